Source: an optimization exercise on an open RTL-to-GDS flow (aim: small area and a short achievable clock period). Production flows keep margins and buffers that such runs may drop.
Only simulation tests tie the RTL to the original design; equivalence was not proved.
Runs are listed by start time; runs that overlapped did not see each other's results, and the first one shown may already differ from the original design.
Not every run is shown, and edits may drop behaviour that the tests do not exercise.

### design/flow/run.sh
#!/bin/bash
# synth_recipe.tcl (not shown) runs the flow's synth.tcl, then flattens the netlist and writes it again
# the make line also repeats each setting of config.mk as NAME=value (left out here)
make -C /OpenROAD-flow-scripts/flow DESIGN_CONFIG=/design/flow/config.mk WORK_HOME=/design/flow/orfs CLKGATE_MAP_FILE= SYNTH_SCRIPT=/design/flow/synth_recipe.tcl finish
### design/flow/config.mk
export PLATFORM = sky130hd
export DESIGN_NAME = sequencer
export DESIGN_NICKNAME = sequencer
export VERILOG_FILES = /design/flow/design.v
export SDC_FILE = /design/flow/constraint.sdc
export NUM_CORES = 4
export LEC_CHECK = 0
export CAP_MARGIN = 20
export CORE_MARGIN = 2
export CORE_UTILIZATION = 40
export PLACE_DENSITY = 0.6
export SLEW_MARGIN = 20
### design/flow/constraint.sdc
create_clock -name core_clock -period 15.0 [get_ports {clk}]
set_input_delay 3.0000 -clock core_clock [delete_from_list [all_inputs] [get_ports {clk}]]
set_output_delay 3.0000 -clock core_clock [all_outputs]
set_load 0.01 [all_outputs]
### design/flow/design.v
module base_ram #(
  parameter int unsigned Words = 32
) (
  input  logic        clk,
  input  logic        nrst,
  input  logic        we,
  input  logic        re,
  input  logic[7:0]   raddr1,
  input  logic[7:0]   raddr2,
  input  logic[7:0]   waddr,
  input  logic[31:0]  wdata,
  output logic[31:0]  rdataA,
  output logic[31:0]  rdataB
);
  localparam int unsigned AW = $clog2(Words);
  logic[31:0] mem [Words-1:0];  
  always_ff @(posedge clk) begin
    if (nrst && we)
      mem[waddr[AW-1:0]] <= wdata;
  end
  always_ff @(posedge clk, negedge nrst) begin
    if(!nrst) begin
      rdataA <= 'hdead_dead;
      rdataB <= 'hdead_dead;
    end
    else if (re) begin
      rdataA	<= mem[raddr1[AW-1:0]];
      rdataB	<= mem[raddr2[AW-1:0]];
    end
    else begin
      rdataA	<= rdataA;
      rdataB	<= rdataB;
    end
  end
endmodule
module tc_sram #(
  parameter int unsigned NumWords		= 128, 			 
  parameter int unsigned NumBanks		= 4,				 
  parameter int unsigned WordsPerBank	= NumWords/NumBanks,
  parameter int unsigned DataWidth    	= 32,  				 
  parameter int unsigned AddrWidth 	= 8
) (
  input  logic	clk,      									 
  input  logic  nrst,     									 
  input  logic  [NumBanks-1:0]re,
  input  logic  [NumBanks-1:0]we,
  input  logic[NumBanks-1:0][AddrWidth-1:0]waddr,    		 
  input  logic[NumBanks-1:0][AddrWidth-1:0]raddr1,
  input  logic[NumBanks-1:0][AddrWidth-1:0]raddr2,
  input  logic[NumBanks-1:0][DataWidth-1:0]wdata,    		 
  output logic[NumBanks-1:0][DataWidth-1:0]rdataA,   		 
  output logic[NumBanks-1:0][DataWidth-1:0]rdataB
);
  genvar i;
    generate
      for (i = 0; i < 4; i = i + 1) begin : MEM_Banks
          base_ram #(.Words(WordsPerBank)) BSRAM
          	(
              .clk(clk),
              .nrst(nrst),
              .we (we[i]),
              .re(re[i]),
              .raddr1(raddr1[i]),
              .raddr2(raddr2[i]),
              .waddr(waddr[i]),
              .wdata (wdata[i]),
              .rdataA(rdataA[i]),
              .rdataB(rdataB[i])
            );
      end
    endgenerate
endmodule
module sc_sram (
  input logic clk,
  input logic nrst,
  input logic we,
  input logic[4:0] addr,
  input logic[31:0] wdata,
  output logic[31:0] rdata
);
  logic[31:0] mem [31:0];  
  always_ff @(posedge clk) begin
    if (nrst && we)
      mem[addr] <= wdata;
  end
  always_ff @(posedge clk, negedge nrst) begin
    if(!nrst) begin
      rdata <= 32'd0;
    end
    else if (we == 1'b1) begin
      rdata	 <= rdata;
    end
    else begin
      rdata	<= mem[addr];
    end
  end
endmodule
module fifo_queue #(
  parameter int unsigned Depth = 16
) (
  input logic clk,
  input logic nrst,
  input logic write,
  input logic read,
  input logic[31:0] wdata,
  output logic[31:0] rdata,
  output logic full,
  output logic empty
 );
  localparam int unsigned PW = $clog2(Depth);
  logic[PW-1:0] fifo_cnt;
  logic[31:0] fifo_mem [Depth-1:0] ;  
  logic [PW-1:0] rd_ptr;
  logic [PW-1:0] wr_ptr;
  always_comb begin
    full = (fifo_cnt == Depth);
    empty = (fifo_cnt == 'd0);
  end
  always_ff @(posedge clk, negedge nrst) begin
    if(!nrst)
      fifo_cnt <= 'd0;
    else if(!full && write && !read)
      fifo_cnt <= fifo_cnt + 1'b1;
    else if(!empty && read && !write)
      fifo_cnt <= fifo_cnt - 1'b1;
    else
      fifo_cnt <= fifo_cnt;
  end
  always_ff @(posedge clk, negedge nrst) begin
    if(!nrst) begin
      for (int k = 0; k < Depth; k++)
        fifo_mem[k] <= '0;
    end
    else if (write)
      fifo_mem[wr_ptr] <= wdata;
  end
  always_ff @(posedge clk, negedge nrst) begin
    if(!nrst) begin
      rd_ptr <= 'd0;
      wr_ptr <= 'd0;
      rdata <= 'hdead;
    end
    else if(!read && write) begin
      wr_ptr <= wr_ptr + 1'b1;
    end
    else if(!write && read) begin
      rdata <= fifo_mem[rd_ptr];
      rd_ptr <= rd_ptr + 1'b1;
    end
    else if (read && write) begin
      rdata <= fifo_mem[rd_ptr];
      rd_ptr	<= rd_ptr + 1;
      wr_ptr	<= wr_ptr + 1;
    end
    else begin
      rd_ptr <= rd_ptr;
      wr_ptr <= wr_ptr;
      rdata <= 'hdead;
    end
  end
endmodule
module valu (
  input logic nrst,
  input logic valu_en,
  input logic[31:0] inA,
  input logic[31:0] inB,
  input logic[7:0] vrfb_addr,  
  input logic[8:0] op,
  output logic[31:0] out_res,
  output logic valid_out,
  output logic[7:0] vrfo_addr
  );
  always_comb begin
    if(!nrst)
      out_res = '0;
    else if(valu_en == 1'b1 && inA != 'hdead_dead && inB != 'hdead_dead) begin
      if( op == 9'h000 || op == 9'h004)
        out_res = inA + inB;
      else if(op == 9'h0B8 || op == 9'h0BC)
        out_res = inA * inB;
      else
        out_res = 'hdead_dead;
    end
    else
      out_res = 'hdead_dead;
  end
  assign vrfo_addr = vrfb_addr;
  assign valid_out = (!nrst || out_res == 'hdead_dead || valu_en == 1'b0) ? 1'b0 : 1'b1;
endmodule
  module arbiter (
  input logic clk,
  input logic nrst,
  input logic ld_req,
  input logic valu_req,
  output logic ld_gnt,
  output logic valu_gnt
);
  always_ff @(posedge clk, negedge nrst) begin
    if(!nrst) begin
      ld_gnt 	<= 'd0;
      valu_gnt	<= 'd0;
    end
    else begin
      if(ld_req == 1) begin
        valu_gnt	<= 'b0;
        ld_gnt		<= 'b1;
      end
      else if (valu_req == 1 && ld_req == 0) begin
        ld_gnt 		<= 'b0;
        valu_gnt	<= 'b1;
      end
      else begin
        valu_gnt	<= 'b0;
        ld_gnt		<= 'b0;
      end
    end
  end
endmodule
module sequencer (
  input logic clk,
  input logic nrst,
  output logic vseq_busy,  
  input logic[4:0] vs1,
  input logic[4:0] vs2,
  input logic[4:0] vd,
  input logic[2:0] lmul,
  input logic[2:0] vsew,
  input logic[31:0] vl,  
  input logic[15:0] var_dec_bits,  
  input logic[127:0] ld_data,  
  output logic[127:0] st_data,  
  input logic rw_done,  
  input logic w_done,  
  input logic s_done,  
  output logic[2:0] vid,
  input logic[4:0] s_addr,  
  input logic[31:0] s_inData,
  output logic[31:0] s_outData,
  input logic se  
);
  logic ldg;
  logic oqg;  
  assign vseq_busy = 1'b0;
  logic[3:0][7:0] vrf_addr1;  
  logic[3:0][7:0] vrf_addr2;
  logic[3:0][7:0] vrfd_addr;
  logic [3:0][31:0] inData;
  logic [3:0][31:0] outDataA;
  logic [3:0][31:0] outDataB;
  logic[3:0]vre;
  logic[3:0]vwe;
  logic lreq;
  logic oq_req;
  logic[31:0] srcA_ele;  
  logic[31:0] srcB_ele;
  logic[2:0]  vfu_id;
  logic[8:0]  valu_op;
  logic valu_start;  
  logic alu_dvalid;  
  logic[31:0] Vin_A;
  logic[31:0] Vin_B;
  logic[31:0] result;  
  logic oq_full;
  logic oq_empty;  
  logic[31:0] rq_out;  
  logic valid_out;  
  logic[31:0] valid_data;  
  logic [7:0] base_addr;
  logic [7:0] rbase_addr1;
  logic [7:0] rbase_addr2;
  logic [2:0] cnt;
  logic [2:0] w_cnt;  
  logic wb_rdy;
  logic wb_valid; 
  logic[7:0] wb_addr;
  logic[2:0] oq_cnt;
  localparam	IS0 = 4'd0,
  				IS1	= 4'd1,
  				IS2 = 4'd2,
  				IS3 = 4'd3,
  				IS4	= 4'd4;
  logic[3:0] INS;
  localparam	oq_IS0 = 4'd0,
  				oq_IS1 = 4'd1,
  				oq_IS2 = 4'd2,
  				oq_IS3 = 4'd3,
  				oq_IS4 = 4'd4;
  logic[3:0] oq_INS;
  assign valu_op = !nrst ? 9'd0 : var_dec_bits[15:7];  
  assign vid = !nrst ? 'd0 : vfu_id; 
  always_comb begin
    if(!nrst) begin
      base_addr = '0;
    end
    else begin
      case(vd) 
        5'd0 : begin
          base_addr = 7'd0;
        end
        5'd1 : begin
          base_addr = 7'd8;
        end
        5'd2 : begin
          base_addr = 7'd16;
        end
        5'd3 : begin
          base_addr = 7'd24;
        end
        default : begin
          base_addr = 7'd0;
        end
      endcase
    end
  end
  always_comb begin
    if(!nrst) begin
      rbase_addr1 = '0;
    end
    else begin
      case(vs1) 
        5'd0 : begin
          rbase_addr1 = 7'd0;
        end
        5'd1 : begin
          rbase_addr1 = 7'd8;
        end
        5'd2 : begin
          rbase_addr1 = 7'd16;
        end
        5'd3 : begin
          rbase_addr1 = 7'd24;
        end
        default : begin
          rbase_addr1 = '0;
        end
      endcase
    end
  end
  always_comb begin
    if(!nrst) begin
      rbase_addr2 = '0;
    end
    else begin
      case(vs2) 
        5'd0 : begin
          rbase_addr2 = 7'd0;
        end
        5'd1 : begin
          rbase_addr2 = 7'd8;
        end
        5'd2 : begin
          rbase_addr2 = 7'd16;
        end
        5'd3 : begin
          rbase_addr2 = 7'd24;
        end
        default : begin
          rbase_addr2 = '0;
        end
      endcase
    end
  end
  always_ff @(posedge clk, negedge nrst) begin
    if(!nrst)
      cnt <= 'd0;
    else if ((vfu_id[2] == 1) && INS == IS3) begin
      cnt <= cnt + 1;
    end
    else
      cnt <= cnt;
  end
  always_ff @(posedge clk, negedge nrst) begin
    if(!nrst)
      w_cnt <= 'd0;
    else if (vfu_id[0] == 1 && rw_done == 0 && ldg == 1)  
      w_cnt <= w_cnt + 1;
    else
      w_cnt <= 'd0;
  end
  always_ff @(posedge clk, negedge nrst) begin
    if(!nrst) begin
      vfu_id <= 3'b000;
      lreq <= 1'b0;
    end
    else if(var_dec_bits[6:0] == 7'b0000111) begin  
      vfu_id <= 3'b001; 
      lreq <= 1'b1;
    end
    else if (var_dec_bits[6:0] == 7'b0100111) begin
      vfu_id <= 3'b010;  
      lreq	 <= 1'b0;
    end
    else if (var_dec_bits[6:0] == 7'b1010111 && var_dec_bits[9:7] != 3'b111) begin
      vfu_id <= 3'b100;  
      lreq	 <= 1'b0;	
    end
    else begin
      vfu_id <= 3'b000;
      lreq <= 1'b0;
    end
  end
  assign valu_start = (vfu_id[2] == 1 && oq_full != 1);  
  always_ff @(posedge clk, negedge nrst) begin
    if(!nrst)
      wb_rdy <= 'b0;
    else if (oq_empty == 0)
      wb_rdy <= 'b1;
    else 
      wb_rdy <= 'b0;
  end
  always_ff @(posedge clk, negedge nrst) begin
    if(!nrst) begin
      wb_valid	<= 'b0;
      valid_data <= '0;
    end
    else if(oqg == 1 && wb_rdy == 1) begin
      wb_valid 	<= 'b1;
      valid_data <= rq_out;
    end
    else begin
      wb_valid	<= 'b0;
      valid_data <= '0;
    end
  end
  always_ff @(posedge clk, negedge nrst) begin
    if(!nrst)
      oq_req	<= 1'b0;
    else if(oq_empty != 1) 
      oq_req  <= 1'b1;
    else
      oq_req  <= 1'b0;
  end
    always_ff @(posedge clk, negedge nrst) begin
      if(!nrst) begin
        vwe			<= 'd0;
        vrfd_addr	<= 'd0;
        INS			<= IS0;
        oq_INS		<= oq_IS0;
        vre			<= 'd0;
        vrf_addr1	<= 'd0;
        vrf_addr2	<= 'd0;
        inData		<= '0;
        st_data		<= {4{32'hDEAD_DEAD}};
        Vin_A		<= 'hdead_dead;
        Vin_B		<= 'hdead_dead;
      end
      else if(vfu_id[0] == 1'b1 && ldg == 1) begin
        if(rw_done == 1) begin
          vwe 			<= 4'd0;
          vrfd_addr[0]	<= vrfd_addr[0];
          vrfd_addr[1]	<= vrfd_addr[1];
          vrfd_addr[2]	<= vrfd_addr[2];
          vrfd_addr[3]	<= vrfd_addr[3];
          inData[0]		<= 32'hDEAD_DEAD;
          inData[1]		<= 32'hDEAD_DEAD;
          inData[2]		<= 32'hDEAD_DEAD;
          inData[3]		<= 32'hDEAD_DEAD;
        end
        else begin
          vwe 			<= 4'hf;
          vrfd_addr[0]	<= base_addr + w_cnt;
          vrfd_addr[1]	<= base_addr + w_cnt;
          vrfd_addr[2]	<= base_addr + w_cnt;
          vrfd_addr[3]	<= base_addr + w_cnt;
          inData[0]		<= ld_data[31:0];
          inData[1]		<= ld_data[63:32];
          inData[2]		<= ld_data[95:64];
          inData[3]		<= ld_data[127:96];
        end
      end
      else if (vfu_id[1] == 1'b1) begin
        if(s_done == 1) begin
          vre 			<= 4'd0;
          vrf_addr1[0]	<= vrf_addr1[0];
          vrf_addr1[1]	<= vrf_addr1[1];
          vrf_addr1[2]	<= vrf_addr1[2];
          vrf_addr1[3]	<= vrf_addr1[3];
          st_data[31:0]		<= 32'hDEAD_DEAD;
          st_data[63:32]	<= 32'hDEAD_DEAD;
          st_data[95:64]	<= 32'hDEAD_DEAD;
          st_data[127:96]	<= 32'hDEAD_DEAD;
        end
        else begin
          vre 			<= 4'hf;
          vrf_addr1[0]	<= base_addr + w_cnt;
          vrf_addr1[1]	<= base_addr + w_cnt;
          vrf_addr1[2]	<= base_addr + w_cnt;
          vrf_addr1[3]	<= base_addr + w_cnt;
          st_data[31:0]		<= outDataA[0];
          st_data[63:32]	<= outDataA[1];
          st_data[95:64]	<= outDataA[2];
          st_data[127:96]	<= outDataA[3];
        end
      end
      else begin
        if(wb_valid == 1) begin
          case(oq_INS)
            oq_IS0	: begin
              vwe				<= 4'd1;
              vrfd_addr[0] 		<= wb_addr + oq_cnt;
              inData[0]	 		<= valid_data;
              oq_INS			<= oq_IS1;
            end
            oq_IS1	: begin
              vwe 				<= 4'd2;
              vrfd_addr[1]		<= wb_addr + oq_cnt;
              inData[1]			<= valid_data;
              oq_INS			<= oq_IS2;
            end
            oq_IS2	: begin
              vwe				<= 4'd4;
              vrfd_addr[2]		<= wb_addr + oq_cnt;
              inData[2]			<= valid_data;
              oq_INS			<= oq_IS3;
            end
            oq_IS3 	: begin
              vwe				<= 4'd8;
              vrfd_addr[3]		<= wb_addr + oq_cnt;
              inData[3]			<= valid_data;
              oq_INS			<= oq_IS0;
            end
          endcase
        end
        if(vfu_id[2] == 1'b1) begin
          case(INS)
            IS0	: begin
              vre				<= 4'd1;
              vrf_addr1[0] 	<= rbase_addr1 + cnt;
              Vin_A			<= outDataA[0];
              if(var_dec_bits[9] != 1) begin
                vrf_addr2[0] 	<= rbase_addr2 + cnt;
                Vin_B			<= outDataB[0];
              end
              else begin
                vrf_addr2[0]	<= '0;
                Vin_B			<= s_outData;
              end
              if(w_done == 0)
                INS				<= IS1;
              else begin
                INS			<= INS;
                vre			<= 'd0;
                vrf_addr1	<= '0;
                Vin_A		<= 'hdead_dead;
                Vin_B		<= 'hdead_dead;
              end
            end
            IS1	: begin
              vre				<= 4'd2;
              vrf_addr1[1] 	<= rbase_addr1 + cnt;
              Vin_A			<= outDataA[1];
              if(var_dec_bits[9] != 1) begin
                vrf_addr2[1] 	<= rbase_addr2 + cnt;
                Vin_B			<= outDataB[1];
              end
              else begin
                vrf_addr2[1]	<= '0;
                Vin_B			<= s_outData;
              end
              INS				<= IS2;
            end
            IS2	: begin
              vre				<= 4'd4;
              vrf_addr1[2] 	<= rbase_addr1 + cnt;
              Vin_A			<= outDataA[2];
              if(var_dec_bits[9] != 1) begin
                vrf_addr2[2] 	<= rbase_addr2 + cnt;
                Vin_B			<= outDataB[2];
              end
              else begin
                vrf_addr2[2]	<= '0;
                Vin_B			<= s_outData;
              end
              INS				<= IS3;
            end
            IS3 	: begin
              vre				<= 4'd8;
              vrf_addr1[3] 	<= rbase_addr1 + cnt;
              Vin_A			<= outDataA[3];
              if(var_dec_bits[9] != 1) begin
                vrf_addr2[3] 	<= rbase_addr2 + cnt;
                Vin_B			<= outDataB[3];
              end
              else begin
                vrf_addr2[3]	<= '0;
                Vin_B			<= s_outData;
              end
              INS				<= IS0;
           end
          endcase
        end
      end
    end
  always_ff @(posedge clk, negedge nrst) begin
    if(!nrst)
      oq_cnt <= 'd0;
    else if (wb_valid == 1 && oq_INS == oq_IS3) begin
      oq_cnt <= oq_cnt + 1;
    end
    else
      oq_cnt <= oq_cnt;
  end
    tc_sram #(
    .NumWords('d128),  
    .NumBanks('d4),	    
    .WordsPerBank('d32),  
    .DataWidth('d32),   
    .AddrWidth('d8)  
  )
  sram_dut0(
    .clk(clk),       
    .nrst(nrst),      
    .re(vre),
    .we(vwe),
    .waddr(vrfd_addr),     
    .raddr1(vrf_addr1),
    .raddr2(vrf_addr2),
    .wdata(inData),     
    .rdataA(outDataA),
    .rdataB(outDataB)
  );
  sc_sram scalar_RF(
    .clk(clk),
    .nrst(nrst),
    .we(se),
    .addr(s_addr),
    .wdata(s_inData),
    .rdata(s_outData)
  );
  valu v_alu(
    .nrst(nrst),
    .valu_en(valu_start),
    .inA(Vin_A),
    .inB(Vin_B),
    .vrfb_addr(base_addr),
    .op(valu_op),
    .out_res(result),
    .valid_out(alu_dvalid),
    .vrfo_addr(wb_addr)
  );
  fifo_queue #(.Depth(16)) fq_out (
    .clk(clk),
    .nrst(nrst),
    .write(alu_dvalid),  
    .read(wb_rdy),    
    .rdata(rq_out),
    .wdata(result),
    .full(oq_full),
    .empty(oq_empty)
  );
  arbiter arb_dut(
    .clk(clk),
    .nrst(nrst),
    .ld_req(lreq),
    .valu_req(oq_req),
    .ld_gnt(ldg),
    .valu_gnt(oqg)
  );
endmodule  
==> results of run 1 <==
## area by class of cell
type | instances | share of cell area [%]
Antenna cell | 102 | 0.0758
Clock buffer | 948 | 5.66
Clock inverter | 324 | 1.07
Inverter | 386 | 0.432
Multi-Input combinational cell | 8016 | 31.5
Sequential cell | 6404 | 55.4
Tap cell | 9858 | 3.66
Timing Repair Buffer | 835 | 2.20
## Yosys cell counts (all sizes together) (12+ instances only)
| cell type | instances | area share (%) |
|---|---|---|
| dfrtp | 965 | 8.1 |
| a222oi | 24 | 0.081 |
| o21a | 13 | 0.033 |
| nand3 | 61 | 0.10 |
| nand4 | 55 | 0.12 |
| dfstp | 319 | 2.8 |
| inv | 385 | 0.49 |
| ha | 175 | 0.74 |
| fa | 410 | 2.8 |
| nor2 | 638 | 0.81 |
| mux4 | 2820 | 21 |
| nor3b | 18 | 0.045 |
| nand2b | 21 | 0.044 |
| a21oi | 579 | 0.98 |
| xnor2 | 85 | 0.25 |
| clkbuf | 845 | 1.1 |
| a22o | 81 | 0.24 |
| o22a | 102 | 0.30 |
| mux2i | 304 | 1.0 |
| and2 | 228 | 0.48 |
| nand3b | 12 | 0.030 |
| nand4b | 19 | 0.096 |
| o22ai | 127 | 0.27 |
| o21ai | 299 | 0.50 |
| or3 | 13 | 0.027 |
| nand2 | 699 | 0.89 |
| nor2b | 19 | 0.040 |
| buf | 381 | 0.60 |
| a21o | 27 | 0.068 |
| a22oi | 246 | 0.62 |
| nor3 | 37 | 0.064 |
| o221ai | 44 | 0.13 |
| and3 | 46 | 0.097 |
| a31oi | 53 | 0.11 |
| a221oi | 43 | 0.14 |
| mux2 | 539 | 2.2 |
| edfxtp | 5120 | 52 |
| xor2 | 41 | 0.12 |
## sequential cells by signal, indices dropped and copies added, names as in the netlist, 4 cells and up
register,count
sram_dut0.MEM_Banks.BSRAM.raddr1,20
sram_dut0.MEM_Banks.BSRAM.rdataA,128
st_data,128
fq_out.rdata,32
fq_out.rd_ptr,4
sram_dut0.MEM_Banks.BSRAM.waddr,20
Vin_A,32
fq_out.fifo_mem,512
sram_dut0.MEM_Banks.BSRAM.rdataB,128
fq_out.fifo_cnt,4
vre,4
valid_data,32
Vin_B,32
fq_out.wr_ptr,4
scalar_RF.rdata,32
sram_dut0.MEM_Banks.BSRAM.mem,4096
vwe,4
inData,128
scalar_RF.mem,1024
sram_dut0.MEM_Banks.BSRAM.raddr2,20
## metal layers
layer / global-route usage [%] / share of wire [%] / up-vias
li1: - / - / 66100
met1: 35.1 / 38 / 93200
met2: 39.4 / 45 / 9868
met3: 7.76 / 11 / 1830
met4: 13.5 / 6.0 / 14
met5: 0.102 / 0.014 / -
## metrics by stage
stage | hold WS (ps) | utilization [%] | setup slack, ps | instances
floorplan | 411 | - | 5960 | 16000
global placement | 457 | 42.4 | 4190 | 25500
detailed placement | 457 | 42.4 | 4220 | 25500
CTS | 458 | 45.4 | 4160 | 26800
global route | 487 | 45.5 | 3650 | 26800
finish | 445 | 45.5 | 4010 | 26900
## how the worst min path moves through the flow
stage,slack (ps),end,depth (start not counted),start
floorplan,410,arb_dut.ld_gnt$_DFF_PN0_,0,vfu_id[0]$_DFF_PN0_
detailed placement,460,fq_out.fifo_cnt[3]$_DFFE_PN0P_,1,fq_out.fifo_cnt[3]$_DFFE_PN0P_
finish,450,valid_data[8]$_DFF_PN0_,1,fq_out.rdata[8]$_DFFE_PN0N_
CTS,460,valid_data[8]$_DFF_PN0_,1,fq_out.rdata[8]$_DFFE_PN0N_
global placement,460,w_cnt[0]$_DFF_PN0_,1,w_cnt[0]$_DFF_PN0_
global route,490,fq_out.fifo_cnt[3]$_DFFE_PN0P_,1,fq_out.fifo_cnt[3]$_DFFE_PN0P_
## logic make-up (layout without fill, tap and decap cells)
kind of cell	count (synthesis)	count (layout)	share of synthesized area, %
AO/OA/AOI/OAI	1727	1727	3.75
XOR/XNOR	126	126	0.371
adder cells (fa/ha/maj)	585	585	3.50
buffers and inverters	1612	2493	2.15
flip-flops	6404	6404	62.6
multiplexers	3663	3663	24.6
other	1	103	0.00126
AND/OR/NAND/NOR	1914	1914	2.98
## critical path: stages, from the launching register on
cell and delay [ps]:
sky130_fd_sc_hd__dfstp_2 1090, sky130_fd_sc_hd__ha_1 420, sky130_fd_sc_hd__inv_1 150, sky130_fd_sc_hd__fa_1 500
sky130_fd_sc_hd__fa_1 450, sky130_fd_sc_hd__fa_1 530, sky130_fd_sc_hd__fa_1 440, sky130_fd_sc_hd__fa_1 490
sky130_fd_sc_hd__fa_1 560, sky130_fd_sc_hd__fa_1 430, sky130_fd_sc_hd__fa_1 510, sky130_fd_sc_hd__inv_1 40
sky130_fd_sc_hd__ha_1 390, sky130_fd_sc_hd__nand3_1 200, sky130_fd_sc_hd__or4_1 530, sky130_fd_sc_hd__o21ai_1 360
sky130_fd_sc_hd__o21ai_0 190, sky130_fd_sc_hd__xor2_1 470, sky130_fd_sc_hd__a221oi_1 180, sky130_fd_sc_hd__and4b_1 300
sky130_fd_sc_hd__a41oi_4 260, sky130_fd_sc_hd__buf_4 500, sky130_fd_sc_hd__and4bb_2 710, sky130_fd_sc_hd__buf_4 650
sky130_fd_sc_hd__mux2_2 400
==> notes.md, run 1 <==
- For the worst setup path, the data required time is 16020 ps.
- Area of the die: 751000 sq um
* Num ports: about 400
- Post-route setup TNS: 0 ps
* Final ANT Viol Nets: 0
- The via count of the first global-routing pass came to 169000.
- After filler insertion, the fill cell instance count of the layout stands at ~63000.
- CTS saw 6404 sinks.
* DR vias/cell: approximately 6.4
* Post-detail-place hpwl: 611 mm
* Die Y-Extent: 866 um
- Clock edge transition at the registers on the reported setup and hold paths: 60 ps
- The most critical setup path has its endpoint at fq_out.fifo_mem[3][0]$_DFFE_PN0P_.
- In the routed design, unresolved DRC markers number 0.
- The worst setup path is launched from a register.
- The routed design could run at a clock period as short as ~11000 ps.
* Routed wire length per instance: 37.5 um
- Entering global routing, the biggest net connects around 180 pins.
- Buffers added to address setup during post-CTS repair amount to 0.
- The worst register-to-register path begins at Vin_B[10]$_DFFE_PN1P_.
- The clock reaches the later pin of the worst-skew pair after 1190 ps.
* Most frequent cells in the layout: sky130_fd_sc_hd__edfxtp_1 (5120), sky130_fd_sc_hd__mux4_2 (2820), sky130_fd_sc_hd__dfrtp_1 (897), sky130_fd_sc_hd__nand2_1 (689), sky130_fd_sc_hd__clkbuf_16 (689)
- In this run the worst setup path begins at Vin_B[10]$_DFFE_PN1P_.
* Type of destination of the critical path: register
- Mean instance size in the synthesized netlist: 18.6 sq um
* Maximum Capacitance Violations: 0
* FF-to-FF End: fq_out.fifo_mem[3][0]$_DFFE_PN0P_
- First-iteration detailed-routing DRC count: ~23000
- Slack of the worst reg-to-reg path: roughly 4000 ps
- TritonCTS built the clock tree.
* Cell Area, Synth: 297000 sq um
* Inserted Clock Buffers: roughly 680
- Main flop type after synthesis: sky130_fd_sc_hd__edfxtp_1
* Antenna violations before repair: 97
- Final worst-path cycle share: 73.2%
* Proportion of layout cells with a drive suffix above 1: 31.6%
- The final number of hold-violating endpoints came to 0.
* Slew Limit Fails: 0
- Class of the most critical hold timing path: reg -> reg
- From synthesis to final layout, the design area changed by 13.2%.
- Master cell of the clock root buffer: sky130_fd_sc_hd__clkbuf_16
* Status: complete, no violations
* Post-synth EDFFs: 5120
* Total grt overflow: 0
* First-pass GRT wire length: 1380 mm
- Unrepaired setup endpoints after global routing: no
- Total core area: 741000 sq um
- Measured against its own limit, the worst slew margin works out to 10.9%.
- Commonest non-fill, non-tap cell in the layout: sky130_fd_sc_hd__edfxtp_1
- The number of nets in the synthesized netlist is 16900.
- CP max FO: 32
- In the synthesized netlist the async set-or-reset flop fraction comes to 20.0%.
- Final WL: 1010 mm
* Post-route standard cell area excluding fillers: 337000 sq um
* Worst Setup Path Type: reg -> reg
* Depth of the CTS H-tree: 6
* Largest clock skew in the final design: 101 ps
- STA puts the critical path data arrival time at approximately 12000 ps.
* Sequential cell area: ~190000 sq um
- Yosys printed 7 warnings.
- Resized Gates After CTS: 0
- Synthesis instantiated roughly 100 different standard cells from the library.
- The floorplan has around 320 rows.
- The multi-input combinational cells in the finished layout cover a total of 106000 sq um.
* Initial Utilization: 40.2%
- Setup violations remaining at the end of the flow were counted as 0.
- Once placement finished, the instance area stood at 314000 sq um.
- Bufs on Longest Clock Path: 4
* Count of state elements after synthesis: 6404
- Via count: 171000
- Max Fclk: 0.0910 GHz
- In this run the horizontal extent of the chip is 866 um.
- After synthesis, flip-flops and latches occupy 62.6% of the total area.
* Number of cell instances on the worst register-to-register path: 24
* Port Buf Inserts: approximately 360
- Across every metal layer, demand over resource in global routing totals around a quarter.
- Number of instances in the synthesized netlist: 16000
- The congestion estimate from routability-driven global placement came to 0.954.
- For this design, the CTS-stage hold fixing added 0 buffers.
- Before antenna repair, the detailed router went through 10 iterations.
- After the last flow step, the layout net total stands at 17100.
- For the pin with the worst max-slew slack, the measured transition is 1340 ps.
Power of run 1 is not shown: the default activity estimate is doubtful for this run.
==> run 2: changes to the inputs <==
==> design/flow/design.v (replaced) <==
module mul_tree (
  input  logic [31:0] a,
  input  logic [31:0] b,
  output logic [4-1:0][31:0] rows
);
  wire t1 = (a[0] & b[28]) ^ (a[1] & b[27]);
  wire t2 = (a[0] & b[28]) & (a[1] & b[27]);
  wire t3 = (a[0] & b[29]) ^ (a[1] & b[28]) ^ (a[2] & b[27]);
  wire t4 = ((a[0] & b[29]) & (a[1] & b[28])) | ((a[0] & b[29]) & (a[2] & b[27])) | ((a[1] & b[28]) & (a[2] & b[27]));
  wire t5 = (a[3] & b[26]) ^ (a[4] & b[25]);
  wire t6 = (a[3] & b[26]) & (a[4] & b[25]);
  wire t7 = (a[0] & b[30]) ^ (a[1] & b[29]) ^ (a[2] & b[28]);
  wire t8 = ((a[0] & b[30]) & (a[1] & b[29])) | ((a[0] & b[30]) & (a[2] & b[28])) | ((a[1] & b[29]) & (a[2] & b[28]));
  wire t9 = (a[3] & b[27]) ^ (a[4] & b[26]) ^ (a[5] & b[25]);
  wire t10 = ((a[3] & b[27]) & (a[4] & b[26])) | ((a[3] & b[27]) & (a[5] & b[25])) | ((a[4] & b[26]) & (a[5] & b[25]));
  wire t11 = (a[6] & b[24]) ^ (a[7] & b[23]);
  wire t12 = (a[6] & b[24]) & (a[7] & b[23]);
  wire t13 = (a[0] & b[31]) ^ (a[1] & b[30]) ^ (a[2] & b[29]);
  wire t14 = ((a[0] & b[31]) & (a[1] & b[30])) | ((a[0] & b[31]) & (a[2] & b[29])) | ((a[1] & b[30]) & (a[2] & b[29]));
  wire t15 = (a[3] & b[28]) ^ (a[4] & b[27]) ^ (a[5] & b[26]);
  wire t16 = ((a[3] & b[28]) & (a[4] & b[27])) | ((a[3] & b[28]) & (a[5] & b[26])) | ((a[4] & b[27]) & (a[5] & b[26]));
  wire t17 = (a[6] & b[25]) ^ (a[7] & b[24]) ^ (a[8] & b[23]);
  wire t18 = ((a[6] & b[25]) & (a[7] & b[24])) | ((a[6] & b[25]) & (a[8] & b[23])) | ((a[7] & b[24]) & (a[8] & b[23]));
  wire t19 = (a[9] & b[22]) ^ (a[10] & b[21]);
  wire t20 = (a[9] & b[22]) & (a[10] & b[21]);
  wire t21 = (a[0] & b[19]) ^ (a[1] & b[18]);
  wire t22 = (a[0] & b[19]) & (a[1] & b[18]);
  wire t23 = (a[0] & b[20]) ^ (a[1] & b[19]) ^ (a[2] & b[18]);
  wire t24 = ((a[0] & b[20]) & (a[1] & b[19])) | ((a[0] & b[20]) & (a[2] & b[18])) | ((a[1] & b[19]) & (a[2] & b[18]));
  wire t25 = (a[3] & b[17]) ^ (a[4] & b[16]);
  wire t26 = (a[3] & b[17]) & (a[4] & b[16]);
  wire t27 = (a[0] & b[21]) ^ (a[1] & b[20]) ^ (a[2] & b[19]);
  wire t28 = ((a[0] & b[21]) & (a[1] & b[20])) | ((a[0] & b[21]) & (a[2] & b[19])) | ((a[1] & b[20]) & (a[2] & b[19]));
  wire t29 = (a[3] & b[18]) ^ (a[4] & b[17]) ^ (a[5] & b[16]);
  wire t30 = ((a[3] & b[18]) & (a[4] & b[17])) | ((a[3] & b[18]) & (a[5] & b[16])) | ((a[4] & b[17]) & (a[5] & b[16]));
  wire t31 = (a[6] & b[15]) ^ (a[7] & b[14]);
  wire t32 = (a[6] & b[15]) & (a[7] & b[14]);
  wire t33 = (a[0] & b[22]) ^ (a[1] & b[21]) ^ (a[2] & b[20]);
  wire t34 = ((a[0] & b[22]) & (a[1] & b[21])) | ((a[0] & b[22]) & (a[2] & b[20])) | ((a[1] & b[21]) & (a[2] & b[20]));
  wire t35 = (a[3] & b[19]) ^ (a[4] & b[18]) ^ (a[5] & b[17]);
  wire t36 = ((a[3] & b[19]) & (a[4] & b[18])) | ((a[3] & b[19]) & (a[5] & b[17])) | ((a[4] & b[18]) & (a[5] & b[17]));
  wire t37 = (a[6] & b[16]) ^ (a[7] & b[15]) ^ (a[8] & b[14]);
  wire t38 = ((a[6] & b[16]) & (a[7] & b[15])) | ((a[6] & b[16]) & (a[8] & b[14])) | ((a[7] & b[15]) & (a[8] & b[14]));
  wire t39 = (a[9] & b[13]) ^ (a[10] & b[12]);
  wire t40 = (a[9] & b[13]) & (a[10] & b[12]);
  wire t41 = (a[0] & b[23]) ^ (a[1] & b[22]) ^ (a[2] & b[21]);
  wire t42 = ((a[0] & b[23]) & (a[1] & b[22])) | ((a[0] & b[23]) & (a[2] & b[21])) | ((a[1] & b[22]) & (a[2] & b[21]));
  wire t43 = (a[3] & b[20]) ^ (a[4] & b[19]) ^ (a[5] & b[18]);
  wire t44 = ((a[3] & b[20]) & (a[4] & b[19])) | ((a[3] & b[20]) & (a[5] & b[18])) | ((a[4] & b[19]) & (a[5] & b[18]));
  wire t45 = (a[6] & b[17]) ^ (a[7] & b[16]) ^ (a[8] & b[15]);
  wire t46 = ((a[6] & b[17]) & (a[7] & b[16])) | ((a[6] & b[17]) & (a[8] & b[15])) | ((a[7] & b[16]) & (a[8] & b[15]));
  wire t47 = (a[9] & b[14]) ^ (a[10] & b[13]) ^ (a[11] & b[12]);
  wire t48 = ((a[9] & b[14]) & (a[10] & b[13])) | ((a[9] & b[14]) & (a[11] & b[12])) | ((a[10] & b[13]) & (a[11] & b[12]));
  wire t49 = (a[12] & b[11]) ^ (a[13] & b[10]);
  wire t50 = (a[12] & b[11]) & (a[13] & b[10]);
  wire t51 = (a[0] & b[24]) ^ (a[1] & b[23]) ^ (a[2] & b[22]);
  wire t52 = ((a[0] & b[24]) & (a[1] & b[23])) | ((a[0] & b[24]) & (a[2] & b[22])) | ((a[1] & b[23]) & (a[2] & b[22]));
  wire t53 = (a[3] & b[21]) ^ (a[4] & b[20]) ^ (a[5] & b[19]);
  wire t54 = ((a[3] & b[21]) & (a[4] & b[20])) | ((a[3] & b[21]) & (a[5] & b[19])) | ((a[4] & b[20]) & (a[5] & b[19]));
  wire t55 = (a[6] & b[18]) ^ (a[7] & b[17]) ^ (a[8] & b[16]);
  wire t56 = ((a[6] & b[18]) & (a[7] & b[17])) | ((a[6] & b[18]) & (a[8] & b[16])) | ((a[7] & b[17]) & (a[8] & b[16]));
  wire t57 = (a[9] & b[15]) ^ (a[10] & b[14]) ^ (a[11] & b[13]);
  wire t58 = ((a[9] & b[15]) & (a[10] & b[14])) | ((a[9] & b[15]) & (a[11] & b[13])) | ((a[10] & b[14]) & (a[11] & b[13]));
  wire t59 = (a[12] & b[12]) ^ (a[13] & b[11]) ^ (a[14] & b[10]);
  wire t60 = ((a[12] & b[12]) & (a[13] & b[11])) | ((a[12] & b[12]) & (a[14] & b[10])) | ((a[13] & b[11]) & (a[14] & b[10]));
  wire t61 = (a[15] & b[9]) ^ (a[16] & b[8]);
  wire t62 = (a[15] & b[9]) & (a[16] & b[8]);
  wire t63 = (a[0] & b[25]) ^ (a[1] & b[24]) ^ (a[2] & b[23]);
  wire t64 = ((a[0] & b[25]) & (a[1] & b[24])) | ((a[0] & b[25]) & (a[2] & b[23])) | ((a[1] & b[24]) & (a[2] & b[23]));
  wire t65 = (a[3] & b[22]) ^ (a[4] & b[21]) ^ (a[5] & b[20]);
  wire t66 = ((a[3] & b[22]) & (a[4] & b[21])) | ((a[3] & b[22]) & (a[5] & b[20])) | ((a[4] & b[21]) & (a[5] & b[20]));
  wire t67 = (a[6] & b[19]) ^ (a[7] & b[18]) ^ (a[8] & b[17]);
  wire t68 = ((a[6] & b[19]) & (a[7] & b[18])) | ((a[6] & b[19]) & (a[8] & b[17])) | ((a[7] & b[18]) & (a[8] & b[17]));
  wire t69 = (a[9] & b[16]) ^ (a[10] & b[15]) ^ (a[11] & b[14]);
  wire t70 = ((a[9] & b[16]) & (a[10] & b[15])) | ((a[9] & b[16]) & (a[11] & b[14])) | ((a[10] & b[15]) & (a[11] & b[14]));
  wire t71 = (a[12] & b[13]) ^ (a[13] & b[12]) ^ (a[14] & b[11]);
  wire t72 = ((a[12] & b[13]) & (a[13] & b[12])) | ((a[12] & b[13]) & (a[14] & b[11])) | ((a[13] & b[12]) & (a[14] & b[11]));
  wire t73 = (a[15] & b[10]) ^ (a[16] & b[9]) ^ (a[17] & b[8]);
  wire t74 = ((a[15] & b[10]) & (a[16] & b[9])) | ((a[15] & b[10]) & (a[17] & b[8])) | ((a[16] & b[9]) & (a[17] & b[8]));
  wire t75 = (a[18] & b[7]) ^ (a[19] & b[6]);
  wire t76 = (a[18] & b[7]) & (a[19] & b[6]);
  wire t77 = (a[0] & b[26]) ^ (a[1] & b[25]) ^ (a[2] & b[24]);
  wire t78 = ((a[0] & b[26]) & (a[1] & b[25])) | ((a[0] & b[26]) & (a[2] & b[24])) | ((a[1] & b[25]) & (a[2] & b[24]));
  wire t79 = (a[3] & b[23]) ^ (a[4] & b[22]) ^ (a[5] & b[21]);
  wire t80 = ((a[3] & b[23]) & (a[4] & b[22])) | ((a[3] & b[23]) & (a[5] & b[21])) | ((a[4] & b[22]) & (a[5] & b[21]));
  wire t81 = (a[6] & b[20]) ^ (a[7] & b[19]) ^ (a[8] & b[18]);
  wire t82 = ((a[6] & b[20]) & (a[7] & b[19])) | ((a[6] & b[20]) & (a[8] & b[18])) | ((a[7] & b[19]) & (a[8] & b[18]));
  wire t83 = (a[9] & b[17]) ^ (a[10] & b[16]) ^ (a[11] & b[15]);
  wire t84 = ((a[9] & b[17]) & (a[10] & b[16])) | ((a[9] & b[17]) & (a[11] & b[15])) | ((a[10] & b[16]) & (a[11] & b[15]));
  wire t85 = (a[12] & b[14]) ^ (a[13] & b[13]) ^ (a[14] & b[12]);
  wire t86 = ((a[12] & b[14]) & (a[13] & b[13])) | ((a[12] & b[14]) & (a[14] & b[12])) | ((a[13] & b[13]) & (a[14] & b[12]));
  wire t87 = (a[15] & b[11]) ^ (a[16] & b[10]) ^ (a[17] & b[9]);
  wire t88 = ((a[15] & b[11]) & (a[16] & b[10])) | ((a[15] & b[11]) & (a[17] & b[9])) | ((a[16] & b[10]) & (a[17] & b[9]));
  wire t89 = (a[18] & b[8]) ^ (a[19] & b[7]) ^ (a[20] & b[6]);
  wire t90 = ((a[18] & b[8]) & (a[19] & b[7])) | ((a[18] & b[8]) & (a[20] & b[6])) | ((a[19] & b[7]) & (a[20] & b[6]));
  wire t91 = (a[21] & b[5]) ^ (a[22] & b[4]);
  wire t92 = (a[21] & b[5]) & (a[22] & b[4]);
  wire t93 = (a[0] & b[27]) ^ (a[1] & b[26]) ^ (a[2] & b[25]);
  wire t94 = ((a[0] & b[27]) & (a[1] & b[26])) | ((a[0] & b[27]) & (a[2] & b[25])) | ((a[1] & b[26]) & (a[2] & b[25]));
  wire t95 = (a[3] & b[24]) ^ (a[4] & b[23]) ^ (a[5] & b[22]);
  wire t96 = ((a[3] & b[24]) & (a[4] & b[23])) | ((a[3] & b[24]) & (a[5] & b[22])) | ((a[4] & b[23]) & (a[5] & b[22]));
  wire t97 = (a[6] & b[21]) ^ (a[7] & b[20]) ^ (a[8] & b[19]);
  wire t98 = ((a[6] & b[21]) & (a[7] & b[20])) | ((a[6] & b[21]) & (a[8] & b[19])) | ((a[7] & b[20]) & (a[8] & b[19]));
  wire t99 = (a[9] & b[18]) ^ (a[10] & b[17]) ^ (a[11] & b[16]);
  wire t100 = ((a[9] & b[18]) & (a[10] & b[17])) | ((a[9] & b[18]) & (a[11] & b[16])) | ((a[10] & b[17]) & (a[11] & b[16]));
  wire t101 = (a[12] & b[15]) ^ (a[13] & b[14]) ^ (a[14] & b[13]);
  wire t102 = ((a[12] & b[15]) & (a[13] & b[14])) | ((a[12] & b[15]) & (a[14] & b[13])) | ((a[13] & b[14]) & (a[14] & b[13]));
  wire t103 = (a[15] & b[12]) ^ (a[16] & b[11]) ^ (a[17] & b[10]);
  wire t104 = ((a[15] & b[12]) & (a[16] & b[11])) | ((a[15] & b[12]) & (a[17] & b[10])) | ((a[16] & b[11]) & (a[17] & b[10]));
  wire t105 = (a[18] & b[9]) ^ (a[19] & b[8]) ^ (a[20] & b[7]);
  wire t106 = ((a[18] & b[9]) & (a[19] & b[8])) | ((a[18] & b[9]) & (a[20] & b[7])) | ((a[19] & b[8]) & (a[20] & b[7]));
  wire t107 = (a[21] & b[6]) ^ (a[22] & b[5]) ^ (a[23] & b[4]);
  wire t108 = ((a[21] & b[6]) & (a[22] & b[5])) | ((a[21] & b[6]) & (a[23] & b[4])) | ((a[22] & b[5]) & (a[23] & b[4]));
  wire t109 = (a[24] & b[3]) ^ (a[25] & b[2]);
  wire t110 = (a[24] & b[3]) & (a[25] & b[2]);
  wire t111 = t1 ^ (a[2] & b[26]) ^ (a[3] & b[25]);
  wire t112 = (t1 & (a[2] & b[26])) | (t1 & (a[3] & b[25])) | ((a[2] & b[26]) & (a[3] & b[25]));
  wire t113 = (a[4] & b[24]) ^ (a[5] & b[23]) ^ (a[6] & b[22]);
  wire t114 = ((a[4] & b[24]) & (a[5] & b[23])) | ((a[4] & b[24]) & (a[6] & b[22])) | ((a[5] & b[23]) & (a[6] & b[22]));
  wire t115 = (a[7] & b[21]) ^ (a[8] & b[20]) ^ (a[9] & b[19]);
  wire t116 = ((a[7] & b[21]) & (a[8] & b[20])) | ((a[7] & b[21]) & (a[9] & b[19])) | ((a[8] & b[20]) & (a[9] & b[19]));
  wire t117 = (a[10] & b[18]) ^ (a[11] & b[17]) ^ (a[12] & b[16]);
  wire t118 = ((a[10] & b[18]) & (a[11] & b[17])) | ((a[10] & b[18]) & (a[12] & b[16])) | ((a[11] & b[17]) & (a[12] & b[16]));
  wire t119 = (a[13] & b[15]) ^ (a[14] & b[14]) ^ (a[15] & b[13]);
  wire t120 = ((a[13] & b[15]) & (a[14] & b[14])) | ((a[13] & b[15]) & (a[15] & b[13])) | ((a[14] & b[14]) & (a[15] & b[13]));
  wire t121 = (a[16] & b[12]) ^ (a[17] & b[11]) ^ (a[18] & b[10]);
  wire t122 = ((a[16] & b[12]) & (a[17] & b[11])) | ((a[16] & b[12]) & (a[18] & b[10])) | ((a[17] & b[11]) & (a[18] & b[10]));
  wire t123 = (a[19] & b[9]) ^ (a[20] & b[8]) ^ (a[21] & b[7]);
  wire t124 = ((a[19] & b[9]) & (a[20] & b[8])) | ((a[19] & b[9]) & (a[21] & b[7])) | ((a[20] & b[8]) & (a[21] & b[7]));
  wire t125 = (a[22] & b[6]) ^ (a[23] & b[5]) ^ (a[24] & b[4]);
  wire t126 = ((a[22] & b[6]) & (a[23] & b[5])) | ((a[22] & b[6]) & (a[24] & b[4])) | ((a[23] & b[5]) & (a[24] & b[4]));
  wire t127 = (a[25] & b[3]) ^ (a[26] & b[2]) ^ (a[27] & b[1]);
  wire t128 = ((a[25] & b[3]) & (a[26] & b[2])) | ((a[25] & b[3]) & (a[27] & b[1])) | ((a[26] & b[2]) & (a[27] & b[1]));
  wire t129 = t3 ^ t5 ^ (a[5] & b[24]);
  wire t130 = (t3 & t5) | (t3 & (a[5] & b[24])) | (t5 & (a[5] & b[24]));
  wire t131 = (a[6] & b[23]) ^ (a[7] & b[22]) ^ (a[8] & b[21]);
  wire t132 = ((a[6] & b[23]) & (a[7] & b[22])) | ((a[6] & b[23]) & (a[8] & b[21])) | ((a[7] & b[22]) & (a[8] & b[21]));
  wire t133 = (a[9] & b[20]) ^ (a[10] & b[19]) ^ (a[11] & b[18]);
  wire t134 = ((a[9] & b[20]) & (a[10] & b[19])) | ((a[9] & b[20]) & (a[11] & b[18])) | ((a[10] & b[19]) & (a[11] & b[18]));
  wire t135 = (a[12] & b[17]) ^ (a[13] & b[16]) ^ (a[14] & b[15]);
  wire t136 = ((a[12] & b[17]) & (a[13] & b[16])) | ((a[12] & b[17]) & (a[14] & b[15])) | ((a[13] & b[16]) & (a[14] & b[15]));
  wire t137 = (a[15] & b[14]) ^ (a[16] & b[13]) ^ (a[17] & b[12]);
  wire t138 = ((a[15] & b[14]) & (a[16] & b[13])) | ((a[15] & b[14]) & (a[17] & b[12])) | ((a[16] & b[13]) & (a[17] & b[12]));
  wire t139 = (a[18] & b[11]) ^ (a[19] & b[10]) ^ (a[20] & b[9]);
  wire t140 = ((a[18] & b[11]) & (a[19] & b[10])) | ((a[18] & b[11]) & (a[20] & b[9])) | ((a[19] & b[10]) & (a[20] & b[9]));
  wire t141 = (a[21] & b[8]) ^ (a[22] & b[7]) ^ (a[23] & b[6]);
  wire t142 = ((a[21] & b[8]) & (a[22] & b[7])) | ((a[21] & b[8]) & (a[23] & b[6])) | ((a[22] & b[7]) & (a[23] & b[6]));
  wire t143 = (a[24] & b[5]) ^ (a[25] & b[4]) ^ (a[26] & b[3]);
  wire t144 = ((a[24] & b[5]) & (a[25] & b[4])) | ((a[24] & b[5]) & (a[26] & b[3])) | ((a[25] & b[4]) & (a[26] & b[3]));
  wire t145 = (a[27] & b[2]) ^ (a[28] & b[1]) ^ (a[29] & b[0]);
  wire t146 = ((a[27] & b[2]) & (a[28] & b[1])) | ((a[27] & b[2]) & (a[29] & b[0])) | ((a[28] & b[1]) & (a[29] & b[0]));
  wire t147 = t7 ^ t9 ^ t11;
  wire t148 = (t7 & t9) | (t7 & t11) | (t9 & t11);
  wire t149 = (a[8] & b[22]) ^ (a[9] & b[21]) ^ (a[10] & b[20]);
  wire t150 = ((a[8] & b[22]) & (a[9] & b[21])) | ((a[8] & b[22]) & (a[10] & b[20])) | ((a[9] & b[21]) & (a[10] & b[20]));
  wire t151 = (a[11] & b[19]) ^ (a[12] & b[18]) ^ (a[13] & b[17]);
  wire t152 = ((a[11] & b[19]) & (a[12] & b[18])) | ((a[11] & b[19]) & (a[13] & b[17])) | ((a[12] & b[18]) & (a[13] & b[17]));
  wire t153 = (a[14] & b[16]) ^ (a[15] & b[15]) ^ (a[16] & b[14]);
  wire t154 = ((a[14] & b[16]) & (a[15] & b[15])) | ((a[14] & b[16]) & (a[16] & b[14])) | ((a[15] & b[15]) & (a[16] & b[14]));
  wire t155 = (a[17] & b[13]) ^ (a[18] & b[12]) ^ (a[19] & b[11]);
  wire t156 = ((a[17] & b[13]) & (a[18] & b[12])) | ((a[17] & b[13]) & (a[19] & b[11])) | ((a[18] & b[12]) & (a[19] & b[11]));
  wire t157 = (a[20] & b[10]) ^ (a[21] & b[9]) ^ (a[22] & b[8]);
  wire t158 = ((a[20] & b[10]) & (a[21] & b[9])) | ((a[20] & b[10]) & (a[22] & b[8])) | ((a[21] & b[9]) & (a[22] & b[8]));
  wire t159 = (a[23] & b[7]) ^ (a[24] & b[6]) ^ (a[25] & b[5]);
  wire t160 = ((a[23] & b[7]) & (a[24] & b[6])) | ((a[23] & b[7]) & (a[25] & b[5])) | ((a[24] & b[6]) & (a[25] & b[5]));
  wire t161 = (a[26] & b[4]) ^ (a[27] & b[3]) ^ (a[28] & b[2]);
  wire t162 = ((a[26] & b[4]) & (a[27] & b[3])) | ((a[26] & b[4]) & (a[28] & b[2])) | ((a[27] & b[3]) & (a[28] & b[2]));
  wire t163 = (a[29] & b[1]) ^ (a[30] & b[0]) ^ t4;
  wire t164 = ((a[29] & b[1]) & (a[30] & b[0])) | ((a[29] & b[1]) & t4) | ((a[30] & b[0]) & t4);
  wire t165 = t13 ^ t15 ^ t17;
  wire t166 = (t13 & t15) | (t13 & t17) | (t15 & t17);
  wire t167 = t19 ^ (a[11] & b[20]) ^ (a[12] & b[19]);
  wire t168 = (t19 & (a[11] & b[20])) | (t19 & (a[12] & b[19])) | ((a[11] & b[20]) & (a[12] & b[19]));
  wire t169 = (a[13] & b[18]) ^ (a[14] & b[17]) ^ (a[15] & b[16]);
  wire t170 = ((a[13] & b[18]) & (a[14] & b[17])) | ((a[13] & b[18]) & (a[15] & b[16])) | ((a[14] & b[17]) & (a[15] & b[16]));
  wire t171 = (a[16] & b[15]) ^ (a[17] & b[14]) ^ (a[18] & b[13]);
  wire t172 = ((a[16] & b[15]) & (a[17] & b[14])) | ((a[16] & b[15]) & (a[18] & b[13])) | ((a[17] & b[14]) & (a[18] & b[13]));
  wire t173 = (a[19] & b[12]) ^ (a[20] & b[11]) ^ (a[21] & b[10]);
  wire t174 = ((a[19] & b[12]) & (a[20] & b[11])) | ((a[19] & b[12]) & (a[21] & b[10])) | ((a[20] & b[11]) & (a[21] & b[10]));
  wire t175 = (a[22] & b[9]) ^ (a[23] & b[8]) ^ (a[24] & b[7]);
  wire t176 = ((a[22] & b[9]) & (a[23] & b[8])) | ((a[22] & b[9]) & (a[24] & b[7])) | ((a[23] & b[8]) & (a[24] & b[7]));
  wire t177 = (a[25] & b[6]) ^ (a[26] & b[5]) ^ (a[27] & b[4]);
  wire t178 = ((a[25] & b[6]) & (a[26] & b[5])) | ((a[25] & b[6]) & (a[27] & b[4])) | ((a[26] & b[5]) & (a[27] & b[4]));
  wire t179 = (a[28] & b[3]) ^ (a[29] & b[2]) ^ (a[30] & b[1]);
  wire t180 = ((a[28] & b[3]) & (a[29] & b[2])) | ((a[28] & b[3]) & (a[30] & b[1])) | ((a[29] & b[2]) & (a[30] & b[1]));
  wire t181 = (a[31] & b[0]) ^ t8 ^ t10;
  wire t182 = ((a[31] & b[0]) & t8) | ((a[31] & b[0]) & t10) | (t8 & t10);
  wire t183 = (a[0] & b[13]) ^ (a[1] & b[12]);
  wire t184 = (a[0] & b[13]) & (a[1] & b[12]);
  wire t185 = (a[0] & b[14]) ^ (a[1] & b[13]) ^ (a[2] & b[12]);
  wire t186 = ((a[0] & b[14]) & (a[1] & b[13])) | ((a[0] & b[14]) & (a[2] & b[12])) | ((a[1] & b[13]) & (a[2] & b[12]));
  wire t187 = (a[3] & b[11]) ^ (a[4] & b[10]);
  wire t188 = (a[3] & b[11]) & (a[4] & b[10]);
  wire t189 = (a[0] & b[15]) ^ (a[1] & b[14]) ^ (a[2] & b[13]);
  wire t190 = ((a[0] & b[15]) & (a[1] & b[14])) | ((a[0] & b[15]) & (a[2] & b[13])) | ((a[1] & b[14]) & (a[2] & b[13]));
  wire t191 = (a[3] & b[12]) ^ (a[4] & b[11]) ^ (a[5] & b[10]);
  wire t192 = ((a[3] & b[12]) & (a[4] & b[11])) | ((a[3] & b[12]) & (a[5] & b[10])) | ((a[4] & b[11]) & (a[5] & b[10]));
  wire t193 = (a[6] & b[9]) ^ (a[7] & b[8]);
  wire t194 = (a[6] & b[9]) & (a[7] & b[8]);
  wire t195 = (a[0] & b[16]) ^ (a[1] & b[15]) ^ (a[2] & b[14]);
  wire t196 = ((a[0] & b[16]) & (a[1] & b[15])) | ((a[0] & b[16]) & (a[2] & b[14])) | ((a[1] & b[15]) & (a[2] & b[14]));
  wire t197 = (a[3] & b[13]) ^ (a[4] & b[12]) ^ (a[5] & b[11]);
  wire t198 = ((a[3] & b[13]) & (a[4] & b[12])) | ((a[3] & b[13]) & (a[5] & b[11])) | ((a[4] & b[12]) & (a[5] & b[11]));
  wire t199 = (a[6] & b[10]) ^ (a[7] & b[9]) ^ (a[8] & b[8]);
  wire t200 = ((a[6] & b[10]) & (a[7] & b[9])) | ((a[6] & b[10]) & (a[8] & b[8])) | ((a[7] & b[9]) & (a[8] & b[8]));
  wire t201 = (a[9] & b[7]) ^ (a[10] & b[6]);
  wire t202 = (a[9] & b[7]) & (a[10] & b[6]);
  wire t203 = (a[0] & b[17]) ^ (a[1] & b[16]) ^ (a[2] & b[15]);
  wire t204 = ((a[0] & b[17]) & (a[1] & b[16])) | ((a[0] & b[17]) & (a[2] & b[15])) | ((a[1] & b[16]) & (a[2] & b[15]));
  wire t205 = (a[3] & b[14]) ^ (a[4] & b[13]) ^ (a[5] & b[12]);
  wire t206 = ((a[3] & b[14]) & (a[4] & b[13])) | ((a[3] & b[14]) & (a[5] & b[12])) | ((a[4] & b[13]) & (a[5] & b[12]));
  wire t207 = (a[6] & b[11]) ^ (a[7] & b[10]) ^ (a[8] & b[9]);
  wire t208 = ((a[6] & b[11]) & (a[7] & b[10])) | ((a[6] & b[11]) & (a[8] & b[9])) | ((a[7] & b[10]) & (a[8] & b[9]));
  wire t209 = (a[9] & b[8]) ^ (a[10] & b[7]) ^ (a[11] & b[6]);
  wire t210 = ((a[9] & b[8]) & (a[10] & b[7])) | ((a[9] & b[8]) & (a[11] & b[6])) | ((a[10] & b[7]) & (a[11] & b[6]));
  wire t211 = (a[12] & b[5]) ^ (a[13] & b[4]);
  wire t212 = (a[12] & b[5]) & (a[13] & b[4]);
  wire t213 = (a[0] & b[18]) ^ (a[1] & b[17]) ^ (a[2] & b[16]);
  wire t214 = ((a[0] & b[18]) & (a[1] & b[17])) | ((a[0] & b[18]) & (a[2] & b[16])) | ((a[1] & b[17]) & (a[2] & b[16]));
  wire t215 = (a[3] & b[15]) ^ (a[4] & b[14]) ^ (a[5] & b[13]);
  wire t216 = ((a[3] & b[15]) & (a[4] & b[14])) | ((a[3] & b[15]) & (a[5] & b[13])) | ((a[4] & b[14]) & (a[5] & b[13]));
  wire t217 = (a[6] & b[12]) ^ (a[7] & b[11]) ^ (a[8] & b[10]);
  wire t218 = ((a[6] & b[12]) & (a[7] & b[11])) | ((a[6] & b[12]) & (a[8] & b[10])) | ((a[7] & b[11]) & (a[8] & b[10]));
  wire t219 = (a[9] & b[9]) ^ (a[10] & b[8]) ^ (a[11] & b[7]);
  wire t220 = ((a[9] & b[9]) & (a[10] & b[8])) | ((a[9] & b[9]) & (a[11] & b[7])) | ((a[10] & b[8]) & (a[11] & b[7]));
  wire t221 = (a[12] & b[6]) ^ (a[13] & b[5]) ^ (a[14] & b[4]);
  wire t222 = ((a[12] & b[6]) & (a[13] & b[5])) | ((a[12] & b[6]) & (a[14] & b[4])) | ((a[13] & b[5]) & (a[14] & b[4]));
  wire t223 = (a[15] & b[3]) ^ (a[16] & b[2]);
  wire t224 = (a[15] & b[3]) & (a[16] & b[2]);
  wire t225 = t21 ^ (a[2] & b[17]) ^ (a[3] & b[16]);
  wire t226 = (t21 & (a[2] & b[17])) | (t21 & (a[3] & b[16])) | ((a[2] & b[17]) & (a[3] & b[16]));
  wire t227 = (a[4] & b[15]) ^ (a[5] & b[14]) ^ (a[6] & b[13]);
  wire t228 = ((a[4] & b[15]) & (a[5] & b[14])) | ((a[4] & b[15]) & (a[6] & b[13])) | ((a[5] & b[14]) & (a[6] & b[13]));
  wire t229 = (a[7] & b[12]) ^ (a[8] & b[11]) ^ (a[9] & b[10]);
  wire t230 = ((a[7] & b[12]) & (a[8] & b[11])) | ((a[7] & b[12]) & (a[9] & b[10])) | ((a[8] & b[11]) & (a[9] & b[10]));
  wire t231 = (a[10] & b[9]) ^ (a[11] & b[8]) ^ (a[12] & b[7]);
  wire t232 = ((a[10] & b[9]) & (a[11] & b[8])) | ((a[10] & b[9]) & (a[12] & b[7])) | ((a[11] & b[8]) & (a[12] & b[7]));
  wire t233 = (a[13] & b[6]) ^ (a[14] & b[5]) ^ (a[15] & b[4]);
  wire t234 = ((a[13] & b[6]) & (a[14] & b[5])) | ((a[13] & b[6]) & (a[15] & b[4])) | ((a[14] & b[5]) & (a[15] & b[4]));
  wire t235 = (a[16] & b[3]) ^ (a[17] & b[2]) ^ (a[18] & b[1]);
  wire t236 = ((a[16] & b[3]) & (a[17] & b[2])) | ((a[16] & b[3]) & (a[18] & b[1])) | ((a[17] & b[2]) & (a[18] & b[1]));
  wire t237 = t23 ^ t25 ^ (a[5] & b[15]);
  wire t238 = (t23 & t25) | (t23 & (a[5] & b[15])) | (t25 & (a[5] & b[15]));
  wire t239 = (a[6] & b[14]) ^ (a[7] & b[13]) ^ (a[8] & b[12]);
  wire t240 = ((a[6] & b[14]) & (a[7] & b[13])) | ((a[6] & b[14]) & (a[8] & b[12])) | ((a[7] & b[13]) & (a[8] & b[12]));
  wire t241 = (a[9] & b[11]) ^ (a[10] & b[10]) ^ (a[11] & b[9]);
  wire t242 = ((a[9] & b[11]) & (a[10] & b[10])) | ((a[9] & b[11]) & (a[11] & b[9])) | ((a[10] & b[10]) & (a[11] & b[9]));
  wire t243 = (a[12] & b[8]) ^ (a[13] & b[7]) ^ (a[14] & b[6]);
  wire t244 = ((a[12] & b[8]) & (a[13] & b[7])) | ((a[12] & b[8]) & (a[14] & b[6])) | ((a[13] & b[7]) & (a[14] & b[6]));
  wire t245 = (a[15] & b[5]) ^ (a[16] & b[4]) ^ (a[17] & b[3]);
  wire t246 = ((a[15] & b[5]) & (a[16] & b[4])) | ((a[15] & b[5]) & (a[17] & b[3])) | ((a[16] & b[4]) & (a[17] & b[3]));
  wire t247 = (a[18] & b[2]) ^ (a[19] & b[1]) ^ (a[20] & b[0]);
  wire t248 = ((a[18] & b[2]) & (a[19] & b[1])) | ((a[18] & b[2]) & (a[20] & b[0])) | ((a[19] & b[1]) & (a[20] & b[0]));
  wire t249 = t27 ^ t29 ^ t31;
  wire t250 = (t27 & t29) | (t27 & t31) | (t29 & t31);
  wire t251 = (a[8] & b[13]) ^ (a[9] & b[12]) ^ (a[10] & b[11]);
  wire t252 = ((a[8] & b[13]) & (a[9] & b[12])) | ((a[8] & b[13]) & (a[10] & b[11])) | ((a[9] & b[12]) & (a[10] & b[11]));
  wire t253 = (a[11] & b[10]) ^ (a[12] & b[9]) ^ (a[13] & b[8]);
  wire t254 = ((a[11] & b[10]) & (a[12] & b[9])) | ((a[11] & b[10]) & (a[13] & b[8])) | ((a[12] & b[9]) & (a[13] & b[8]));
  wire t255 = (a[14] & b[7]) ^ (a[15] & b[6]) ^ (a[16] & b[5]);
  wire t256 = ((a[14] & b[7]) & (a[15] & b[6])) | ((a[14] & b[7]) & (a[16] & b[5])) | ((a[15] & b[6]) & (a[16] & b[5]));
  wire t257 = (a[17] & b[4]) ^ (a[18] & b[3]) ^ (a[19] & b[2]);
  wire t258 = ((a[17] & b[4]) & (a[18] & b[3])) | ((a[17] & b[4]) & (a[19] & b[2])) | ((a[18] & b[3]) & (a[19] & b[2]));
  wire t259 = (a[20] & b[1]) ^ (a[21] & b[0]) ^ t24;
  wire t260 = ((a[20] & b[1]) & (a[21] & b[0])) | ((a[20] & b[1]) & t24) | ((a[21] & b[0]) & t24);
  wire t261 = t33 ^ t35 ^ t37;
  wire t262 = (t33 & t35) | (t33 & t37) | (t35 & t37);
  wire t263 = t39 ^ (a[11] & b[11]) ^ (a[12] & b[10]);
  wire t264 = (t39 & (a[11] & b[11])) | (t39 & (a[12] & b[10])) | ((a[11] & b[11]) & (a[12] & b[10]));
  wire t265 = (a[13] & b[9]) ^ (a[14] & b[8]) ^ (a[15] & b[7]);
  wire t266 = ((a[13] & b[9]) & (a[14] & b[8])) | ((a[13] & b[9]) & (a[15] & b[7])) | ((a[14] & b[8]) & (a[15] & b[7]));
  wire t267 = (a[16] & b[6]) ^ (a[17] & b[5]) ^ (a[18] & b[4]);
  wire t268 = ((a[16] & b[6]) & (a[17] & b[5])) | ((a[16] & b[6]) & (a[18] & b[4])) | ((a[17] & b[5]) & (a[18] & b[4]));
  wire t269 = (a[19] & b[3]) ^ (a[20] & b[2]) ^ (a[21] & b[1]);
  wire t270 = ((a[19] & b[3]) & (a[20] & b[2])) | ((a[19] & b[3]) & (a[21] & b[1])) | ((a[20] & b[2]) & (a[21] & b[1]));
  wire t271 = (a[22] & b[0]) ^ t28 ^ t30;
  wire t272 = ((a[22] & b[0]) & t28) | ((a[22] & b[0]) & t30) | (t28 & t30);
  wire t273 = t41 ^ t43 ^ t45;
  wire t274 = (t41 & t43) | (t41 & t45) | (t43 & t45);
  wire t275 = t47 ^ t49 ^ (a[14] & b[9]);
  wire t276 = (t47 & t49) | (t47 & (a[14] & b[9])) | (t49 & (a[14] & b[9]));
  wire t277 = (a[15] & b[8]) ^ (a[16] & b[7]) ^ (a[17] & b[6]);
  wire t278 = ((a[15] & b[8]) & (a[16] & b[7])) | ((a[15] & b[8]) & (a[17] & b[6])) | ((a[16] & b[7]) & (a[17] & b[6]));
  wire t279 = (a[18] & b[5]) ^ (a[19] & b[4]) ^ (a[20] & b[3]);
  wire t280 = ((a[18] & b[5]) & (a[19] & b[4])) | ((a[18] & b[5]) & (a[20] & b[3])) | ((a[19] & b[4]) & (a[20] & b[3]));
  wire t281 = (a[21] & b[2]) ^ (a[22] & b[1]) ^ (a[23] & b[0]);
  wire t282 = ((a[21] & b[2]) & (a[22] & b[1])) | ((a[21] & b[2]) & (a[23] & b[0])) | ((a[22] & b[1]) & (a[23] & b[0]));
  wire t283 = t34 ^ t36 ^ t38;
  wire t284 = (t34 & t36) | (t34 & t38) | (t36 & t38);
  wire t285 = t51 ^ t53 ^ t55;
  wire t286 = (t51 & t53) | (t51 & t55) | (t53 & t55);
  wire t287 = t57 ^ t59 ^ t61;
  wire t288 = (t57 & t59) | (t57 & t61) | (t59 & t61);
  wire t289 = (a[17] & b[7]) ^ (a[18] & b[6]) ^ (a[19] & b[5]);
  wire t290 = ((a[17] & b[7]) & (a[18] & b[6])) | ((a[17] & b[7]) & (a[19] & b[5])) | ((a[18] & b[6]) & (a[19] & b[5]));
  wire t291 = (a[20] & b[4]) ^ (a[21] & b[3]) ^ (a[22] & b[2]);
  wire t292 = ((a[20] & b[4]) & (a[21] & b[3])) | ((a[20] & b[4]) & (a[22] & b[2])) | ((a[21] & b[3]) & (a[22] & b[2]));
  wire t293 = (a[23] & b[1]) ^ (a[24] & b[0]) ^ t42;
  wire t294 = ((a[23] & b[1]) & (a[24] & b[0])) | ((a[23] & b[1]) & t42) | ((a[24] & b[0]) & t42);
  wire t295 = t44 ^ t46 ^ t48;
  wire t296 = (t44 & t46) | (t44 & t48) | (t46 & t48);
  wire t297 = t63 ^ t65 ^ t67;
  wire t298 = (t63 & t65) | (t63 & t67) | (t65 & t67);
  wire t299 = t69 ^ t71 ^ t73;
  wire t300 = (t69 & t71) | (t69 & t73) | (t71 & t73);
  wire t301 = t75 ^ (a[20] & b[5]) ^ (a[21] & b[4]);
  wire t302 = (t75 & (a[20] & b[5])) | (t75 & (a[21] & b[4])) | ((a[20] & b[5]) & (a[21] & b[4]));
  wire t303 = (a[22] & b[3]) ^ (a[23] & b[2]) ^ (a[24] & b[1]);
  wire t304 = ((a[22] & b[3]) & (a[23] & b[2])) | ((a[22] & b[3]) & (a[24] & b[1])) | ((a[23] & b[2]) & (a[24] & b[1]));
  wire t305 = (a[25] & b[0]) ^ t52 ^ t54;
  wire t306 = ((a[25] & b[0]) & t52) | ((a[25] & b[0]) & t54) | (t52 & t54);
  wire t307 = t56 ^ t58 ^ t60;
  wire t308 = (t56 & t58) | (t56 & t60) | (t58 & t60);
  wire t309 = t77 ^ t79 ^ t81;
  wire t310 = (t77 & t79) | (t77 & t81) | (t79 & t81);
  wire t311 = t83 ^ t85 ^ t87;
  wire t312 = (t83 & t85) | (t83 & t87) | (t85 & t87);
  wire t313 = t89 ^ t91 ^ (a[23] & b[3]);
  wire t314 = (t89 & t91) | (t89 & (a[23] & b[3])) | (t91 & (a[23] & b[3]));
  wire t315 = (a[24] & b[2]) ^ (a[25] & b[1]) ^ (a[26] & b[0]);
  wire t316 = ((a[24] & b[2]) & (a[25] & b[1])) | ((a[24] & b[2]) & (a[26] & b[0])) | ((a[25] & b[1]) & (a[26] & b[0]));
  wire t317 = t64 ^ t66 ^ t68;
  wire t318 = (t64 & t66) | (t64 & t68) | (t66 & t68);
  wire t319 = t70 ^ t72 ^ t74;
  wire t320 = (t70 & t72) | (t70 & t74) | (t72 & t74);
  wire t321 = t93 ^ t95 ^ t97;
  wire t322 = (t93 & t95) | (t93 & t97) | (t95 & t97);
  wire t323 = t99 ^ t101 ^ t103;
  wire t324 = (t99 & t101) | (t99 & t103) | (t101 & t103);
  wire t325 = t105 ^ t107 ^ t109;
  wire t326 = (t105 & t107) | (t105 & t109) | (t107 & t109);
  wire t327 = (a[26] & b[1]) ^ (a[27] & b[0]) ^ t78;
  wire t328 = ((a[26] & b[1]) & (a[27] & b[0])) | ((a[26] & b[1]) & t78) | ((a[27] & b[0]) & t78);
  wire t329 = t80 ^ t82 ^ t84;
  wire t330 = (t80 & t82) | (t80 & t84) | (t82 & t84);
  wire t331 = t86 ^ t88 ^ t90;
  wire t332 = (t86 & t88) | (t86 & t90) | (t88 & t90);
  wire t333 = t111 ^ t113 ^ t115;
  wire t334 = (t111 & t113) | (t111 & t115) | (t113 & t115);
  wire t335 = t117 ^ t119 ^ t121;
  wire t336 = (t117 & t119) | (t117 & t121) | (t119 & t121);
  wire t337 = t123 ^ t125 ^ t127;
  wire t338 = (t123 & t125) | (t123 & t127) | (t125 & t127);
  wire t339 = (a[28] & b[0]) ^ t94 ^ t96;
  wire t340 = ((a[28] & b[0]) & t94) | ((a[28] & b[0]) & t96) | (t94 & t96);
  wire t341 = t98 ^ t100 ^ t102;
  wire t342 = (t98 & t100) | (t98 & t102) | (t100 & t102);
  wire t343 = t104 ^ t106 ^ t108;
  wire t344 = (t104 & t106) | (t104 & t108) | (t106 & t108);
  wire t345 = t129 ^ t131 ^ t133;
  wire t346 = (t129 & t131) | (t129 & t133) | (t131 & t133);
  wire t347 = t135 ^ t137 ^ t139;
  wire t348 = (t135 & t137) | (t135 & t139) | (t137 & t139);
  wire t349 = t141 ^ t143 ^ t145;
  wire t350 = (t141 & t143) | (t141 & t145) | (t143 & t145);
  wire t351 = t2 ^ t112 ^ t114;
  wire t352 = (t2 & t112) | (t2 & t114) | (t112 & t114);
  wire t353 = t116 ^ t118 ^ t120;
  wire t354 = (t116 & t118) | (t116 & t120) | (t118 & t120);
  wire t355 = t122 ^ t124 ^ t126;
  wire t356 = (t122 & t124) | (t122 & t126) | (t124 & t126);
  wire t357 = t147 ^ t149 ^ t151;
  wire t358 = (t147 & t149) | (t147 & t151) | (t149 & t151);
  wire t359 = t153 ^ t155 ^ t157;
  wire t360 = (t153 & t155) | (t153 & t157) | (t155 & t157);
  wire t361 = t159 ^ t161 ^ t163;
  wire t362 = (t159 & t161) | (t159 & t163) | (t161 & t163);
  wire t363 = t6 ^ t130 ^ t132;
  wire t364 = (t6 & t130) | (t6 & t132) | (t130 & t132);
  wire t365 = t134 ^ t136 ^ t138;
  wire t366 = (t134 & t136) | (t134 & t138) | (t136 & t138);
  wire t367 = t140 ^ t142 ^ t144;
  wire t368 = (t140 & t142) | (t140 & t144) | (t142 & t144);
  wire t369 = t165 ^ t167 ^ t169;
  wire t370 = (t165 & t167) | (t165 & t169) | (t167 & t169);
  wire t371 = t171 ^ t173 ^ t175;
  wire t372 = (t171 & t173) | (t171 & t175) | (t173 & t175);
  wire t373 = t177 ^ t179 ^ t181;
  wire t374 = (t177 & t179) | (t177 & t181) | (t179 & t181);
  wire t375 = t12 ^ t148 ^ t150;
  wire t376 = (t12 & t148) | (t12 & t150) | (t148 & t150);
  wire t377 = t152 ^ t154 ^ t156;
  wire t378 = (t152 & t154) | (t152 & t156) | (t154 & t156);
  wire t379 = t158 ^ t160 ^ t162;
  wire t380 = (t158 & t160) | (t158 & t162) | (t160 & t162);
  wire t381 = (a[0] & b[9]) ^ (a[1] & b[8]);
  wire t382 = (a[0] & b[9]) & (a[1] & b[8]);
  wire t383 = (a[0] & b[10]) ^ (a[1] & b[9]) ^ (a[2] & b[8]);
  wire t384 = ((a[0] & b[10]) & (a[1] & b[9])) | ((a[0] & b[10]) & (a[2] & b[8])) | ((a[1] & b[9]) & (a[2] & b[8]));
  wire t385 = (a[3] & b[7]) ^ (a[4] & b[6]);
  wire t386 = (a[3] & b[7]) & (a[4] & b[6]);
  wire t387 = (a[0] & b[11]) ^ (a[1] & b[10]) ^ (a[2] & b[9]);
  wire t388 = ((a[0] & b[11]) & (a[1] & b[10])) | ((a[0] & b[11]) & (a[2] & b[9])) | ((a[1] & b[10]) & (a[2] & b[9]));
  wire t389 = (a[3] & b[8]) ^ (a[4] & b[7]) ^ (a[5] & b[6]);
  wire t390 = ((a[3] & b[8]) & (a[4] & b[7])) | ((a[3] & b[8]) & (a[5] & b[6])) | ((a[4] & b[7]) & (a[5] & b[6]));
  wire t391 = (a[6] & b[5]) ^ (a[7] & b[4]);
  wire t392 = (a[6] & b[5]) & (a[7] & b[4]);
  wire t393 = (a[0] & b[12]) ^ (a[1] & b[11]) ^ (a[2] & b[10]);
  wire t394 = ((a[0] & b[12]) & (a[1] & b[11])) | ((a[0] & b[12]) & (a[2] & b[10])) | ((a[1] & b[11]) & (a[2] & b[10]));
  wire t395 = (a[3] & b[9]) ^ (a[4] & b[8]) ^ (a[5] & b[7]);
  wire t396 = ((a[3] & b[9]) & (a[4] & b[8])) | ((a[3] & b[9]) & (a[5] & b[7])) | ((a[4] & b[8]) & (a[5] & b[7]));
  wire t397 = (a[6] & b[6]) ^ (a[7] & b[5]) ^ (a[8] & b[4]);
  wire t398 = ((a[6] & b[6]) & (a[7] & b[5])) | ((a[6] & b[6]) & (a[8] & b[4])) | ((a[7] & b[5]) & (a[8] & b[4]));
  wire t399 = (a[9] & b[3]) ^ (a[10] & b[2]);
  wire t400 = (a[9] & b[3]) & (a[10] & b[2]);
  wire t401 = t183 ^ (a[2] & b[11]) ^ (a[3] & b[10]);
  wire t402 = (t183 & (a[2] & b[11])) | (t183 & (a[3] & b[10])) | ((a[2] & b[11]) & (a[3] & b[10]));
  wire t403 = (a[4] & b[9]) ^ (a[5] & b[8]) ^ (a[6] & b[7]);
  wire t404 = ((a[4] & b[9]) & (a[5] & b[8])) | ((a[4] & b[9]) & (a[6] & b[7])) | ((a[5] & b[8]) & (a[6] & b[7]));
  wire t405 = (a[7] & b[6]) ^ (a[8] & b[5]) ^ (a[9] & b[4]);
  wire t406 = ((a[7] & b[6]) & (a[8] & b[5])) | ((a[7] & b[6]) & (a[9] & b[4])) | ((a[8] & b[5]) & (a[9] & b[4]));
  wire t407 = (a[10] & b[3]) ^ (a[11] & b[2]) ^ (a[12] & b[1]);
  wire t408 = ((a[10] & b[3]) & (a[11] & b[2])) | ((a[10] & b[3]) & (a[12] & b[1])) | ((a[11] & b[2]) & (a[12] & b[1]));
  wire t409 = t185 ^ t187 ^ (a[5] & b[9]);
  wire t410 = (t185 & t187) | (t185 & (a[5] & b[9])) | (t187 & (a[5] & b[9]));
  wire t411 = (a[6] & b[8]) ^ (a[7] & b[7]) ^ (a[8] & b[6]);
  wire t412 = ((a[6] & b[8]) & (a[7] & b[7])) | ((a[6] & b[8]) & (a[8] & b[6])) | ((a[7] & b[7]) & (a[8] & b[6]));
  wire t413 = (a[9] & b[5]) ^ (a[10] & b[4]) ^ (a[11] & b[3]);
  wire t414 = ((a[9] & b[5]) & (a[10] & b[4])) | ((a[9] & b[5]) & (a[11] & b[3])) | ((a[10] & b[4]) & (a[11] & b[3]));
  wire t415 = (a[12] & b[2]) ^ (a[13] & b[1]) ^ (a[14] & b[0]);
  wire t416 = ((a[12] & b[2]) & (a[13] & b[1])) | ((a[12] & b[2]) & (a[14] & b[0])) | ((a[13] & b[1]) & (a[14] & b[0]));
  wire t417 = t189 ^ t191 ^ t193;
  wire t418 = (t189 & t191) | (t189 & t193) | (t191 & t193);
  wire t419 = (a[8] & b[7]) ^ (a[9] & b[6]) ^ (a[10] & b[5]);
  wire t420 = ((a[8] & b[7]) & (a[9] & b[6])) | ((a[8] & b[7]) & (a[10] & b[5])) | ((a[9] & b[6]) & (a[10] & b[5]));
  wire t421 = (a[11] & b[4]) ^ (a[12] & b[3]) ^ (a[13] & b[2]);
  wire t422 = ((a[11] & b[4]) & (a[12] & b[3])) | ((a[11] & b[4]) & (a[13] & b[2])) | ((a[12] & b[3]) & (a[13] & b[2]));
  wire t423 = (a[14] & b[1]) ^ (a[15] & b[0]) ^ t186;
  wire t424 = ((a[14] & b[1]) & (a[15] & b[0])) | ((a[14] & b[1]) & t186) | ((a[15] & b[0]) & t186);
  wire t425 = t195 ^ t197 ^ t199;
  wire t426 = (t195 & t197) | (t195 & t199) | (t197 & t199);
  wire t427 = t201 ^ (a[11] & b[5]) ^ (a[12] & b[4]);
  wire t428 = (t201 & (a[11] & b[5])) | (t201 & (a[12] & b[4])) | ((a[11] & b[5]) & (a[12] & b[4]));
  wire t429 = (a[13] & b[3]) ^ (a[14] & b[2]) ^ (a[15] & b[1]);
  wire t430 = ((a[13] & b[3]) & (a[14] & b[2])) | ((a[13] & b[3]) & (a[15] & b[1])) | ((a[14] & b[2]) & (a[15] & b[1]));
  wire t431 = (a[16] & b[0]) ^ t190 ^ t192;
  wire t432 = ((a[16] & b[0]) & t190) | ((a[16] & b[0]) & t192) | (t190 & t192);
  wire t433 = t203 ^ t205 ^ t207;
  wire t434 = (t203 & t205) | (t203 & t207) | (t205 & t207);
  wire t435 = t209 ^ t211 ^ (a[14] & b[3]);
  wire t436 = (t209 & t211) | (t209 & (a[14] & b[3])) | (t211 & (a[14] & b[3]));
  wire t437 = (a[15] & b[2]) ^ (a[16] & b[1]) ^ (a[17] & b[0]);
  wire t438 = ((a[15] & b[2]) & (a[16] & b[1])) | ((a[15] & b[2]) & (a[17] & b[0])) | ((a[16] & b[1]) & (a[17] & b[0]));
  wire t439 = t196 ^ t198 ^ t200;
  wire t440 = (t196 & t198) | (t196 & t200) | (t198 & t200);
  wire t441 = t213 ^ t215 ^ t217;
  wire t442 = (t213 & t215) | (t213 & t217) | (t215 & t217);
  wire t443 = t219 ^ t221 ^ t223;
  wire t444 = (t219 & t221) | (t219 & t223) | (t221 & t223);
  wire t445 = (a[17] & b[1]) ^ (a[18] & b[0]) ^ t204;
  wire t446 = ((a[17] & b[1]) & (a[18] & b[0])) | ((a[17] & b[1]) & t204) | ((a[18] & b[0]) & t204);
  wire t447 = t206 ^ t208 ^ t210;
  wire t448 = (t206 & t208) | (t206 & t210) | (t208 & t210);
  wire t449 = t225 ^ t227 ^ t229;
  wire t450 = (t225 & t227) | (t225 & t229) | (t227 & t229);
  wire t451 = t231 ^ t233 ^ t235;
  wire t452 = (t231 & t233) | (t231 & t235) | (t233 & t235);
  wire t453 = (a[19] & b[0]) ^ t214 ^ t216;
  wire t454 = ((a[19] & b[0]) & t214) | ((a[19] & b[0]) & t216) | (t214 & t216);
  wire t455 = t218 ^ t220 ^ t222;
  wire t456 = (t218 & t220) | (t218 & t222) | (t220 & t222);
  wire t457 = t237 ^ t239 ^ t241;
  wire t458 = (t237 & t239) | (t237 & t241) | (t239 & t241);
  wire t459 = t243 ^ t245 ^ t247;
  wire t460 = (t243 & t245) | (t243 & t247) | (t245 & t247);
  wire t461 = t22 ^ t226 ^ t228;
  wire t462 = (t22 & t226) | (t22 & t228) | (t226 & t228);
  wire t463 = t230 ^ t232 ^ t234;
  wire t464 = (t230 & t232) | (t230 & t234) | (t232 & t234);
  wire t465 = t249 ^ t251 ^ t253;
  wire t466 = (t249 & t251) | (t249 & t253) | (t251 & t253);
  wire t467 = t255 ^ t257 ^ t259;
  wire t468 = (t255 & t257) | (t255 & t259) | (t257 & t259);
  wire t469 = t26 ^ t238 ^ t240;
  wire t470 = (t26 & t238) | (t26 & t240) | (t238 & t240);
  wire t471 = t242 ^ t244 ^ t246;
  wire t472 = (t242 & t244) | (t242 & t246) | (t244 & t246);
  wire t473 = t261 ^ t263 ^ t265;
  wire t474 = (t261 & t263) | (t261 & t265) | (t263 & t265);
  wire t475 = t267 ^ t269 ^ t271;
  wire t476 = (t267 & t269) | (t267 & t271) | (t269 & t271);
  wire t477 = t32 ^ t250 ^ t252;
  wire t478 = (t32 & t250) | (t32 & t252) | (t250 & t252);
  wire t479 = t254 ^ t256 ^ t258;
  wire t480 = (t254 & t256) | (t254 & t258) | (t256 & t258);
  wire t481 = t273 ^ t275 ^ t277;
  wire t482 = (t273 & t275) | (t273 & t277) | (t275 & t277);
  wire t483 = t279 ^ t281 ^ t283;
  wire t484 = (t279 & t281) | (t279 & t283) | (t281 & t283);
  wire t485 = t40 ^ t262 ^ t264;
  wire t486 = (t40 & t262) | (t40 & t264) | (t262 & t264);
  wire t487 = t266 ^ t268 ^ t270;
  wire t488 = (t266 & t268) | (t266 & t270) | (t268 & t270);
  wire t489 = t285 ^ t287 ^ t289;
  wire t490 = (t285 & t287) | (t285 & t289) | (t287 & t289);
  wire t491 = t291 ^ t293 ^ t295;
  wire t492 = (t291 & t293) | (t291 & t295) | (t293 & t295);
  wire t493 = t50 ^ t274 ^ t276;
  wire t494 = (t50 & t274) | (t50 & t276) | (t274 & t276);
  wire t495 = t278 ^ t280 ^ t282;
  wire t496 = (t278 & t280) | (t278 & t282) | (t280 & t282);
  wire t497 = t297 ^ t299 ^ t301;
  wire t498 = (t297 & t299) | (t297 & t301) | (t299 & t301);
  wire t499 = t303 ^ t305 ^ t307;
  wire t500 = (t303 & t305) | (t303 & t307) | (t305 & t307);
  wire t501 = t62 ^ t286 ^ t288;
  wire t502 = (t62 & t286) | (t62 & t288) | (t286 & t288);
  wire t503 = t290 ^ t292 ^ t294;
  wire t504 = (t290 & t292) | (t290 & t294) | (t292 & t294);
  wire t505 = t309 ^ t311 ^ t313;
  wire t506 = (t309 & t311) | (t309 & t313) | (t311 & t313);
  wire t507 = t315 ^ t317 ^ t319;
  wire t508 = (t315 & t317) | (t315 & t319) | (t317 & t319);
  wire t509 = t76 ^ t298 ^ t300;
  wire t510 = (t76 & t298) | (t76 & t300) | (t298 & t300);
  wire t511 = t302 ^ t304 ^ t306;
  wire t512 = (t302 & t304) | (t302 & t306) | (t304 & t306);
  wire t513 = t321 ^ t323 ^ t325;
  wire t514 = (t321 & t323) | (t321 & t325) | (t323 & t325);
  wire t515 = t327 ^ t329 ^ t331;
  wire t516 = (t327 & t329) | (t327 & t331) | (t329 & t331);
  wire t517 = t92 ^ t310 ^ t312;
  wire t518 = (t92 & t310) | (t92 & t312) | (t310 & t312);
  wire t519 = t314 ^ t316 ^ t318;
  wire t520 = (t314 & t316) | (t314 & t318) | (t316 & t318);
  wire t521 = t333 ^ t335 ^ t337;
  wire t522 = (t333 & t335) | (t333 & t337) | (t335 & t337);
  wire t523 = t339 ^ t341 ^ t343;
  wire t524 = (t339 & t341) | (t339 & t343) | (t341 & t343);
  wire t525 = t110 ^ t322 ^ t324;
  wire t526 = (t110 & t322) | (t110 & t324) | (t322 & t324);
  wire t527 = t326 ^ t328 ^ t330;
  wire t528 = (t326 & t328) | (t326 & t330) | (t328 & t330);
  wire t529 = t345 ^ t347 ^ t349;
  wire t530 = (t345 & t347) | (t345 & t349) | (t347 & t349);
  wire t531 = t351 ^ t353 ^ t355;
  wire t532 = (t351 & t353) | (t351 & t355) | (t353 & t355);
  wire t533 = t128 ^ t334 ^ t336;
  wire t534 = (t128 & t334) | (t128 & t336) | (t334 & t336);
  wire t535 = t338 ^ t340 ^ t342;
  wire t536 = (t338 & t340) | (t338 & t342) | (t340 & t342);
  wire t537 = t357 ^ t359 ^ t361;
  wire t538 = (t357 & t359) | (t357 & t361) | (t359 & t361);
  wire t539 = t363 ^ t365 ^ t367;
  wire t540 = (t363 & t365) | (t363 & t367) | (t365 & t367);
  wire t541 = t146 ^ t346 ^ t348;
  wire t542 = (t146 & t346) | (t146 & t348) | (t346 & t348);
  wire t543 = t350 ^ t352 ^ t354;
  wire t544 = (t350 & t352) | (t350 & t354) | (t352 & t354);
  wire t545 = t369 ^ t371 ^ t373;
  wire t546 = (t369 & t371) | (t369 & t373) | (t371 & t373);
  wire t547 = t375 ^ t377 ^ t379;
  wire t548 = (t375 & t377) | (t375 & t379) | (t377 & t379);
  wire t549 = t164 ^ t358 ^ t360;
  wire t550 = (t164 & t358) | (t164 & t360) | (t358 & t360);
  wire t551 = t362 ^ t364 ^ t366;
  wire t552 = (t362 & t364) | (t362 & t366) | (t364 & t366);
  wire t553 = (a[0] & b[6]) ^ (a[1] & b[5]);
  wire t554 = (a[0] & b[6]) & (a[1] & b[5]);
  wire t555 = (a[0] & b[7]) ^ (a[1] & b[6]) ^ (a[2] & b[5]);
  wire t556 = ((a[0] & b[7]) & (a[1] & b[6])) | ((a[0] & b[7]) & (a[2] & b[5])) | ((a[1] & b[6]) & (a[2] & b[5]));
  wire t557 = (a[3] & b[4]) ^ (a[4] & b[3]);
  wire t558 = (a[3] & b[4]) & (a[4] & b[3]);
  wire t559 = (a[0] & b[8]) ^ (a[1] & b[7]) ^ (a[2] & b[6]);
  wire t560 = ((a[0] & b[8]) & (a[1] & b[7])) | ((a[0] & b[8]) & (a[2] & b[6])) | ((a[1] & b[7]) & (a[2] & b[6]));
  wire t561 = (a[3] & b[5]) ^ (a[4] & b[4]) ^ (a[5] & b[3]);
  wire t562 = ((a[3] & b[5]) & (a[4] & b[4])) | ((a[3] & b[5]) & (a[5] & b[3])) | ((a[4] & b[4]) & (a[5] & b[3]));
  wire t563 = (a[6] & b[2]) ^ (a[7] & b[1]);
  wire t564 = (a[6] & b[2]) & (a[7] & b[1]);
  wire t565 = t381 ^ (a[2] & b[7]) ^ (a[3] & b[6]);
  wire t566 = (t381 & (a[2] & b[7])) | (t381 & (a[3] & b[6])) | ((a[2] & b[7]) & (a[3] & b[6]));
  wire t567 = (a[4] & b[5]) ^ (a[5] & b[4]) ^ (a[6] & b[3]);
  wire t568 = ((a[4] & b[5]) & (a[5] & b[4])) | ((a[4] & b[5]) & (a[6] & b[3])) | ((a[5] & b[4]) & (a[6] & b[3]));
  wire t569 = (a[7] & b[2]) ^ (a[8] & b[1]) ^ (a[9] & b[0]);
  wire t570 = ((a[7] & b[2]) & (a[8] & b[1])) | ((a[7] & b[2]) & (a[9] & b[0])) | ((a[8] & b[1]) & (a[9] & b[0]));
  wire t571 = t383 ^ t385 ^ (a[5] & b[5]);
  wire t572 = (t383 & t385) | (t383 & (a[5] & b[5])) | (t385 & (a[5] & b[5]));
  wire t573 = (a[6] & b[4]) ^ (a[7] & b[3]) ^ (a[8] & b[2]);
  wire t574 = ((a[6] & b[4]) & (a[7] & b[3])) | ((a[6] & b[4]) & (a[8] & b[2])) | ((a[7] & b[3]) & (a[8] & b[2]));
  wire t575 = (a[9] & b[1]) ^ (a[10] & b[0]) ^ t382;
  wire t576 = ((a[9] & b[1]) & (a[10] & b[0])) | ((a[9] & b[1]) & t382) | ((a[10] & b[0]) & t382);
  wire t577 = t387 ^ t389 ^ t391;
  wire t578 = (t387 & t389) | (t387 & t391) | (t389 & t391);
  wire t579 = (a[8] & b[3]) ^ (a[9] & b[2]) ^ (a[10] & b[1]);
  wire t580 = ((a[8] & b[3]) & (a[9] & b[2])) | ((a[8] & b[3]) & (a[10] & b[1])) | ((a[9] & b[2]) & (a[10] & b[1]));
  wire t581 = (a[11] & b[0]) ^ t384 ^ t386;
  wire t582 = ((a[11] & b[0]) & t384) | ((a[11] & b[0]) & t386) | (t384 & t386);
  wire t583 = t393 ^ t395 ^ t397;
  wire t584 = (t393 & t395) | (t393 & t397) | (t395 & t397);
  wire t585 = t399 ^ (a[11] & b[1]) ^ (a[12] & b[0]);
  wire t586 = (t399 & (a[11] & b[1])) | (t399 & (a[12] & b[0])) | ((a[11] & b[1]) & (a[12] & b[0]));
  wire t587 = t388 ^ t390 ^ t392;
  wire t588 = (t388 & t390) | (t388 & t392) | (t390 & t392);
  wire t589 = t401 ^ t403 ^ t405;
  wire t590 = (t401 & t403) | (t401 & t405) | (t403 & t405);
  wire t591 = t407 ^ (a[13] & b[0]) ^ t394;
  wire t592 = (t407 & (a[13] & b[0])) | (t407 & t394) | ((a[13] & b[0]) & t394);
  wire t593 = t396 ^ t398 ^ t400;
  wire t594 = (t396 & t398) | (t396 & t400) | (t398 & t400);
  wire t595 = t409 ^ t411 ^ t413;
  wire t596 = (t409 & t411) | (t409 & t413) | (t411 & t413);
  wire t597 = t415 ^ t184 ^ t402;
  wire t598 = (t415 & t184) | (t415 & t402) | (t184 & t402);
  wire t599 = t404 ^ t406 ^ t408;
  wire t600 = (t404 & t406) | (t404 & t408) | (t406 & t408);
  wire t601 = t417 ^ t419 ^ t421;
  wire t602 = (t417 & t419) | (t417 & t421) | (t419 & t421);
  wire t603 = t423 ^ t188 ^ t410;
  wire t604 = (t423 & t188) | (t423 & t410) | (t188 & t410);
  wire t605 = t412 ^ t414 ^ t416;
  wire t606 = (t412 & t414) | (t412 & t416) | (t414 & t416);
  wire t607 = t425 ^ t427 ^ t429;
  wire t608 = (t425 & t427) | (t425 & t429) | (t427 & t429);
  wire t609 = t431 ^ t194 ^ t418;
  wire t610 = (t431 & t194) | (t431 & t418) | (t194 & t418);
  wire t611 = t420 ^ t422 ^ t424;
  wire t612 = (t420 & t422) | (t420 & t424) | (t422 & t424);
  wire t613 = t433 ^ t435 ^ t437;
  wire t614 = (t433 & t435) | (t433 & t437) | (t435 & t437);
  wire t615 = t439 ^ t202 ^ t426;
  wire t616 = (t439 & t202) | (t439 & t426) | (t202 & t426);
  wire t617 = t428 ^ t430 ^ t432;
  wire t618 = (t428 & t430) | (t428 & t432) | (t430 & t432);
  wire t619 = t441 ^ t443 ^ t445;
  wire t620 = (t441 & t443) | (t441 & t445) | (t443 & t445);
  wire t621 = t447 ^ t212 ^ t434;
  wire t622 = (t447 & t212) | (t447 & t434) | (t212 & t434);
  wire t623 = t436 ^ t438 ^ t440;
  wire t624 = (t436 & t438) | (t436 & t440) | (t438 & t440);
  wire t625 = t449 ^ t451 ^ t453;
  wire t626 = (t449 & t451) | (t449 & t453) | (t451 & t453);
  wire t627 = t455 ^ t224 ^ t442;
  wire t628 = (t455 & t224) | (t455 & t442) | (t224 & t442);
  wire t629 = t444 ^ t446 ^ t448;
  wire t630 = (t444 & t446) | (t444 & t448) | (t446 & t448);
  wire t631 = t457 ^ t459 ^ t461;
  wire t632 = (t457 & t459) | (t457 & t461) | (t459 & t461);
  wire t633 = t463 ^ t236 ^ t450;
  wire t634 = (t463 & t236) | (t463 & t450) | (t236 & t450);
  wire t635 = t452 ^ t454 ^ t456;
  wire t636 = (t452 & t454) | (t452 & t456) | (t454 & t456);
  wire t637 = t465 ^ t467 ^ t469;
  wire t638 = (t465 & t467) | (t465 & t469) | (t467 & t469);
  wire t639 = t471 ^ t248 ^ t458;
  wire t640 = (t471 & t248) | (t471 & t458) | (t248 & t458);
  wire t641 = t460 ^ t462 ^ t464;
  wire t642 = (t460 & t462) | (t460 & t464) | (t462 & t464);
  wire t643 = t473 ^ t475 ^ t477;
  wire t644 = (t473 & t475) | (t473 & t477) | (t475 & t477);
  wire t645 = t479 ^ t260 ^ t466;
  wire t646 = (t479 & t260) | (t479 & t466) | (t260 & t466);
  wire t647 = t468 ^ t470 ^ t472;
  wire t648 = (t468 & t470) | (t468 & t472) | (t470 & t472);
  wire t649 = t481 ^ t483 ^ t485;
  wire t650 = (t481 & t483) | (t481 & t485) | (t483 & t485);
  wire t651 = t487 ^ t272 ^ t474;
  wire t652 = (t487 & t272) | (t487 & t474) | (t272 & t474);
  wire t653 = t476 ^ t478 ^ t480;
  wire t654 = (t476 & t478) | (t476 & t480) | (t478 & t480);
  wire t655 = t489 ^ t491 ^ t493;
  wire t656 = (t489 & t491) | (t489 & t493) | (t491 & t493);
  wire t657 = t495 ^ t284 ^ t482;
  wire t658 = (t495 & t284) | (t495 & t482) | (t284 & t482);
  wire t659 = t484 ^ t486 ^ t488;
  wire t660 = (t484 & t486) | (t484 & t488) | (t486 & t488);
  wire t661 = t497 ^ t499 ^ t501;
  wire t662 = (t497 & t499) | (t497 & t501) | (t499 & t501);
  wire t663 = t503 ^ t296 ^ t490;
  wire t664 = (t503 & t296) | (t503 & t490) | (t296 & t490);
  wire t665 = t492 ^ t494 ^ t496;
  wire t666 = (t492 & t494) | (t492 & t496) | (t494 & t496);
  wire t667 = t505 ^ t507 ^ t509;
  wire t668 = (t505 & t507) | (t505 & t509) | (t507 & t509);
  wire t669 = t511 ^ t308 ^ t498;
  wire t670 = (t511 & t308) | (t511 & t498) | (t308 & t498);
  wire t671 = t500 ^ t502 ^ t504;
  wire t672 = (t500 & t502) | (t500 & t504) | (t502 & t504);
  wire t673 = t513 ^ t515 ^ t517;
  wire t674 = (t513 & t515) | (t513 & t517) | (t515 & t517);
  wire t675 = t519 ^ t320 ^ t506;
  wire t676 = (t519 & t320) | (t519 & t506) | (t320 & t506);
  wire t677 = t508 ^ t510 ^ t512;
  wire t678 = (t508 & t510) | (t508 & t512) | (t510 & t512);
  wire t679 = t521 ^ t523 ^ t525;
  wire t680 = (t521 & t523) | (t521 & t525) | (t523 & t525);
  wire t681 = t527 ^ t332 ^ t514;
  wire t682 = (t527 & t332) | (t527 & t514) | (t332 & t514);
  wire t683 = t516 ^ t518 ^ t520;
  wire t684 = (t516 & t518) | (t516 & t520) | (t518 & t520);
  wire t685 = t529 ^ t531 ^ t533;
  wire t686 = (t529 & t531) | (t529 & t533) | (t531 & t533);
  wire t687 = t535 ^ t344 ^ t522;
  wire t688 = (t535 & t344) | (t535 & t522) | (t344 & t522);
  wire t689 = t524 ^ t526 ^ t528;
  wire t690 = (t524 & t526) | (t524 & t528) | (t526 & t528);
  wire t691 = t537 ^ t539 ^ t541;
  wire t692 = (t537 & t539) | (t537 & t541) | (t539 & t541);
  wire t693 = t543 ^ t356 ^ t530;
  wire t694 = (t543 & t356) | (t543 & t530) | (t356 & t530);
  wire t695 = t532 ^ t534 ^ t536;
  wire t696 = (t532 & t534) | (t532 & t536) | (t534 & t536);
  wire t697 = t545 ^ t547 ^ t549;
  wire t698 = (t545 & t547) | (t545 & t549) | (t547 & t549);
  wire t699 = t551 ^ t368 ^ t538;
  wire t700 = (t551 & t368) | (t551 & t538) | (t368 & t538);
  wire t701 = t540 ^ t542 ^ t544;
  wire t702 = (t540 & t542) | (t540 & t544) | (t542 & t544);
  wire t703 = (a[0] & b[4]) ^ (a[1] & b[3]);
  wire t704 = (a[0] & b[4]) & (a[1] & b[3]);
  wire t705 = (a[0] & b[5]) ^ (a[1] & b[4]) ^ (a[2] & b[3]);
  wire t706 = ((a[0] & b[5]) & (a[1] & b[4])) | ((a[0] & b[5]) & (a[2] & b[3])) | ((a[1] & b[4]) & (a[2] & b[3]));
  wire t707 = (a[3] & b[2]) ^ (a[4] & b[1]);
  wire t708 = (a[3] & b[2]) & (a[4] & b[1]);
  wire t709 = t553 ^ (a[2] & b[4]) ^ (a[3] & b[3]);
  wire t710 = (t553 & (a[2] & b[4])) | (t553 & (a[3] & b[3])) | ((a[2] & b[4]) & (a[3] & b[3]));
  wire t711 = (a[4] & b[2]) ^ (a[5] & b[1]) ^ (a[6] & b[0]);
  wire t712 = ((a[4] & b[2]) & (a[5] & b[1])) | ((a[4] & b[2]) & (a[6] & b[0])) | ((a[5] & b[1]) & (a[6] & b[0]));
  wire t713 = t555 ^ t557 ^ (a[5] & b[2]);
  wire t714 = (t555 & t557) | (t555 & (a[5] & b[2])) | (t557 & (a[5] & b[2]));
  wire t715 = (a[6] & b[1]) ^ (a[7] & b[0]) ^ t554;
  wire t716 = ((a[6] & b[1]) & (a[7] & b[0])) | ((a[6] & b[1]) & t554) | ((a[7] & b[0]) & t554);
  wire t717 = t559 ^ t561 ^ t563;
  wire t718 = (t559 & t561) | (t559 & t563) | (t561 & t563);
  wire t719 = (a[8] & b[0]) ^ t556 ^ t558;
  wire t720 = ((a[8] & b[0]) & t556) | ((a[8] & b[0]) & t558) | (t556 & t558);
  wire t721 = t565 ^ t567 ^ t569;
  wire t722 = (t565 & t567) | (t565 & t569) | (t567 & t569);
  wire t723 = t560 ^ t562 ^ t564;
  wire t724 = (t560 & t562) | (t560 & t564) | (t562 & t564);
  wire t725 = t571 ^ t573 ^ t575;
  wire t726 = (t571 & t573) | (t571 & t575) | (t573 & t575);
  wire t727 = t566 ^ t568 ^ t570;
  wire t728 = (t566 & t568) | (t566 & t570) | (t568 & t570);
  wire t729 = t577 ^ t579 ^ t581;
  wire t730 = (t577 & t579) | (t577 & t581) | (t579 & t581);
  wire t731 = t572 ^ t574 ^ t576;
  wire t732 = (t572 & t574) | (t572 & t576) | (t574 & t576);
  wire t733 = t583 ^ t585 ^ t587;
  wire t734 = (t583 & t585) | (t583 & t587) | (t585 & t587);
  wire t735 = t578 ^ t580 ^ t582;
  wire t736 = (t578 & t580) | (t578 & t582) | (t580 & t582);
  wire t737 = t589 ^ t591 ^ t593;
  wire t738 = (t589 & t591) | (t589 & t593) | (t591 & t593);
  wire t739 = t584 ^ t586 ^ t588;
  wire t740 = (t584 & t586) | (t584 & t588) | (t586 & t588);
  wire t741 = t595 ^ t597 ^ t599;
  wire t742 = (t595 & t597) | (t595 & t599) | (t597 & t599);
  wire t743 = t590 ^ t592 ^ t594;
  wire t744 = (t590 & t592) | (t590 & t594) | (t592 & t594);
  wire t745 = t601 ^ t603 ^ t605;
  wire t746 = (t601 & t603) | (t601 & t605) | (t603 & t605);
  wire t747 = t596 ^ t598 ^ t600;
  wire t748 = (t596 & t598) | (t596 & t600) | (t598 & t600);
  wire t749 = t607 ^ t609 ^ t611;
  wire t750 = (t607 & t609) | (t607 & t611) | (t609 & t611);
  wire t751 = t602 ^ t604 ^ t606;
  wire t752 = (t602 & t604) | (t602 & t606) | (t604 & t606);
  wire t753 = t613 ^ t615 ^ t617;
  wire t754 = (t613 & t615) | (t613 & t617) | (t615 & t617);
  wire t755 = t608 ^ t610 ^ t612;
  wire t756 = (t608 & t610) | (t608 & t612) | (t610 & t612);
  wire t757 = t619 ^ t621 ^ t623;
  wire t758 = (t619 & t621) | (t619 & t623) | (t621 & t623);
  wire t759 = t614 ^ t616 ^ t618;
  wire t760 = (t614 & t616) | (t614 & t618) | (t616 & t618);
  wire t761 = t625 ^ t627 ^ t629;
  wire t762 = (t625 & t627) | (t625 & t629) | (t627 & t629);
  wire t763 = t620 ^ t622 ^ t624;
  wire t764 = (t620 & t622) | (t620 & t624) | (t622 & t624);
  wire t765 = t631 ^ t633 ^ t635;
  wire t766 = (t631 & t633) | (t631 & t635) | (t633 & t635);
  wire t767 = t626 ^ t628 ^ t630;
  wire t768 = (t626 & t628) | (t626 & t630) | (t628 & t630);
  wire t769 = t637 ^ t639 ^ t641;
  wire t770 = (t637 & t639) | (t637 & t641) | (t639 & t641);
  wire t771 = t632 ^ t634 ^ t636;
  wire t772 = (t632 & t634) | (t632 & t636) | (t634 & t636);
  wire t773 = t643 ^ t645 ^ t647;
  wire t774 = (t643 & t645) | (t643 & t647) | (t645 & t647);
  wire t775 = t638 ^ t640 ^ t642;
  wire t776 = (t638 & t640) | (t638 & t642) | (t640 & t642);
  wire t777 = t649 ^ t651 ^ t653;
  wire t778 = (t649 & t651) | (t649 & t653) | (t651 & t653);
  wire t779 = t644 ^ t646 ^ t648;
  wire t780 = (t644 & t646) | (t644 & t648) | (t646 & t648);
  wire t781 = t655 ^ t657 ^ t659;
  wire t782 = (t655 & t657) | (t655 & t659) | (t657 & t659);
  wire t783 = t650 ^ t652 ^ t654;
  wire t784 = (t650 & t652) | (t650 & t654) | (t652 & t654);
  wire t785 = t661 ^ t663 ^ t665;
  wire t786 = (t661 & t663) | (t661 & t665) | (t663 & t665);
  wire t787 = t656 ^ t658 ^ t660;
  wire t788 = (t656 & t658) | (t656 & t660) | (t658 & t660);
  wire t789 = t667 ^ t669 ^ t671;
  wire t790 = (t667 & t669) | (t667 & t671) | (t669 & t671);
  wire t791 = t662 ^ t664 ^ t666;
  wire t792 = (t662 & t664) | (t662 & t666) | (t664 & t666);
  wire t793 = t673 ^ t675 ^ t677;
  wire t794 = (t673 & t675) | (t673 & t677) | (t675 & t677);
  wire t795 = t668 ^ t670 ^ t672;
  wire t796 = (t668 & t670) | (t668 & t672) | (t670 & t672);
  wire t797 = t679 ^ t681 ^ t683;
  wire t798 = (t679 & t681) | (t679 & t683) | (t681 & t683);
  wire t799 = t674 ^ t676 ^ t678;
  wire t800 = (t674 & t676) | (t674 & t678) | (t676 & t678);
  wire t801 = t685 ^ t687 ^ t689;
  wire t802 = (t685 & t687) | (t685 & t689) | (t687 & t689);
  wire t803 = t680 ^ t682 ^ t684;
  wire t804 = (t680 & t682) | (t680 & t684) | (t682 & t684);
  wire t805 = t691 ^ t693 ^ t695;
  wire t806 = (t691 & t693) | (t691 & t695) | (t693 & t695);
  wire t807 = t686 ^ t688 ^ t690;
  wire t808 = (t686 & t688) | (t686 & t690) | (t688 & t690);
  wire t809 = t697 ^ t699 ^ t701;
  wire t810 = (t697 & t699) | (t697 & t701) | (t699 & t701);
  wire t811 = t692 ^ t694 ^ t696;
  wire t812 = (t692 & t694) | (t692 & t696) | (t694 & t696);
  assign rows[0][0] = (a[0] & b[0]);
  assign rows[0][1] = (a[0] & b[1]);
  assign rows[0][2] = (a[0] & b[2]);
  assign rows[0][3] = (a[0] & b[3]);
  assign rows[0][4] = t703;
  assign rows[0][5] = t705;
  assign rows[0][6] = t709;
  assign rows[0][7] = t713;
  assign rows[0][8] = t717;
  assign rows[0][9] = t721;
  assign rows[0][10] = t725;
  assign rows[0][11] = t729;
  assign rows[0][12] = t733;
  assign rows[0][13] = t737;
  assign rows[0][14] = t741;
  assign rows[0][15] = t745;
  assign rows[0][16] = t749;
  assign rows[0][17] = t753;
  assign rows[0][18] = t757;
  assign rows[0][19] = t761;
  assign rows[0][20] = t765;
  assign rows[0][21] = t769;
  assign rows[0][22] = t773;
  assign rows[0][23] = t777;
  assign rows[0][24] = t781;
  assign rows[0][25] = t785;
  assign rows[0][26] = t789;
  assign rows[0][27] = t793;
  assign rows[0][28] = t797;
  assign rows[0][29] = t801;
  assign rows[0][30] = t805;
  assign rows[0][31] = t809;
  assign rows[1][0] = 1'b0;
  assign rows[1][1] = (a[1] & b[0]);
  assign rows[1][2] = (a[1] & b[1]);
  assign rows[1][3] = (a[1] & b[2]);
  assign rows[1][4] = (a[2] & b[2]);
  assign rows[1][5] = t707;
  assign rows[1][6] = t711;
  assign rows[1][7] = t715;
  assign rows[1][8] = t719;
  assign rows[1][9] = t723;
  assign rows[1][10] = t727;
  assign rows[1][11] = t731;
  assign rows[1][12] = t735;
  assign rows[1][13] = t739;
  assign rows[1][14] = t743;
  assign rows[1][15] = t747;
  assign rows[1][16] = t751;
  assign rows[1][17] = t755;
  assign rows[1][18] = t759;
  assign rows[1][19] = t763;
  assign rows[1][20] = t767;
  assign rows[1][21] = t771;
  assign rows[1][22] = t775;
  assign rows[1][23] = t779;
  assign rows[1][24] = t783;
  assign rows[1][25] = t787;
  assign rows[1][26] = t791;
  assign rows[1][27] = t795;
  assign rows[1][28] = t799;
  assign rows[1][29] = t803;
  assign rows[1][30] = t807;
  assign rows[1][31] = t811;
  assign rows[2][0] = 1'b0;
  assign rows[2][1] = 1'b0;
  assign rows[2][2] = (a[2] & b[0]);
  assign rows[2][3] = (a[2] & b[1]);
  assign rows[2][4] = (a[3] & b[1]);
  assign rows[2][5] = (a[5] & b[0]);
  assign rows[2][6] = t706;
  assign rows[2][7] = t710;
  assign rows[2][8] = t714;
  assign rows[2][9] = t718;
  assign rows[2][10] = t722;
  assign rows[2][11] = t726;
  assign rows[2][12] = t730;
  assign rows[2][13] = t734;
  assign rows[2][14] = t738;
  assign rows[2][15] = t742;
  assign rows[2][16] = t746;
  assign rows[2][17] = t750;
  assign rows[2][18] = t754;
  assign rows[2][19] = t758;
  assign rows[2][20] = t762;
  assign rows[2][21] = t766;
  assign rows[2][22] = t770;
  assign rows[2][23] = t774;
  assign rows[2][24] = t778;
  assign rows[2][25] = t782;
  assign rows[2][26] = t786;
  assign rows[2][27] = t790;
  assign rows[2][28] = t794;
  assign rows[2][29] = t798;
  assign rows[2][30] = t802;
  assign rows[2][31] = t806;
  assign rows[3][0] = 1'b0;
  assign rows[3][1] = 1'b0;
  assign rows[3][2] = 1'b0;
  assign rows[3][3] = (a[3] & b[0]);
  assign rows[3][4] = (a[4] & b[0]);
  assign rows[3][5] = t704;
  assign rows[3][6] = t708;
  assign rows[3][7] = t712;
  assign rows[3][8] = t716;
  assign rows[3][9] = t720;
  assign rows[3][10] = t724;
  assign rows[3][11] = t728;
  assign rows[3][12] = t732;
  assign rows[3][13] = t736;
  assign rows[3][14] = t740;
  assign rows[3][15] = t744;
  assign rows[3][16] = t748;
  assign rows[3][17] = t752;
  assign rows[3][18] = t756;
  assign rows[3][19] = t760;
  assign rows[3][20] = t764;
  assign rows[3][21] = t768;
  assign rows[3][22] = t772;
  assign rows[3][23] = t776;
  assign rows[3][24] = t780;
  assign rows[3][25] = t784;
  assign rows[3][26] = t788;
  assign rows[3][27] = t792;
  assign rows[3][28] = t796;
  assign rows[3][29] = t800;
  assign rows[3][30] = t804;
  assign rows[3][31] = t808;
endmodule
module sequencer (
  input  logic         clk,
  input  logic         nrst,
  output logic         vseq_busy,
  input  logic [4:0]   vs1,
  input  logic [4:0]   vs2,
  input  logic [4:0]   vd,
  input  logic [2:0]   lmul,
  input  logic [2:0]   vsew,
  input  logic [31:0]  vl,
  input  logic [15:0]  var_dec_bits,
  input  logic [127:0] ld_data,
  output logic [127:0] st_data,
  input  logic         rw_done,
  input  logic         w_done,
  input  logic         s_done,
  output logic [2:0]   vid,
  input  logic [4:0]   s_addr,
  input  logic [31:0]  s_inData,
  output logic [31:0]  s_outData,
  input  logic         se
);
  localparam logic [31:0] DD   = 32'hDEAD_DEAD;
  localparam logic [31:0] QDEF = 32'h0000_DEAD;
  assign vseq_busy = 1'b0;
  logic [1:0] vd_i, vs1_i, vs2_i;
  assign vd_i  = (vd[4:2]  == 3'd0) ? vd[1:0]  : 2'd0;
  assign vs1_i = (vs1[4:2] == 3'd0) ? vs1[1:0] : 2'd0;
  assign vs2_i = (vs2[4:2] == 3'd0) ? vs2[1:0] : 2'd0;
  logic [2:0] vfu_id;
  logic       ldg, oqg;
  logic [2:0] cnt, w_cnt, oq_cnt;
  logic [1:0] INS, oq_INS;
  logic       wb_rdy, wb_valid;
  logic [31:0] valid_data;
  logic       q_empty;           
  logic [31:0] rq_out;           
  always_ff @(posedge clk, negedge nrst) begin
    if (!nrst) begin
      vfu_id <= 3'b000;
    end else if (var_dec_bits[6:0] == 7'b0000111) begin
      vfu_id <= 3'b001;
    end else if (var_dec_bits[6:0] == 7'b0100111) begin
      vfu_id <= 3'b010;
    end else if (var_dec_bits[6:0] == 7'b1010111 && var_dec_bits[9:7] != 3'b111) begin
      vfu_id <= 3'b100;
    end else begin
      vfu_id <= 3'b000;
    end
  end
  assign vid = vfu_id;
  always_ff @(posedge clk, negedge nrst) begin
    if (!nrst) begin
      ldg <= 1'b0;
      oqg <= 1'b0;
    end else begin
      ldg <= vfu_id[0];
      oqg <= !vfu_id[0] && wb_rdy;
    end
  end
  always_ff @(posedge clk, negedge nrst) begin
    if (!nrst) begin
      cnt        <= 3'd0;
      w_cnt      <= 3'd0;
      oq_cnt     <= 3'd0;
      wb_rdy     <= 1'b0;
      wb_valid   <= 1'b0;
      valid_data <= 32'd0;
    end else begin
      if (vfu_id[2] && INS == 2'd3)
        cnt <= cnt + 3'd1;
      w_cnt <= (vfu_id[0] && !rw_done && ldg) ? w_cnt + 3'd1 : 3'd0;
      if (wb_valid && oq_INS == 2'd3)
        oq_cnt <= oq_cnt + 3'd1;
      wb_rdy     <= !q_empty;
      wb_valid   <= oqg && wb_rdy;
      valid_data <= (oqg && wb_rdy) ? rq_out : 32'd0;
    end
  end
  logic [3:0]       vwe, vre;
  logic [3:0][4:0]  vrfd_addr, vrf_addr1, vrf_addr2;
  logic [3:0][31:0] inData, outDataA, outDataB;
  logic [31:0]      Vin_A, Vin_B;
  always_ff @(posedge clk, negedge nrst) begin
    if (!nrst) begin
      vwe       <= 4'd0;
      vrfd_addr <= '0;
      INS       <= 2'd0;
      oq_INS    <= 2'd0;
      vre       <= 4'd0;
      vrf_addr1 <= '0;
      vrf_addr2 <= '0;
      inData    <= '0;
      st_data   <= {4{DD}};
      Vin_A     <= DD;
      Vin_B     <= DD;
    end else if (vfu_id[0] && ldg) begin
      if (rw_done) begin
        vwe    <= 4'd0;
        inData <= {4{DD}};
      end else begin
        vwe <= 4'hf;
        for (int b = 0; b < 4; b++) begin
          vrfd_addr[b] <= {vd_i, w_cnt};
          inData[b]    <= ld_data[32*b +: 32];
        end
      end
    end else if (vfu_id[1]) begin
      if (s_done) begin
        vre     <= 4'd0;
        st_data <= {4{DD}};
      end else begin
        vre <= 4'hf;
        for (int b = 0; b < 4; b++)
          vrf_addr1[b] <= {vd_i, w_cnt};
        st_data <= outDataA;
      end
    end else begin
      if (wb_valid) begin
        vwe               <= 4'd1 << oq_INS;
        vrfd_addr[oq_INS] <= {vd_i, oq_cnt};
        inData[oq_INS]    <= valid_data;
        oq_INS            <= oq_INS + 2'd1;
      end
      if (vfu_id[2]) begin
        vre            <= 4'd1 << INS;
        vrf_addr1[INS] <= {vs1_i, cnt};
        Vin_A          <= outDataA[INS];
        if (!var_dec_bits[9]) begin
          vrf_addr2[INS] <= {vs2_i, cnt};
          Vin_B          <= outDataB[INS];
        end else begin
          vrf_addr2[INS] <= 5'd0;
          Vin_B          <= s_outData;
        end
        if (INS == 2'd0 && w_done) begin
          vre       <= 4'd0;
          vrf_addr1 <= '0;
          Vin_A     <= DD;
          Vin_B     <= DD;
        end else begin
          INS <= INS + 2'd1;
        end
      end
    end
  end
  logic [31:0] vmem [4][32];
  always_ff @(posedge clk) begin
    for (int b = 0; b < 4; b++)
      if (vwe[b])
        vmem[b][vrfd_addr[b]] <= inData[b];
  end
  always_ff @(posedge clk, negedge nrst) begin
    if (!nrst) begin
      outDataA <= {4{DD}};
      outDataB <= {4{DD}};
    end else begin
      for (int b = 0; b < 4; b++)
        if (vre[b]) begin
          outDataA[b] <= vmem[b][vrf_addr1[b]];
          outDataB[b] <= vmem[b][vrf_addr2[b]];
        end
    end
  end
  logic [31:0] smem [32];
  always_ff @(posedge clk) begin
    if (nrst && se)
      smem[s_addr] <= s_inData;
  end
  always_ff @(posedge clk, negedge nrst) begin
    if (!nrst)
      s_outData <= 32'd0;
    else if (!se)
      s_outData <= smem[s_addr];
  end
  logic [3:0][31:0] mrows;
  mul_tree u_mul (.a(Vin_A), .b(Vin_B), .rows(mrows));
  logic [8:0] op;
  logic       op_add, op_mul, pv_d;
  assign op     = var_dec_bits[15:7];
  assign op_add = (op == 9'h000) || (op == 9'h004);
  assign op_mul = (op == 9'h0B8) || (op == 9'h0BC);
  assign pv_d   = vfu_id[2] && (Vin_A != DD) && (Vin_B != DD) && (op_add || op_mul);
  logic             pv;    
  logic [3:0][31:0] pr;    
  always_ff @(posedge clk, negedge nrst) begin
    if (!nrst)
      pv <= 1'b0;
    else
      pv <= pv_d;
  end
  always_ff @(posedge clk) begin
    pr[0] <= op[3] ? mrows[0] : Vin_A;
    pr[1] <= op[3] ? mrows[1] : Vin_B;
    pr[2] <= op[3] ? mrows[2] : 32'd0;
    pr[3] <= op[3] ? mrows[3] : 32'd0;
  end
  logic [31:0] s1, c1, s2, c2, res;
  logic        res_dd, qw;
  assign s1 = pr[0] ^ pr[1] ^ pr[2];
  assign c1 = {((pr[0] & pr[1]) | (pr[0] & pr[2]) | (pr[1] & pr[2])), 1'b0};
  assign s2 = s1 ^ pr[3] ^ c1;
  assign c2 = {((s1 & pr[3]) | (s1 & c1) | (pr[3] & c1)), 1'b0};
  assign res = s2 + c2;
  assign res_dd = ((s2 ^ c2 ^ DD) == {((s2 & c2) | ((s2 | c2) & ~DD)), 1'b0});
  assign qw = pv && !res_dd;
  logic [3:0]  q_cnt;       
  logic [3:0]  q_wp;        
  logic [3:0]  q_rp;        
  logic        q_rd;        
  logic [31:0] q_rdata;     
  logic [31:0] qmem [16];
  logic [15:0] qv;          
  logic [3:0]  q_cnt_a;
  logic [31:0] q_rdval;
  always_comb begin
    if (qw && !q_rd)
      q_cnt_a = q_cnt + 4'd1;
    else if (q_rd && !qw && q_cnt != 4'd0)
      q_cnt_a = q_cnt - 4'd1;
    else
      q_cnt_a = q_cnt;
  end
  assign q_empty = (q_cnt_a == 4'd0);
  assign rq_out  = (!q_rd && !qw) ? QDEF : q_rdata;
  assign q_rdval = (qw && q_wp == q_rp) ? res : (qv[q_rp] ? qmem[q_rp] : 32'd0);
  always_ff @(posedge clk, negedge nrst) begin
    if (!nrst) begin
      q_cnt   <= 4'd0;
      q_wp    <= 4'd0;
      q_rp    <= 4'd0;
      q_rd    <= 1'b0;
      q_rdata <= QDEF;
      qv      <= 16'd0;
    end else begin
      q_cnt   <= q_cnt_a;
      q_wp    <= q_wp + {3'd0, qw};
      q_rp    <= q_rp + {3'd0, wb_rdy};
      q_rd    <= wb_rdy;
      q_rdata <= wb_rdy ? q_rdval : rq_out;
      if (qw)
        qv[q_wp] <= 1'b1;
    end
  end
  always_ff @(posedge clk) begin
    if (qw)
      qmem[q_wp] <= res;
  end
endmodule
==> run 2 against run 1 <==
Against the previous run: routed wire length down 0.29%; final cell count shrank 1.7%; sequential share of layout area is 1.4 points higher; synthesized cell count is 3.9% lower; utilization about the same; clock skew up 9.4 ps; global-route usage hardly changed; design area grew 0.44%; hold slack better by 10 ps; die area increased by 0.26%; critical path depth shrank 14; synthesized area is 0.27% higher; critical path type is now in -> reg; highest routed layer unchanged.
==> notes.md, run 2 <==
* CP max FO: 45
* Detailed-routing wirelength on met1: 378 mm
- Of all flip-flops after synthesis, the portion carrying an async set or reset was about an eighth.
* Final WL: ~1000 mm
- Depth of the CTS H-tree: 6
* Worst Tran Pin Value: around 1300 ps
* Commonest non-fill, non-tap cell in the layout: sky130_fd_sc_hd__edfxtp_1
- Static timing analysis puts the maximum clock frequency at 0.157 GHz.
- First-pass GRT wire length: around 1400 mm
* Element type at the critical path start: input pin
- Worst hold stages: 1
- Slew Limit Fails: 0
* Cell Area, Synth: 298000 sq um
* Most frequent cells in the layout: sky130_fd_sc_hd__edfxtp_1 (5632), sky130_fd_sc_hd__mux4_2 (3053), sky130_fd_sc_hd__clkbuf_16 (698), sky130_fd_sc_hd__nor2_1 (585), sky130_fd_sc_hd__inv_1 (511)
- The register with the most flip-flops in the layout has between 4000 and 5000 of them.
- Die Y-Extent: ~870 um
* Highest layer used for signal routing: met5
- The synthesized design spends more area on one cell type than any other, namely sky130_fd_sc_hd__edfxtp_1.
- # clock sinks: approximately 6500
- The run finished with no timing, DRC or antenna violations.
- Main flop type after synthesis: sky130_fd_sc_hd__edfxtp_1
- Final hold vios: 0
- Detailed placement ended at an HPWL of a little over 600 mm.
- Main area contributors after synthesis: sky130_fd_sc_hd__edfxtp_1 (57%), sky130_fd_sc_hd__mux4_2 (23%), sky130_fd_sc_hd__dfrtp_1 (4.0%), sky130_fd_sc_hd__fa_1 (2.9%), sky130_fd_sc_hd__dfstp_2 (2.8%)
- STA classifies the critical path endpoint as a register.
- Timing analysis after detailed placement gives a worst setup slack of 7380 ps.
* Number of warnings issued by yosys: 1
- In the final layout, the share of cells above drive strength 1 is 32.5%.
- Port Buf Inserts: approximately 360
- Detailed routing inserted a total of approximately 170k vias.
* Post-layout min period: 6370 ps
- Area of the die: ~750000 sq um
- After clock tree synthesis, the clock-pin slew on the worst setup and hold paths is 60 ps.
* Total iterations of the first detailed-routing run: 8
- After detailed routing, the average wire length per cell comes to 38.0 um.
* Ranking of synthesized cells by instance count: sky130_fd_sc_hd__edfxtp_1 (5632), sky130_fd_sc_hd__mux4_2 (3053), sky130_fd_sc_hd__nor2_1 (761)
- Setup Buffers After CTS: 0
- The worst setup path is of the in -> reg kind.
- Crit path setup slack, layout: 8630 ps
- Width of the die: ~870 um
* Master cell of the clock root buffer: sky130_fd_sc_hd__clkbuf_16
* CTS tree: yes
* First-iteration detailed-routing DRC count: approximately 23000
* Post-route setup TNS: 0 ps
- Compared with the post-synthesis result, the final layout area differs by 13.5%.
* Number of cell instances on the worst register-to-register path: 11
- The startpoint identified for the worst register-to-register timing path is pr[3]$_DFF_P_.
- Number of standard-cell rows in the floorplan: 317
* Global-route total usage across every layer: between 20% and 30%
- Vias in the first global route: 165000
- The endpoint identified for the worst register-to-register timing path is qmem[2][17]$_DFFE_PP_.
- The clock passes through at most 4 buffers.
* Mean instance size in the synthesized netlist: around 19 sq um
- Post-CTS Hold Buffers: 0
- Endpoints failing setup: 0
- Synthesis inferred around 6500 register bits.
* Inserted Clock Buffers: 692
* Largest clock skew in the final design: 110 ps
- Across all register-to-register paths, the minimum setup slack is 9310 ps.
* Initial Utilization: 40.1%
- Num ports: 404
* Most frequent cell after synthesis: sky130_fd_sc_hd__edfxtp_1
* Final ANT Viol Nets: 0
- In this run the most critical hold path is launched from qv[15]$_DFFE_PN0P_.
- The congestion estimate from routability-driven global placement came to 0.890.
- Post-synth EDFFs: 5632
- Synth Net Count: 16200
- The tool flagged a number of max-cap violations equal to 0.
* Number of instances in the synthesized netlist: approximately 15000
- The worst hold path belongs to the class reg -> reg.
- Summed over all nets, wire length on met2 after detailed routing comes to 454 mm.
* Total grt overflow: 0
- Setup repair after global routing left no endpoint under its margin.
* Yosys top cell area share: 56.7%
- Worst path required time: 16020 ps
- Number of cells after detailed placement: around 25000
- Endpoint of the worst hold path: qv[15]$_DFFE_PN0P_
- After detailed routing, the met3 layer carries 112 mm of wire.
- Number of distinct library cell variants in the gate-level netlist after synthesis: 79
* DR vias/cell: 6.32
- After detailed routing, the number of remaining DRC violations is 0.
* Worst skew pair latency: around 1200 ps
- The count of cells in the finished layout, fillers not included, comes to 26400.
* Final worst-path cycle share: 42.5%
- Data on the critical path arrives at its endpoint at around 7400 ps.
- Final net count: 16600
- After synthesis, flip-flops and latches occupy 64.3% of the total area.
* Total core area: 744000 sq um
- Entering global routing, the biggest net connects 149 pins.
* Antenna violations before repair: 147
- Tightest slew margin relative to the limit: 14.2%
* Resized Gates After CTS: 0
run 2: how the worst max path moves through the flow:
stage / slack, ps / startpoint / to / depth (start not counted)
3_5_place_dp: 7380 / s_addr[0] / s_outData[25]$_DFFE_PN0N_ / 10
4_1_cts: 8640 / s_addr[0] / s_outData[25]$_DFFE_PN0N_ / 10
3_3_place_gp: 7340 / s_addr[0] / s_outData[25]$_DFFE_PN0N_ / 10
5_1_grt: 8280 / s_addr[0] / s_outData[25]$_DFFE_PN0N_ / 10
6_report: 8630 / s_addr[0] / s_outData[25]$_DFFE_PN0N_ / 10
2_1_floorplan: 7920 / s_addr[1] / smem[11][0]$_DFFE_PP_ / 6
run 2: cells by family after synthesis:
| logic type | share of synthesized area (%) |
|---|---|
| xor+xnor | 0.332 |
| buf+inv | 2.16 |
| compound gates | 2.28 |
| simple gates | 3.22 |
| flops | 64.3 |
| other cells | 0.00126 |
| mux | 24.5 |
| fa+ha+maj | 3.26 |
run 2: metrics by stage:
stage | util (%) | cell area, sq um | hold WS (ps)
floorplan | - | 298000 | 378
global route | 45.4 | 338000 | 473
finish | 45.5 | 338000 | 455
detailed placement | 42.4 | 315000 | 442
CTS | 45.4 | 338000 | 456
global placement | 42.4 | 315000 | 436
run 2: final cells by class:
| class | count | area, sq um |
|---|---|---|
| Sequential cell | 6545 | 192000 |
| Clock buffer | 942 | 19000 |
| Timing Repair Buffer | 833 | 7370 |
| Antenna cell | 112 | 280 |
| Fill cell | 62900 | 406000 |
| Clock inverter | 349 | 3720 |
| Tap cell | 9889 | 12400 |
| Inverter | 516 | 1960 |
| Multi-Input combinational cell | 7243 | 102000 |
run 2: routing by layer:
metal | up-vias | track usage [%]
met5 | - | 0
met4 | 52 | 14.2
met3 | 1954 | 7.08
met2 | 10100 | 39.3
met1 | 91000 | 35.4
li1 | 63900 | -
run 2: critical path, stage by stage:
cell and delay (ps):
sky130_fd_sc_hd__buf_8 380, sky130_fd_sc_hd__buf_4 690, sky130_fd_sc_hd__buf_4 670, sky130_fd_sc_hd__buf_4 770
sky130_fd_sc_hd__mux4_2 610, sky130_fd_sc_hd__a22o_1 280, sky130_fd_sc_hd__a221oi_1 220, sky130_fd_sc_hd__o21ai_0 130
sky130_fd_sc_hd__a211oi_1 290, sky130_fd_sc_hd__a21oi_1 60
Power of run 2 is not shown: the default activity estimate is doubtful for this run.
==> run 3: changes to the inputs <==
==> design/flow/design.v (replaced) <==
module mul_tree (
  input  logic [31:0] a,
  input  logic [31:0] b,
  output logic [4-1:0][31:0] rows
);
  wire t1 = a[0] & b[0];
  wire t2 = a[0] & b[1];
  wire t3 = a[1] & b[0];
  wire t4 = a[0] & b[2];
  wire t5 = a[1] & b[1];
  wire t6 = a[2] & b[0];
  wire t7 = a[0] & b[3];
  wire t8 = a[1] & b[2];
  wire t9 = a[2] & b[1];
  wire t10 = a[3] & b[0];
  wire t11 = a[0] & b[4];
  wire t12 = a[1] & b[3];
  wire t13 = a[2] & b[2];
  wire t14 = a[3] & b[1];
  wire t15 = a[4] & b[0];
  wire t16 = a[0] & b[5];
  wire t17 = a[1] & b[4];
  wire t18 = a[2] & b[3];
  wire t19 = a[3] & b[2];
  wire t20 = a[4] & b[1];
  wire t21 = a[5] & b[0];
  wire t22 = a[0] & b[6];
  wire t23 = a[1] & b[5];
  wire t24 = a[2] & b[4];
  wire t25 = a[3] & b[3];
  wire t26 = a[4] & b[2];
  wire t27 = a[5] & b[1];
  wire t28 = a[6] & b[0];
  wire t29 = a[0] & b[7];
  wire t30 = a[1] & b[6];
  wire t31 = a[2] & b[5];
  wire t32 = a[3] & b[4];
  wire t33 = a[4] & b[3];
  wire t34 = a[5] & b[2];
  wire t35 = a[6] & b[1];
  wire t36 = a[7] & b[0];
  wire t37 = a[0] & b[8];
  wire t38 = a[1] & b[7];
  wire t39 = a[2] & b[6];
  wire t40 = a[3] & b[5];
  wire t41 = a[4] & b[4];
  wire t42 = a[5] & b[3];
  wire t43 = a[6] & b[2];
  wire t44 = a[7] & b[1];
  wire t45 = a[8] & b[0];
  wire t46 = a[0] & b[9];
  wire t47 = a[1] & b[8];
  wire t48 = a[2] & b[7];
  wire t49 = a[3] & b[6];
  wire t50 = a[4] & b[5];
  wire t51 = a[5] & b[4];
  wire t52 = a[6] & b[3];
  wire t53 = a[7] & b[2];
  wire t54 = a[8] & b[1];
  wire t55 = a[9] & b[0];
  wire t56 = a[0] & b[10];
  wire t57 = a[1] & b[9];
  wire t58 = a[2] & b[8];
  wire t59 = a[3] & b[7];
  wire t60 = a[4] & b[6];
  wire t61 = a[5] & b[5];
  wire t62 = a[6] & b[4];
  wire t63 = a[7] & b[3];
  wire t64 = a[8] & b[2];
  wire t65 = a[9] & b[1];
  wire t66 = a[10] & b[0];
  wire t67 = a[0] & b[11];
  wire t68 = a[1] & b[10];
  wire t69 = a[2] & b[9];
  wire t70 = a[3] & b[8];
  wire t71 = a[4] & b[7];
  wire t72 = a[5] & b[6];
  wire t73 = a[6] & b[5];
  wire t74 = a[7] & b[4];
  wire t75 = a[8] & b[3];
  wire t76 = a[9] & b[2];
  wire t77 = a[10] & b[1];
  wire t78 = a[11] & b[0];
  wire t79 = a[0] & b[12];
  wire t80 = a[1] & b[11];
  wire t81 = a[2] & b[10];
  wire t82 = a[3] & b[9];
  wire t83 = a[4] & b[8];
  wire t84 = a[5] & b[7];
  wire t85 = a[6] & b[6];
  wire t86 = a[7] & b[5];
  wire t87 = a[8] & b[4];
  wire t88 = a[9] & b[3];
  wire t89 = a[10] & b[2];
  wire t90 = a[11] & b[1];
  wire t91 = a[12] & b[0];
  wire t92 = a[0] & b[13];
  wire t93 = a[1] & b[12];
  wire t94 = a[2] & b[11];
  wire t95 = a[3] & b[10];
  wire t96 = a[4] & b[9];
  wire t97 = a[5] & b[8];
  wire t98 = a[6] & b[7];
  wire t99 = a[7] & b[6];
  wire t100 = a[8] & b[5];
  wire t101 = a[9] & b[4];
  wire t102 = a[10] & b[3];
  wire t103 = a[11] & b[2];
  wire t104 = a[12] & b[1];
  wire t105 = a[13] & b[0];
  wire t106 = a[0] & b[14];
  wire t107 = a[1] & b[13];
  wire t108 = a[2] & b[12];
  wire t109 = a[3] & b[11];
  wire t110 = a[4] & b[10];
  wire t111 = a[5] & b[9];
  wire t112 = a[6] & b[8];
  wire t113 = a[7] & b[7];
  wire t114 = a[8] & b[6];
  wire t115 = a[9] & b[5];
  wire t116 = a[10] & b[4];
  wire t117 = a[11] & b[3];
  wire t118 = a[12] & b[2];
  wire t119 = a[13] & b[1];
  wire t120 = a[14] & b[0];
  wire t121 = a[0] & b[15];
  wire t122 = a[1] & b[14];
  wire t123 = a[2] & b[13];
  wire t124 = a[3] & b[12];
  wire t125 = a[4] & b[11];
  wire t126 = a[5] & b[10];
  wire t127 = a[6] & b[9];
  wire t128 = a[7] & b[8];
  wire t129 = a[8] & b[7];
  wire t130 = a[9] & b[6];
  wire t131 = a[10] & b[5];
  wire t132 = a[11] & b[4];
  wire t133 = a[12] & b[3];
  wire t134 = a[13] & b[2];
  wire t135 = a[14] & b[1];
  wire t136 = a[15] & b[0];
  wire t137 = a[0] & b[16];
  wire t138 = a[1] & b[15];
  wire t139 = a[2] & b[14];
  wire t140 = a[3] & b[13];
  wire t141 = a[4] & b[12];
  wire t142 = a[5] & b[11];
  wire t143 = a[6] & b[10];
  wire t144 = a[7] & b[9];
  wire t145 = a[8] & b[8];
  wire t146 = a[9] & b[7];
  wire t147 = a[10] & b[6];
  wire t148 = a[11] & b[5];
  wire t149 = a[12] & b[4];
  wire t150 = a[13] & b[3];
  wire t151 = a[14] & b[2];
  wire t152 = a[15] & b[1];
  wire t153 = a[16] & b[0];
  wire t154 = a[0] & b[17];
  wire t155 = a[1] & b[16];
  wire t156 = a[2] & b[15];
  wire t157 = a[3] & b[14];
  wire t158 = a[4] & b[13];
  wire t159 = a[5] & b[12];
  wire t160 = a[6] & b[11];
  wire t161 = a[7] & b[10];
  wire t162 = a[8] & b[9];
  wire t163 = a[9] & b[8];
  wire t164 = a[10] & b[7];
  wire t165 = a[11] & b[6];
  wire t166 = a[12] & b[5];
  wire t167 = a[13] & b[4];
  wire t168 = a[14] & b[3];
  wire t169 = a[15] & b[2];
  wire t170 = a[16] & b[1];
  wire t171 = a[17] & b[0];
  wire t172 = a[0] & b[18];
  wire t173 = a[1] & b[17];
  wire t174 = a[2] & b[16];
  wire t175 = a[3] & b[15];
  wire t176 = a[4] & b[14];
  wire t177 = a[5] & b[13];
  wire t178 = a[6] & b[12];
  wire t179 = a[7] & b[11];
  wire t180 = a[8] & b[10];
  wire t181 = a[9] & b[9];
  wire t182 = a[10] & b[8];
  wire t183 = a[11] & b[7];
  wire t184 = a[12] & b[6];
  wire t185 = a[13] & b[5];
  wire t186 = a[14] & b[4];
  wire t187 = a[15] & b[3];
  wire t188 = a[16] & b[2];
  wire t189 = a[17] & b[1];
  wire t190 = a[18] & b[0];
  wire t191 = a[0] & b[19];
  wire t192 = a[1] & b[18];
  wire t193 = a[2] & b[17];
  wire t194 = a[3] & b[16];
  wire t195 = a[4] & b[15];
  wire t196 = a[5] & b[14];
  wire t197 = a[6] & b[13];
  wire t198 = a[7] & b[12];
  wire t199 = a[8] & b[11];
  wire t200 = a[9] & b[10];
  wire t201 = a[10] & b[9];
  wire t202 = a[11] & b[8];
  wire t203 = a[12] & b[7];
  wire t204 = a[13] & b[6];
  wire t205 = a[14] & b[5];
  wire t206 = a[15] & b[4];
  wire t207 = a[16] & b[3];
  wire t208 = a[17] & b[2];
  wire t209 = a[18] & b[1];
  wire t210 = a[19] & b[0];
  wire t211 = a[0] & b[20];
  wire t212 = a[1] & b[19];
  wire t213 = a[2] & b[18];
  wire t214 = a[3] & b[17];
  wire t215 = a[4] & b[16];
  wire t216 = a[5] & b[15];
  wire t217 = a[6] & b[14];
  wire t218 = a[7] & b[13];
  wire t219 = a[8] & b[12];
  wire t220 = a[9] & b[11];
  wire t221 = a[10] & b[10];
  wire t222 = a[11] & b[9];
  wire t223 = a[12] & b[8];
  wire t224 = a[13] & b[7];
  wire t225 = a[14] & b[6];
  wire t226 = a[15] & b[5];
  wire t227 = a[16] & b[4];
  wire t228 = a[17] & b[3];
  wire t229 = a[18] & b[2];
  wire t230 = a[19] & b[1];
  wire t231 = a[20] & b[0];
  wire t232 = a[0] & b[21];
  wire t233 = a[1] & b[20];
  wire t234 = a[2] & b[19];
  wire t235 = a[3] & b[18];
  wire t236 = a[4] & b[17];
  wire t237 = a[5] & b[16];
  wire t238 = a[6] & b[15];
  wire t239 = a[7] & b[14];
  wire t240 = a[8] & b[13];
  wire t241 = a[9] & b[12];
  wire t242 = a[10] & b[11];
  wire t243 = a[11] & b[10];
  wire t244 = a[12] & b[9];
  wire t245 = a[13] & b[8];
  wire t246 = a[14] & b[7];
  wire t247 = a[15] & b[6];
  wire t248 = a[16] & b[5];
  wire t249 = a[17] & b[4];
  wire t250 = a[18] & b[3];
  wire t251 = a[19] & b[2];
  wire t252 = a[20] & b[1];
  wire t253 = a[21] & b[0];
  wire t254 = a[0] & b[22];
  wire t255 = a[1] & b[21];
  wire t256 = a[2] & b[20];
  wire t257 = a[3] & b[19];
  wire t258 = a[4] & b[18];
  wire t259 = a[5] & b[17];
  wire t260 = a[6] & b[16];
  wire t261 = a[7] & b[15];
  wire t262 = a[8] & b[14];
  wire t263 = a[9] & b[13];
  wire t264 = a[10] & b[12];
  wire t265 = a[11] & b[11];
  wire t266 = a[12] & b[10];
  wire t267 = a[13] & b[9];
  wire t268 = a[14] & b[8];
  wire t269 = a[15] & b[7];
  wire t270 = a[16] & b[6];
  wire t271 = a[17] & b[5];
  wire t272 = a[18] & b[4];
  wire t273 = a[19] & b[3];
  wire t274 = a[20] & b[2];
  wire t275 = a[21] & b[1];
  wire t276 = a[22] & b[0];
  wire t277 = a[0] & b[23];
  wire t278 = a[1] & b[22];
  wire t279 = a[2] & b[21];
  wire t280 = a[3] & b[20];
  wire t281 = a[4] & b[19];
  wire t282 = a[5] & b[18];
  wire t283 = a[6] & b[17];
  wire t284 = a[7] & b[16];
  wire t285 = a[8] & b[15];
  wire t286 = a[9] & b[14];
  wire t287 = a[10] & b[13];
  wire t288 = a[11] & b[12];
  wire t289 = a[12] & b[11];
  wire t290 = a[13] & b[10];
  wire t291 = a[14] & b[9];
  wire t292 = a[15] & b[8];
  wire t293 = a[16] & b[7];
  wire t294 = a[17] & b[6];
  wire t295 = a[18] & b[5];
  wire t296 = a[19] & b[4];
  wire t297 = a[20] & b[3];
  wire t298 = a[21] & b[2];
  wire t299 = a[22] & b[1];
  wire t300 = a[23] & b[0];
  wire t301 = a[0] & b[24];
  wire t302 = a[1] & b[23];
  wire t303 = a[2] & b[22];
  wire t304 = a[3] & b[21];
  wire t305 = a[4] & b[20];
  wire t306 = a[5] & b[19];
  wire t307 = a[6] & b[18];
  wire t308 = a[7] & b[17];
  wire t309 = a[8] & b[16];
  wire t310 = a[9] & b[15];
  wire t311 = a[10] & b[14];
  wire t312 = a[11] & b[13];
  wire t313 = a[12] & b[12];
  wire t314 = a[13] & b[11];
  wire t315 = a[14] & b[10];
  wire t316 = a[15] & b[9];
  wire t317 = a[16] & b[8];
  wire t318 = a[17] & b[7];
  wire t319 = a[18] & b[6];
  wire t320 = a[19] & b[5];
  wire t321 = a[20] & b[4];
  wire t322 = a[21] & b[3];
  wire t323 = a[22] & b[2];
  wire t324 = a[23] & b[1];
  wire t325 = a[24] & b[0];
  wire t326 = a[0] & b[25];
  wire t327 = a[1] & b[24];
  wire t328 = a[2] & b[23];
  wire t329 = a[3] & b[22];
  wire t330 = a[4] & b[21];
  wire t331 = a[5] & b[20];
  wire t332 = a[6] & b[19];
  wire t333 = a[7] & b[18];
  wire t334 = a[8] & b[17];
  wire t335 = a[9] & b[16];
  wire t336 = a[10] & b[15];
  wire t337 = a[11] & b[14];
  wire t338 = a[12] & b[13];
  wire t339 = a[13] & b[12];
  wire t340 = a[14] & b[11];
  wire t341 = a[15] & b[10];
  wire t342 = a[16] & b[9];
  wire t343 = a[17] & b[8];
  wire t344 = a[18] & b[7];
  wire t345 = a[19] & b[6];
  wire t346 = a[20] & b[5];
  wire t347 = a[21] & b[4];
  wire t348 = a[22] & b[3];
  wire t349 = a[23] & b[2];
  wire t350 = a[24] & b[1];
  wire t351 = a[25] & b[0];
  wire t352 = a[0] & b[26];
  wire t353 = a[1] & b[25];
  wire t354 = a[2] & b[24];
  wire t355 = a[3] & b[23];
  wire t356 = a[4] & b[22];
  wire t357 = a[5] & b[21];
  wire t358 = a[6] & b[20];
  wire t359 = a[7] & b[19];
  wire t360 = a[8] & b[18];
  wire t361 = a[9] & b[17];
  wire t362 = a[10] & b[16];
  wire t363 = a[11] & b[15];
  wire t364 = a[12] & b[14];
  wire t365 = a[13] & b[13];
  wire t366 = a[14] & b[12];
  wire t367 = a[15] & b[11];
  wire t368 = a[16] & b[10];
  wire t369 = a[17] & b[9];
  wire t370 = a[18] & b[8];
  wire t371 = a[19] & b[7];
  wire t372 = a[20] & b[6];
  wire t373 = a[21] & b[5];
  wire t374 = a[22] & b[4];
  wire t375 = a[23] & b[3];
  wire t376 = a[24] & b[2];
  wire t377 = a[25] & b[1];
  wire t378 = a[26] & b[0];
  wire t379 = a[0] & b[27];
  wire t380 = a[1] & b[26];
  wire t381 = a[2] & b[25];
  wire t382 = a[3] & b[24];
  wire t383 = a[4] & b[23];
  wire t384 = a[5] & b[22];
  wire t385 = a[6] & b[21];
  wire t386 = a[7] & b[20];
  wire t387 = a[8] & b[19];
  wire t388 = a[9] & b[18];
  wire t389 = a[10] & b[17];
  wire t390 = a[11] & b[16];
  wire t391 = a[12] & b[15];
  wire t392 = a[13] & b[14];
  wire t393 = a[14] & b[13];
  wire t394 = a[15] & b[12];
  wire t395 = a[16] & b[11];
  wire t396 = a[17] & b[10];
  wire t397 = a[18] & b[9];
  wire t398 = a[19] & b[8];
  wire t399 = a[20] & b[7];
  wire t400 = a[21] & b[6];
  wire t401 = a[22] & b[5];
  wire t402 = a[23] & b[4];
  wire t403 = a[24] & b[3];
  wire t404 = a[25] & b[2];
  wire t405 = a[26] & b[1];
  wire t406 = a[27] & b[0];
  wire t407 = a[0] & b[28];
  wire t408 = a[1] & b[27];
  wire t409 = a[2] & b[26];
  wire t410 = a[3] & b[25];
  wire t411 = a[4] & b[24];
  wire t412 = a[5] & b[23];
  wire t413 = a[6] & b[22];
  wire t414 = a[7] & b[21];
  wire t415 = a[8] & b[20];
  wire t416 = a[9] & b[19];
  wire t417 = a[10] & b[18];
  wire t418 = a[11] & b[17];
  wire t419 = a[12] & b[16];
  wire t420 = a[13] & b[15];
  wire t421 = a[14] & b[14];
  wire t422 = a[15] & b[13];
  wire t423 = a[16] & b[12];
  wire t424 = a[17] & b[11];
  wire t425 = a[18] & b[10];
  wire t426 = a[19] & b[9];
  wire t427 = a[20] & b[8];
  wire t428 = a[21] & b[7];
  wire t429 = a[22] & b[6];
  wire t430 = a[23] & b[5];
  wire t431 = a[24] & b[4];
  wire t432 = a[25] & b[3];
  wire t433 = a[26] & b[2];
  wire t434 = a[27] & b[1];
  wire t435 = a[28] & b[0];
  wire t436 = a[0] & b[29];
  wire t437 = a[1] & b[28];
  wire t438 = a[2] & b[27];
  wire t439 = a[3] & b[26];
  wire t440 = a[4] & b[25];
  wire t441 = a[5] & b[24];
  wire t442 = a[6] & b[23];
  wire t443 = a[7] & b[22];
  wire t444 = a[8] & b[21];
  wire t445 = a[9] & b[20];
  wire t446 = a[10] & b[19];
  wire t447 = a[11] & b[18];
  wire t448 = a[12] & b[17];
  wire t449 = a[13] & b[16];
  wire t450 = a[14] & b[15];
  wire t451 = a[15] & b[14];
  wire t452 = a[16] & b[13];
  wire t453 = a[17] & b[12];
  wire t454 = a[18] & b[11];
  wire t455 = a[19] & b[10];
  wire t456 = a[20] & b[9];
  wire t457 = a[21] & b[8];
  wire t458 = a[22] & b[7];
  wire t459 = a[23] & b[6];
  wire t460 = a[24] & b[5];
  wire t461 = a[25] & b[4];
  wire t462 = a[26] & b[3];
  wire t463 = a[27] & b[2];
  wire t464 = a[28] & b[1];
  wire t465 = a[29] & b[0];
  wire t466 = a[0] & b[30];
  wire t467 = a[1] & b[29];
  wire t468 = a[2] & b[28];
  wire t469 = a[3] & b[27];
  wire t470 = a[4] & b[26];
  wire t471 = a[5] & b[25];
  wire t472 = a[6] & b[24];
  wire t473 = a[7] & b[23];
  wire t474 = a[8] & b[22];
  wire t475 = a[9] & b[21];
  wire t476 = a[10] & b[20];
  wire t477 = a[11] & b[19];
  wire t478 = a[12] & b[18];
  wire t479 = a[13] & b[17];
  wire t480 = a[14] & b[16];
  wire t481 = a[15] & b[15];
  wire t482 = a[16] & b[14];
  wire t483 = a[17] & b[13];
  wire t484 = a[18] & b[12];
  wire t485 = a[19] & b[11];
  wire t486 = a[20] & b[10];
  wire t487 = a[21] & b[9];
  wire t488 = a[22] & b[8];
  wire t489 = a[23] & b[7];
  wire t490 = a[24] & b[6];
  wire t491 = a[25] & b[5];
  wire t492 = a[26] & b[4];
  wire t493 = a[27] & b[3];
  wire t494 = a[28] & b[2];
  wire t495 = a[29] & b[1];
  wire t496 = a[30] & b[0];
  wire t497 = a[0] & b[31];
  wire t498 = a[1] & b[30];
  wire t499 = a[2] & b[29];
  wire t500 = a[3] & b[28];
  wire t501 = a[4] & b[27];
  wire t502 = a[5] & b[26];
  wire t503 = a[6] & b[25];
  wire t504 = a[7] & b[24];
  wire t505 = a[8] & b[23];
  wire t506 = a[9] & b[22];
  wire t507 = a[10] & b[21];
  wire t508 = a[11] & b[20];
  wire t509 = a[12] & b[19];
  wire t510 = a[13] & b[18];
  wire t511 = a[14] & b[17];
  wire t512 = a[15] & b[16];
  wire t513 = a[16] & b[15];
  wire t514 = a[17] & b[14];
  wire t515 = a[18] & b[13];
  wire t516 = a[19] & b[12];
  wire t517 = a[20] & b[11];
  wire t518 = a[21] & b[10];
  wire t519 = a[22] & b[9];
  wire t520 = a[23] & b[8];
  wire t521 = a[24] & b[7];
  wire t522 = a[25] & b[6];
  wire t523 = a[26] & b[5];
  wire t524 = a[27] & b[4];
  wire t525 = a[28] & b[3];
  wire t526 = a[29] & b[2];
  wire t527 = a[30] & b[1];
  wire t528 = a[31] & b[0];
  wire t529 = t407 ^ t408;
  wire t530 = t407 & t408;
  wire t531 = t436 ^ t437 ^ t438;
  wire t532 = (t436 & t437) | (t436 & t438) | (t437 & t438);
  wire t533 = t439 ^ t440;
  wire t534 = t439 & t440;
  wire t535 = t466 ^ t467 ^ t468;
  wire t536 = (t466 & t467) | (t466 & t468) | (t467 & t468);
  wire t537 = t469 ^ t470 ^ t471;
  wire t538 = (t469 & t470) | (t469 & t471) | (t470 & t471);
  wire t539 = t472 ^ t473;
  wire t540 = t472 & t473;
  wire t541 = t497 ^ t498 ^ t499;
  wire t542 = (t497 & t498) | (t497 & t499) | (t498 & t499);
  wire t543 = t500 ^ t501 ^ t502;
  wire t544 = (t500 & t501) | (t500 & t502) | (t501 & t502);
  wire t545 = t503 ^ t504 ^ t505;
  wire t546 = (t503 & t504) | (t503 & t505) | (t504 & t505);
  wire t547 = t506 ^ t507;
  wire t548 = t506 & t507;
  wire t549 = t191 ^ t192;
  wire t550 = t191 & t192;
  wire t551 = t211 ^ t212 ^ t213;
  wire t552 = (t211 & t212) | (t211 & t213) | (t212 & t213);
  wire t553 = t214 ^ t215;
  wire t554 = t214 & t215;
  wire t555 = t232 ^ t233 ^ t234;
  wire t556 = (t232 & t233) | (t232 & t234) | (t233 & t234);
  wire t557 = t235 ^ t236 ^ t237;
  wire t558 = (t235 & t236) | (t235 & t237) | (t236 & t237);
  wire t559 = t238 ^ t239;
  wire t560 = t238 & t239;
  wire t561 = t254 ^ t255 ^ t256;
  wire t562 = (t254 & t255) | (t254 & t256) | (t255 & t256);
  wire t563 = t257 ^ t258 ^ t259;
  wire t564 = (t257 & t258) | (t257 & t259) | (t258 & t259);
  wire t565 = t260 ^ t261 ^ t262;
  wire t566 = (t260 & t261) | (t260 & t262) | (t261 & t262);
  wire t567 = t263 ^ t264;
  wire t568 = t263 & t264;
  wire t569 = t277 ^ t278 ^ t279;
  wire t570 = (t277 & t278) | (t277 & t279) | (t278 & t279);
  wire t571 = t280 ^ t281 ^ t282;
  wire t572 = (t280 & t281) | (t280 & t282) | (t281 & t282);
  wire t573 = t283 ^ t284 ^ t285;
  wire t574 = (t283 & t284) | (t283 & t285) | (t284 & t285);
  wire t575 = t286 ^ t287 ^ t288;
  wire t576 = (t286 & t287) | (t286 & t288) | (t287 & t288);
  wire t577 = t289 ^ t290;
  wire t578 = t289 & t290;
  wire t579 = t301 ^ t302 ^ t303;
  wire t580 = (t301 & t302) | (t301 & t303) | (t302 & t303);
  wire t581 = t304 ^ t305 ^ t306;
  wire t582 = (t304 & t305) | (t304 & t306) | (t305 & t306);
  wire t583 = t307 ^ t308 ^ t309;
  wire t584 = (t307 & t308) | (t307 & t309) | (t308 & t309);
  wire t585 = t310 ^ t311 ^ t312;
  wire t586 = (t310 & t311) | (t310 & t312) | (t311 & t312);
  wire t587 = t313 ^ t314 ^ t315;
  wire t588 = (t313 & t314) | (t313 & t315) | (t314 & t315);
  wire t589 = t316 ^ t317;
  wire t590 = t316 & t317;
  wire t591 = t326 ^ t327 ^ t328;
  wire t592 = (t326 & t327) | (t326 & t328) | (t327 & t328);
  wire t593 = t329 ^ t330 ^ t331;
  wire t594 = (t329 & t330) | (t329 & t331) | (t330 & t331);
  wire t595 = t332 ^ t333 ^ t334;
  wire t596 = (t332 & t333) | (t332 & t334) | (t333 & t334);
  wire t597 = t335 ^ t336 ^ t337;
  wire t598 = (t335 & t336) | (t335 & t337) | (t336 & t337);
  wire t599 = t338 ^ t339 ^ t340;
  wire t600 = (t338 & t339) | (t338 & t340) | (t339 & t340);
  wire t601 = t341 ^ t342 ^ t343;
  wire t602 = (t341 & t342) | (t341 & t343) | (t342 & t343);
  wire t603 = t344 ^ t345;
  wire t604 = t344 & t345;
  wire t605 = t352 ^ t353 ^ t354;
  wire t606 = (t352 & t353) | (t352 & t354) | (t353 & t354);
  wire t607 = t355 ^ t356 ^ t357;
  wire t608 = (t355 & t356) | (t355 & t357) | (t356 & t357);
  wire t609 = t358 ^ t359 ^ t360;
  wire t610 = (t358 & t359) | (t358 & t360) | (t359 & t360);
  wire t611 = t361 ^ t362 ^ t363;
  wire t612 = (t361 & t362) | (t361 & t363) | (t362 & t363);
  wire t613 = t364 ^ t365 ^ t366;
  wire t614 = (t364 & t365) | (t364 & t366) | (t365 & t366);
  wire t615 = t367 ^ t368 ^ t369;
  wire t616 = (t367 & t368) | (t367 & t369) | (t368 & t369);
  wire t617 = t370 ^ t371 ^ t372;
  wire t618 = (t370 & t371) | (t370 & t372) | (t371 & t372);
  wire t619 = t373 ^ t374;
  wire t620 = t373 & t374;
  wire t621 = t379 ^ t380 ^ t381;
  wire t622 = (t379 & t380) | (t379 & t381) | (t380 & t381);
  wire t623 = t382 ^ t383 ^ t384;
  wire t624 = (t382 & t383) | (t382 & t384) | (t383 & t384);
  wire t625 = t385 ^ t386 ^ t387;
  wire t626 = (t385 & t386) | (t385 & t387) | (t386 & t387);
  wire t627 = t388 ^ t389 ^ t390;
  wire t628 = (t388 & t389) | (t388 & t390) | (t389 & t390);
  wire t629 = t391 ^ t392 ^ t393;
  wire t630 = (t391 & t392) | (t391 & t393) | (t392 & t393);
  wire t631 = t394 ^ t395 ^ t396;
  wire t632 = (t394 & t395) | (t394 & t396) | (t395 & t396);
  wire t633 = t397 ^ t398 ^ t399;
  wire t634 = (t397 & t398) | (t397 & t399) | (t398 & t399);
  wire t635 = t400 ^ t401 ^ t402;
  wire t636 = (t400 & t401) | (t400 & t402) | (t401 & t402);
  wire t637 = t403 ^ t404;
  wire t638 = t403 & t404;
  wire t639 = t529 ^ t409 ^ t410;
  wire t640 = (t529 & t409) | (t529 & t410) | (t409 & t410);
  wire t641 = t411 ^ t412 ^ t413;
  wire t642 = (t411 & t412) | (t411 & t413) | (t412 & t413);
  wire t643 = t414 ^ t415 ^ t416;
  wire t644 = (t414 & t415) | (t414 & t416) | (t415 & t416);
  wire t645 = t417 ^ t418 ^ t419;
  wire t646 = (t417 & t418) | (t417 & t419) | (t418 & t419);
  wire t647 = t420 ^ t421 ^ t422;
  wire t648 = (t420 & t421) | (t420 & t422) | (t421 & t422);
  wire t649 = t423 ^ t424 ^ t425;
  wire t650 = (t423 & t424) | (t423 & t425) | (t424 & t425);
  wire t651 = t426 ^ t427 ^ t428;
  wire t652 = (t426 & t427) | (t426 & t428) | (t427 & t428);
  wire t653 = t429 ^ t430 ^ t431;
  wire t654 = (t429 & t430) | (t429 & t431) | (t430 & t431);
  wire t655 = t432 ^ t433 ^ t434;
  wire t656 = (t432 & t433) | (t432 & t434) | (t433 & t434);
  wire t657 = t531 ^ t533 ^ t441;
  wire t658 = (t531 & t533) | (t531 & t441) | (t533 & t441);
  wire t659 = t442 ^ t443 ^ t444;
  wire t660 = (t442 & t443) | (t442 & t444) | (t443 & t444);
  wire t661 = t445 ^ t446 ^ t447;
  wire t662 = (t445 & t446) | (t445 & t447) | (t446 & t447);
  wire t663 = t448 ^ t449 ^ t450;
  wire t664 = (t448 & t449) | (t448 & t450) | (t449 & t450);
  wire t665 = t451 ^ t452 ^ t453;
  wire t666 = (t451 & t452) | (t451 & t453) | (t452 & t453);
  wire t667 = t454 ^ t455 ^ t456;
  wire t668 = (t454 & t455) | (t454 & t456) | (t455 & t456);
  wire t669 = t457 ^ t458 ^ t459;
  wire t670 = (t457 & t458) | (t457 & t459) | (t458 & t459);
  wire t671 = t460 ^ t461 ^ t462;
  wire t672 = (t460 & t461) | (t460 & t462) | (t461 & t462);
  wire t673 = t463 ^ t464 ^ t465;
  wire t674 = (t463 & t464) | (t463 & t465) | (t464 & t465);
  wire t675 = t535 ^ t537 ^ t539;
  wire t676 = (t535 & t537) | (t535 & t539) | (t537 & t539);
  wire t677 = t474 ^ t475 ^ t476;
  wire t678 = (t474 & t475) | (t474 & t476) | (t475 & t476);
  wire t679 = t477 ^ t478 ^ t479;
  wire t680 = (t477 & t478) | (t477 & t479) | (t478 & t479);
  wire t681 = t480 ^ t481 ^ t482;
  wire t682 = (t480 & t481) | (t480 & t482) | (t481 & t482);
  wire t683 = t483 ^ t484 ^ t485;
  wire t684 = (t483 & t484) | (t483 & t485) | (t484 & t485);
  wire t685 = t486 ^ t487 ^ t488;
  wire t686 = (t486 & t487) | (t486 & t488) | (t487 & t488);
  wire t687 = t489 ^ t490 ^ t491;
  wire t688 = (t489 & t490) | (t489 & t491) | (t490 & t491);
  wire t689 = t492 ^ t493 ^ t494;
  wire t690 = (t492 & t493) | (t492 & t494) | (t493 & t494);
  wire t691 = t495 ^ t496 ^ t532;
  wire t692 = (t495 & t496) | (t495 & t532) | (t496 & t532);
  wire t693 = t541 ^ t543 ^ t545;
  wire t694 = (t541 & t543) | (t541 & t545) | (t543 & t545);
  wire t695 = t547 ^ t508 ^ t509;
  wire t696 = (t547 & t508) | (t547 & t509) | (t508 & t509);
  wire t697 = t510 ^ t511 ^ t512;
  wire t698 = (t510 & t511) | (t510 & t512) | (t511 & t512);
  wire t699 = t513 ^ t514 ^ t515;
  wire t700 = (t513 & t514) | (t513 & t515) | (t514 & t515);
  wire t701 = t516 ^ t517 ^ t518;
  wire t702 = (t516 & t517) | (t516 & t518) | (t517 & t518);
  wire t703 = t519 ^ t520 ^ t521;
  wire t704 = (t519 & t520) | (t519 & t521) | (t520 & t521);
  wire t705 = t522 ^ t523 ^ t524;
  wire t706 = (t522 & t523) | (t522 & t524) | (t523 & t524);
  wire t707 = t525 ^ t526 ^ t527;
  wire t708 = (t525 & t526) | (t525 & t527) | (t526 & t527);
  wire t709 = t528 ^ t536 ^ t538;
  wire t710 = (t528 & t536) | (t528 & t538) | (t536 & t538);
  wire t711 = t92 ^ t93;
  wire t712 = t92 & t93;
  wire t713 = t106 ^ t107 ^ t108;
  wire t714 = (t106 & t107) | (t106 & t108) | (t107 & t108);
  wire t715 = t109 ^ t110;
  wire t716 = t109 & t110;
  wire t717 = t121 ^ t122 ^ t123;
  wire t718 = (t121 & t122) | (t121 & t123) | (t122 & t123);
  wire t719 = t124 ^ t125 ^ t126;
  wire t720 = (t124 & t125) | (t124 & t126) | (t125 & t126);
  wire t721 = t127 ^ t128;
  wire t722 = t127 & t128;
  wire t723 = t137 ^ t138 ^ t139;
  wire t724 = (t137 & t138) | (t137 & t139) | (t138 & t139);
  wire t725 = t140 ^ t141 ^ t142;
  wire t726 = (t140 & t141) | (t140 & t142) | (t141 & t142);
  wire t727 = t143 ^ t144 ^ t145;
  wire t728 = (t143 & t144) | (t143 & t145) | (t144 & t145);
  wire t729 = t146 ^ t147;
  wire t730 = t146 & t147;
  wire t731 = t154 ^ t155 ^ t156;
  wire t732 = (t154 & t155) | (t154 & t156) | (t155 & t156);
  wire t733 = t157 ^ t158 ^ t159;
  wire t734 = (t157 & t158) | (t157 & t159) | (t158 & t159);
  wire t735 = t160 ^ t161 ^ t162;
  wire t736 = (t160 & t161) | (t160 & t162) | (t161 & t162);
  wire t737 = t163 ^ t164 ^ t165;
  wire t738 = (t163 & t164) | (t163 & t165) | (t164 & t165);
  wire t739 = t166 ^ t167;
  wire t740 = t166 & t167;
  wire t741 = t172 ^ t173 ^ t174;
  wire t742 = (t172 & t173) | (t172 & t174) | (t173 & t174);
  wire t743 = t175 ^ t176 ^ t177;
  wire t744 = (t175 & t176) | (t175 & t177) | (t176 & t177);
  wire t745 = t178 ^ t179 ^ t180;
  wire t746 = (t178 & t179) | (t178 & t180) | (t179 & t180);
  wire t747 = t181 ^ t182 ^ t183;
  wire t748 = (t181 & t182) | (t181 & t183) | (t182 & t183);
  wire t749 = t184 ^ t185 ^ t186;
  wire t750 = (t184 & t185) | (t184 & t186) | (t185 & t186);
  wire t751 = t187 ^ t188;
  wire t752 = t187 & t188;
  wire t753 = t549 ^ t193 ^ t194;
  wire t754 = (t549 & t193) | (t549 & t194) | (t193 & t194);
  wire t755 = t195 ^ t196 ^ t197;
  wire t756 = (t195 & t196) | (t195 & t197) | (t196 & t197);
  wire t757 = t198 ^ t199 ^ t200;
  wire t758 = (t198 & t199) | (t198 & t200) | (t199 & t200);
  wire t759 = t201 ^ t202 ^ t203;
  wire t760 = (t201 & t202) | (t201 & t203) | (t202 & t203);
  wire t761 = t204 ^ t205 ^ t206;
  wire t762 = (t204 & t205) | (t204 & t206) | (t205 & t206);
  wire t763 = t207 ^ t208 ^ t209;
  wire t764 = (t207 & t208) | (t207 & t209) | (t208 & t209);
  wire t765 = t551 ^ t553 ^ t216;
  wire t766 = (t551 & t553) | (t551 & t216) | (t553 & t216);
  wire t767 = t217 ^ t218 ^ t219;
  wire t768 = (t217 & t218) | (t217 & t219) | (t218 & t219);
  wire t769 = t220 ^ t221 ^ t222;
  wire t770 = (t220 & t221) | (t220 & t222) | (t221 & t222);
  wire t771 = t223 ^ t224 ^ t225;
  wire t772 = (t223 & t224) | (t223 & t225) | (t224 & t225);
  wire t773 = t226 ^ t227 ^ t228;
  wire t774 = (t226 & t227) | (t226 & t228) | (t227 & t228);
  wire t775 = t229 ^ t230 ^ t231;
  wire t776 = (t229 & t230) | (t229 & t231) | (t230 & t231);
  wire t777 = t555 ^ t557 ^ t559;
  wire t778 = (t555 & t557) | (t555 & t559) | (t557 & t559);
  wire t779 = t240 ^ t241 ^ t242;
  wire t780 = (t240 & t241) | (t240 & t242) | (t241 & t242);
  wire t781 = t243 ^ t244 ^ t245;
  wire t782 = (t243 & t244) | (t243 & t245) | (t244 & t245);
  wire t783 = t246 ^ t247 ^ t248;
  wire t784 = (t246 & t247) | (t246 & t248) | (t247 & t248);
  wire t785 = t249 ^ t250 ^ t251;
  wire t786 = (t249 & t250) | (t249 & t251) | (t250 & t251);
  wire t787 = t252 ^ t253 ^ t552;
  wire t788 = (t252 & t253) | (t252 & t552) | (t253 & t552);
  wire t789 = t561 ^ t563 ^ t565;
  wire t790 = (t561 & t563) | (t561 & t565) | (t563 & t565);
  wire t791 = t567 ^ t265 ^ t266;
  wire t792 = (t567 & t265) | (t567 & t266) | (t265 & t266);
  wire t793 = t267 ^ t268 ^ t269;
  wire t794 = (t267 & t268) | (t267 & t269) | (t268 & t269);
  wire t795 = t270 ^ t271 ^ t272;
  wire t796 = (t270 & t271) | (t270 & t272) | (t271 & t272);
  wire t797 = t273 ^ t274 ^ t275;
  wire t798 = (t273 & t274) | (t273 & t275) | (t274 & t275);
  wire t799 = t276 ^ t556 ^ t558;
  wire t800 = (t276 & t556) | (t276 & t558) | (t556 & t558);
  wire t801 = t569 ^ t571 ^ t573;
  wire t802 = (t569 & t571) | (t569 & t573) | (t571 & t573);
  wire t803 = t575 ^ t577 ^ t291;
  wire t804 = (t575 & t577) | (t575 & t291) | (t577 & t291);
  wire t805 = t292 ^ t293 ^ t294;
  wire t806 = (t292 & t293) | (t292 & t294) | (t293 & t294);
  wire t807 = t295 ^ t296 ^ t297;
  wire t808 = (t295 & t296) | (t295 & t297) | (t296 & t297);
  wire t809 = t298 ^ t299 ^ t300;
  wire t810 = (t298 & t299) | (t298 & t300) | (t299 & t300);
  wire t811 = t562 ^ t564 ^ t566;
  wire t812 = (t562 & t564) | (t562 & t566) | (t564 & t566);
  wire t813 = t579 ^ t581 ^ t583;
  wire t814 = (t579 & t581) | (t579 & t583) | (t581 & t583);
  wire t815 = t585 ^ t587 ^ t589;
  wire t816 = (t585 & t587) | (t585 & t589) | (t587 & t589);
  wire t817 = t318 ^ t319 ^ t320;
  wire t818 = (t318 & t319) | (t318 & t320) | (t319 & t320);
  wire t819 = t321 ^ t322 ^ t323;
  wire t820 = (t321 & t322) | (t321 & t323) | (t322 & t323);
  wire t821 = t324 ^ t325 ^ t570;
  wire t822 = (t324 & t325) | (t324 & t570) | (t325 & t570);
  wire t823 = t572 ^ t574 ^ t576;
  wire t824 = (t572 & t574) | (t572 & t576) | (t574 & t576);
  wire t825 = t591 ^ t593 ^ t595;
  wire t826 = (t591 & t593) | (t591 & t595) | (t593 & t595);
  wire t827 = t597 ^ t599 ^ t601;
  wire t828 = (t597 & t599) | (t597 & t601) | (t599 & t601);
  wire t829 = t603 ^ t346 ^ t347;
  wire t830 = (t603 & t346) | (t603 & t347) | (t346 & t347);
  wire t831 = t348 ^ t349 ^ t350;
  wire t832 = (t348 & t349) | (t348 & t350) | (t349 & t350);
  wire t833 = t351 ^ t580 ^ t582;
  wire t834 = (t351 & t580) | (t351 & t582) | (t580 & t582);
  wire t835 = t584 ^ t586 ^ t588;
  wire t836 = (t584 & t586) | (t584 & t588) | (t586 & t588);
  wire t837 = t605 ^ t607 ^ t609;
  wire t838 = (t605 & t607) | (t605 & t609) | (t607 & t609);
  wire t839 = t611 ^ t613 ^ t615;
  wire t840 = (t611 & t613) | (t611 & t615) | (t613 & t615);
  wire t841 = t617 ^ t619 ^ t375;
  wire t842 = (t617 & t619) | (t617 & t375) | (t619 & t375);
  wire t843 = t376 ^ t377 ^ t378;
  wire t844 = (t376 & t377) | (t376 & t378) | (t377 & t378);
  wire t845 = t592 ^ t594 ^ t596;
  wire t846 = (t592 & t594) | (t592 & t596) | (t594 & t596);
  wire t847 = t598 ^ t600 ^ t602;
  wire t848 = (t598 & t600) | (t598 & t602) | (t600 & t602);
  wire t849 = t621 ^ t623 ^ t625;
  wire t850 = (t621 & t623) | (t621 & t625) | (t623 & t625);
  wire t851 = t627 ^ t629 ^ t631;
  wire t852 = (t627 & t629) | (t627 & t631) | (t629 & t631);
  wire t853 = t633 ^ t635 ^ t637;
  wire t854 = (t633 & t635) | (t633 & t637) | (t635 & t637);
  wire t855 = t405 ^ t406 ^ t606;
  wire t856 = (t405 & t406) | (t405 & t606) | (t406 & t606);
  wire t857 = t608 ^ t610 ^ t612;
  wire t858 = (t608 & t610) | (t608 & t612) | (t610 & t612);
  wire t859 = t614 ^ t616 ^ t618;
  wire t860 = (t614 & t616) | (t614 & t618) | (t616 & t618);
  wire t861 = t639 ^ t641 ^ t643;
  wire t862 = (t639 & t641) | (t639 & t643) | (t641 & t643);
  wire t863 = t645 ^ t647 ^ t649;
  wire t864 = (t645 & t647) | (t645 & t649) | (t647 & t649);
  wire t865 = t651 ^ t653 ^ t655;
  wire t866 = (t651 & t653) | (t651 & t655) | (t653 & t655);
  wire t867 = t435 ^ t622 ^ t624;
  wire t868 = (t435 & t622) | (t435 & t624) | (t622 & t624);
  wire t869 = t626 ^ t628 ^ t630;
  wire t870 = (t626 & t628) | (t626 & t630) | (t628 & t630);
  wire t871 = t632 ^ t634 ^ t636;
  wire t872 = (t632 & t634) | (t632 & t636) | (t634 & t636);
  wire t873 = t657 ^ t659 ^ t661;
  wire t874 = (t657 & t659) | (t657 & t661) | (t659 & t661);
  wire t875 = t663 ^ t665 ^ t667;
  wire t876 = (t663 & t665) | (t663 & t667) | (t665 & t667);
  wire t877 = t669 ^ t671 ^ t673;
  wire t878 = (t669 & t671) | (t669 & t673) | (t671 & t673);
  wire t879 = t530 ^ t640 ^ t642;
  wire t880 = (t530 & t640) | (t530 & t642) | (t640 & t642);
  wire t881 = t644 ^ t646 ^ t648;
  wire t882 = (t644 & t646) | (t644 & t648) | (t646 & t648);
  wire t883 = t650 ^ t652 ^ t654;
  wire t884 = (t650 & t652) | (t650 & t654) | (t652 & t654);
  wire t885 = t675 ^ t677 ^ t679;
  wire t886 = (t675 & t677) | (t675 & t679) | (t677 & t679);
  wire t887 = t681 ^ t683 ^ t685;
  wire t888 = (t681 & t683) | (t681 & t685) | (t683 & t685);
  wire t889 = t687 ^ t689 ^ t691;
  wire t890 = (t687 & t689) | (t687 & t691) | (t689 & t691);
  wire t891 = t534 ^ t658 ^ t660;
  wire t892 = (t534 & t658) | (t534 & t660) | (t658 & t660);
  wire t893 = t662 ^ t664 ^ t666;
  wire t894 = (t662 & t664) | (t662 & t666) | (t664 & t666);
  wire t895 = t668 ^ t670 ^ t672;
  wire t896 = (t668 & t670) | (t668 & t672) | (t670 & t672);
  wire t897 = t693 ^ t695 ^ t697;
  wire t898 = (t693 & t695) | (t693 & t697) | (t695 & t697);
  wire t899 = t699 ^ t701 ^ t703;
  wire t900 = (t699 & t701) | (t699 & t703) | (t701 & t703);
  wire t901 = t705 ^ t707 ^ t709;
  wire t902 = (t705 & t707) | (t705 & t709) | (t707 & t709);
  wire t903 = t540 ^ t676 ^ t678;
  wire t904 = (t540 & t676) | (t540 & t678) | (t676 & t678);
  wire t905 = t680 ^ t682 ^ t684;
  wire t906 = (t680 & t682) | (t680 & t684) | (t682 & t684);
  wire t907 = t686 ^ t688 ^ t690;
  wire t908 = (t686 & t688) | (t686 & t690) | (t688 & t690);
  wire t909 = t46 ^ t47;
  wire t910 = t46 & t47;
  wire t911 = t56 ^ t57 ^ t58;
  wire t912 = (t56 & t57) | (t56 & t58) | (t57 & t58);
  wire t913 = t59 ^ t60;
  wire t914 = t59 & t60;
  wire t915 = t67 ^ t68 ^ t69;
  wire t916 = (t67 & t68) | (t67 & t69) | (t68 & t69);
  wire t917 = t70 ^ t71 ^ t72;
  wire t918 = (t70 & t71) | (t70 & t72) | (t71 & t72);
  wire t919 = t73 ^ t74;
  wire t920 = t73 & t74;
  wire t921 = t79 ^ t80 ^ t81;
  wire t922 = (t79 & t80) | (t79 & t81) | (t80 & t81);
  wire t923 = t82 ^ t83 ^ t84;
  wire t924 = (t82 & t83) | (t82 & t84) | (t83 & t84);
  wire t925 = t85 ^ t86 ^ t87;
  wire t926 = (t85 & t86) | (t85 & t87) | (t86 & t87);
  wire t927 = t88 ^ t89;
  wire t928 = t88 & t89;
  wire t929 = t711 ^ t94 ^ t95;
  wire t930 = (t711 & t94) | (t711 & t95) | (t94 & t95);
  wire t931 = t96 ^ t97 ^ t98;
  wire t932 = (t96 & t97) | (t96 & t98) | (t97 & t98);
  wire t933 = t99 ^ t100 ^ t101;
  wire t934 = (t99 & t100) | (t99 & t101) | (t100 & t101);
  wire t935 = t102 ^ t103 ^ t104;
  wire t936 = (t102 & t103) | (t102 & t104) | (t103 & t104);
  wire t937 = t713 ^ t715 ^ t111;
  wire t938 = (t713 & t715) | (t713 & t111) | (t715 & t111);
  wire t939 = t112 ^ t113 ^ t114;
  wire t940 = (t112 & t113) | (t112 & t114) | (t113 & t114);
  wire t941 = t115 ^ t116 ^ t117;
  wire t942 = (t115 & t116) | (t115 & t117) | (t116 & t117);
  wire t943 = t118 ^ t119 ^ t120;
  wire t944 = (t118 & t119) | (t118 & t120) | (t119 & t120);
  wire t945 = t717 ^ t719 ^ t721;
  wire t946 = (t717 & t719) | (t717 & t721) | (t719 & t721);
  wire t947 = t129 ^ t130 ^ t131;
  wire t948 = (t129 & t130) | (t129 & t131) | (t130 & t131);
  wire t949 = t132 ^ t133 ^ t134;
  wire t950 = (t132 & t133) | (t132 & t134) | (t133 & t134);
  wire t951 = t135 ^ t136 ^ t714;
  wire t952 = (t135 & t136) | (t135 & t714) | (t136 & t714);
  wire t953 = t723 ^ t725 ^ t727;
  wire t954 = (t723 & t725) | (t723 & t727) | (t725 & t727);
  wire t955 = t729 ^ t148 ^ t149;
  wire t956 = (t729 & t148) | (t729 & t149) | (t148 & t149);
  wire t957 = t150 ^ t151 ^ t152;
  wire t958 = (t150 & t151) | (t150 & t152) | (t151 & t152);
  wire t959 = t153 ^ t718 ^ t720;
  wire t960 = (t153 & t718) | (t153 & t720) | (t718 & t720);
  wire t961 = t731 ^ t733 ^ t735;
  wire t962 = (t731 & t733) | (t731 & t735) | (t733 & t735);
  wire t963 = t737 ^ t739 ^ t168;
  wire t964 = (t737 & t739) | (t737 & t168) | (t739 & t168);
  wire t965 = t169 ^ t170 ^ t171;
  wire t966 = (t169 & t170) | (t169 & t171) | (t170 & t171);
  wire t967 = t724 ^ t726 ^ t728;
  wire t968 = (t724 & t726) | (t724 & t728) | (t726 & t728);
  wire t969 = t741 ^ t743 ^ t745;
  wire t970 = (t741 & t743) | (t741 & t745) | (t743 & t745);
  wire t971 = t747 ^ t749 ^ t751;
  wire t972 = (t747 & t749) | (t747 & t751) | (t749 & t751);
  wire t973 = t189 ^ t190 ^ t732;
  wire t974 = (t189 & t190) | (t189 & t732) | (t190 & t732);
  wire t975 = t734 ^ t736 ^ t738;
  wire t976 = (t734 & t736) | (t734 & t738) | (t736 & t738);
  wire t977 = t753 ^ t755 ^ t757;
  wire t978 = (t753 & t755) | (t753 & t757) | (t755 & t757);
  wire t979 = t759 ^ t761 ^ t763;
  wire t980 = (t759 & t761) | (t759 & t763) | (t761 & t763);
  wire t981 = t210 ^ t742 ^ t744;
  wire t982 = (t210 & t742) | (t210 & t744) | (t742 & t744);
  wire t983 = t746 ^ t748 ^ t750;
  wire t984 = (t746 & t748) | (t746 & t750) | (t748 & t750);
  wire t985 = t765 ^ t767 ^ t769;
  wire t986 = (t765 & t767) | (t765 & t769) | (t767 & t769);
  wire t987 = t771 ^ t773 ^ t775;
  wire t988 = (t771 & t773) | (t771 & t775) | (t773 & t775);
  wire t989 = t550 ^ t754 ^ t756;
  wire t990 = (t550 & t754) | (t550 & t756) | (t754 & t756);
  wire t991 = t758 ^ t760 ^ t762;
  wire t992 = (t758 & t760) | (t758 & t762) | (t760 & t762);
  wire t993 = t777 ^ t779 ^ t781;
  wire t994 = (t777 & t779) | (t777 & t781) | (t779 & t781);
  wire t995 = t783 ^ t785 ^ t787;
  wire t996 = (t783 & t785) | (t783 & t787) | (t785 & t787);
  wire t997 = t554 ^ t766 ^ t768;
  wire t998 = (t554 & t766) | (t554 & t768) | (t766 & t768);
  wire t999 = t770 ^ t772 ^ t774;
  wire t1000 = (t770 & t772) | (t770 & t774) | (t772 & t774);
  wire t1001 = t789 ^ t791 ^ t793;
  wire t1002 = (t789 & t791) | (t789 & t793) | (t791 & t793);
  wire t1003 = t795 ^ t797 ^ t799;
  wire t1004 = (t795 & t797) | (t795 & t799) | (t797 & t799);
  wire t1005 = t560 ^ t778 ^ t780;
  wire t1006 = (t560 & t778) | (t560 & t780) | (t778 & t780);
  wire t1007 = t782 ^ t784 ^ t786;
  wire t1008 = (t782 & t784) | (t782 & t786) | (t784 & t786);
  wire t1009 = t801 ^ t803 ^ t805;
  wire t1010 = (t801 & t803) | (t801 & t805) | (t803 & t805);
  wire t1011 = t807 ^ t809 ^ t811;
  wire t1012 = (t807 & t809) | (t807 & t811) | (t809 & t811);
  wire t1013 = t568 ^ t790 ^ t792;
  wire t1014 = (t568 & t790) | (t568 & t792) | (t790 & t792);
  wire t1015 = t794 ^ t796 ^ t798;
  wire t1016 = (t794 & t796) | (t794 & t798) | (t796 & t798);
  wire t1017 = t813 ^ t815 ^ t817;
  wire t1018 = (t813 & t815) | (t813 & t817) | (t815 & t817);
  wire t1019 = t819 ^ t821 ^ t823;
  wire t1020 = (t819 & t821) | (t819 & t823) | (t821 & t823);
  wire t1021 = t578 ^ t802 ^ t804;
  wire t1022 = (t578 & t802) | (t578 & t804) | (t802 & t804);
  wire t1023 = t806 ^ t808 ^ t810;
  wire t1024 = (t806 & t808) | (t806 & t810) | (t808 & t810);
  wire t1025 = t825 ^ t827 ^ t829;
  wire t1026 = (t825 & t827) | (t825 & t829) | (t827 & t829);
  wire t1027 = t831 ^ t833 ^ t835;
  wire t1028 = (t831 & t833) | (t831 & t835) | (t833 & t835);
  wire t1029 = t590 ^ t814 ^ t816;
  wire t1030 = (t590 & t814) | (t590 & t816) | (t814 & t816);
  wire t1031 = t818 ^ t820 ^ t822;
  wire t1032 = (t818 & t820) | (t818 & t822) | (t820 & t822);
  wire t1033 = t837 ^ t839 ^ t841;
  wire t1034 = (t837 & t839) | (t837 & t841) | (t839 & t841);
  wire t1035 = t843 ^ t845 ^ t847;
  wire t1036 = (t843 & t845) | (t843 & t847) | (t845 & t847);
  wire t1037 = t604 ^ t826 ^ t828;
  wire t1038 = (t604 & t826) | (t604 & t828) | (t826 & t828);
  wire t1039 = t830 ^ t832 ^ t834;
  wire t1040 = (t830 & t832) | (t830 & t834) | (t832 & t834);
  wire t1041 = t849 ^ t851 ^ t853;
  wire t1042 = (t849 & t851) | (t849 & t853) | (t851 & t853);
  wire t1043 = t855 ^ t857 ^ t859;
  wire t1044 = (t855 & t857) | (t855 & t859) | (t857 & t859);
  wire t1045 = t620 ^ t838 ^ t840;
  wire t1046 = (t620 & t838) | (t620 & t840) | (t838 & t840);
  wire t1047 = t842 ^ t844 ^ t846;
  wire t1048 = (t842 & t844) | (t842 & t846) | (t844 & t846);
  wire t1049 = t861 ^ t863 ^ t865;
  wire t1050 = (t861 & t863) | (t861 & t865) | (t863 & t865);
  wire t1051 = t867 ^ t869 ^ t871;
  wire t1052 = (t867 & t869) | (t867 & t871) | (t869 & t871);
  wire t1053 = t638 ^ t850 ^ t852;
  wire t1054 = (t638 & t850) | (t638 & t852) | (t850 & t852);
  wire t1055 = t854 ^ t856 ^ t858;
  wire t1056 = (t854 & t856) | (t854 & t858) | (t856 & t858);
  wire t1057 = t873 ^ t875 ^ t877;
  wire t1058 = (t873 & t875) | (t873 & t877) | (t875 & t877);
  wire t1059 = t879 ^ t881 ^ t883;
  wire t1060 = (t879 & t881) | (t879 & t883) | (t881 & t883);
  wire t1061 = t656 ^ t862 ^ t864;
  wire t1062 = (t656 & t862) | (t656 & t864) | (t862 & t864);
  wire t1063 = t866 ^ t868 ^ t870;
  wire t1064 = (t866 & t868) | (t866 & t870) | (t868 & t870);
  wire t1065 = t885 ^ t887 ^ t889;
  wire t1066 = (t885 & t887) | (t885 & t889) | (t887 & t889);
  wire t1067 = t891 ^ t893 ^ t895;
  wire t1068 = (t891 & t893) | (t891 & t895) | (t893 & t895);
  wire t1069 = t674 ^ t874 ^ t876;
  wire t1070 = (t674 & t874) | (t674 & t876) | (t874 & t876);
  wire t1071 = t878 ^ t880 ^ t882;
  wire t1072 = (t878 & t880) | (t878 & t882) | (t880 & t882);
  wire t1073 = t897 ^ t899 ^ t901;
  wire t1074 = (t897 & t899) | (t897 & t901) | (t899 & t901);
  wire t1075 = t903 ^ t905 ^ t907;
  wire t1076 = (t903 & t905) | (t903 & t907) | (t905 & t907);
  wire t1077 = t692 ^ t886 ^ t888;
  wire t1078 = (t692 & t886) | (t692 & t888) | (t886 & t888);
  wire t1079 = t890 ^ t892 ^ t894;
  wire t1080 = (t890 & t892) | (t890 & t894) | (t892 & t894);
  wire t1081 = t22 ^ t23;
  wire t1082 = t22 & t23;
  wire t1083 = t29 ^ t30 ^ t31;
  wire t1084 = (t29 & t30) | (t29 & t31) | (t30 & t31);
  wire t1085 = t32 ^ t33;
  wire t1086 = t32 & t33;
  wire t1087 = t37 ^ t38 ^ t39;
  wire t1088 = (t37 & t38) | (t37 & t39) | (t38 & t39);
  wire t1089 = t40 ^ t41 ^ t42;
  wire t1090 = (t40 & t41) | (t40 & t42) | (t41 & t42);
  wire t1091 = t43 ^ t44;
  wire t1092 = t43 & t44;
  wire t1093 = t909 ^ t48 ^ t49;
  wire t1094 = (t909 & t48) | (t909 & t49) | (t48 & t49);
  wire t1095 = t50 ^ t51 ^ t52;
  wire t1096 = (t50 & t51) | (t50 & t52) | (t51 & t52);
  wire t1097 = t53 ^ t54 ^ t55;
  wire t1098 = (t53 & t54) | (t53 & t55) | (t54 & t55);
  wire t1099 = t911 ^ t913 ^ t61;
  wire t1100 = (t911 & t913) | (t911 & t61) | (t913 & t61);
  wire t1101 = t62 ^ t63 ^ t64;
  wire t1102 = (t62 & t63) | (t62 & t64) | (t63 & t64);
  wire t1103 = t65 ^ t66 ^ t910;
  wire t1104 = (t65 & t66) | (t65 & t910) | (t66 & t910);
  wire t1105 = t915 ^ t917 ^ t919;
  wire t1106 = (t915 & t917) | (t915 & t919) | (t917 & t919);
  wire t1107 = t75 ^ t76 ^ t77;
  wire t1108 = (t75 & t76) | (t75 & t77) | (t76 & t77);
  wire t1109 = t78 ^ t912 ^ t914;
  wire t1110 = (t78 & t912) | (t78 & t914) | (t912 & t914);
  wire t1111 = t921 ^ t923 ^ t925;
  wire t1112 = (t921 & t923) | (t921 & t925) | (t923 & t925);
  wire t1113 = t927 ^ t90 ^ t91;
  wire t1114 = (t927 & t90) | (t927 & t91) | (t90 & t91);
  wire t1115 = t916 ^ t918 ^ t920;
  wire t1116 = (t916 & t918) | (t916 & t920) | (t918 & t920);
  wire t1117 = t929 ^ t931 ^ t933;
  wire t1118 = (t929 & t931) | (t929 & t933) | (t931 & t933);
  wire t1119 = t935 ^ t105 ^ t922;
  wire t1120 = (t935 & t105) | (t935 & t922) | (t105 & t922);
  wire t1121 = t924 ^ t926 ^ t928;
  wire t1122 = (t924 & t926) | (t924 & t928) | (t926 & t928);
  wire t1123 = t937 ^ t939 ^ t941;
  wire t1124 = (t937 & t939) | (t937 & t941) | (t939 & t941);
  wire t1125 = t943 ^ t712 ^ t930;
  wire t1126 = (t943 & t712) | (t943 & t930) | (t712 & t930);
  wire t1127 = t932 ^ t934 ^ t936;
  wire t1128 = (t932 & t934) | (t932 & t936) | (t934 & t936);
  wire t1129 = t945 ^ t947 ^ t949;
  wire t1130 = (t945 & t947) | (t945 & t949) | (t947 & t949);
  wire t1131 = t951 ^ t716 ^ t938;
  wire t1132 = (t951 & t716) | (t951 & t938) | (t716 & t938);
  wire t1133 = t940 ^ t942 ^ t944;
  wire t1134 = (t940 & t942) | (t940 & t944) | (t942 & t944);
  wire t1135 = t953 ^ t955 ^ t957;
  wire t1136 = (t953 & t955) | (t953 & t957) | (t955 & t957);
  wire t1137 = t959 ^ t722 ^ t946;
  wire t1138 = (t959 & t722) | (t959 & t946) | (t722 & t946);
  wire t1139 = t948 ^ t950 ^ t952;
  wire t1140 = (t948 & t950) | (t948 & t952) | (t950 & t952);
  wire t1141 = t961 ^ t963 ^ t965;
  wire t1142 = (t961 & t963) | (t961 & t965) | (t963 & t965);
  wire t1143 = t967 ^ t730 ^ t954;
  wire t1144 = (t967 & t730) | (t967 & t954) | (t730 & t954);
  wire t1145 = t956 ^ t958 ^ t960;
  wire t1146 = (t956 & t958) | (t956 & t960) | (t958 & t960);
  wire t1147 = t969 ^ t971 ^ t973;
  wire t1148 = (t969 & t971) | (t969 & t973) | (t971 & t973);
  wire t1149 = t975 ^ t740 ^ t962;
  wire t1150 = (t975 & t740) | (t975 & t962) | (t740 & t962);
  wire t1151 = t964 ^ t966 ^ t968;
  wire t1152 = (t964 & t966) | (t964 & t968) | (t966 & t968);
  wire t1153 = t977 ^ t979 ^ t981;
  wire t1154 = (t977 & t979) | (t977 & t981) | (t979 & t981);
  wire t1155 = t983 ^ t752 ^ t970;
  wire t1156 = (t983 & t752) | (t983 & t970) | (t752 & t970);
  wire t1157 = t972 ^ t974 ^ t976;
  wire t1158 = (t972 & t974) | (t972 & t976) | (t974 & t976);
  wire t1159 = t985 ^ t987 ^ t989;
  wire t1160 = (t985 & t987) | (t985 & t989) | (t987 & t989);
  wire t1161 = t991 ^ t764 ^ t978;
  wire t1162 = (t991 & t764) | (t991 & t978) | (t764 & t978);
  wire t1163 = t980 ^ t982 ^ t984;
  wire t1164 = (t980 & t982) | (t980 & t984) | (t982 & t984);
  wire t1165 = t993 ^ t995 ^ t997;
  wire t1166 = (t993 & t995) | (t993 & t997) | (t995 & t997);
  wire t1167 = t999 ^ t776 ^ t986;
  wire t1168 = (t999 & t776) | (t999 & t986) | (t776 & t986);
  wire t1169 = t988 ^ t990 ^ t992;
  wire t1170 = (t988 & t990) | (t988 & t992) | (t990 & t992);
  wire t1171 = t1001 ^ t1003 ^ t1005;
  wire t1172 = (t1001 & t1003) | (t1001 & t1005) | (t1003 & t1005);
  wire t1173 = t1007 ^ t788 ^ t994;
  wire t1174 = (t1007 & t788) | (t1007 & t994) | (t788 & t994);
  wire t1175 = t996 ^ t998 ^ t1000;
  wire t1176 = (t996 & t998) | (t996 & t1000) | (t998 & t1000);
  wire t1177 = t1009 ^ t1011 ^ t1013;
  wire t1178 = (t1009 & t1011) | (t1009 & t1013) | (t1011 & t1013);
  wire t1179 = t1015 ^ t800 ^ t1002;
  wire t1180 = (t1015 & t800) | (t1015 & t1002) | (t800 & t1002);
  wire t1181 = t1004 ^ t1006 ^ t1008;
  wire t1182 = (t1004 & t1006) | (t1004 & t1008) | (t1006 & t1008);
  wire t1183 = t1017 ^ t1019 ^ t1021;
  wire t1184 = (t1017 & t1019) | (t1017 & t1021) | (t1019 & t1021);
  wire t1185 = t1023 ^ t812 ^ t1010;
  wire t1186 = (t1023 & t812) | (t1023 & t1010) | (t812 & t1010);
  wire t1187 = t1012 ^ t1014 ^ t1016;
  wire t1188 = (t1012 & t1014) | (t1012 & t1016) | (t1014 & t1016);
  wire t1189 = t1025 ^ t1027 ^ t1029;
  wire t1190 = (t1025 & t1027) | (t1025 & t1029) | (t1027 & t1029);
  wire t1191 = t1031 ^ t824 ^ t1018;
  wire t1192 = (t1031 & t824) | (t1031 & t1018) | (t824 & t1018);
  wire t1193 = t1020 ^ t1022 ^ t1024;
  wire t1194 = (t1020 & t1022) | (t1020 & t1024) | (t1022 & t1024);
  wire t1195 = t1033 ^ t1035 ^ t1037;
  wire t1196 = (t1033 & t1035) | (t1033 & t1037) | (t1035 & t1037);
  wire t1197 = t1039 ^ t836 ^ t1026;
  wire t1198 = (t1039 & t836) | (t1039 & t1026) | (t836 & t1026);
  wire t1199 = t1028 ^ t1030 ^ t1032;
  wire t1200 = (t1028 & t1030) | (t1028 & t1032) | (t1030 & t1032);
  wire t1201 = t1041 ^ t1043 ^ t1045;
  wire t1202 = (t1041 & t1043) | (t1041 & t1045) | (t1043 & t1045);
  wire t1203 = t1047 ^ t848 ^ t1034;
  wire t1204 = (t1047 & t848) | (t1047 & t1034) | (t848 & t1034);
  wire t1205 = t1036 ^ t1038 ^ t1040;
  wire t1206 = (t1036 & t1038) | (t1036 & t1040) | (t1038 & t1040);
  wire t1207 = t1049 ^ t1051 ^ t1053;
  wire t1208 = (t1049 & t1051) | (t1049 & t1053) | (t1051 & t1053);
  wire t1209 = t1055 ^ t860 ^ t1042;
  wire t1210 = (t1055 & t860) | (t1055 & t1042) | (t860 & t1042);
  wire t1211 = t1044 ^ t1046 ^ t1048;
  wire t1212 = (t1044 & t1046) | (t1044 & t1048) | (t1046 & t1048);
  wire t1213 = t1057 ^ t1059 ^ t1061;
  wire t1214 = (t1057 & t1059) | (t1057 & t1061) | (t1059 & t1061);
  wire t1215 = t1063 ^ t872 ^ t1050;
  wire t1216 = (t1063 & t872) | (t1063 & t1050) | (t872 & t1050);
  wire t1217 = t1052 ^ t1054 ^ t1056;
  wire t1218 = (t1052 & t1054) | (t1052 & t1056) | (t1054 & t1056);
  wire t1219 = t1065 ^ t1067 ^ t1069;
  wire t1220 = (t1065 & t1067) | (t1065 & t1069) | (t1067 & t1069);
  wire t1221 = t1071 ^ t884 ^ t1058;
  wire t1222 = (t1071 & t884) | (t1071 & t1058) | (t884 & t1058);
  wire t1223 = t1060 ^ t1062 ^ t1064;
  wire t1224 = (t1060 & t1062) | (t1060 & t1064) | (t1062 & t1064);
  wire t1225 = t1073 ^ t1075 ^ t1077;
  wire t1226 = (t1073 & t1075) | (t1073 & t1077) | (t1075 & t1077);
  wire t1227 = t1079 ^ t896 ^ t1066;
  wire t1228 = (t1079 & t896) | (t1079 & t1066) | (t896 & t1066);
  wire t1229 = t1068 ^ t1070 ^ t1072;
  wire t1230 = (t1068 & t1070) | (t1068 & t1072) | (t1070 & t1072);
  wire t1231 = t11 ^ t12;
  wire t1232 = t11 & t12;
  wire t1233 = t16 ^ t17 ^ t18;
  wire t1234 = (t16 & t17) | (t16 & t18) | (t17 & t18);
  wire t1235 = t19 ^ t20;
  wire t1236 = t19 & t20;
  wire t1237 = t1081 ^ t24 ^ t25;
  wire t1238 = (t1081 & t24) | (t1081 & t25) | (t24 & t25);
  wire t1239 = t26 ^ t27 ^ t28;
  wire t1240 = (t26 & t27) | (t26 & t28) | (t27 & t28);
  wire t1241 = t1083 ^ t1085 ^ t34;
  wire t1242 = (t1083 & t1085) | (t1083 & t34) | (t1085 & t34);
  wire t1243 = t35 ^ t36 ^ t1082;
  wire t1244 = (t35 & t36) | (t35 & t1082) | (t36 & t1082);
  wire t1245 = t1087 ^ t1089 ^ t1091;
  wire t1246 = (t1087 & t1089) | (t1087 & t1091) | (t1089 & t1091);
  wire t1247 = t45 ^ t1084 ^ t1086;
  wire t1248 = (t45 & t1084) | (t45 & t1086) | (t1084 & t1086);
  wire t1249 = t1093 ^ t1095 ^ t1097;
  wire t1250 = (t1093 & t1095) | (t1093 & t1097) | (t1095 & t1097);
  wire t1251 = t1088 ^ t1090 ^ t1092;
  wire t1252 = (t1088 & t1090) | (t1088 & t1092) | (t1090 & t1092);
  wire t1253 = t1099 ^ t1101 ^ t1103;
  wire t1254 = (t1099 & t1101) | (t1099 & t1103) | (t1101 & t1103);
  wire t1255 = t1094 ^ t1096 ^ t1098;
  wire t1256 = (t1094 & t1096) | (t1094 & t1098) | (t1096 & t1098);
  wire t1257 = t1105 ^ t1107 ^ t1109;
  wire t1258 = (t1105 & t1107) | (t1105 & t1109) | (t1107 & t1109);
  wire t1259 = t1100 ^ t1102 ^ t1104;
  wire t1260 = (t1100 & t1102) | (t1100 & t1104) | (t1102 & t1104);
  wire t1261 = t1111 ^ t1113 ^ t1115;
  wire t1262 = (t1111 & t1113) | (t1111 & t1115) | (t1113 & t1115);
  wire t1263 = t1106 ^ t1108 ^ t1110;
  wire t1264 = (t1106 & t1108) | (t1106 & t1110) | (t1108 & t1110);
  wire t1265 = t1117 ^ t1119 ^ t1121;
  wire t1266 = (t1117 & t1119) | (t1117 & t1121) | (t1119 & t1121);
  wire t1267 = t1112 ^ t1114 ^ t1116;
  wire t1268 = (t1112 & t1114) | (t1112 & t1116) | (t1114 & t1116);
  wire t1269 = t1123 ^ t1125 ^ t1127;
  wire t1270 = (t1123 & t1125) | (t1123 & t1127) | (t1125 & t1127);
  wire t1271 = t1118 ^ t1120 ^ t1122;
  wire t1272 = (t1118 & t1120) | (t1118 & t1122) | (t1120 & t1122);
  wire t1273 = t1129 ^ t1131 ^ t1133;
  wire t1274 = (t1129 & t1131) | (t1129 & t1133) | (t1131 & t1133);
  wire t1275 = t1124 ^ t1126 ^ t1128;
  wire t1276 = (t1124 & t1126) | (t1124 & t1128) | (t1126 & t1128);
  wire t1277 = t1135 ^ t1137 ^ t1139;
  wire t1278 = (t1135 & t1137) | (t1135 & t1139) | (t1137 & t1139);
  wire t1279 = t1130 ^ t1132 ^ t1134;
  wire t1280 = (t1130 & t1132) | (t1130 & t1134) | (t1132 & t1134);
  wire t1281 = t1141 ^ t1143 ^ t1145;
  wire t1282 = (t1141 & t1143) | (t1141 & t1145) | (t1143 & t1145);
  wire t1283 = t1136 ^ t1138 ^ t1140;
  wire t1284 = (t1136 & t1138) | (t1136 & t1140) | (t1138 & t1140);
  wire t1285 = t1147 ^ t1149 ^ t1151;
  wire t1286 = (t1147 & t1149) | (t1147 & t1151) | (t1149 & t1151);
  wire t1287 = t1142 ^ t1144 ^ t1146;
  wire t1288 = (t1142 & t1144) | (t1142 & t1146) | (t1144 & t1146);
  wire t1289 = t1153 ^ t1155 ^ t1157;
  wire t1290 = (t1153 & t1155) | (t1153 & t1157) | (t1155 & t1157);
  wire t1291 = t1148 ^ t1150 ^ t1152;
  wire t1292 = (t1148 & t1150) | (t1148 & t1152) | (t1150 & t1152);
  wire t1293 = t1159 ^ t1161 ^ t1163;
  wire t1294 = (t1159 & t1161) | (t1159 & t1163) | (t1161 & t1163);
  wire t1295 = t1154 ^ t1156 ^ t1158;
  wire t1296 = (t1154 & t1156) | (t1154 & t1158) | (t1156 & t1158);
  wire t1297 = t1165 ^ t1167 ^ t1169;
  wire t1298 = (t1165 & t1167) | (t1165 & t1169) | (t1167 & t1169);
  wire t1299 = t1160 ^ t1162 ^ t1164;
  wire t1300 = (t1160 & t1162) | (t1160 & t1164) | (t1162 & t1164);
  wire t1301 = t1171 ^ t1173 ^ t1175;
  wire t1302 = (t1171 & t1173) | (t1171 & t1175) | (t1173 & t1175);
  wire t1303 = t1166 ^ t1168 ^ t1170;
  wire t1304 = (t1166 & t1168) | (t1166 & t1170) | (t1168 & t1170);
  wire t1305 = t1177 ^ t1179 ^ t1181;
  wire t1306 = (t1177 & t1179) | (t1177 & t1181) | (t1179 & t1181);
  wire t1307 = t1172 ^ t1174 ^ t1176;
  wire t1308 = (t1172 & t1174) | (t1172 & t1176) | (t1174 & t1176);
  wire t1309 = t1183 ^ t1185 ^ t1187;
  wire t1310 = (t1183 & t1185) | (t1183 & t1187) | (t1185 & t1187);
  wire t1311 = t1178 ^ t1180 ^ t1182;
  wire t1312 = (t1178 & t1180) | (t1178 & t1182) | (t1180 & t1182);
  wire t1313 = t1189 ^ t1191 ^ t1193;
  wire t1314 = (t1189 & t1191) | (t1189 & t1193) | (t1191 & t1193);
  wire t1315 = t1184 ^ t1186 ^ t1188;
  wire t1316 = (t1184 & t1186) | (t1184 & t1188) | (t1186 & t1188);
  wire t1317 = t1195 ^ t1197 ^ t1199;
  wire t1318 = (t1195 & t1197) | (t1195 & t1199) | (t1197 & t1199);
  wire t1319 = t1190 ^ t1192 ^ t1194;
  wire t1320 = (t1190 & t1192) | (t1190 & t1194) | (t1192 & t1194);
  wire t1321 = t1201 ^ t1203 ^ t1205;
  wire t1322 = (t1201 & t1203) | (t1201 & t1205) | (t1203 & t1205);
  wire t1323 = t1196 ^ t1198 ^ t1200;
  wire t1324 = (t1196 & t1198) | (t1196 & t1200) | (t1198 & t1200);
  wire t1325 = t1207 ^ t1209 ^ t1211;
  wire t1326 = (t1207 & t1209) | (t1207 & t1211) | (t1209 & t1211);
  wire t1327 = t1202 ^ t1204 ^ t1206;
  wire t1328 = (t1202 & t1204) | (t1202 & t1206) | (t1204 & t1206);
  wire t1329 = t1213 ^ t1215 ^ t1217;
  wire t1330 = (t1213 & t1215) | (t1213 & t1217) | (t1215 & t1217);
  wire t1331 = t1208 ^ t1210 ^ t1212;
  wire t1332 = (t1208 & t1210) | (t1208 & t1212) | (t1210 & t1212);
  wire t1333 = t1219 ^ t1221 ^ t1223;
  wire t1334 = (t1219 & t1221) | (t1219 & t1223) | (t1221 & t1223);
  wire t1335 = t1214 ^ t1216 ^ t1218;
  wire t1336 = (t1214 & t1216) | (t1214 & t1218) | (t1216 & t1218);
  wire t1337 = t1225 ^ t1227 ^ t1229;
  wire t1338 = (t1225 & t1227) | (t1225 & t1229) | (t1227 & t1229);
  wire t1339 = t1220 ^ t1222 ^ t1224;
  wire t1340 = (t1220 & t1222) | (t1220 & t1224) | (t1222 & t1224);
  assign rows[0][0] = t1;
  assign rows[0][1] = t2;
  assign rows[0][2] = t4;
  assign rows[0][3] = t7;
  assign rows[0][4] = t1231;
  assign rows[0][5] = t1233;
  assign rows[0][6] = t1237;
  assign rows[0][7] = t1241;
  assign rows[0][8] = t1245;
  assign rows[0][9] = t1249;
  assign rows[0][10] = t1253;
  assign rows[0][11] = t1257;
  assign rows[0][12] = t1261;
  assign rows[0][13] = t1265;
  assign rows[0][14] = t1269;
  assign rows[0][15] = t1273;
  assign rows[0][16] = t1277;
  assign rows[0][17] = t1281;
  assign rows[0][18] = t1285;
  assign rows[0][19] = t1289;
  assign rows[0][20] = t1293;
  assign rows[0][21] = t1297;
  assign rows[0][22] = t1301;
  assign rows[0][23] = t1305;
  assign rows[0][24] = t1309;
  assign rows[0][25] = t1313;
  assign rows[0][26] = t1317;
  assign rows[0][27] = t1321;
  assign rows[0][28] = t1325;
  assign rows[0][29] = t1329;
  assign rows[0][30] = t1333;
  assign rows[0][31] = t1337;
  assign rows[1][0] = 1'b0;
  assign rows[1][1] = t3;
  assign rows[1][2] = t5;
  assign rows[1][3] = t8;
  assign rows[1][4] = t13;
  assign rows[1][5] = t1235;
  assign rows[1][6] = t1239;
  assign rows[1][7] = t1243;
  assign rows[1][8] = t1247;
  assign rows[1][9] = t1251;
  assign rows[1][10] = t1255;
  assign rows[1][11] = t1259;
  assign rows[1][12] = t1263;
  assign rows[1][13] = t1267;
  assign rows[1][14] = t1271;
  assign rows[1][15] = t1275;
  assign rows[1][16] = t1279;
  assign rows[1][17] = t1283;
  assign rows[1][18] = t1287;
  assign rows[1][19] = t1291;
  assign rows[1][20] = t1295;
  assign rows[1][21] = t1299;
  assign rows[1][22] = t1303;
  assign rows[1][23] = t1307;
  assign rows[1][24] = t1311;
  assign rows[1][25] = t1315;
  assign rows[1][26] = t1319;
  assign rows[1][27] = t1323;
  assign rows[1][28] = t1327;
  assign rows[1][29] = t1331;
  assign rows[1][30] = t1335;
  assign rows[1][31] = t1339;
  assign rows[2][0] = 1'b0;
  assign rows[2][1] = 1'b0;
  assign rows[2][2] = t6;
  assign rows[2][3] = t9;
  assign rows[2][4] = t14;
  assign rows[2][5] = t21;
  assign rows[2][6] = t1234;
  assign rows[2][7] = t1238;
  assign rows[2][8] = t1242;
  assign rows[2][9] = t1246;
  assign rows[2][10] = t1250;
  assign rows[2][11] = t1254;
  assign rows[2][12] = t1258;
  assign rows[2][13] = t1262;
  assign rows[2][14] = t1266;
  assign rows[2][15] = t1270;
  assign rows[2][16] = t1274;
  assign rows[2][17] = t1278;
  assign rows[2][18] = t1282;
  assign rows[2][19] = t1286;
  assign rows[2][20] = t1290;
  assign rows[2][21] = t1294;
  assign rows[2][22] = t1298;
  assign rows[2][23] = t1302;
  assign rows[2][24] = t1306;
  assign rows[2][25] = t1310;
  assign rows[2][26] = t1314;
  assign rows[2][27] = t1318;
  assign rows[2][28] = t1322;
  assign rows[2][29] = t1326;
  assign rows[2][30] = t1330;
  assign rows[2][31] = t1334;
  assign rows[3][0] = 1'b0;
  assign rows[3][1] = 1'b0;
  assign rows[3][2] = 1'b0;
  assign rows[3][3] = t10;
  assign rows[3][4] = t15;
  assign rows[3][5] = t1232;
  assign rows[3][6] = t1236;
  assign rows[3][7] = t1240;
  assign rows[3][8] = t1244;
  assign rows[3][9] = t1248;
  assign rows[3][10] = t1252;
  assign rows[3][11] = t1256;
  assign rows[3][12] = t1260;
  assign rows[3][13] = t1264;
  assign rows[3][14] = t1268;
  assign rows[3][15] = t1272;
  assign rows[3][16] = t1276;
  assign rows[3][17] = t1280;
  assign rows[3][18] = t1284;
  assign rows[3][19] = t1288;
  assign rows[3][20] = t1292;
  assign rows[3][21] = t1296;
  assign rows[3][22] = t1300;
  assign rows[3][23] = t1304;
  assign rows[3][24] = t1308;
  assign rows[3][25] = t1312;
  assign rows[3][26] = t1316;
  assign rows[3][27] = t1320;
  assign rows[3][28] = t1324;
  assign rows[3][29] = t1328;
  assign rows[3][30] = t1332;
  assign rows[3][31] = t1336;
endmodule
module row_add (
  input  logic [4-1:0][31:0] r,
  output logic [31:0] s,
  output logic [31:0] c
);
  wire t1341 = r[0][0] ^ r[1][0];
  wire t1342 = r[0][0] & r[1][0];
  wire t1343 = r[0][1] ^ r[1][1] ^ r[2][1];
  wire t1344 = (r[0][1] & r[1][1]) | (r[0][1] & r[2][1]) | (r[1][1] & r[2][1]);
  wire t1345 = r[0][2] ^ r[1][2] ^ r[2][2];
  wire t1346 = (r[0][2] & r[1][2]) | (r[0][2] & r[2][2]) | (r[1][2] & r[2][2]);
  wire t1347 = r[0][3] ^ r[1][3] ^ r[2][3];
  wire t1348 = (r[0][3] & r[1][3]) | (r[0][3] & r[2][3]) | (r[1][3] & r[2][3]);
  wire t1349 = r[0][4] ^ r[1][4] ^ r[2][4];
  wire t1350 = (r[0][4] & r[1][4]) | (r[0][4] & r[2][4]) | (r[1][4] & r[2][4]);
  wire t1351 = r[0][5] ^ r[1][5] ^ r[2][5];
  wire t1352 = (r[0][5] & r[1][5]) | (r[0][5] & r[2][5]) | (r[1][5] & r[2][5]);
  wire t1353 = r[0][6] ^ r[1][6] ^ r[2][6];
  wire t1354 = (r[0][6] & r[1][6]) | (r[0][6] & r[2][6]) | (r[1][6] & r[2][6]);
  wire t1355 = r[0][7] ^ r[1][7] ^ r[2][7];
  wire t1356 = (r[0][7] & r[1][7]) | (r[0][7] & r[2][7]) | (r[1][7] & r[2][7]);
  wire t1357 = r[0][8] ^ r[1][8] ^ r[2][8];
  wire t1358 = (r[0][8] & r[1][8]) | (r[0][8] & r[2][8]) | (r[1][8] & r[2][8]);
  wire t1359 = r[0][9] ^ r[1][9] ^ r[2][9];
  wire t1360 = (r[0][9] & r[1][9]) | (r[0][9] & r[2][9]) | (r[1][9] & r[2][9]);
  wire t1361 = r[0][10] ^ r[1][10] ^ r[2][10];
  wire t1362 = (r[0][10] & r[1][10]) | (r[0][10] & r[2][10]) | (r[1][10] & r[2][10]);
  wire t1363 = r[0][11] ^ r[1][11] ^ r[2][11];
  wire t1364 = (r[0][11] & r[1][11]) | (r[0][11] & r[2][11]) | (r[1][11] & r[2][11]);
  wire t1365 = r[0][12] ^ r[1][12] ^ r[2][12];
  wire t1366 = (r[0][12] & r[1][12]) | (r[0][12] & r[2][12]) | (r[1][12] & r[2][12]);
  wire t1367 = r[0][13] ^ r[1][13] ^ r[2][13];
  wire t1368 = (r[0][13] & r[1][13]) | (r[0][13] & r[2][13]) | (r[1][13] & r[2][13]);
  wire t1369 = r[0][14] ^ r[1][14] ^ r[2][14];
  wire t1370 = (r[0][14] & r[1][14]) | (r[0][14] & r[2][14]) | (r[1][14] & r[2][14]);
  wire t1371 = r[0][15] ^ r[1][15] ^ r[2][15];
  wire t1372 = (r[0][15] & r[1][15]) | (r[0][15] & r[2][15]) | (r[1][15] & r[2][15]);
  wire t1373 = r[0][16] ^ r[1][16] ^ r[2][16];
  wire t1374 = (r[0][16] & r[1][16]) | (r[0][16] & r[2][16]) | (r[1][16] & r[2][16]);
  wire t1375 = r[0][17] ^ r[1][17] ^ r[2][17];
  wire t1376 = (r[0][17] & r[1][17]) | (r[0][17] & r[2][17]) | (r[1][17] & r[2][17]);
  wire t1377 = r[0][18] ^ r[1][18] ^ r[2][18];
  wire t1378 = (r[0][18] & r[1][18]) | (r[0][18] & r[2][18]) | (r[1][18] & r[2][18]);
  wire t1379 = r[0][19] ^ r[1][19] ^ r[2][19];
  wire t1380 = (r[0][19] & r[1][19]) | (r[0][19] & r[2][19]) | (r[1][19] & r[2][19]);
  wire t1381 = r[0][20] ^ r[1][20] ^ r[2][20];
  wire t1382 = (r[0][20] & r[1][20]) | (r[0][20] & r[2][20]) | (r[1][20] & r[2][20]);
  wire t1383 = r[0][21] ^ r[1][21] ^ r[2][21];
  wire t1384 = (r[0][21] & r[1][21]) | (r[0][21] & r[2][21]) | (r[1][21] & r[2][21]);
  wire t1385 = r[0][22] ^ r[1][22] ^ r[2][22];
  wire t1386 = (r[0][22] & r[1][22]) | (r[0][22] & r[2][22]) | (r[1][22] & r[2][22]);
  wire t1387 = r[0][23] ^ r[1][23] ^ r[2][23];
  wire t1388 = (r[0][23] & r[1][23]) | (r[0][23] & r[2][23]) | (r[1][23] & r[2][23]);
  wire t1389 = r[0][24] ^ r[1][24] ^ r[2][24];
  wire t1390 = (r[0][24] & r[1][24]) | (r[0][24] & r[2][24]) | (r[1][24] & r[2][24]);
  wire t1391 = r[0][25] ^ r[1][25] ^ r[2][25];
  wire t1392 = (r[0][25] & r[1][25]) | (r[0][25] & r[2][25]) | (r[1][25] & r[2][25]);
  wire t1393 = r[0][26] ^ r[1][26] ^ r[2][26];
  wire t1394 = (r[0][26] & r[1][26]) | (r[0][26] & r[2][26]) | (r[1][26] & r[2][26]);
  wire t1395 = r[0][27] ^ r[1][27] ^ r[2][27];
  wire t1396 = (r[0][27] & r[1][27]) | (r[0][27] & r[2][27]) | (r[1][27] & r[2][27]);
  wire t1397 = r[0][28] ^ r[1][28] ^ r[2][28];
  wire t1398 = (r[0][28] & r[1][28]) | (r[0][28] & r[2][28]) | (r[1][28] & r[2][28]);
  wire t1399 = r[0][29] ^ r[1][29] ^ r[2][29];
  wire t1400 = (r[0][29] & r[1][29]) | (r[0][29] & r[2][29]) | (r[1][29] & r[2][29]);
  wire t1401 = r[0][30] ^ r[1][30] ^ r[2][30];
  wire t1402 = (r[0][30] & r[1][30]) | (r[0][30] & r[2][30]) | (r[1][30] & r[2][30]);
  wire t1403 = r[0][31] ^ r[1][31] ^ r[2][31];
  wire t1404 = (r[0][31] & r[1][31]) | (r[0][31] & r[2][31]) | (r[1][31] & r[2][31]);
  wire t1405 = t1341 ^ r[2][0];
  wire t1406 = t1341 & r[2][0];
  wire t1407 = t1343 ^ r[3][1] ^ t1342;
  wire t1408 = (t1343 & r[3][1]) | (t1343 & t1342) | (r[3][1] & t1342);
  wire t1409 = t1345 ^ r[3][2] ^ t1344;
  wire t1410 = (t1345 & r[3][2]) | (t1345 & t1344) | (r[3][2] & t1344);
  wire t1411 = t1347 ^ r[3][3] ^ t1346;
  wire t1412 = (t1347 & r[3][3]) | (t1347 & t1346) | (r[3][3] & t1346);
  wire t1413 = t1349 ^ r[3][4] ^ t1348;
  wire t1414 = (t1349 & r[3][4]) | (t1349 & t1348) | (r[3][4] & t1348);
  wire t1415 = t1351 ^ r[3][5] ^ t1350;
  wire t1416 = (t1351 & r[3][5]) | (t1351 & t1350) | (r[3][5] & t1350);
  wire t1417 = t1353 ^ r[3][6] ^ t1352;
  wire t1418 = (t1353 & r[3][6]) | (t1353 & t1352) | (r[3][6] & t1352);
  wire t1419 = t1355 ^ r[3][7] ^ t1354;
  wire t1420 = (t1355 & r[3][7]) | (t1355 & t1354) | (r[3][7] & t1354);
  wire t1421 = t1357 ^ r[3][8] ^ t1356;
  wire t1422 = (t1357 & r[3][8]) | (t1357 & t1356) | (r[3][8] & t1356);
  wire t1423 = t1359 ^ r[3][9] ^ t1358;
  wire t1424 = (t1359 & r[3][9]) | (t1359 & t1358) | (r[3][9] & t1358);
  wire t1425 = t1361 ^ r[3][10] ^ t1360;
  wire t1426 = (t1361 & r[3][10]) | (t1361 & t1360) | (r[3][10] & t1360);
  wire t1427 = t1363 ^ r[3][11] ^ t1362;
  wire t1428 = (t1363 & r[3][11]) | (t1363 & t1362) | (r[3][11] & t1362);
  wire t1429 = t1365 ^ r[3][12] ^ t1364;
  wire t1430 = (t1365 & r[3][12]) | (t1365 & t1364) | (r[3][12] & t1364);
  wire t1431 = t1367 ^ r[3][13] ^ t1366;
  wire t1432 = (t1367 & r[3][13]) | (t1367 & t1366) | (r[3][13] & t1366);
  wire t1433 = t1369 ^ r[3][14] ^ t1368;
  wire t1434 = (t1369 & r[3][14]) | (t1369 & t1368) | (r[3][14] & t1368);
  wire t1435 = t1371 ^ r[3][15] ^ t1370;
  wire t1436 = (t1371 & r[3][15]) | (t1371 & t1370) | (r[3][15] & t1370);
  wire t1437 = t1373 ^ r[3][16] ^ t1372;
  wire t1438 = (t1373 & r[3][16]) | (t1373 & t1372) | (r[3][16] & t1372);
  wire t1439 = t1375 ^ r[3][17] ^ t1374;
  wire t1440 = (t1375 & r[3][17]) | (t1375 & t1374) | (r[3][17] & t1374);
  wire t1441 = t1377 ^ r[3][18] ^ t1376;
  wire t1442 = (t1377 & r[3][18]) | (t1377 & t1376) | (r[3][18] & t1376);
  wire t1443 = t1379 ^ r[3][19] ^ t1378;
  wire t1444 = (t1379 & r[3][19]) | (t1379 & t1378) | (r[3][19] & t1378);
  wire t1445 = t1381 ^ r[3][20] ^ t1380;
  wire t1446 = (t1381 & r[3][20]) | (t1381 & t1380) | (r[3][20] & t1380);
  wire t1447 = t1383 ^ r[3][21] ^ t1382;
  wire t1448 = (t1383 & r[3][21]) | (t1383 & t1382) | (r[3][21] & t1382);
  wire t1449 = t1385 ^ r[3][22] ^ t1384;
  wire t1450 = (t1385 & r[3][22]) | (t1385 & t1384) | (r[3][22] & t1384);
  wire t1451 = t1387 ^ r[3][23] ^ t1386;
  wire t1452 = (t1387 & r[3][23]) | (t1387 & t1386) | (r[3][23] & t1386);
  wire t1453 = t1389 ^ r[3][24] ^ t1388;
  wire t1454 = (t1389 & r[3][24]) | (t1389 & t1388) | (r[3][24] & t1388);
  wire t1455 = t1391 ^ r[3][25] ^ t1390;
  wire t1456 = (t1391 & r[3][25]) | (t1391 & t1390) | (r[3][25] & t1390);
  wire t1457 = t1393 ^ r[3][26] ^ t1392;
  wire t1458 = (t1393 & r[3][26]) | (t1393 & t1392) | (r[3][26] & t1392);
  wire t1459 = t1395 ^ r[3][27] ^ t1394;
  wire t1460 = (t1395 & r[3][27]) | (t1395 & t1394) | (r[3][27] & t1394);
  wire t1461 = t1397 ^ r[3][28] ^ t1396;
  wire t1462 = (t1397 & r[3][28]) | (t1397 & t1396) | (r[3][28] & t1396);
  wire t1463 = t1399 ^ r[3][29] ^ t1398;
  wire t1464 = (t1399 & r[3][29]) | (t1399 & t1398) | (r[3][29] & t1398);
  wire t1465 = t1401 ^ r[3][30] ^ t1400;
  wire t1466 = (t1401 & r[3][30]) | (t1401 & t1400) | (r[3][30] & t1400);
  wire t1467 = t1403 ^ r[3][31] ^ t1402;
  wire t1468 = (t1403 & r[3][31]) | (t1403 & t1402) | (r[3][31] & t1402);
  assign s[0] = t1405;
  assign c[0] = r[3][0];
  assign s[1] = t1407;
  assign c[1] = t1406;
  assign s[2] = t1409;
  assign c[2] = t1408;
  assign s[3] = t1411;
  assign c[3] = t1410;
  assign s[4] = t1413;
  assign c[4] = t1412;
  assign s[5] = t1415;
  assign c[5] = t1414;
  assign s[6] = t1417;
  assign c[6] = t1416;
  assign s[7] = t1419;
  assign c[7] = t1418;
  assign s[8] = t1421;
  assign c[8] = t1420;
  assign s[9] = t1423;
  assign c[9] = t1422;
  assign s[10] = t1425;
  assign c[10] = t1424;
  assign s[11] = t1427;
  assign c[11] = t1426;
  assign s[12] = t1429;
  assign c[12] = t1428;
  assign s[13] = t1431;
  assign c[13] = t1430;
  assign s[14] = t1433;
  assign c[14] = t1432;
  assign s[15] = t1435;
  assign c[15] = t1434;
  assign s[16] = t1437;
  assign c[16] = t1436;
  assign s[17] = t1439;
  assign c[17] = t1438;
  assign s[18] = t1441;
  assign c[18] = t1440;
  assign s[19] = t1443;
  assign c[19] = t1442;
  assign s[20] = t1445;
  assign c[20] = t1444;
  assign s[21] = t1447;
  assign c[21] = t1446;
  assign s[22] = t1449;
  assign c[22] = t1448;
  assign s[23] = t1451;
  assign c[23] = t1450;
  assign s[24] = t1453;
  assign c[24] = t1452;
  assign s[25] = t1455;
  assign c[25] = t1454;
  assign s[26] = t1457;
  assign c[26] = t1456;
  assign s[27] = t1459;
  assign c[27] = t1458;
  assign s[28] = t1461;
  assign c[28] = t1460;
  assign s[29] = t1463;
  assign c[29] = t1462;
  assign s[30] = t1465;
  assign c[30] = t1464;
  assign s[31] = t1467;
  assign c[31] = t1466;
endmodule
module sequencer (
  input  logic         clk,
  input  logic         nrst,
  output logic         vseq_busy,
  input  logic [4:0]   vs1,
  input  logic [4:0]   vs2,
  input  logic [4:0]   vd,
  input  logic [2:0]   lmul,
  input  logic [2:0]   vsew,
  input  logic [31:0]  vl,
  input  logic [15:0]  var_dec_bits,
  input  logic [127:0] ld_data,
  output logic [127:0] st_data,
  input  logic         rw_done,
  input  logic         w_done,
  input  logic         s_done,
  output logic [2:0]   vid,
  input  logic [4:0]   s_addr,
  input  logic [31:0]  s_inData,
  output logic [31:0]  s_outData,
  input  logic         se
);
  localparam logic [31:0] DD   = 32'hDEAD_DEAD;
  localparam logic [31:0] QDEF = 32'h0000_DEAD;
  assign vseq_busy = 1'b0;
  logic [1:0] vd_i, vs1_i, vs2_i;
  assign vd_i  = (vd[4:2]  == 3'd0) ? vd[1:0]  : 2'd0;
  assign vs1_i = (vs1[4:2] == 3'd0) ? vs1[1:0] : 2'd0;
  assign vs2_i = (vs2[4:2] == 3'd0) ? vs2[1:0] : 2'd0;
  logic [2:0] vfu_id;
  logic       ldg, oqg;
  logic [2:0] cnt, w_cnt, oq_cnt;
  logic [1:0] INS, oq_INS;
  logic       wb_rdy, wb_valid;
  logic [31:0] valid_data;
  logic       q_empty;           
  logic [31:0] q_rdreg;          
  logic       q_kill;            
  always_ff @(posedge clk, negedge nrst) begin
    if (!nrst) begin
      vfu_id <= 3'b000;
    end else if (var_dec_bits[6:0] == 7'b0000111) begin
      vfu_id <= 3'b001;
    end else if (var_dec_bits[6:0] == 7'b0100111) begin
      vfu_id <= 3'b010;
    end else if (var_dec_bits[6:0] == 7'b1010111 && var_dec_bits[9:7] != 3'b111) begin
      vfu_id <= 3'b100;
    end else begin
      vfu_id <= 3'b000;
    end
  end
  assign vid = vfu_id;
  always_ff @(posedge clk, negedge nrst) begin
    if (!nrst) begin
      ldg <= 1'b0;
      oqg <= 1'b0;
    end else begin
      ldg <= vfu_id[0];
      oqg <= !vfu_id[0] && wb_rdy;
    end
  end
  always_ff @(posedge clk, negedge nrst) begin
    if (!nrst) begin
      cnt        <= 3'd0;
      w_cnt      <= 3'd0;
      oq_cnt     <= 3'd0;
      wb_rdy     <= 1'b0;
      wb_valid   <= 1'b0;
    end else begin
      if (vfu_id[2] && INS == 2'd3)
        cnt <= cnt + 3'd1;
      w_cnt <= (vfu_id[0] && !rw_done && ldg) ? w_cnt + 3'd1 : 3'd0;
      if (wb_valid && oq_INS == 2'd3)
        oq_cnt <= oq_cnt + 3'd1;
      wb_rdy     <= !q_empty;
      wb_valid   <= oqg && wb_rdy;
    end
  end
  logic [31:0] vd_raw;
  logic        vd_kill;
  always_ff @(posedge clk) begin
    vd_raw  <= q_rdreg;
    vd_kill <= q_kill;
  end
  assign valid_data = vd_kill ? QDEF : vd_raw;
  logic [3:0]       vwe, vre;
  logic [3:0][4:0]  vrfd_addr;
  logic [3:0][4:0]  ra1, ra2;     
  logic [3:0][31:0] inData, outDataA, outDataB;
  logic [31:0]      Vin_A, Vin_B;
  logic             vin_dd;       
  logic br_ld, br_st, alu_w0;
  assign br_ld  = vfu_id[0] && ldg;
  assign br_st  = !br_ld && vfu_id[1];
  assign alu_w0 = INS == 2'd0 && w_done;
  always_ff @(posedge clk, negedge nrst) begin
    if (!nrst) begin
      vwe     <= 4'd0;
      INS     <= 2'd0;
      oq_INS  <= 2'd0;
      vre     <= 4'd0;
      ra2     <= '0;
      st_data <= {4{DD}};
      vin_dd  <= 1'b1;
    end else if (br_ld) begin
      vwe <= rw_done ? 4'd0 : 4'hf;
    end else if (br_st) begin
      if (s_done) begin
        vre     <= 4'd0;
        st_data <= {4{DD}};
      end else begin
        vre     <= 4'hf;
        st_data <= outDataA;
      end
    end else begin
      if (wb_valid) begin
        vwe    <= 4'd1 << oq_INS;
        oq_INS <= oq_INS + 2'd1;
      end
      if (vfu_id[2]) begin
        vre         <= 4'd1 << INS;
        ra2[INS]    <= var_dec_bits[9] ? 5'd0 : {vs2_i, cnt};
        vin_dd      <= alu_w0;
        if (alu_w0)
          vre <= 4'd0;
        else
          INS <= INS + 2'd1;
      end
    end
  end
  always_ff @(posedge clk) begin
    if (br_ld) begin
      if (rw_done) begin
        inData <= {4{DD}};
      end else begin
        for (int b = 0; b < 4; b++) begin
          vrfd_addr[b] <= {vd_i, w_cnt};
          inData[b]    <= ld_data[32*b +: 32];
        end
      end
    end else if (br_st) begin
      if (!s_done)
        for (int b = 0; b < 4; b++)
          ra1[b] <= {vd_i, w_cnt};
    end else begin
      if (wb_valid) begin
        vrfd_addr[oq_INS] <= {vd_i, oq_cnt};
        inData[oq_INS]    <= valid_data;
      end
      if (vfu_id[2]) begin
        ra1[INS] <= {vs1_i, cnt};
        Vin_A    <= outDataA[INS];
        Vin_B    <= var_dec_bits[9] ? s_outData : outDataB[INS];
      end
    end
  end
  logic [31:0] vmem [4][32];
  always_ff @(posedge clk) begin
    for (int b = 0; b < 4; b++)
      if (vwe[b])
        vmem[b][vrfd_addr[b]] <= inData[b];
  end
  logic [3:0][31:0] rdA, rdB;
  for (genvar b = 0; b < 4; b++) begin : g_rd
    assign rdA[b] = vmem[b][ra1[b]];
    assign rdB[b] = vmem[b][ra2[b]];
  end
  always_ff @(posedge clk, negedge nrst) begin
    if (!nrst) begin
      outDataA <= {4{DD}};
      outDataB <= {4{DD}};
    end else begin
      for (int b = 0; b < 4; b++)
        if (vre[b]) begin
          outDataA[b] <= rdA[b];
          outDataB[b] <= rdB[b];
        end
    end
  end
  logic [31:0] smem [32];
  logic        s_pw;
  logic [4:0]  s_pa;
  logic [31:0] s_pd;
  always_ff @(posedge clk) begin
    s_pw <= nrst && se;
    s_pa <= s_addr;
    s_pd <= s_inData;
    if (s_pw)
      smem[s_pa] <= s_pd;
  end
  logic [31:0] s_sel, s_rd;
  assign s_sel = 32'd1 << s_addr;
  always_comb begin
    s_rd = '0;
    for (int w = 0; w < 32; w++)
      s_rd = s_rd | (smem[w] & {32{s_sel[w]}});
    if (s_pw && s_pa == s_addr)
      s_rd = s_pd;
  end
  always_ff @(posedge clk, negedge nrst) begin
    if (!nrst)
      s_outData <= 32'd0;
    else if (!se)
      s_outData <= s_rd;
  end
  logic [3:0][31:0] mrows;
  mul_tree u_mul (.a(Vin_A), .b(Vin_B), .rows(mrows));
  logic [8:0] op;
  logic       op_add, op_mul, pv_d;
  assign op     = var_dec_bits[15:7];
  assign op_add = (op == 9'h000) || (op == 9'h004);
  assign op_mul = (op == 9'h0B8) || (op == 9'h0BC);
  assign pv_d   = vfu_id[2] && !vin_dd && (Vin_A != DD) && (Vin_B != DD) && (op_add || op_mul);
  logic             pv;      
  logic [3:0][31:0] pr;      
  always_ff @(posedge clk, negedge nrst) begin
    if (!nrst)
      pv <= 1'b0;
    else
      pv <= pv_d;
  end
  always_ff @(posedge clk) begin
    pr[0] <= op[3] ? mrows[0] : Vin_A;
    pr[1] <= op[3] ? mrows[1] : Vin_B;
    for (int r = 2; r < 4; r++)
      pr[r] <= op[3] ? mrows[r] : 32'd0;
  end
  logic [31:0] s2, c2, res;
  logic        res_dd, qw;
  row_add u_radd (.r(pr), .s(s2), .c(c2));
  assign res = s2 + c2;
  assign res_dd = ((s2 ^ c2 ^ DD) == {((s2 & c2) | ((s2 | c2) & ~DD)), 1'b0});
  assign qw = pv && !res_dd;
  logic [3:0]  q_cnt;       
  logic [15:0] q_wpl;       
  logic [15:0] q_wp;        
  logic [15:0] q_rp;        
  logic        q_rd;        
  logic [31:0] q_rdata;     
  logic        q_rres;      
  logic        q_dead;      
  logic [31:0] qmem [16];
  logic [15:0] qv;
  logic        q_dw;
  logic [15:0] q_da;
  logic [31:0] q_dd;
  logic [3:0]  q_cnt_w, q_cnt_n;
  logic        q_empty_w, q_empty_n;
  logic [31:0] q_rdm;
  logic [15:0] q_rsel;
  logic        q_hitw;
  assign q_wp = q_dw ? {q_wpl[14:0], q_wpl[15]} : q_wpl;
  assign q_cnt_w   = q_rd ? q_cnt : q_cnt + 4'd1;
  assign q_cnt_n   = (q_rd && q_cnt != 4'd0) ? q_cnt - 4'd1 : q_cnt;
  assign q_empty_w = (q_cnt_w == 4'd0);
  assign q_empty_n = (q_cnt_n == 4'd0);
  assign q_empty   = qw ? q_empty_w : q_empty_n;
  assign q_rdreg = q_rres ? q_dd : q_rdata;
  assign q_kill  = (!q_rd && !qw) || q_dead;
  assign q_rsel = q_rp & qv;
  assign q_hitw = (q_wp & q_rp) != 16'd0;
  always_comb begin
    q_rdm = '0;
    for (int s = 0; s < 16; s++)
      q_rdm = q_rdm | (qmem[s] & {32{q_rsel[s]}});
    if (q_dw && (q_da & q_rp) != 16'd0)
      q_rdm = q_dd;
  end
  always_ff @(posedge clk, negedge nrst) begin
    if (!nrst) begin
      q_cnt   <= 4'd0;
      q_wpl   <= 16'd1;
      q_rp    <= 16'd1;
      q_rd    <= 1'b0;
      q_rdata <= QDEF;
      q_rres  <= 1'b0;
      q_dead  <= 1'b0;
      qv      <= 16'd0;
      q_dw    <= 1'b0;
    end else begin
      q_cnt   <= qw ? q_cnt_w : q_cnt_n;
      q_wpl   <= q_wp;
      if (wb_rdy)
        q_rp  <= {q_rp[14:0], q_rp[15]};
      q_rd    <= wb_rdy;
      q_rdata <= wb_rdy ? q_rdm : q_rdreg;
      q_rres  <= wb_rdy && qw && q_hitw;
      q_dead  <= !wb_rdy && q_kill;
      if (q_dw)
        qv    <= qv | q_da;
      q_dw    <= qw;
    end
  end
  always_ff @(posedge clk) begin
    q_da <= q_wp;
    q_dd <= res;
    for (int s = 0; s < 16; s++)
      if (q_dw && q_da[s])
        qmem[s] <= q_dd;
  end
endmodule
==> design/flow/flow/run.sh (new file) <==
#!/bin/bash
# The standard layout (standard.sh) with two changes to its settings:
# - repair_timing is asked to leave more setup slack than the clock period
#   needs (SETUP_SLACK_MARGIN), so that it shortens the critical paths;
# - clock tree synthesis clusters up to 20 sinks per leaf buffer and adds
#   no dummy loads (the tree stays balanced; it is just smaller).
# The constraints and every step are the standard flow's. standard.sh's output goes to
# standard.log; each ORFS step logs under orfs/logs/.
set -e
cat >> config.mk <<'EOF'
export SETUP_SLACK_MARGIN = 10.4
export CTS_ARGS = -sink_clustering_enable -repair_clock_nets -sink_clustering_size 20 -sink_clustering_max_diameter 100 -buf_list sky130_fd_sc_hd__clkbuf_16 -dont_use_dummy_load
EOF
bash standard.sh > standard.log 2>&1
==> design/flow/standard.sh (new file) <==
#!/bin/bash
# synth_recipe.tcl (not shown) runs the flow's synth.tcl, then flattens the netlist and writes it again
# the make line also repeats each setting of config.mk as NAME=value (left out here)
make -C /OpenROAD-flow-scripts/flow DESIGN_CONFIG=/design/flow/config.mk WORK_HOME=/design/flow/orfs CLKGATE_MAP_FILE= SYNTH_SCRIPT=/design/flow/synth_recipe.tcl "${@:-finish}"
--- a/design/flow/config.mk
+++ b/design/flow/config.mk
@@ -10,3 +10,5 @@
 export CORE_UTILIZATION = 40
 export PLACE_DENSITY = 0.6
 export SLEW_MARGIN = 20
+export SETUP_SLACK_MARGIN = 10.4
+export CTS_ARGS = -sink_clustering_enable -repair_clock_nets -sink_clustering_size 20 -sink_clustering_max_diameter 100 -buf_list sky130_fd_sc_hd__clkbuf_16 -dont_use_dummy_load
removed: design/flow/run.sh
==> run 3 against run 2 <==
Against the previous run: critical path depth is 8 lower; flip-flop and latch count increased by 115; global-route usage increased by 0.46 points; clock-buffer cell count decreased by 562; hold slack worse by 5.0 ps; worst setup slack improved by 1400 ps; design area decreased by 3.5%; synthesized cell count up 2.3%; sequential share of layout area grew 3.1 points; synthesized area about the same; via count increased by 1.3%; largest cell class unchanged.
==> notes.md, run 3 <==
- Counting every sink on the clock net gives 6660.
* Main flop type after synthesis: sky130_fd_sc_hd__edfxtp_1
* Yosys top cell area share: between 50% and 60%
* Tightest slew margin relative to the limit: 14.0%
- Dividing the detail-routed via count by the number of cells gives 6.51.
- The startpoint identified for the worst hold timing path is q_dead$_DFF_PN0_.
- Post-CTS Hold Buffers: 0
- The max-slew violation count is 0.
- Total grt overflow: 0
- CTS tree: yes
- The initial antenna violation count came to 118.
* Depth of the CTS H-tree: 5
- Pin count of the biggest net entering global routing: roughly 140
- After synthesis, the cell types taking the most area are sky130_fd_sc_hd__edfxtp_1 (59%), sky130_fd_sc_hd__mux4_2 (20%), sky130_fd_sc_hd__fa_1 (2.9%), sky130_fd_sc_hd__dfstp_2 (2.5%), sky130_fd_sc_hd__dfrtp_1 (2.3%).
- Cell taking the most area after synthesis: sky130_fd_sc_hd__edfxtp_1
- Worst skew pair latency: roughly 1200 ps
* Final hold vios: 0
- Leaving out fill and tap cells, the most frequent cell in the layout is sky130_fd_sc_hd__edfxtp_1.
- For this run, the post-layout net count is ~17000.
- The die is 867 um wide.
- Proportion of layout cells with a drive suffix above 1: 29.0%
- The total area inside the core boundary comes to 744000 sq um.
- In the synthesized netlist the async set-or-reset flop fraction comes to 8.32%.
- Tracing the worst setup path back leads to its startpoint at st_data[47]$_DFFE_PN1P_.
- Post-detail-place hpwl: roughly 610 mm
* Worst EP arrival: ~2000 ps
- Synthesis produced a netlist whose cell count is 15800.
- Post-layout min period: 4960 ps
- The register with the most flip-flops in the layout has roughly 4100 of them.
- Port Buf Inserts: between 300 and 400
* Number of warnings issued by yosys: 2
* FF-to-FF End: pr[26]$_DFF_P_
* Most frequent cells in the layout: sky130_fd_sc_hd__edfxtp_1 (5864), sky130_fd_sc_hd__mux4_2 (2624), sky130_fd_sc_hd__a22oi_1 (639), sky130_fd_sc_hd__nor2_1 (547), sky130_fd_sc_hd__buf_4 (484)
- Clock edge transition at the registers on the reported setup and hold paths: 90 ps
* Worst path required time: 12000 ps
* Final worst-path cycle share: 33.1%
- The die covers 752000 sq um.
- Total iterations of the first detailed-routing run: 9
- DRC errors left: 0
- Post-synth EDFFs: 5864
- Worst Setup Path Type: reg -> out
- The die is approximately 870 um tall.
* Routed wire length per instance: 39.8 um
- Initial Utilization: between 40% and 50%
- CP max FO: 2
- Setup repair after global routing could not meet its margin everywhere.
- From synthesis to final layout, the design area changed by 9.55%.
- The share of the Yosys chip area taken by registers is 65.5%.
- First-iteration detailed-routing DRC count: 25000
* Element type at the critical path start: register
- STA classifies the critical path endpoint as an output pin.
- Ranking of synthesized cells by instance count: sky130_fd_sc_hd__edfxtp_1 (5864), sky130_fd_sc_hd__mux4_2 (2624), sky130_fd_sc_hd__nor2_1 (724)
- The run finished with no timing, DRC or antenna violations.
- The worst register-to-register path has a depth of 8.
* Vias in the first global route: 165000
- Class of the most critical hold timing path: reg -> reg
- In this run the count of I/O pins placed on the die edge is 404.
- Final WL: 1030 mm
- Largest clock skew in the final design: 196 ps
- Final ANT Viol Nets: 0
- First-pass GRT wire length: 1390 mm
- Synth Net Count: 16500
- Across the run, the number of max-cap violations was 0.
- In the global route stage, overall resource usage came out at 26.8%.
- Mean instance size in the synthesized netlist: between 15 and 20 sq um
- Setup total negative slack on the finished layout was measured at 0 ps.
- Number of standard-cell rows in the floorplan: between 300 and 400
* Number of distinct library cell variants in the gate-level netlist after synthesis: 79
- Cell Area, Synth: slightly below 300000 sq um
- Counting flops and latches in the post-synthesis netlist gives 6660.
- Worst Tran Pin Value: 1250 ps
* Multi-input gate area: between 90000 and 100000 sq um
- The path with the worst hold slack has its endpoint at vd_kill$_DFF_P_.
- Inserted Clock Buffers: 380
- Setup violations remaining at the end of the flow were counted as 0.
- Filler cells: about 64000
- In the post-synthesis netlist, the cell with the most instances is sky130_fd_sc_hd__edfxtp_1.
- Registers take 195000 sq um.
- Along the worst hold path, the cell count comes to 1.
- Across all register-to-register paths, the minimum setup slack is 10470 ps.
- Global placement routability congestion: 0.900
* Master cell of the clock root buffer: sky130_fd_sc_hd__clkbuf_16
* Bufs on Longest Clock Path: 4
* Startpoint of the worst register-to-register path: Vin_B[5]$_DFFE_PP_
* Max Fclk: 0.201 GHz
- For this block, the via count after detailed routing is roughly 170k.
run 3: cell count changes in the layout (fill, tap and decap cells not counted), moves of 132 or more:
cell and change:
sky130_fd_sc_hd__clkbuf_16 -315, sky130_fd_sc_hd__dfrtp_1 -154, sky130_fd_sc_hd__mux4_2 -429, sky130_fd_sc_hd__clkbuf_1 -179, sky130_fd_sc_hd__edfxtp_1 +232, sky130_fd_sc_hd__clkdlybuf4s50_1 -140, sky130_fd_sc_hd__buf_6 +170, sky130_fd_sc_hd__a22oi_1 +582
sky130_fd_sc_hd__clkinv_2 -132
run 3: cell type report:
cell class,count,area share (%)
sequential,6660,59.8
multi-input combinational,7565,30.1
tap,9889,3.79
clock buffer,380,2.91
timing repair buffer,964,2.81
inverter,394,0.456
antenna,128,0.0981
run 3: through the flow:
stage	hold WS (ps)	setup WS, ps	instance area (sq um)	std cells	util (%)
floorplan	389	10400	298000	15800	-
global placement	425	8600	315000	25400	42.3
detailed placement	426	8630	315000	25400	42.3
CTS	454	9990	325000	25800	43.7
global route	482	10020	326000	25900	43.9
finish	450	10040	326000	26000	43.9
run 3: worst max path at each step:
stage	end	slack (ps)	cells after the start
after floorplan	s_outData[1]$_DFFE_PN0N_	10400	10
after global placement	s_outData[19]$_DFFE_PN0N_	8600	9
after detailed placement	s_outData[13]$_DFFE_PN0N_	8630	9
after CTS	st_data[47]	9990	2
after global routing	st_data[47]	10020	2
final	st_data[47]	10040	2
run 3: timing repair:
item | CTS | global route
setup endpoints to repair | 232 | 216
cloned | 4 | 6
endpoints found under the hold margin | 0 | 0
pin swaps | 7 | 9
buffers inserted | 45 | 25
resized for setup | 967 | 57
run 3: layer usage:
metal	track usage, %	vias to the layer above	part of all wire (%)
met5	0	-	0.028
met4	14.1	36	6.1
met3	6.75	2022	12
met2	41.6	11000	46
met1	35.0	91500	36
li1	-	64400	-
run 3: logic make-up (layout without fill, tap and decap cells):
group	count (synthesis)	in the layout	synth area share, %
multiplexers	3035	3035	21.3
AND/OR/NAND/NOR	2200	2207	3.62
flip-flops	6660	6660	65.5
XOR/XNOR	106	106	0.316
AO/OA/AOI/OAI	1705	1705	3.91
other	1	129	0.00126
buffers and inverters	1553	1738	2.17
adder cells (fa/ha/maj)	511	511	3.22
run 3: critical path, cell delays in order, from the launching register on:
cell and delay (ps):
sky130_fd_sc_hd__dfstp_2 560, sky130_fd_sc_hd__buf_12 140, sky130_fd_sc_hd__buf_6 110
Power of run 3 is not shown: the default activity estimate is doubtful for this run.

[what the ideal ports hide]
No port has a modelled driver above. Below, the same layouts with a new extraction and two added sets of constraints.
Step 1 sets driving cells, clkbuf_16 on the clock port and buf_2 on the other inputs (assumed; they add their load-dependent delay and slew).
Step 2 moves the port delays by t, midway between the first and last clock arrival at a register: inputs arrive t later, outputs are due t later. That takes back most of the time a late clock gives input paths.
Three values: ideal ports, drivers, drivers and shift; two values: the first two.
run | t (ns) | slack for setup (ns) | hold WS [ns]
run 1 | 1.282 | 4.013 / 4.013 / 4.013 | 0.445 / 0.445 / 0.445
run 2 | 1.277 | 8.628 / 8.705 / 7.428 | 0.455 / 0.455 / 0.455
run 3 | 1.177 | 10.036 / 9.888 / 9.230 | 0.450 / 0.450 / 0.450
After both steps every run listed still meets setup and hold. The setup slack of run 2, which loses most, moves by +0.077 ns with the drivers and by -1.200 ns with both steps.
